Context: an optimization exercise on an open-source flow, tuned for small area. The choices shown serve that exercise and are no tape-out recipe. RTL that was checked went through simulation tests only; none was proved equivalent to the original. The runs stand in the order in which they began. Some may have run side by side, so a run need not build on the results above it, and the first need not be the original design. Not every run is shown, and edits may drop behaviour that the tests do not exercise. Function not checked in run 2: the RTL went through the layout flow alone. No activity file was given, so power comes from the tool's default toggle rates.

[flow/run.sh]
#!/bin/bash
# synth_recipe.tcl (not shown) runs the flow's synth.tcl, then flattens the netlist and writes it again
# the make line also repeats each setting of config.mk as NAME=value (left out here)
make -C /OpenROAD-flow-scripts/flow DESIGN_CONFIG=/design/flow/config.mk WORK_HOME=/design/flow/orfs CLKGATE_MAP_FILE= SYNTH_SCRIPT=/design/flow/synth_recipe.tcl finish
[flow/config.mk]
export PLATFORM = sky130hd
export DESIGN_NAME = elevator_top
export DESIGN_NICKNAME = elevator_top
export VERILOG_FILES = /design/flow/design.v
export SDC_FILE = /design/flow/constraint.sdc
export NUM_CORES = 4
export LEC_CHECK = 0
export CAP_MARGIN = 20
export CORE_MARGIN = 2
export CORE_UTILIZATION = 30
export PLACE_DENSITY = 0.5
export SLEW_MARGIN = 20
[flow/constraint.sdc]
create_clock -name core_clock -period 5.0 [get_ports {clk}]
set_input_delay 1.0000 -clock core_clock [delete_from_list [all_inputs] [get_ports {clk}]]
set_output_delay 1.0000 -clock core_clock [all_outputs]
set_load 0.01 [all_outputs]
[flow/design.v]
module lights
(
input [2:0] floornum,
input [1:0] state,
output reg [6:0] floorseg,
output reg [6:0] stateseg
);
always @(floornum)begin
   case(floornum)
	3'b000: floorseg<=7'b0000001; 
	3'b001: floorseg<=7'b1001111; 
	3'b010: floorseg<=7'b0010010; 
	3'b011: floorseg<=7'b0000110; 
	3'b100: floorseg<=7'b1001100; 
	3'b101: floorseg<=7'b0100100; 
	3'b110: floorseg<=7'b0100000; 
	3'b111: floorseg<=7'b0001111; 
	default:floorseg<=7'b1111111; 
   endcase 
end
always @(state)begin
   case(state)
	2'b01: stateseg<=7'b1000001; 
	2'b10: stateseg<=7'b1000010; 
	default:stateseg<=7'b1111111; 
   endcase 
end
endmodule 
module elevatorController
(
input clk, reset, Dsensor, Emergency,  
Dopen, Dclose,  
F1, F2, F3, F4, 
F1up, F2down, F2up, 
F3down, F3up, F4down, 
output [1:0] state, 
output reg [2:0] floor 
);
reg[1:0] elevatorstate; 
reg doorstate; 
reg[3:0] count; 
reg[1:0] nextstate; 
reg[1:0] nextfloor; 
parameter CT = 4'b0101; 
parameter OPEN = 1'b1, CLOSED = 1'b0;  
parameter IDLE = 2'b00, UP = 2'b01, DOWN = 2'b10;
always @(posedge clk)begin
   if (reset == 1) begin  
	elevatorstate <= IDLE;
	doorstate <= CLOSED;
	count <= 0;
	nextstate <= IDLE;
	nextfloor <= 0;
	floor <= 0;
   end
   else begin 
 case(floor)
   0:  
     if(Emergency == 1)begin 
	doorstate <= OPEN; 
	nextstate <= 0;
	count <= 0;
	nextfloor <= 0;
	elevatorstate <= IDLE; 
     end
     else begin
	if(elevatorstate == IDLE && nextstate == IDLE)begin 
	   if(doorstate == CLOSED)begin  
		if(F1up == 1)begin  
	  	   doorstate <= OPEN;  
	  	   nextstate <= UP; 
		   count <= 0;  
		   nextfloor <= 0; 
	  	end
	  	else if(F2up == 1)begin
		   nextstate <= UP;
		   count <= 0;
		   nextfloor <= 1;  
		   floor <= 1;
		   elevatorstate <= UP;
	  	end
		else if(F2down == 1)begin
		   nextstate <= DOWN; 
		   count <= 0;
		   nextfloor <= 1;
		   floor <= 1;
		   elevatorstate <= UP;
		end
	  	else begin
		   if (F3up == 1)begin
		       nextstate <= UP;
		       count <= 0;
		       nextfloor <= 2;
		       floor <= 1;
		       elevatorstate <= UP;
		   end
		   else if (F3down == 1)begin
		       nextstate <= DOWN;
		       count <= 0;
		       nextfloor <= 2;
		       floor <= 1;
		       elevatorstate <= UP;
		   end
		   else if (F4down == 1)begin
		       nextstate <= DOWN;
		       count <= 0;
		       nextfloor <= 3;
		       floor <= 1;
		       elevatorstate <= UP;
		   end
		   else begin 
		       if (Dopen == 1) begin  
		           doorstate <= OPEN; 
		           count <= 0;
		       end
		       else if (F1 == 1) begin 
		           doorstate <= OPEN; 
		           count <= 0;
		       end
		       else begin
		           if (F2 == 1) begin 
			       nextstate <= IDLE; 
			       count <= 0;
			       nextfloor <= 1; 
			       floor <= 1;
			       elevatorstate <= UP;
			   end
		           else if (F3 == 1) begin
			       nextstate <= IDLE;
			       count <= 0;
			       nextfloor <= 2;
			       floor <= 1;
			       elevatorstate <= UP;
			   end
		           else if (F4 == 1) begin
			       nextstate <= IDLE;
			       count <= 0;
			       nextfloor <= 3;
			       floor <= 1;
			       elevatorstate <= UP;
			   end
			   else begin
			       doorstate <= CLOSED;
			       nextstate <= IDLE;
			       nextfloor <= floor;
			   end
		       end
		  end
	        end
	   end
	   else begin  
		if(count >= CT)begin
		   if(Dsensor == 1)begin 
		      doorstate <= OPEN; 
		   end
		   else begin
		      doorstate <= CLOSED; 
	 	   end
		end 
		else begin
		    if(Dclose == 1 && count >=3) 
		       count <= 5;
		    else
		       count <= count + 1; 
		end
	   end
	end
	else if (elevatorstate == IDLE && nextstate != IDLE)begin  
	   if(doorstate == OPEN)begin  
		if(count >= CT)begin 
		   if(Dsensor == 1)
		      doorstate <= OPEN; 
		   else
		      doorstate <= CLOSED; 
		end
		else
		    if(Dclose == 1 && count >=3) 
		       count <= 5;
		    else
		       count <= count + 1;
	   end
	   else begin
		if(F1 == 1)begin
		   doorstate <= OPEN;
		   count <= 2;
		end
		else if(Dopen == 1)begin
		   doorstate <= OPEN;
		   count <= 2;
		end
		else if(F1up == 1) begin
		   doorstate <= OPEN;
		   count <= 2;
		end
		else if(F2 == 1)begin
		   nextfloor <= 1;
		   floor <= 1;
		   elevatorstate <= UP;
		end
		else if(F3 == 1)begin
		   nextfloor <= 2;
		   floor <= 1;
		   elevatorstate <= UP;
		end
		else if(F4 == 1)begin
		   nextfloor <= 3;
		   floor <= 1;
		   elevatorstate <= UP;
		end
		else 
		   nextstate <= 0;
	   end
	end
	else begin 
	   if(elevatorstate == DOWN)begin
	   	nextfloor <= 0;
		elevatorstate <= IDLE;
		nextstate <= IDLE;
		count <= 0;
		doorstate <= OPEN;
	   end
	end
     end
    1: 
     if(Emergency == 1)begin
	if(elevatorstate == 1) 
	   floor <= 2; 
	else 
	   floor <= 0; 
     end
     else begin
	if(elevatorstate == UP)begin 
	   if(nextfloor == 1)begin 
	      if(F3 == 1 || F4 == 1)begin
		 nextstate <= UP; 
		 floor <= 2; 
	      end
	      else if(F3up == 1 || F4down == 1)begin
		 nextstate <= UP;
		 floor <= 2;
	      end
	      else if (F3down == 1)begin
		 nextstate <= UP;
		 floor <= 2;
	      end
	      else if (F2up == 1)begin
	         nextstate <= IDLE;
		 floor <= 2;
	      end
	      else if (F2down == 1) begin
		 nextstate <= IDLE;
		 floor <= 2;
	      end
	      else if (F1up || F1 == 1)begin
		 nextstate <= DOWN;
		 floor <= 2;
	      end
	      else begin
		 nextstate <= IDLE;
		 floor <= 2;
	      end
	   end
	   else if(nextfloor == 2 || nextfloor == 3)begin
	      if(F2 == 1 || F2up == 1)begin
		 nextfloor <= 1;
		 nextstate <= UP;
		 floor <= 2;
	      end
	      else
		 floor <= 2;
		 nextstate <= UP;
	   end
	   else
		 floor <= 2;
	end
	else begin 
	      nextstate <= UP; 
	      floor <= 0; 
	end
     end
    2:  
     if(Emergency == 1)begin
	doorstate <= OPEN; 
	nextstate <= 0;
	count <= 0;
	nextfloor <= 1;
	elevatorstate <= IDLE; 
     end
     else begin
	if(elevatorstate == IDLE && nextstate == IDLE)begin 
	   if(doorstate == CLOSED)begin  
		if(F2up == 1)begin  
	  	   doorstate <= OPEN;  
	  	   nextstate <= UP; 
		   count <= 0;  
		   nextfloor <= 1; 
	  	end
	  	else if(F2down == 1)begin
		   doorstate <= OPEN;
		   nextstate <= DOWN;
		   count <= 0;
		   nextfloor <= 1;
	  	end
		else if(F3up == 1)begin
		   nextstate <= UP; 
		   count <= 0;
		   nextfloor <= 2;
		   floor <= 3;
		   elevatorstate <= UP;
		end
	  	else begin
		   if (F3down == 1)begin
		       nextstate <= DOWN;
		       count <= 0;
		       nextfloor <= 2;
		       floor <= 3;
		       elevatorstate <= UP;
		   end
		   else if (F1up == 1)begin
		       nextstate <= UP;
		       count <= 0;
		       nextfloor <= 0;
		       floor <= 1;
		       elevatorstate <= DOWN;
		   end
		   else if (F4down == 1)begin
		       nextstate <= DOWN;
		       count <= 0;
		       nextfloor <= 3;
		       floor <= 3;
		       elevatorstate <= UP;
		   end
		   else begin 
		       if (Dopen == 1) begin 
		           doorstate <= OPEN;
		           count <= 0;
		       end
		       else if (F2 == 1) begin  
		           doorstate <= OPEN; 
		           count <= 0;
		       end
		       else begin
		           if (F3 == 1) begin  
			       nextstate <= UP; 
			       count <= 0;
			       nextfloor <= 2; 
			       floor <= 3;
			       elevatorstate <= UP;
			   end
		           else if (F1 == 1) begin
			       nextstate <= DOWN;
			       count <= 0;
			       nextfloor <= 0; 
			       floor <= 1;
			       elevatorstate <= DOWN;
			   end
		           else if (F4 == 1) begin
			       nextstate <= UP;
			       count <= 0;
			       nextfloor <= 3; 
			       floor <= 3;
			       elevatorstate <= UP;
			   end
			   else begin
			       doorstate <= CLOSED;
			       nextstate <= IDLE;
			       nextfloor <= floor;
			   end
		       end
		   end
	        end
	   end
	   else begin  
		if(count >= CT)begin
		   if(Dsensor == 1)begin 
		      doorstate <= OPEN; 
		   end
		   else begin
		      doorstate <= CLOSED; 
	 	   end
		end 
		else begin
		    if(Dclose == 1 && count >=3) 
		       count <= 5;
		    else
		       count <= count + 1; 
		end
	   end
	end
	else if (elevatorstate == IDLE && nextstate != IDLE)begin  
	   if(doorstate == OPEN)begin  
		if(count >= CT)begin 
		   if(Dsensor == 1)
		      doorstate <= OPEN; 
		   else
		      doorstate <= CLOSED; 
		end
		else
		    if(Dclose == 1 && count >=3) 
		       count <= 5;
		    else
		       count <= count + 1; 
	   end
	   else begin
		if(nextstate == UP)begin 
		   if(F2 == 1 || Dopen == 1)begin
		      doorstate <= OPEN;
		      count <= 2;
		   end
		   else if(F2up == 1)begin
		      doorstate <= OPEN;
		      count <= 2;	
		   end
		   else if(F3 == 1)begin
		      nextfloor <= 2;
		      floor <= 3;
		      elevatorstate <= UP;
		   end
		   else if(F4 == 1)begin
		      nextfloor <= 3;
		      floor <= 3;
		      elevatorstate <= UP;
		   end
		   else begin
		      nextstate <= IDLE;
		   end
		end
		else begin
		   if(F2 == 1 || Dopen == 1)begin
		      doorstate <= OPEN;
		      count <= 2;
		   end
		   else if(F2down == 1)begin
		      doorstate <= OPEN;
		      count <= 2;	
		   end
		   else if(F1 == 1)begin
		      nextfloor <= 0;
		      floor <= 1;
		      elevatorstate <= DOWN;
		   end
		   else begin
		      nextstate <= IDLE;
		   end
		end
	   end
	end
	else begin 
	   if(elevatorstate == UP)begin 
	      if(doorstate == CLOSED)begin 
		 if(nextfloor == 1)begin
		    doorstate <= OPEN;
		    count <= 0;
		 end
		 else if(nextfloor == 2 || nextfloor == 3) 
		    floor <= 3;
		 else
		    floor <= 1;
	      end
	      else begin 
		 if(count >= CT)begin 
		    if(Dsensor == 1)
		       doorstate <= OPEN; 
		    else begin
		       if(nextstate == UP)begin
			  if(F2 == 1 || F2up == 1)begin
			     floor <= 2;
			     doorstate <= OPEN;
			     count <= 3;
			  end
			  else begin
			     floor <= 3;
			     elevatorstate <= UP;
		     	     doorstate <= CLOSED; 
			     if(F3 == 1 || F3up == 1)
				nextfloor <= 2;
			     else
				nextfloor <= 3;
			  end
		       end
		       else if(nextstate == DOWN)begin
			  if(F2 == 1 || F2down == 1)begin
			     floor <= 2;
			     doorstate <= OPEN;
			     count <= 3;
			  end
			  else begin
			     floor <= 1;
			     elevatorstate <= DOWN;
			     doorstate <= CLOSED;
			     nextfloor <= 0;
			  end
		       end
		       else begin
			  elevatorstate <= IDLE;
			  doorstate <= CLOSED;
		       end
		    end
		 end
		 else
		    if(Dclose == 1 && count >=3) 
		       count <= 5;
		    else
		       count <= count + 1; 
	      end
	   end
	   else begin 
	      if(doorstate == CLOSED)begin 
		 if(nextfloor == 1)begin
		    doorstate <= OPEN;
		    count <= 0;
		 end
		 else if(nextfloor == 0) 
		    floor <= 1; 
		 else
		    floor <= 3; 
	      end
	      else begin 
		 if(count >= CT)begin 
		    if(Dsensor == 1)
		       doorstate <= OPEN; 
		    else begin
		       if(nextstate == DOWN)begin
			  if(F2 == 1 || F2down == 1)begin
			     floor <= 2;
			     doorstate <= OPEN;
			     count <= 3;
			  end
			  else begin
			     floor <= 1;
			     elevatorstate <= DOWN;
		     	     doorstate <= CLOSED; 
			     nextfloor <= 0;
			  end
		       end
		       else if(nextstate == UP)begin
			  if(F2 == 1 || F2up == 1)begin
			     floor <= 2;
			     doorstate <= OPEN;
			     count <= 3;
			  end
			  else begin
			     floor <= 3;
			     elevatorstate <= UP;
			     doorstate <= CLOSED;
			     nextfloor <= 2;
			  end
		       end
		       else begin
			  elevatorstate <= IDLE;
			  doorstate <= CLOSED;
		       end
		    end
		 end
		 else
		    if(Dclose == 1 && count >=3) 
		       count <= 5;
		    else
		       count <= count + 1; 
	      end
	   end
	end
     end
    3:  
     if(Emergency == 1)begin
	if(elevatorstate == 1) 
	   floor <= 4; 
	else 
	   floor <= 2; 
     end
     else begin
	if(elevatorstate == UP)begin 
	   if(nextfloor == 2)begin 
	      if(F4 == 1)begin 
		 nextstate <= UP; 
		 floor <= 4; 
	      end
	      else if(F4down == 1)begin 
		 nextstate <= UP; 
		 floor <= 4;
	      end
	      else if (F3up == 1)begin
		 nextstate <= IDLE;
		 floor <= 4;
	      end
	      else if (F3down == 1 || F3 == 1)begin
	         nextstate <= IDLE;
		 floor <= 4;
	      end
	      else if (F2up == 1 || F2down == 1 || F2 == 1) begin
		 nextstate <= DOWN;
		 floor <= 4;
	      end
	      else if (F1up || F1 == 1)begin
		 nextstate <= DOWN;
		 floor <= 4;
	      end
	      else begin
		 nextstate <= IDLE;
		 floor <= 4;
	      end
	   end
	   else if(nextfloor == 3)begin
	      if(F3 == 1 || F3up == 1)begin
		 nextfloor <= 2;
		 nextstate <= UP;
		 floor <= 4;
	      end
	      else
		 floor <= 4;
		 nextstate <= UP;
	   end
	   else
		 floor <= 4;
	end
	else begin 
	   if(nextfloor == 1)begin 
	      if(F1 == 1||F1up == 1)begin
		 nextstate <= DOWN; 
		 floor <= 2; 
	      end
	      else if(F2 == 1 || F2down == 1 || F2up == 1)begin
		 nextstate <= IDLE;
		 floor <= 2;
	      end
	      else if (F3up == 1 || F3 == 1 || F3down == 1)begin
		 nextstate <= UP;
		 floor <= 2;
	      end
	      else if (F4down == 1|| F4 == 1)begin
	         nextstate <= UP;
		 floor <= 2;
	      end
	      else begin
		 nextstate <= IDLE;
		 floor <= 2;
	      end
	   end
	   else if(nextfloor == 0)begin
	      if(F2 == 1 || F2up == 1)begin
		 nextfloor <= 1;
		 nextstate <= DOWN;
		 floor <= 2;
	      end
	      else
		 floor <= 2;
		 nextstate <= DOWN;
	   end
	   else 
		 floor <= 2;
	end
     end
    4:
     if(Emergency == 1)begin
	doorstate <= OPEN; 
	nextstate <= 0;
	count <= 0;
	nextfloor <= 0;
	elevatorstate <= IDLE; 
     end
     else begin
	if(elevatorstate == IDLE && nextstate == IDLE)begin 
	   if(doorstate == CLOSED)begin  
		if(F3down == 1)begin  
	  	   doorstate <= OPEN;  
	  	   nextstate <= DOWN; 
		   count <= 0;  
		   nextfloor <= 2; 
	  	end
	  	else if(F3up == 1)begin
		   doorstate <= OPEN;
		   nextstate <= UP;
		   count <= 0;
		   nextfloor <= 2;
	  	end
		else if(F2down == 1)begin
		   nextstate <= DOWN; 
		   count <= 0;
		   nextfloor <= 1;
		   floor <= 3;
		   elevatorstate <= DOWN;
		end
	  	else begin
		   if (F2up == 1)begin
		       nextstate <= UP;
		       count <= 0;
		       nextfloor <= 1;
		       floor <= 3;
		       elevatorstate <= DOWN;
		   end
		   else if (F4down == 1)begin
		       nextstate <= DOWN;
		       count <= 0;
		       nextfloor <= 3;
		       floor <= 5;
		       elevatorstate <= UP;
		   end
		   else if (F1up == 1)begin
		       nextstate <= UP;
		       count <= 0;
		       nextfloor <= 0;
		       floor <= 3;
		       elevatorstate <= DOWN;
		   end
		   else begin 
		       if (Dopen == 1) begin 
		           doorstate <= OPEN;
		           count <= 0;
		       end
		       else if (F3 == 1) begin  
		           doorstate <= OPEN; 
		           count <= 0;
		       end
		       else begin
		           if (F2 == 1) begin  
			       nextstate <= DOWN; 
			       count <= 0;
			       nextfloor <= 1; 
			       floor <= 3;
			       elevatorstate <= DOWN;
			   end
		           else if (F4 == 1) begin
			       nextstate <= UP;
			       count <= 0;
			       nextfloor <= 3; 
			       floor <= 5;
			       elevatorstate <= UP;
			   end
		           else if (F1 == 1) begin
			       nextstate <= DOWN;
			       count <= 0;
			       nextfloor <= 0; 
			       floor <= 3;
			       elevatorstate <= DOWN;
			   end
			   else begin
			       doorstate <= CLOSED;
			       nextstate <= IDLE;
			       nextfloor <= floor;
			   end
		       end
		   end
	        end
	   end
	   else begin  
		if(count >= CT)begin
		   if(Dsensor == 1)begin 
		      doorstate <= OPEN; 
		   end
		   else begin
		      doorstate <= CLOSED; 
	 	   end
		end 
		else begin
		    if(Dclose == 1 && count >=3) 
		       count <= 5;
		    else
		       count <= count + 1; 
		end
	   end
	end
	else if (elevatorstate == IDLE && nextstate != IDLE)begin  
	   if(doorstate == OPEN)begin  
		if(count >= CT)begin 
		   if(Dsensor == 1)
		      doorstate <= OPEN; 
		   else
		      doorstate <= CLOSED; 
		end
		else
		    if(Dclose == 1 && count >=3) 
		       count <= 5;
		    else
		       count <= count + 1; 
	   end
	   else begin
		if(nextstate == DOWN)begin 
		   if(F3 == 1 || Dopen == 1)begin
		      doorstate <= OPEN;
		      count <= 2;
		   end
		   else if(F3down == 1)begin
		      doorstate <= OPEN;
		      count <= 2;	
		   end
		   else if(F2 == 1)begin
		      nextfloor <= 1;
		      floor <= 3;
		      elevatorstate <= DOWN;
		   end
		   else if(F1 == 1)begin
		      nextfloor <= 0;
		      floor <= 3;
		      elevatorstate <= DOWN;
		   end
		   else begin
		      nextstate <= IDLE;
		   end
		end
		else begin
		   if(F3 == 1 || Dopen == 1)begin
		      doorstate <= OPEN;
		      count <= 2;
		   end
		   else if(F3up == 1)begin
		      doorstate <= OPEN;
		      count <= 2;	
		   end
		   else if(F4 == 1)begin
		      nextfloor <= 3;
		      floor <= 5;
		      elevatorstate <= UP;
		   end
		   else begin
		      nextstate <= IDLE;
		   end
		end
	   end
	end
	else begin 
	   if(elevatorstate == UP)begin 
	      if(doorstate == CLOSED)begin 
		 if(nextfloor == 2)begin
		    doorstate <= OPEN;
		    count <= 0;
		 end
		 else if(nextfloor == 3) 
		    floor <= 5;
		 else
		    floor <= 3;
	      end
	      else begin 
		 if(count >= CT)begin 
		    if(Dsensor == 1)
		       doorstate <= OPEN; 
		    else begin
		       if(nextstate == UP)begin
			  if(F3 == 1 || F3up == 1)begin
			     floor <= 4;
			     doorstate <= OPEN;
			     count <= 3;
			  end
			  else begin
			     floor <= 5;
			     elevatorstate <= UP;
		     	     doorstate <= CLOSED; 
			     nextfloor <= 3;
			  end
		       end
		       else if(nextstate == DOWN)begin
			  if(F3 == 1 || F3down == 1)begin
			     floor <= 4;
			     doorstate <= OPEN;
			     count <= 3;
			  end
			  else begin
			     floor <= 3;
			     elevatorstate <= DOWN;
			     doorstate <= CLOSED;
			     if(F2 == 1 || F2down == 1)
				nextfloor <= 1;
			     else
				nextfloor <= 0;
			  end
		       end
		       else begin
			  elevatorstate <= IDLE;
			  doorstate <= CLOSED;
		       end
		    end
		 end
		 else
		    if(Dclose == 1 && count >=3) 
		       count <= 5;
		    else
		       count <= count + 1; 
	      end
	   end
	   else begin 
	      if(doorstate == CLOSED)begin 
		 if(nextfloor == 2)begin
		    doorstate <= OPEN;
		    count <= 0;
		 end
		 else if(nextfloor == 0 || nextfloor == 1) 
		    floor <= 3; 
		 else
		    floor <= 5; 
	      end
	      else begin 
		 if(count >= CT)begin 
		    if(Dsensor == 1)
		       doorstate <= OPEN; 
		    else begin
		       if(nextstate == DOWN)begin
			  if(F3 == 1 || F3down == 1)begin
			     floor <= 4;
			     doorstate <= OPEN;
			     count <= 3;
			  end
			  else begin
			     floor <= 3;
			     elevatorstate <= DOWN;
		     	     doorstate <= CLOSED; 
			     if(F2 == 1 || F2down == 1)
				nextfloor <= 1;
			     else
				nextfloor <= 0;
			  end
		       end
		       else if(nextstate == UP)begin
			  floor <= 5;
			  elevatorstate <= UP;
			  doorstate <= CLOSED;
			  nextfloor <= 3;
		       end
		       else begin
			  elevatorstate <= IDLE;
			  doorstate <= CLOSED;
		       end
		    end
		 end
		 else
		    if(Dclose == 1 && count >=3) 
		       count <= 5;
		    else
		       count <= count + 1; 
	      end
	   end
	end
     end
    5: 
     if(Emergency == 1)begin
	if(elevatorstate == 1) 
	   floor <= 6; 
	else 
	   floor <= 4; 
     end
     else begin
	if(elevatorstate == DOWN)begin 
	   if(nextfloor == 2)begin 
	      if(F1 == 1 || F2 == 1)begin
		 nextstate <= DOWN; 
		 floor <= 4; 
	      end
	      else if(F1up == 1 || F2down == 1)begin
		 nextstate <= DOWN;
		 floor <= 4;
	      end
	      else if (F2up == 1)begin
		 nextstate <= DOWN;
		 floor <= 4;
	      end
	      else if (F3down == 1)begin
	         nextstate <= IDLE;
		 floor <= 4;
	      end
	      else if (F3up == 1 || F3 == 1) begin
		 nextstate <= IDLE;
		 floor <= 4;
	      end
	      else if (F4down || F4 == 1)begin
		 nextstate <= UP;
		 floor <= 4;
	      end
	      else begin
		 nextstate <= IDLE;
		 floor <= 4;
	      end
	   end
	   else if(nextfloor == 0 || nextfloor == 1)begin
	      if(F3 == 1 || F3down == 1)begin
		 nextfloor <= 2;
		 nextstate <= DOWN;
		 floor <= 4;
	      end
	      else
		 floor <= 4;
		 nextstate <= DOWN;
	   end
	   else
		 floor <= 4;
	end
	else begin 
	      nextstate <= DOWN; 
	      floor <= 6; 
	end
     end
    6:
     if(Emergency == 1)begin
	doorstate <= OPEN; 
	nextstate <= 0;
	count <= 0;
	nextfloor <= 0;
	elevatorstate <= IDLE; 
     end
     else begin
	if(elevatorstate == IDLE && nextstate == IDLE)begin 
	   if(doorstate == CLOSED)begin  
		if(F4down == 1)begin  
	  	   doorstate <= OPEN;  
	  	   nextstate <= DOWN; 
		   count <= 0;  
		   nextfloor <= 3; 
	  	end
	  	else if(F3down == 1)begin
		   nextstate <= DOWN;
		   count <= 0;
		   nextfloor <= 2;  
		   floor <= 5;
		   elevatorstate <= DOWN;
	  	end
		else if(F3up == 1)begin
		   nextstate <= UP; 
		   count <= 0;
		   nextfloor <= 2;
		   floor <= 5;
		   elevatorstate <= DOWN;
		end
	  	else begin
		   if (F2down == 1)begin
		       nextstate <= DOWN;
		       count <= 0;
		       nextfloor <= 1;
		       floor <= 5;
		       elevatorstate <= DOWN;
		   end
		   else if (F2up == 1)begin
		       nextstate <= UP;
		       count <= 0;
		       nextfloor <= 1;
		       floor <= 5;
		       elevatorstate <= DOWN;
		   end
		   else if (F1up == 1)begin
		       nextstate <= UP;
		       count <= 0;
		       nextfloor <= 0;
		       floor <= 5;
		       elevatorstate <= DOWN;
		   end
		   else begin 
		       if (Dopen == 1) begin  
		           doorstate <= OPEN; 
		           count <= 0;
		       end
		       else if (F4 == 1) begin 
		           doorstate <= OPEN; 
		           count <= 0;
		       end
		       else begin
		           if (F3 == 1) begin 
			       nextstate <= IDLE; 
			       count <= 0;
			       nextfloor <= 2; 
			       floor <= 5;
			       elevatorstate <= DOWN;
			   end
		           else if (F2 == 1) begin
			       nextstate <= IDLE;
			       count <= 0;
			       nextfloor <= 1;
			       floor <= 5;
			       elevatorstate <= DOWN;
			   end
		           else if (F1 == 1) begin
			       nextstate <= IDLE;
			       count <= 0;
			       nextfloor <= 0;
			       floor <= 5;
			       elevatorstate <= DOWN;
			   end
			   else begin
			       doorstate <= CLOSED;
			       nextstate <= IDLE;
			       nextfloor <= floor;
			   end
		       end
		  end
	        end
	   end
	   else begin  
		if(count >= CT)begin
		   if(Dsensor == 1)begin 
		      doorstate <= OPEN; 
		   end
		   else begin
		      doorstate <= CLOSED; 
	 	   end
		end 
		else begin
		    if(Dclose == 1 && count >=3) 
		       count <= 5;
		    else
		       count <= count + 1; 
		end
	   end
	end
	else if (elevatorstate == IDLE && nextstate != IDLE)begin  
	   if(doorstate == OPEN)begin  
		if(count >= CT)begin 
		   if(Dsensor == 1)
		      doorstate <= OPEN; 
		   else
		      doorstate <= CLOSED; 
		end
		else
		    if(Dclose == 1 && count >=3) 
		       count <= 5;
		    else
		       count <= count + 1;
	   end
	   else begin
		if(F4 == 1)begin
		   doorstate <= OPEN;
		   count <= 2;
		end
		else if(Dopen == 1)begin
		   doorstate <= OPEN;
		   count <= 2; 
		end
		else if(F4down == 1) begin
		   doorstate <= OPEN;
		   count <= 2;
		end
		else if(F3 == 1)begin
		   nextfloor <= 2;
		   floor <= 5;
		   elevatorstate <= DOWN;
		end
		else if(F2 == 1)begin
		   nextfloor <= 1;
		   floor <= 5;
		   elevatorstate <= DOWN;
		end
		else if(F1 == 1)begin
		   nextfloor <= 0;
		   floor <= 5;
		   elevatorstate <= DOWN;
		end
		else 
		   nextstate <= 0; 
	   end
	end
	else begin 
	   if(elevatorstate == UP)begin
	   	nextfloor <= 3;
		elevatorstate <= IDLE;
		nextstate <= IDLE;
		count <= 0;
		doorstate <= OPEN;
	   end
	end
     end
	default 
	begin 
	floor <= 0;
	elevatorstate <= 0;
	doorstate <= 0;
	count <= 0;
	nextstate <= 0;
	nextfloor <= 0;
	end
 endcase 
 end
end
assign state = elevatorstate;
endmodule 
module elevator_top
(
input clk, reset, Dsensor, Emergency,
Dopen, Dclose,
F1, F2, F3, F4,
F1up, F2down, F2up,
F3down, F3up, F4down,
output reg [6:0] floordisp, 
output reg [6:0] statedisp, 
output emergencylight 
);
wire [2:0] tempfloor;
wire [1:0] tempstate;
reg [2:0] floor;
reg [2:0] heldfloor; 
reg [1:0] state;
wire [6:0] fseg, sseg; 
elevatorController eC1(
clk, reset, Dsensor, Emergency, Dopen, Dclose,
F1, F2, F3, F4, F1up, F2down, F2up, F3down, F3up, F4down,
tempstate, tempfloor);
always@(*)begin
   state <= tempstate;
   floordisp <= fseg;
   statedisp <= sseg;
end
always@(posedge clk)begin
   if(reset == 1)
      heldfloor <= 1;
   else
      heldfloor <= floor;
end
always@(*)begin
   if(tempfloor == 0)
      floor <= 1;
   else if(tempfloor == 2)
      floor <= 2;
   else if(tempfloor == 4)
      floor <= 3;
   else if(tempfloor == 6)
      floor <= 4;
   else
      floor <= heldfloor;
end
lights lut1(
floor, state,
fseg, sseg);
assign emergencylight = Emergency;
endmodule
==> flow_results.org, run 1 <==
** Clocking
- Once the clock tree was built, the setup fixing pass inserted 0 buffers.
- In this run the number of H-tree levels came out at 1.
- Number of hold buffers added after CTS :: 0
- At the later pin of the worst-skew pair, clock insertion delay measures around 0.26 ns.
- Gates resized during post-CTS repair numbered 0.
- The clock drives 17 sinks.
- No sink is reached through more buffers than the 2 on the longest clock path.
- Clock tree from TritonCTS :: done
- Clock-pin slew was measured on the worst setup and hold paths at 0.06 ns.
- The tree is rooted in a clkbuf_16.
- Clock tree synthesis inserted a total of 3 buffers.

** Timing
- For the finished layout, the period the worst path requires is approximately 3.9 ns.
- Final hold slack :: approximately 0.57 ns
- Summed over all failing endpoints, the final setup total negative slack is 0 ns.
- The number of pins with negative max-slew slack in the final report was 0.
- Slew of the pin with the lowest slew margin :: 1.08 ns
- In this run the tightest slew margin relative to its limit is between 20 and 30%.
- Setup violations remaining at the end of the flow were counted as 0.
- After layout, the worst path uses between 70% and 80% of the clock period.
- Setup repair after global routing left no endpoint under its margin.
- The final hold violation count is 0.
- Final worst clock skew :: about 0.002 ns
- Fmax :: roughly 250 MHz

** Worst setup path
- Data on the critical path is required at its endpoint by 5.17 ns.
- The endpoint identified for the worst register-to-register timing path is eC1.count[2].
- Cell chain of the critical path :: inv_1 -> ha_1 -> nand2_1 -> o21ai_0 -> o211ai_1 -> a21oi_1 -> a32o_1 -> a21oi_1 -> o31ai_1
- The worst register-to-register path has a depth of 9.
- In this run the register-to-register setup slack is ~1.1 ns.
- In this run the worst path has a maximum fanout of 27.
- The worst setup path is launched from a register.
- The worst setup path is captured at a register.
- In this design, the stage delay of the slowest critical-path cell is 0.93 ns.
- The worst register-to-register path begins at eC1.elevatorstate[1].
- Library cell appearing most often on the critical path :: a21oi_1
- Crit path DAT :: ~4 ns
- Among all stages on the critical path, the largest delay is contributed by ha_1.
- The setup path with the least slack is of type register to register.

** Synthesis
- Seq/Total Area, Yosys :: under 10%
- Average cell area after synthesis :: 6.38 um^2
- In this run the cell area of the synthesized design comes to between 4000 and 5000 um^2.
- Among all flip-flop cells after synthesis, the most frequent one is dfxtp_1.
- The largest total area in the synthesized netlist belongs to a21oi_1.
- Seq cells post-synth :: 17
- The number of nets in the synthesized netlist is 730.
- The top cell type by area accounts for ~8% of the synthesized area.
- a21oi_1 is the most common cell in the netlist.
- Top cells by count, synth :: a21oi_1, nor2_1, o21ai_0
- Ranking of synthesized cells by area :: a21oi_1, dfxtp_1, o21ai_0, nor2_1, ha_1
- Synthesis instantiated 80 different standard cells from the library.
- After synthesis, the share of flip-flops with an asynchronous set or reset is 0%.
- After technology mapping, the gate count stands at between 600 and 700.
- Number of flops mapped to enable cells by yosys :: 0
- The Yosys step of the flow raised 3 warnings.

** Routing
- Post-route DRC :: 0
- The final route contains between 6,000 and 7,000 vias.
- Number of optimization iterations in the first detailed-route pass :: 9
- After detailed routing, the average wire length per cell comes to between 20 and 30 um.
- In this run, the number of DRC markers left after iteration 0 of detailed routing was between 1,000 and 1,500.
- Total wire length :: between 20 and 25 mm
- In the routed layout, each cell is associated on average with a via count of approximately 7.0.
- In this run the remaining antenna-violating nets after routing total 0.

** Power and ir drop
- Maximum VDD drop :: 182 uV
- Power dissipated by switching net loads :: 1.25 mW
- Fraction of power spent switching nets :: between 60% and 70%
- The share of total power dissipated in the clock network is under 10%.
- Part of the total power dissipated in combinational logic :: a little under 80%
- The analysis attributes to cell leakage a power of roughly 1.6 nW.
- Overall power consumption after layout is estimated at around 2.1 mW.
- For this design the ratio of total power to cell area is approximately 420 nW/um^2.
- Flop pwr share :: around 13%
- Cell internal power was estimated by the tool at about 800 uW.

** Hold path
- The startpoint identified for the worst hold timing path is heldfloor[0].
- Worst Hold Class :: register to register
- Along the worst hold path, the cell count comes to 2.
- Hold Path End :: heldfloor[0]

** GRT
- The first global-routing pass estimated 33.9 mm of wire.
- Number of global-route vias before repair :: around 5,500
- Pin count of the biggest net entering global routing :: a little over 40
- Total routing resource utilization after global routing :: between 20% and 30%
- The number of antenna violations at the first check in global routing came to 0.
- Total congestion overflow :: 0

** Die
- Once the floorplan was initialized, standard cells occupied between 30 and 40% of the core.
- Row generation in the floorplan step produced 44 rows.
- Core region area :: ~14,000 um^2
- Overall die height :: approximately 130 um
- Ports :: 31
- From left edge to right edge, the die measures 126 um.
- Die outline area :: between 15,000 and 20,000 um^2

** Placement
- At the end of routability-driven placement, the weighted congestion stood at around 1.0.
- Count of buffers from port buffering :: 29
- Total half-perimeter wirelength after legalization and detailed placement :: around 16 mm

** Cells and area
- Layout cells sized above 1 :: between 7 and 8%
- Area added between synthesis and finish :: 9.68%
- The net count of the finished layout is a little over 700.
- Diode count :: 0
- Number of fillers in the final layout :: between 1,500 and 2,000

** Flow run
- Number of maximum-capacitance constraint violations :: 0

** Outcome
- Result of the run :: timing/DRC/antenna clean
per-stage QoR:
step	util, %	cell area (um^2)	instances	worst slack (ns)
2_1_floorplan	-	4450	697	1.45
3_3_place_gp	33.1	4800	856	1.01
3_5_place_dp	33.1	4800	856	1.02
4_1_cts	33.7	4880	860	1.27
5_1_grt	33.7	4880	860	0.939
6_report	33.7	4880	860	1.08
layer usage:
layer  wire length (um)  part of all wire (%)  vias up  global-route usage [%]
met5                  0                     0        -                    2.48
met4               1420                   6.3        0                    13.8
met3               2860                    13      111                    6.37
met2               9290                    41      555                    40.3
met1               9100                    40     2795                    36.8
li1                   -                     -     2601                       -
critical path: cells and delay by family (launching register included):
kind	cells	cell delay [ns]
and+or+nand+nor	1	0.46
DFF	1	0.40
AOI/OAI and AO/OA	6	1.79
buffers and inverters	1	0.25
adders and majority gates	1	0.93
how the worst max path moves through the flow:
stage,start,endpoint,slack (ns),depth (start not counted)
global route,eC1.elevatorstate[1],eC1.count[2],0.94,9
global placement,F2down,eC1.count[1],1.01,6
detailed placement,F2down,eC1.count[1],1.02,6
finish,eC1.elevatorstate[1],eC1.count[2],1.08,9
floorplan,eC1.floor[0],floordisp[3],1.45,8
CTS,F2down,eC1.count[1],1.27,6
state kept, by name (all words and copies together), names as in the netlist:
register	flops
eC1.nextstate	2
eC1.floor	3
eC1.count	4
eC1.nextfloor	2
eC1.elevatorstate	2
heldfloor	3
eC1.doorstate	1
layout by cell type, fill, tap and decap left out, types with 7 or more instances in the layout:
cell type         n
nor2_1           65
clkdlybuf4s50_1  29
o311ai_0          8
inv_1            24
nand2b_1         11
dfxtp_1          17
a31oi_1          21
a21oi_1          71
a22oi_1           8
mux2i_1          11
o31ai_1          14
o21ai_0          59
nand3_1          20
nand2_1          47
ha_1             17
a211oi_1         13
o22ai_1           9
buf_4            28
nand4_1          10
o211ai_1         18
nor3_1           22
or3_1             7
nor2b_1          13
final cells by class:
type                            count  area [um^2]  share of cell area, %
Multi-Input combinational cell    571         3620                   74.3
Timing Repair Buffer               57          500                   10.3
Sequential cell                    17          340                   6.98
Tap cell                          184          230                   4.72
Inverter                           27          101                   2.08
Clock buffer                        3         75.1                   1.54
Clock inverter                      1         5.00                  0.103
logic make-up after synthesis:
group / count (synthesis) / synth area share (%)
AND/OR/NAND/NOR: 247 / 29.6
XOR/XNOR: 2 / 0.394
adder cells (fa/ha/maj): 17 / 4.78
buffers and inverters: 109 / 10.8
flip-flops: 17 / 7.66
multiplexers: 12 / 2.73
AO/OA/AOI/OAI: 292 / 44.0
other: 1 / 0.0844
power groups by stage:
stage	combinational [mW]	clock [mW]	sequential, mW
after global placement	1.55	0	0.255
final	1.61	0.179	0.258
after floorplan	1.06	0	0.192
after detailed placement	1.53	0	0.255
after CTS	1.54	0.179	0.252
after global routing	1.68	0.185	0.265
==> run 2, diff against run 1 <==
==> flow/design.v (replaced) <==
module lights
(
input [1:0] floornum,    
input [1:0] state,
output reg [6:0] floorseg,
output reg [6:0] stateseg
);
always @(*) begin
   case(floornum)
	2'd0: floorseg = 7'b1001111; 
	2'd1: floorseg = 7'b0010010; 
	2'd2: floorseg = 7'b0000110; 
	default: floorseg = 7'b1001100; 
   endcase
end
always @(*) begin
   case(state)
	2'b01: stateseg = 7'b1000001; 
	2'b10: stateseg = 7'b1000010; 
	default: stateseg = 7'b1111111;
   endcase
end
endmodule
module elevatorController
(
input clk, reset, Dsensor, Emergency,
Dopen, Dclose,
F1, F2, F3, F4,
F1up, F2down, F2up,
F3down, F3up, F4down,
output [1:0] state,
output reg [2:0] floor
);
parameter IDLE = 2'b00, UP = 2'b01, DOWN = 2'b10;
reg [1:0] es;      
reg door;          
reg [2:0] count;   
reg [1:0] ns;      
reg [1:0] nf;      
wire [1:0] k = floor[2:1];
wire done = count[2] & count[0];    
reg [2:0] next_count;
always @(*) begin
  case (count)
  3'd0: next_count = 3'd1;
  3'd1: next_count = 3'd2;
  3'd2: next_count = 3'd3;
  3'd3: next_count = Dclose ? 3'd5 : 3'd4;
  default: next_count = 3'd5;
  endcase
end
always @(posedge clk) begin
  if (reset) begin
    es <= IDLE; door <= 0; count <= 0; ns <= IDLE; nf <= 0; floor <= 0;
  end else if (floor[0]) begin
    if (Emergency) begin
      case ({k, es[0]})
      3'b000: floor <= 3'd0;
      3'b001: floor <= 3'd2;
      3'b010: floor <= 3'd2;
      3'b011: floor <= 3'd4;
      3'b100: floor <= 3'd4;
      default: floor <= 3'd6;
      endcase
    end else begin
      case (k)
      2'd0: if (es[0]) begin
              floor <= 3'd2;
              if (nf == 2'd1) begin
                if (F3 | F4 | F3up | F4down | F3down) ns <= UP;
                else if (F2up | F2down) ns <= IDLE;
                else if (F1up | F1) ns <= DOWN;
                else ns <= IDLE;
              end else if (nf[1]) begin
                ns <= UP;
                if (F2 | F2up) nf <= 2'd1;
              end
            end else begin
              ns <= UP; floor <= 3'd0;
            end
      2'd1: if (es[0]) begin
              floor <= 3'd4;
              if (nf == 2'd2) begin
                if (F4 | F4down) ns <= UP;
                else if (F3up | F3down | F3) ns <= IDLE;
                else if (F2up | F2down | F2 | F1up | F1) ns <= DOWN;
                else ns <= IDLE;
              end else if (nf == 2'd3) begin
                ns <= UP;
                if (F3 | F3up) nf <= 2'd2;
              end
            end else begin
              floor <= 3'd2;
              if (nf == 2'd1) begin
                if (F1 | F1up) ns <= DOWN;
                else if (F2 | F2down | F2up) ns <= IDLE;
                else if (F3up | F3 | F3down | F4down | F4) ns <= UP;
                else ns <= IDLE;
              end else if (nf == 2'd0) begin
                ns <= DOWN;
                if (F2 | F2up) nf <= 2'd1;
              end
            end
      default: if (es[1]) begin
              floor <= 3'd4;
              if (nf == 2'd2) begin
                if (F1 | F2 | F1up | F2down | F2up) ns <= DOWN;
                else if (F3down | F3up | F3) ns <= IDLE;
                else if (F4down | F4) ns <= UP;
                else ns <= IDLE;
              end else if (~nf[1]) begin
                ns <= DOWN;
                if (F3 | F3down) nf <= 2'd2;
              end
            end else begin
              ns <= DOWN; floor <= 3'd6;
            end
      endcase
    end
  end else if (Emergency) begin
    door <= 1; ns <= IDLE; count <= 0; es <= IDLE;
  end else if (es == IDLE) begin
    if (door) begin
      if (done) door <= Dsensor;
      else count <= next_count;
    end else if (ns == IDLE) begin
      count <= 0;
      case (k)
      2'd0:
        if (F1up) begin door <= 1; ns <= UP; end
        else if (F2up)   begin ns <= UP;   nf <= 2'd1; floor <= 3'd1; es <= UP; end
        else if (F2down) begin ns <= DOWN; nf <= 2'd1; floor <= 3'd1; es <= UP; end
        else if (F3up)   begin ns <= UP;   nf <= 2'd2; floor <= 3'd1; es <= UP; end
        else if (F3down) begin ns <= DOWN; nf <= 2'd2; floor <= 3'd1; es <= UP; end
        else if (F4down) begin ns <= DOWN; nf <= 2'd3; floor <= 3'd1; es <= UP; end
        else if (Dopen | F1) door <= 1;
        else if (F2) begin nf <= 2'd1; floor <= 3'd1; es <= UP; end
        else if (F3) begin nf <= 2'd2; floor <= 3'd1; es <= UP; end
        else if (F4) begin nf <= 2'd3; floor <= 3'd1; es <= UP; end
      2'd1:
        if (F2up) begin door <= 1; ns <= UP; end
        else if (F2down) begin door <= 1; ns <= DOWN; end
        else if (F3up)   begin ns <= UP;   nf <= 2'd2; floor <= 3'd3; es <= UP; end
        else if (F3down) begin ns <= DOWN; nf <= 2'd2; floor <= 3'd3; es <= UP; end
        else if (F1up)   begin ns <= UP;   nf <= 2'd0; floor <= 3'd1; es <= DOWN; end
        else if (F4down) begin ns <= DOWN; nf <= 2'd3; floor <= 3'd3; es <= UP; end
        else if (Dopen | F2) door <= 1;
        else if (F3) begin ns <= UP;   nf <= 2'd2; floor <= 3'd3; es <= UP; end
        else if (F1) begin ns <= DOWN; nf <= 2'd0; floor <= 3'd1; es <= DOWN; end
        else if (F4) begin ns <= UP;   nf <= 2'd3; floor <= 3'd3; es <= UP; end
      2'd2:
        if (F3down) begin door <= 1; ns <= DOWN; end
        else if (F3up) begin door <= 1; ns <= UP; end
        else if (F2down) begin ns <= DOWN; nf <= 2'd1; floor <= 3'd3; es <= DOWN; end
        else if (F2up)   begin ns <= UP;   nf <= 2'd1; floor <= 3'd3; es <= DOWN; end
        else if (F4down) begin ns <= DOWN; nf <= 2'd3; floor <= 3'd5; es <= UP; end
        else if (F1up)   begin ns <= UP;   nf <= 2'd0; floor <= 3'd3; es <= DOWN; end
        else if (Dopen | F3) door <= 1;
        else if (F2) begin ns <= DOWN; nf <= 2'd1; floor <= 3'd3; es <= DOWN; end
        else if (F4) begin ns <= UP;   nf <= 2'd3; floor <= 3'd5; es <= UP; end
        else if (F1) begin ns <= DOWN; nf <= 2'd0; floor <= 3'd3; es <= DOWN; end
      2'd3:
        if (F4down) begin door <= 1; ns <= DOWN; end
        else if (F3down) begin ns <= DOWN; nf <= 2'd2; floor <= 3'd5; es <= DOWN; end
        else if (F3up)   begin ns <= UP;   nf <= 2'd2; floor <= 3'd5; es <= DOWN; end
        else if (F2down) begin ns <= DOWN; nf <= 2'd1; floor <= 3'd5; es <= DOWN; end
        else if (F2up)   begin ns <= UP;   nf <= 2'd1; floor <= 3'd5; es <= DOWN; end
        else if (F1up)   begin ns <= UP;   nf <= 2'd0; floor <= 3'd5; es <= DOWN; end
        else if (Dopen | F4) door <= 1;
        else if (F3) begin nf <= 2'd2; floor <= 3'd5; es <= DOWN; end
        else if (F2) begin nf <= 2'd1; floor <= 3'd5; es <= DOWN; end
        else if (F1) begin nf <= 2'd0; floor <= 3'd5; es <= DOWN; end
      endcase
    end else begin
      count <= 3'd2;
      case (k)
      2'd0:
        if (F1 | Dopen | F1up) door <= 1;
        else if (F2) begin nf <= 2'd1; floor <= 3'd1; es <= UP; end
        else if (F3) begin nf <= 2'd2; floor <= 3'd1; es <= UP; end
        else if (F4) begin nf <= 2'd3; floor <= 3'd1; es <= UP; end
        else ns <= IDLE;
      2'd1:
        if (ns[0]) begin
          if (F2 | Dopen | F2up) door <= 1;
          else if (F3) begin nf <= 2'd2; floor <= 3'd3; es <= UP; end
          else if (F4) begin nf <= 2'd3; floor <= 3'd3; es <= UP; end
          else ns <= IDLE;
        end else begin
          if (F2 | Dopen | F2down) door <= 1;
          else if (F1) begin nf <= 2'd0; floor <= 3'd1; es <= DOWN; end
          else ns <= IDLE;
        end
      2'd2:
        if (ns[1]) begin
          if (F3 | Dopen | F3down) door <= 1;
          else if (F2) begin nf <= 2'd1; floor <= 3'd3; es <= DOWN; end
          else if (F1) begin nf <= 2'd0; floor <= 3'd3; es <= DOWN; end
          else ns <= IDLE;
        end else begin
          if (F3 | Dopen | F3up) door <= 1;
          else if (F4) begin nf <= 2'd3; floor <= 3'd5; es <= UP; end
          else ns <= IDLE;
        end
      2'd3:
        if (F4 | Dopen | F4down) door <= 1;
        else if (F3) begin nf <= 2'd2; floor <= 3'd5; es <= DOWN; end
        else if (F2) begin nf <= 2'd1; floor <= 3'd5; es <= DOWN; end
        else if (F1) begin nf <= 2'd0; floor <= 3'd5; es <= DOWN; end
        else ns <= IDLE;
      endcase
    end
  end else if (k == 2'd0 || k == 2'd3) begin
    es <= IDLE; ns <= IDLE; count <= 0; door <= 1;
  end else if (~door) begin
    if (k[0] ? (nf == 2'd1) : (nf == 2'd2)) begin door <= 1; count <= 0; end
    else if (k[0]) floor <= nf[1] ? 3'd3 : 3'd1;
    else floor <= nf[1] ? 3'd5 : 3'd3;
  end else if (~done) begin
    count <= next_count;
  end else if (~Dsensor) begin
    if (k == 2'd1) begin
      if (ns == UP) begin
        if (F2 | F2up) count <= 3'd3;
        else begin floor <= 3'd3; es <= UP; door <= 0; nf <= (es[0] & ~(F3 | F3up)) ? 2'd3 : 2'd2; end
      end else if (ns == DOWN) begin
        if (F2 | F2down) count <= 3'd3;
        else begin floor <= 3'd1; es <= DOWN; door <= 0; nf <= 2'd0; end
      end else begin
        es <= IDLE; door <= 0;
      end
    end else begin
      if (ns == UP) begin
        if (es[0] & (F3 | F3up)) count <= 3'd3;
        else begin floor <= 3'd5; es <= UP; door <= 0; nf <= 2'd3; end
      end else if (ns == DOWN) begin
        if (F3 | F3down) count <= 3'd3;
        else begin floor <= 3'd3; es <= DOWN; door <= 0; nf <= (F2 | F2down) ? 2'd1 : 2'd0; end
      end else begin
        es <= IDLE; door <= 0;
      end
    end
  end
end
assign state = es;
endmodule
module elevator_top
(
input clk, reset, Dsensor, Emergency,
Dopen, Dclose,
F1, F2, F3, F4,
F1up, F2down, F2up,
F3down, F3up, F4down,
output [6:0] floordisp,
output [6:0] statedisp,
output emergencylight
);
wire [2:0] floor;
wire [1:0] state;
elevatorController eC1(
clk, reset, Dsensor, Emergency, Dopen, Dclose,
F1, F2, F3, F4, F1up, F2down, F2up, F3down, F3up, F4down,
state, floor);
reg [1:0] shown;
always @(*) begin
  case ({floor, state[1]})
  4'b0000, 4'b0001, 4'b0010: shown = 2'd0;
  4'b0011, 4'b0100, 4'b0101, 4'b0110: shown = 2'd1;
  4'b0111, 4'b1000, 4'b1001, 4'b1010: shown = 2'd2;
  default: shown = 2'd3;
  endcase
end
lights lut1(shown, state, floordisp, statedisp);
assign emergencylight = Emergency;
endmodule
==> flow/flow/run.sh (new file) <==
#!/bin/bash
bash standard.sh > standard.log 2>&1
==> flow/standard.sh (new file) <==
#!/bin/bash
# synth_recipe.tcl (not shown) runs the flow's synth.tcl, then flattens the netlist and writes it again
# the make line also repeats each setting of config.mk as NAME=value (left out here)
make -C /OpenROAD-flow-scripts/flow DESIGN_CONFIG=/design/flow/config.mk WORK_HOME=/design/flow/orfs CLKGATE_MAP_FILE= SYNTH_SCRIPT=/design/flow/synth_recipe.tcl "${@:-finish}"
removed: flow/run.sh
==> flow_results.org, run 2 <==
** GRT
- Number of global-route vias before repair :: 4,635 (-16%)
- Number of antenna violations at the first check in global routing :: 0 (unchanged)
- Total congestion overflow :: 0 (unchanged)
- The maximum number of pins on one net before global-route repair was 25 (-39%).
- The first-pass GRT wire length was 27.9 mm (-18%).
- The global-route usage over all layers was 27.5% (+0.27 points).

** Timing
- The slew at the pin closest to its max-slew limit came to 0.841 ns (-0.241 ns).
- The period utilization came to 80.5% (+2.1 points).
- The post-route minimum period came to 4.03 ns (+0.103 ns).
- Fmax :: 248 MHz (-2.6%)
- Final worst clock skew :: 0.000917 ns (-0.00108 ns)
- The sum of negative setup slack is 0 ns (unchanged).
- Slew HR :: 43.8% (+16 points)
- Setup repair after global routing left no endpoint under its margin.
- The number of pins with negative max-slew slack in the final report is 0 (unchanged).
- Final hold slack :: 0.563 ns (-0.00329 ns)
- The final hold violation count was 0 (unchanged).
- Final setup violation count :: 0 (unchanged)

** Placement
- Total half-perimeter wirelength after legalization and detailed placement :: 13.0 mm (-19%)
- Routability-driven placement congestion ratio :: 1.08 (+4.3%)
- Area after DPL :: 3970 um^2 (-17%)
- The count of port buffers added during placement was 28 (-3.4%).

** Synthesis
- Main combinational cell family by area after synthesis :: compound AO/OA/AOI/OAI gates
- The fraction of synthesized cell area in xor and xnor cells is 0.243% (-0.15 points).
- Average cell area after synthesis :: 6.31 um^2 (-1.1%)
- Proportion of synthesized area in mux cells :: 1.95% (-0.78 points)
- The number of flops mapped to enable cells by yosys was 0 (unchanged).
- The number of nets produced by synthesis was 605 (-17%).
- The synthesis warning total was 3 (unchanged).
- The area share of and/or/nand/nor cells after synthesis is 31.2% (+1.7 points).
- After synthesis, the cell types taking the most area are dfxtp_1, o21ai_0, nor2_1, a21oi_1, ha_1.
- Most repeated cell in the gate-level netlist after synthesis :: nor2_1
- Async SR Flop Fraction :: 0% (unchanged)
- Top cells by count, synth :: nor2_1, o21ai_0, a21oi_1
- The adder and majority cell fraction of the synthesized area came to 6.25% (+1.5 points).
- Cell type contributing the most total cell area after synthesis :: dfxtp_1
- Seq/Total Area, Yosys :: 7.23% (-0.43 points)
- The total standard cell area after synthesis came to 3600 um^2 (-19%).
- The number of distinct library cells after synthesis is 74 (-7.5%).
- Cell count after synthesis :: 571 (-18%)
- Seq cells post-synth :: 13 (-4)
- Most used flip-flop cell after synthesis :: dfxtp_1
- The top-area cell type share of the netlist area is 7.23% (-0.77 points).
- Compound-Gate Fraction of Synth Area :: 42.6% (-1.3 points)

** Die
- Overall die height :: 114 um (-9.7%)
- Horizontal die dimension :: 114 um (-9.7%)
- The starting density of the core is 30.4% (-0.34 points).
- The die footprint is 12,900 um^2 (-18%).
- The number of standard-cell rows in the floorplan is 40 (-9.1%).
- The I/O pin total came to 31 (unchanged).
- The core footprint is 11,900 um^2 (-18%).

** Worst setup path
- Largest delay share family, worst path :: simple AND/OR/NAND/NOR gates
- Type of origin of the critical path :: input port
- Among all stages on the critical path, the largest delay is contributed by clkdlybuf4s50_1.
- The critical path in this run is classified as input port to register.
- The count of buffer and inverter cells on the critical path came to 1 (unchanged).
- Worst EP required :: 5.11 ns (-0.06 ns)
- The top fanout value on the critical path is 20 (-26%).
- The largest incremental delay on the critical path is 0.84 ns (-0.09 ns).
- Library cell appearing most often on the critical path :: o22ai_1
- The worst setup path is captured at a register.
- The critical path data arrival time was 4.14 ns (+0.05 ns).
- Traced cell by cell, the critical path runs through clkdlybuf4s50_1 -> nor2_1 -> o22ai_1 -> a22oi_1 -> a21oi_1 -> nor3_1 -> mux2i_1 -> o22ai_1.

** Cells and area
- The final standard cell utilization of the core came to 34.1% (+0.46 points).
- The share of final-layout standard cells stronger than drive strength 1 is 6.70% (-0.99 points).
- Diode count :: 0 (unchanged)
- Leading cell type in the layout, fill and taps excluded :: nor2_1
- Area of all placed cells without fillers :: 4050 um^2 (-17%)
- Leaving out fill and tap cells, the most frequent cells in the layout are nor2_1, o21ai_0, a21oi_1.
- Registers with the highest flip-flop counts :: eC1.count x3, eC1.floor x3
- Area added between synthesis and finish :: 12.4%
- Number of fillers in the final layout :: 1,301 (-18%)
- The final-stage net count came to 602 (-15%).

** Clocking
- TritonCTS built the clock tree.
- Post-CTS Setup Inserts :: 0 (unchanged)
- Resized Gates After CTS :: 0 (unchanged)
- The clock latency on the worst-skew pair was 0.25 ns (about the same).
- Clock Root Buffer :: clkbuf_16
- The TritonCTS sink count was 13 (-4).
- Number of hold buffers added after CTS :: 0 (unchanged)
- Longest Clk Path Bufs :: 2 (unchanged)
- The clock-pin slew on the worst setup and hold paths came to 0.05 ns (about the same).
- Level count of the clock H-tree :: 1 (unchanged)
- The number of CTS-inserted buffers came to 3 (unchanged).

** Power and ir drop
- The leakage power is 1.35 nW (-18%).
- The power consumption is 1.63 mW (-20%).
- The peak ir drop on the vdd network came to 220 uV (+21%).
- The power per cell area came to 404 nW/um^2 (-4.0%).

** Outcome
- Result of the run :: timing/DRC/antenna clean

** Routing
- The post-detailed-routing wire length was 18.2 mm (-20%).
- DR vias/cell :: 7.06 (+0.12%)
- Via count of the routed design :: 5,039 (-17%)
- Post-route DRC :: 0 (unchanged)
- The number of nets still failing antenna checks after routing is 0 (unchanged).
- The number of DRC markers after the initial detailed-route iteration is 823 (-31%).
- Post-DR wirelength/cell :: 25.5 um (-3.3%)
- Number of optimization iterations in the first detailed-route pass :: 10 (+1)

** Flow run
- Number of maximum-capacitance constraint violations :: 0 (unchanged)

** Hold path
- Worst Hold Class :: register to register
==> run 2: cell types whose count changed after synthesis, moves of 6 or more <==
cell	change
nand3_1	-10
buf_2	-8
clkbuf_1	-9
o31ai_1	-8
o21ai_0	-11
o211ai_1	-7
a31oi_1	-6
nand2_1	-9
a21oi_1	-26
==> run 2: kinds of logic after synthesis <==
kind of cell / after synthesis
AOI/OAI and AO/OA: 223
xor gates and xnor gates: 1
adders and majority gates: 18
buffers and inverters: 88
DFF: 13
muxes: 7
other: 2
and+or+nand+nor: 219
==> run 2: power breakdown <==
group / total, mW / switching [mW] / leakage (nW) / internal (mW)
clock: 0.160 / 0.0520 / 0.0382 / 0.108
combinational: 1.29 / 0.834 / 1.21 / 0.456
sequential: 0.183 / 0.0551 / 0.106 / 0.128
==> run 2: metrics by stage <==
stage | worst slack [ns] | std cells
6_report | 0.973 | 714
2_1_floorplan | 2.06 | 571
3_5_place_dp | 0.885 | 710
3_3_place_gp | 0.858 | 710
4_1_cts | 1.15 | 714
5_1_grt | 0.763 | 714
==> run 2: layout make-up <==
| type | count | area [um^2] | area share [%] |
|---|---|---|---|
| well taps | 147 | 184 | 4.54 |
| clock buffers | 4 | 78.8 | 1.95 |
| flip-flops and latches | 13 | 260 | 6.43 |
| multi-input cells | 470 | 2970 | 73.4 |
| repair buffers | 49 | 438 | 10.8 |
| inverters | 31 | 116 | 2.87 |
==> run 2: routing by layer <==
metal | wire length [um] | GRT usage, % | vias to the layer above
li1 | - | - | 2158
met1 | 6830 | 36.1 | 2312
met2 | 7660 | 42.8 | 456
met3 | 2570 | 7.23 | 113
met4 | 1150 | 11.5 | 0
met5 | 0 | 0 | -
==> run 2: final timing paths <==
check / from / endpoint / slack, ns / cells past startpoint
setup / recovery: F2 / eC1.floor[1] / 0.97 / 8
hold / removal: eC1.count[1] / eC1.count[1] / 0.56 / 2
setup reg to reg: eC1.floor[2] / eC1.floor[1] / 1.45 / 9
hold reg to reg: eC1.count[1] / eC1.count[1] / 0.56 / 2
==> run 2: worst min-delay path, delay by kind of cell (launching register included) <==
family           cells  cell delay [ns]
AND/OR/NAND/NOR      1             0.05
flip-flops           1             0.34
multiplexers         1             0.13
==> run 3, diff against run 2 <==
==> flow/design.v (replaced) <==
module lights
(
input [1:0] floornum,    
input [1:0] state,
output reg [6:0] floorseg,
output reg [6:0] stateseg
);
always @(*) begin
   case(floornum)
	2'd0: floorseg = 7'b1001111; 
	2'd1: floorseg = 7'b0010010; 
	2'd2: floorseg = 7'b0000110; 
	default: floorseg = 7'b1001100; 
   endcase
end
always @(*) begin
   case(state)
	2'b01: stateseg = 7'b1000001; 
	2'b10: stateseg = 7'b1000010; 
	default: stateseg = 7'b1111111;
   endcase
end
endmodule
module elevatorController
(
input clk, reset, Dsensor, Emergency,
Dopen, Dclose,
F1, F2, F3, F4,
F1up, F2down, F2up,
F3down, F3up, F4down,
output [1:0] state,
output [1:0] dfloor
);
parameter IDLE = 2'b00, UP = 2'b01, DOWN = 2'b10;
parameter C0 = 3'b000, C2 = 3'b011, C3 = 3'b111;
reg [1:0] d;
reg odd;
reg [1:0] es;
reg door;
reg [2:0] c;
reg [1:0] ns;
reg [1:0] nf;
wire done = c[2] & ~c[1];                                    
wire [2:0] c_step = {c[1], c[0] & ~(Dclose & c[2]), ~c[2]};  
wire [3:0] Fin   = {F4, F3, F2, F1};
wire [3:0] Hup   = {1'b0, F3up, F2up, F1up};
wire [3:0] Hdown = {F4down, F3down, F2down, 1'b0};
always @(posedge clk) begin
  if (reset) begin
    d <= 0; odd <= 0; es <= IDLE; door <= 0; c <= C0; ns <= IDLE; nf <= 0;
  end else if (odd) begin
    odd <= 0;
    d <= es[0] ? d + 2'd1 : d - 2'd1;
    if (!Emergency) begin
      if (es[0]) begin
        case (d)
        2'd0:  
          if (nf == 2'd1) begin
            if (F3 | F4 | F3up | F4down | F3down) ns <= UP;
            else if (F2up | F2down) ns <= IDLE;
            else if (F1up | F1) ns <= DOWN;
            else ns <= IDLE;
          end else if (nf[1]) begin
            ns <= UP;
            if (F2 | F2up) nf <= 2'd1;
          end
        2'd1:  
          if (nf == 2'd2) begin
            if (F4 | F4down) ns <= UP;
            else if (F3up | F3down | F3) ns <= IDLE;
            else if (F2up | F2down | F2 | F1up | F1) ns <= DOWN;
            else ns <= IDLE;
          end else if (nf == 2'd3) begin
            ns <= UP;
            if (F3 | F3up) nf <= 2'd2;
          end
        default: ;
        endcase
      end else begin
        case (d)
        2'd2:  
          if (nf == 2'd1) begin
            if (F1 | F1up) ns <= DOWN;
            else if (F2 | F2down | F2up) ns <= IDLE;
            else if (F3up | F3 | F3down | F4down | F4) ns <= UP;
            else ns <= IDLE;
          end else if (nf == 2'd0) begin
            ns <= DOWN;
            if (F2 | F2up) nf <= 2'd1;
          end
        2'd3:  
          if (nf == 2'd2) begin
            if (F1 | F2 | F1up | F2down | F2up) ns <= DOWN;
            else if (F3down | F3up | F3) ns <= IDLE;
            else if (F4down | F4) ns <= UP;
            else ns <= IDLE;
          end else if (~nf[1]) begin
            ns <= DOWN;
            if (F3 | F3down) nf <= 2'd2;
          end
        default: ;
        endcase
      end
    end
  end else if (Emergency) begin
    door <= 1; ns <= IDLE; c <= C0; es <= IDLE;
  end else if (es == IDLE) begin
    if (door) begin
      if (done) door <= Dsensor;
      else c <= c_step;
    end else if (ns == IDLE) begin
      c <= C0;
      case (d)
      2'd0:
        if (F1up) begin door <= 1; ns <= UP; end
        else if (F2up)   begin ns <= UP;   nf <= 2'd1; odd <= 1; es <= UP; end
        else if (F2down) begin ns <= DOWN; nf <= 2'd1; odd <= 1; es <= UP; end
        else if (F3up)   begin ns <= UP;   nf <= 2'd2; odd <= 1; es <= UP; end
        else if (F3down) begin ns <= DOWN; nf <= 2'd2; odd <= 1; es <= UP; end
        else if (F4down) begin ns <= DOWN; nf <= 2'd3; odd <= 1; es <= UP; end
        else if (Dopen | F1) door <= 1;
        else if (F2) begin nf <= 2'd1; odd <= 1; es <= UP; end
        else if (F3) begin nf <= 2'd2; odd <= 1; es <= UP; end
        else if (F4) begin nf <= 2'd3; odd <= 1; es <= UP; end
      2'd1:
        if (F2up) begin door <= 1; ns <= UP; end
        else if (F2down) begin door <= 1; ns <= DOWN; end
        else if (F3up)   begin ns <= UP;   nf <= 2'd2; odd <= 1; es <= UP; end
        else if (F3down) begin ns <= DOWN; nf <= 2'd2; odd <= 1; es <= UP; end
        else if (F1up)   begin ns <= UP;   nf <= 2'd0; odd <= 1; es <= DOWN; end
        else if (F4down) begin ns <= DOWN; nf <= 2'd3; odd <= 1; es <= UP; end
        else if (Dopen | F2) door <= 1;
        else if (F3) begin ns <= UP;   nf <= 2'd2; odd <= 1; es <= UP; end
        else if (F1) begin ns <= DOWN; nf <= 2'd0; odd <= 1; es <= DOWN; end
        else if (F4) begin ns <= UP;   nf <= 2'd3; odd <= 1; es <= UP; end
      2'd2:
        if (F3down) begin door <= 1; ns <= DOWN; end
        else if (F3up) begin door <= 1; ns <= UP; end
        else if (F2down) begin ns <= DOWN; nf <= 2'd1; odd <= 1; es <= DOWN; end
        else if (F2up)   begin ns <= UP;   nf <= 2'd1; odd <= 1; es <= DOWN; end
        else if (F4down) begin ns <= DOWN; nf <= 2'd3; odd <= 1; es <= UP; end
        else if (F1up)   begin ns <= UP;   nf <= 2'd0; odd <= 1; es <= DOWN; end
        else if (Dopen | F3) door <= 1;
        else if (F2) begin ns <= DOWN; nf <= 2'd1; odd <= 1; es <= DOWN; end
        else if (F4) begin ns <= UP;   nf <= 2'd3; odd <= 1; es <= UP; end
        else if (F1) begin ns <= DOWN; nf <= 2'd0; odd <= 1; es <= DOWN; end
      2'd3:
        if (F4down) begin door <= 1; ns <= DOWN; end
        else if (F3down) begin ns <= DOWN; nf <= 2'd2; odd <= 1; es <= DOWN; end
        else if (F3up)   begin ns <= UP;   nf <= 2'd2; odd <= 1; es <= DOWN; end
        else if (F2down) begin ns <= DOWN; nf <= 2'd1; odd <= 1; es <= DOWN; end
        else if (F2up)   begin ns <= UP;   nf <= 2'd1; odd <= 1; es <= DOWN; end
        else if (F1up)   begin ns <= UP;   nf <= 2'd0; odd <= 1; es <= DOWN; end
        else if (Dopen | F4) door <= 1;
        else if (F3) begin nf <= 2'd2; odd <= 1; es <= DOWN; end
        else if (F2) begin nf <= 2'd1; odd <= 1; es <= DOWN; end
        else if (F1) begin nf <= 2'd0; odd <= 1; es <= DOWN; end
      endcase
    end else begin
      c <= C2;
      case (d)
      2'd0:
        if (F1 | Dopen | F1up) door <= 1;
        else if (F2) begin nf <= 2'd1; odd <= 1; es <= UP; end
        else if (F3) begin nf <= 2'd2; odd <= 1; es <= UP; end
        else if (F4) begin nf <= 2'd3; odd <= 1; es <= UP; end
        else ns <= IDLE;
      2'd1:
        if (ns[0]) begin
          if (F2 | Dopen | F2up) door <= 1;
          else if (F3) begin nf <= 2'd2; odd <= 1; es <= UP; end
          else if (F4) begin nf <= 2'd3; odd <= 1; es <= UP; end
          else ns <= IDLE;
        end else begin
          if (F2 | Dopen | F2down) door <= 1;
          else if (F1) begin nf <= 2'd0; odd <= 1; es <= DOWN; end
          else ns <= IDLE;
        end
      2'd2:
        if (ns[1]) begin
          if (F3 | Dopen | F3down) door <= 1;
          else if (F2) begin nf <= 2'd1; odd <= 1; es <= DOWN; end
          else if (F1) begin nf <= 2'd0; odd <= 1; es <= DOWN; end
          else ns <= IDLE;
        end else begin
          if (F3 | Dopen | F3up) door <= 1;
          else if (F4) begin nf <= 2'd3; odd <= 1; es <= UP; end
          else ns <= IDLE;
        end
      2'd3:
        if (F4 | Dopen | F4down) door <= 1;
        else if (F3) begin nf <= 2'd2; odd <= 1; es <= DOWN; end
        else if (F2) begin nf <= 2'd1; odd <= 1; es <= DOWN; end
        else if (F1) begin nf <= 2'd0; odd <= 1; es <= DOWN; end
        else ns <= IDLE;
      endcase
    end
  end else if (d == 2'd0 || d == 2'd3) begin
    es <= IDLE; ns <= IDLE; c <= C0; door <= 1;
  end else if (~door) begin
    if (nf == d) begin door <= 1; c <= C0; end
    else odd <= 1;
  end else if (~done) begin
    c <= c_step;
  end else if (~Dsensor) begin
    if (d == 2'd1) begin
      if (ns == UP) begin
        if (F2 | F2up) c <= C3;
        else begin odd <= 1; es <= UP; door <= 0; nf <= (es[0] & ~(F3 | F3up)) ? 2'd3 : 2'd2; end
      end else if (ns == DOWN) begin
        if (F2 | F2down) c <= C3;
        else begin odd <= 1; es <= DOWN; door <= 0; nf <= 2'd0; end
      end else begin
        es <= IDLE; door <= 0;
      end
    end else begin
      if (ns == UP) begin
        if (es[0] & (F3 | F3up)) c <= C3;
        else begin odd <= 1; es <= UP; door <= 0; nf <= 2'd3; end
      end else if (ns == DOWN) begin
        if (F3 | F3down) c <= C3;
        else begin odd <= 1; es <= DOWN; door <= 0; nf <= (F2 | F2down) ? 2'd1 : 2'd0; end
      end else begin
        es <= IDLE; door <= 0;
      end
    end
  end
end
assign state = es;
assign dfloor = d;
endmodule
module elevator_top
(
input clk, reset, Dsensor, Emergency,
Dopen, Dclose,
F1, F2, F3, F4,
F1up, F2down, F2up,
F3down, F3up, F4down,
output [6:0] floordisp, 
output [6:0] statedisp, 
output emergencylight 
);
wire [1:0] dfloor;   
wire [1:0] state;
elevatorController eC1(
clk, reset, Dsensor, Emergency, Dopen, Dclose,
F1, F2, F3, F4, F1up, F2down, F2up, F3down, F3up, F4down,
state, dfloor);
lights lut1(dfloor, state, floordisp, statedisp);
assign emergencylight = Emergency;
endmodule
==> flow/flow/run.sh (replaced) <==
#!/bin/bash
# Layout flow: the standard synthesis, then the combinational logic between
# the standard synthesis's flip-flops is re-optimised for area with ABC
# (flip-flop instances, names and cell types are kept; four tries with
# different ABC seeds, the smallest is used), then the standard flow from
# floorplan to finish.
set -euo pipefail
RES=$PWD/orfs/results/$FLOW_PLATFORM/elevator_top/base
bash standard.sh $RES/1_2_yosys.v > standard_synth.log 2>&1
cp $RES/1_2_yosys.v $RES/1_2_yosys_std.v
LIB=$FLOW_HOME/platforms/$FLOW_PLATFORM/lib/sky130_fd_sc_hd__tt_025C_1v80.lib
for s in 1 2 3 4; do
  sed -e "s#@SEED@#$s#g" flow/area.abc > area_$s.abc
  sed -e "s#@LIB@#$LIB#g" -e "s#@IN@#$RES/1_2_yosys_std.v#g" -e "s#@OUT@#$PWD/resynth_$s.v#g" \
      -e "s#@ABC@#$PWD/area_$s.abc#g" -e "s#@STAT@#$PWD/resynth_$s.stat#g" flow/resynth.ys > resynth_$s.ys
  yosys -s resynth_$s.ys > resynth_$s.log 2>&1 &
done
wait
best=$(for s in 1 2 3 4; do echo "$(grep 'Chip area' resynth_$s.stat | awk '{print $NF}') $s"; done | sort -g | head -1 | awk '{print $2}')
echo "using resynth_$best" > resynth_choice.txt
cat resynth_*.stat | grep 'Chip area' >> resynth_choice.txt
cp resynth_$best.v $RES/1_2_yosys.v
bash standard.sh > standard_finish.log 2>&1
==> flow/flow/area.abc (new file) <==
strash
&get -n
&deepsyn -T 60 -S @SEED@
&put
dch -f
amap
topo
==> flow/flow/resynth.ys (new file) <==
# read the cells' functions, keep the flip-flops and tie cells as instances
read_liberty -ignore_miss_func @LIB@
read_verilog -defer @IN@
hierarchy -top elevator_top
blackbox sky130_fd_sc_hd__df* sky130_fd_sc_hd__conb_1
# hide the names of the combinational cells so that nets keep the netlist's names
rename -hide c:* t:sky130_fd_sc_hd__df* %d
flatten
opt -purge
abc -script @ABC@ -liberty @LIB@ -dont_use sky130_fd_sc_hd__probe_p_8 -dont_use sky130_fd_sc_hd__probec_p_8 -dont_use sky130_fd_sc_hd__lpflow_*
opt_clean -purge
hilomap -singleton -hicell sky130_fd_sc_hd__conb_1 HI -locell sky130_fd_sc_hd__conb_1 LO
insbuf -buf sky130_fd_sc_hd__buf_1 A X
splitnets
opt_clean -purge
select elevator_top
write_verilog -noattr -noexpr -nohex -nodec -selected @OUT@
select -clear
blackbox sky130_fd_sc_hd__*
tee -o @STAT@ stat -liberty @LIB@
==> flow_results.org, run 3 <==
** Die
- Ports :: 31 (unchanged)
- Initial Util :: 31.3% (+0.95 points)
- Die outline area :: 4740 um^2 (-63%)
- The core footprint is 4030 um^2 (-66%).
- The number of standard-cell rows in the floorplan was 23 (-43%).
- Horizontal die dimension :: 68.8 um (-39%)
- The die height was 68.8 um (-39%).

** Clocking
- Clock tree from TritonCTS :: done
- The clock latency on the worst-skew pair was 0.26 ns (about the same).
- The tree is rooted in a clkbuf_8.
- The maximum buffer depth of the clock tree came to 2 (unchanged).
- Number of hold buffers added after CTS :: 0 (unchanged)
- Sink count of the clock tree :: 13 (unchanged)
- The number of CTS-inserted buffers is 3 (unchanged).
- Post-CTS Setup Inserts :: 0 (unchanged)
- Clock-pin slew of the registers on the worst-case setup and hold paths :: 0.07 ns (+0.02 ns)
- Level count of the clock H-tree :: 1 (unchanged)
- The quantity of gates resized following cts is 0 (unchanged).

** Worst setup path
- The critical path data arrival time is 3.96 ns (-0.18 ns).
- The worst setup path is launched from an input port.
- The required time reported for the critical path endpoint was 5.14 ns (+0.03 ns).
- STA classifies the critical path endpoint as a register.
- The critical path is of the input port to register type.
- The number of cells on the worst reg-to-reg path is 11 (+2).
- Worst Path Max Fanout :: 5 (-75%)

** Cells and area
- From synthesis to final layout, the design area changed by 28.8%.
- The share of final-layout standard cells stronger than drive strength 1 came to 1.72% (-5.0 points).
- Leading cell type in the layout, fill and taps excluded :: nor2_1
- Number of flip-flops under the largest register name :: 3
- Leaving out fill and tap cells, the most frequent cells in the layout are nor2_1, clkinv_1, clkdlybuf4s50_1.
- Diode count :: 0 (unchanged)
- Top reg by flops :: eC1.c
- Final layout net count :: 250 (-58%)

** Routing
- Number of optimization iterations in the first detailed-route pass :: 4 (-6)
- The number of DRC markers after the initial detailed-route iteration is 227 (-72%).
- DR vias/cell :: 5.72 (-19%)
- The post-detailed-routing wire length came to 4.72 mm (-74%).
- Via count of the routed design :: 1,619 (-68%)
- Routed Antenna Nets :: 0 (unchanged)
- The routed length per placed instance is 16.7 um (-35%).
- Post-route DRC :: 0 (unchanged)

** Synthesis
- The mean post-synth cell area came to 6.06 um^2 (-3.9%).
- The total standard cell area after synthesis came to 1260 um^2 (-65%).
- Count of synthesis-stage warnings from yosys :: 2 (-1)
- Cell count after synthesis :: 208 (-64%)
- The number of nets produced by synthesis came to 224 (-63%).

** GRT
- Total congestion overflow :: 0 (unchanged)
- The number of antenna violations at the first check in global routing was 0 (unchanged).
- Total routing resource utilization after global routing :: 21.5% (-6.0 points)
- The first-pass GRT wire length was 7.53 mm (-73%).
- The via count of the first global-routing pass was 1,529 (-67%).
- The maximum number of pins on one net before global-route repair was 13 (-48%).

** Hold path
- Worst Hold Class :: register to register
- Worst hold path stage count :: 2 (unchanged)

** Timing
- The period utilization came to 76.3% (-4.2 points).
- Aggregate negative setup slack :: 0 ns (unchanged)
- The largest clock skew in the final design was 0.00998 ns (+0.00906 ns).
- Hold Fails Final Rpt :: 0 (unchanged)
- Pins Over Slew Limit :: 0 (unchanged)
- The final number of setup-violating endpoints came to 0 (unchanged).
- The tightest slew margin relative to the limit was 54.0% (+10 points).
- The post-route minimum period was 3.82 ns (-0.211 ns).
- The slew at the pin closest to its max-slew limit is 0.672 ns (-0.169 ns).
- Setup repair after global routing left no endpoint under its margin.
- Fmax :: 262 MHz (+5.5%)

** Power and ir drop
- The power per cell area came to 557 nW/um^2 (+38%).
- The leakage power was 0.544 nW (-60%).
- The power consumption was 904 uW (-45%).
- Maximum VDD drop :: 233 uV (+6.0%)

** Placement
- Routability-driven placement congestion ratio :: 0.966 (-10%)
- The count of port buffers added during placement is 28 (unchanged).
- Total half-perimeter wirelength after legalization and detailed placement :: 3.69 mm (-72%)

** Flow run
- The count of max-cap constraint violations came to 0 (unchanged).

** Outcome
- Result of the run :: timing/DRC/antenna clean
run 3: area by class of cell:
| cell class | instances | area (um^2) |
|---|---|---|
| Timing Repair Buffer | 28 | 280 |
| Sequential cell | 13 | 260 |
| Fill cell | 439 | 2400 |
| Multi-Input combinational cell | 152 | 840 |
| Clock inverter | 1 | 5.00 |
| Inverter | 36 | 135 |
| Clock buffer | 3 | 41.3 |
| Tap cell | 50 | 62.6 |
run 3: report_power, final:
group	internal (mW)	leakage (nW)	switching [mW]	total (mW)
registers	0.140	0.106	0.0619	0.202
logic	0.238	0.412	0.361	0.598
clock network	0.0553	0.0255	0.0481	0.103
run 3: layer usage:
layer | share of wire [%] | track usage, % | wire (um) | up-vias
met3 | 7.2 | 2.44 | 341 | 13
met4 | 2.5 | 7.35 | 120 | 0
met5 | 0 | 0 | 0 | -
met2 | 45 | 36.2 | 2150 | 78
met1 | 45 | 28.4 | 2110 | 742
li1 | - | - | - | 786
run 3: worst paths after layout:
check                              start   endpoint  slack (ns)
worst max-delay path                F3up  eC1.nf[0]        1.18
worst min-delay path            eC1.c[0]   eC1.c[0]        0.48
worst max register to register  eC1.d[1]  eC1.nf[0]        1.55
worst min register to register  eC1.c[0]   eC1.c[0]        0.48
run 3: stage by stage:
step           hold WS (ns)  instance area (um^2)  setup WS (ns)  std cells  utilization, %
2_1_floorplan         0.434                  1260           1.94        208               -
3_3_place_gp          0.465                  1580          0.947        279            39.2
3_5_place_dp          0.463                  1580          0.974        279            39.2
4_1_cts               0.477                  1620           1.24        283            40.3
5_1_grt               0.501                  1620          0.919        283            40.3
6_report              0.475                  1620           1.18        283            40.3
run 3: worst max-delay path: stages:
cell and delay [ns]:
clkdlybuf4s50_1 0.51, a221o_1 0.42, nor2_1 0.14, o21ai_0 0.12
nor2_1 0.12, nor4_1 0.06, o21bai_1 0.19, o21a_1 0.15
nor2_1 0.11, a31oi_1 0.07, nor3_1 0.43, nor2_1 0.16
a21oi_1 0.19, nand2_1 0.07, o221a_1 0.20
==> run 4, diff against run 3 <==
--- a/flow/flow/run.sh
+++ b/flow/flow/run.sh
@@ -20,4 +20,4 @@
 echo "using resynth_$best" > resynth_choice.txt
 cat resynth_*.stat | grep 'Chip area' >> resynth_choice.txt
 cp resynth_$best.v $RES/1_2_yosys.v
-bash standard.sh > standard_finish.log 2>&1
+bash standard.sh BUFFER_PORTS_ARGS="-buffer_cell sky130_fd_sc_hd__buf_1" finish > standard_finish.log 2>&1
--- a/flow/config.mk
+++ b/flow/config.mk
@@ -8,5 +8,8 @@
 export CAP_MARGIN = 20
 export CORE_MARGIN = 2
 export CORE_UTILIZATION = 30
+export CTS_BUF_LIST = sky130_fd_sc_hd__clkbuf_4
+export CTS_CLUSTER_DIAMETER = 100
+export CTS_CLUSTER_SIZE = 30
 export PLACE_DENSITY = 0.5
 export SLEW_MARGIN = 20
==> flow_results.org, run 4 <==
** Routing
- Number of DRC violations after detailed-routing iteration 0 :: 193 (-15%)
- Post-DR wirelength/cell :: 16.8 um (+0.81%)
- Number of optimization iterations in the first detailed-route pass :: 4 (unchanged)
- Detailed route wirelength on metal2 :: 2.15 mm (+0.28%)
- The number of nets still failing antenna checks after routing was 0 (unchanged).
- The via-per-instance ratio was 5.98 (+4.6%).
- Via count of the routed design :: 1,753 (+8.3%)
- The residual DRC count was 0 (unchanged).
- The detailed-routed wire length on met3 is 521 um (+53%).
- The highest layer touched by signal routing is met4.
- The post-detailed-routing wire length is 4.92 mm (+4.4%).
- Wl on met1 :: 2.13 mm (+1.2%)

** Worst setup path
- Number of buffers and inverters on the critical path :: 2 (+1)
- Type of origin of the critical path :: register
- Crit path DAT :: 3.71 ns (-0.25 ns)
- Worst Path Max Fanout :: 10 (+5)
- Crit. End Element :: register
- Type of the setup path with the least slack :: register to register
- Slowest cell on the critical path :: dfxtp_1
- In this design, the critical path's most frequently occurring cell is nor2_1.
- Largest delay share family, worst path :: compound AO/OA/AOI/OAI gates
- Worst EP required :: 5.14 ns (about the same)
- Cell chain of the critical path :: clkinv_1 -> nor2_1 -> clkinv_1 -> nor3_1 -> nor2_1 -> o21ai_0 -> nor2_1 -> a31o_1 -> o21a_1 -> nor2_1 -> o21ai_0 -> o41ai_1 -> a21boi_0 -> o311a_1 -> nor3_1
- Maximum single-stage delay on the critical path :: 0.56 ns (+0.05 ns)

** Power and ir drop
- LEAKAGE :: 0.449 nW (-17%)
- The part of the power in registers was 23.4% (+1.0 points).
- Maximum VDD drop :: 238 uV (+2.2%)
- Clock network power share :: 9.4% (-2.0 points)
- The cell-internal power came to 344 uW (-21%).
- Fraction of power spent switching nets :: 55.6% (+3.6 points)
- Power density normalized to cell area :: 517 nW/um^2 (-7.1%)
- The logic gate share of total power came to 67.2% (+1.0 points).
- Power dissipated by switching net loads :: 431 uW (-8.4%)

** Cells and area
- The share of final-layout standard cells stronger than drive strength 1 was 2.88% (+1.2 points).
- The flip-flop count of the largest register, all copies and words added was 3 (unchanged).
- Area of all placed cells without fillers :: 1500 um^2 (-7.8%)
- Relative to the synthesized area, the layout overhead comes to 14.9%.
- The top cell types in the final layout, fill and taps aside, are nor2_1, clkinv_1, buf_1.
- The final-stage net count is 260 (+4.0%).
- Counting flops per register, the top entry is eC1.c.
- Leading cell type in the layout, fill and taps excluded :: nor2_1
- The antenna diode count is 0 (unchanged).

** Timing
- Hold Fails Final Rpt :: 0 (unchanged)
- Slew of the pin with the lowest slew margin :: 0.584 ns (-0.0884 ns)
- The sum of negative setup slack was 0 ns (unchanged).
- Setup repair after global routing left no endpoint under its margin.
- Pins Over Slew Limit :: 0 (unchanged)
- Fmax :: 280 MHz (+6.9%)
- Post-route minimum period :: 3.57 ns (-0.246 ns)
- Final worst clock skew :: 0.00164 ns (-0.00834 ns)
- Slew HR :: 61.1% (+7.0 points)
- Final worst path period share :: 71.4% (-4.9 points)
- Final setup violation count :: 0 (unchanged)

** GRT
- The via count of the first global-routing pass is 1,670 (+9.2%).
- The maximum number of pins on one net before global-route repair is 12 (-1).
- The number of antenna violations at the first check in global routing is 0 (unchanged).
- Total congestion overflow :: 0 (unchanged)
- Total routing resource utilization after global routing :: 20.1% (-1.4 points)
- The first-pass GRT wire length is 8.02 mm (+6.6%).

** Synthesis
- Cell count after synthesis :: 215 (+3.4%)
- The number of nets produced by synthesis came to 231 (+3.1%).
- The mean post-synth cell area is 6.06 um^2 (about the same).
- Post-Synthesis Cell Area :: 1300 um^2 (+3.4%)
- Count of synthesis-stage warnings from yosys :: 2 (unchanged)

** Clocking
- CTS Buf Count :: 3 (unchanged)
- Longest Clk Path Bufs :: 2 (unchanged)
- CTS placed an instance of clkbuf_4 at the clock tree root.
- Resized Gates After CTS :: 0 (unchanged)
- The post-CTS setup buffer count is 0 (unchanged).
- Sink count of the clock tree :: 13 (unchanged)
- Clock tree from TritonCTS :: done
- The clock latency on the worst-skew pair was 0.28 ns (+0.02 ns).
- The clock-pin slew on the worst setup and hold paths is 0.08 ns (about the same).
- Level count of the clock H-tree :: 1 (unchanged)
- The post-cts hold buffer count came to 0 (unchanged).

** Placement
- The count of port buffers added during placement came to 28 (unchanged).
- Routability-driven placement congestion ratio :: 0.966 (about the same)
- Area after DPL :: 1470 um^2 (-7.0%)
- Total half-perimeter wirelength after legalization and detailed placement :: 3.87 mm (+4.9%)

** Die
- The die footprint came to 4890 um^2 (+3.2%).
- The core footprint is 4090 um^2 (+1.4%).
- Horizontal die dimension :: 69.9 um (+1.6%)
- Initial Util :: 31.9% (+0.60 points)
- The I/O pin total is 31 (unchanged).
- The die height came to 69.9 um (+1.6%).
- Rows :: 23 (unchanged)

** Flow run
- Number of maximum-capacitance constraint violations :: 0 (unchanged)

** Hold path
- The min-delay analysis places its worst path in the category register to register.

** Outcome
- The run finished with no timing, DRC or antenna violations.
## run 4: cell types whose count changed in the layout (fill, tap and decap cells not counted), sizes merged, moves of 6 or more
cell / before / now
a21oi: 12 / 20
clkdlybuf4s50: 28 / 0
clkinv: 37 / 31
nand2: 17 / 11
buf: 0 / 31
nor3: 4 / 15
## run 4: path summary, 6_finish.rpt
check,slack (ns),cells after the start,startpoint,to
hold / removal,0.47,2,eC1.c[0],eC1.c[0]
setup reg to reg,1.43,15,eC1.d[0],eC1.nf[0]
setup / recovery,1.43,15,eC1.d[0],eC1.nf[0]
hold reg to reg,0.47,2,eC1.c[0],eC1.c[0]
## run 4: metal layers
metal / global-route usage, % / vias up
li1: - / 845
met3: 3.61 / 10
met1: 26.6 / 782
met5: 0 / -
met4: 9.83 / 0
met2: 31.3 / 116
## run 4: worst reg2reg max path: stages, from the launching register on
cell      delay (ns)
dfxtp_1         0.56
clkinv_1        0.39
nor2_1          0.38
clkinv_1        0.15
nor3_1          0.22
nor2_1          0.10
o21ai_0         0.18
nor2_1          0.08
a31o_1          0.21
o21a_1          0.10
nor2_1          0.10
o21ai_0         0.21
o41ai_1         0.18
a21boi_0        0.32
o311a_1         0.21
nor3_1          0.05
## run 4: per-stage QoR
step                      std cells  power [mW]  hold slack (ns)  utilization, %  setup WS, ns
final                           293       0.775            0.472            36.7          1.43
after global routing            293       0.854            0.514            36.7          1.14
after CTS                       293       0.771            0.485            36.7          1.54
after detailed placement        289       0.694            0.467            35.9          1.28
after global placement          289       0.707            0.460            35.9          1.31
after floorplan                 215       0.546            0.434               -          1.97
## run 4: area by class of cell
| type | instances | area (um^2) |
|---|---|---|
| Fill cell | 478 | 2590 |
| Multi-Input combinational cell | 164 | 901 |
| Sequential cell | 13 | 260 |
| Timing Repair Buffer | 31 | 128 |
| Inverter | 31 | 116 |
| Tap cell | 50 | 62.6 |
| Clock buffer | 4 | 30.0 |
## run 4: power by group through the flow
stage	sequential, mW	combinational [mW]	clock, mW
after global placement	0.185	0.522	0
after detailed placement	0.182	0.512	0
after CTS	0.180	0.515	0.0766
final	0.182	0.520	0.0727
after global routing	0.185	0.587	0.0813
after floorplan	0.166	0.380	0
==> run 5, diff against run 4 <==
--- a/flow/design.v
+++ b/flow/design.v
@@ -47,7 +47,7 @@
 wire [3:0] Hdown = {F4down, F3down, F2down, 1'b0};
 always @(posedge clk) begin
   if (reset) begin
-    d <= 0; odd <= 0; es <= IDLE; door <= 0; c <= C0; ns <= IDLE; nf <= 0;
+    d <= 0; odd <= 0; es <= IDLE; door <= 0; ns <= IDLE;
   end else if (odd) begin
     odd <= 0;
     d <= es[0] ? d + 2'd1 : d - 2'd1;
==> flow/flow/run.sh (replaced) <==
#!/bin/bash
# Layout flow: the standard synthesis, then the combinational logic between
# the standard synthesis's flip-flops is re-optimised for area with ABC
# (flip-flop instances, names and cell types are kept; eight tries with
# different ABC seeds, the smallest is used), then the standard flow from
# floorplan to finish.
set -euo pipefail
RES=$PWD/orfs/results/$FLOW_PLATFORM/elevator_top/base
bash standard.sh $RES/1_2_yosys.v > standard_synth.log 2>&1
cp $RES/1_2_yosys.v $RES/1_2_yosys_std.v
LIB=$FLOW_HOME/platforms/$FLOW_PLATFORM/lib/sky130_fd_sc_hd__tt_025C_1v80.lib
for s in 1 2 3 4 5 6 7 8; do
  sed -e "s#@SEED@#$s#g" flow/area.abc > area_$s.abc
  sed -e "s#@LIB@#$LIB#g" -e "s#@IN@#$RES/1_2_yosys_std.v#g" -e "s#@OUT@#$PWD/resynth_$s.v#g" \
      -e "s#@ABC@#$PWD/area_$s.abc#g" -e "s#@STAT@#$PWD/resynth_$s.stat#g" flow/resynth.ys > resynth_$s.ys
done
for s in 1 2 3 4 5 6 7 8; do
  yosys -s resynth_$s.ys > resynth_$s.log 2>&1 &
  if [ $s = 4 ]; then wait; fi
done
wait
best=$(for s in 1 2 3 4 5 6 7 8; do echo "$(grep 'Chip area' resynth_$s.stat | awk '{print $NF}') $s"; done | sort -g | head -1 | awk '{print $2}')
echo "using resynth_$best" > resynth_choice.txt
cat resynth_*.stat | grep 'Chip area' >> resynth_choice.txt
cp resynth_$best.v $RES/1_2_yosys.v
# ports are buffered with the smallest buffer
bash standard.sh BUFFER_PORTS_ARGS="-buffer_cell sky130_fd_sc_hd__buf_1" finish > standard_finish.log 2>&1
==> flow_results.org, run 5 <==
** Outcome
- Result of the run :: did not finish
- Stage where the flow stopped :: 1_synth
- The first error in the log reads "[ERROR ORD-2013] instance _415__reg LEF master $_DFF_P_ not found".

** Synthesis
- The synthesis warning total is 2 (unchanged).
==> run 6, diff against run 5 <==
==> flow/design.v (replaced) <==
module lights
(
input [1:0] floornum,    
input [1:0] state,
output reg [6:0] floorseg,
output reg [6:0] stateseg
);
always @(*) begin
   case(floornum)
	2'd0: floorseg = 7'b1001111; 
	2'd1: floorseg = 7'b0010010; 
	2'd2: floorseg = 7'b0000110; 
	default: floorseg = 7'b1001100; 
   endcase
end
always @(*) begin
   case(state)
	2'b01: stateseg = 7'b1000001; 
	2'b10: stateseg = 7'b1000010; 
	default: stateseg = 7'b1111111;
   endcase
end
endmodule
module elevatorController
(
input clk, reset, Dsensor, Emergency,
Dopen, Dclose,
F1, F2, F3, F4,
F1up, F2down, F2up,
F3down, F3up, F4down,
output [1:0] state,
output [1:0] dfloor
);
parameter IDLE = 2'b00, UP = 2'b01, DOWN = 2'b10;
parameter C0 = 3'b000, C2 = 3'b011, C3 = 3'b111;
reg [1:0] d;
reg odd;
reg [1:0] es;
reg door;
reg [2:0] c;
reg [1:0] ns;
reg [1:0] nf;
wire done = c[2] & ~c[1];                                    
wire [2:0] c_step = {c[1], c[0] & ~(Dclose & c[2]), ~c[2]};  
wire [3:0] Fin   = {F4, F3, F2, F1};
wire [3:0] Hup   = {1'b0, F3up, F2up, F1up};
wire [3:0] Hdown = {F4down, F3down, F2down, 1'b0};
wire [3:0] hall = Hup | Hdown;
wire anyhall = |hall;
wire [3:0] above = 4'b1110 << d;
wire [3:0] below = (4'b0001 << d) - 4'd1;
wire [3:0] beyond = (ns == IDLE) ? 4'b1111 : (ns[0] ? above : below);
wire [3:0] R = ((ns == IDLE) & anyhall) ? hall : (Fin & beyond);
wire found = |R;
reg [1:0] j;
always @(*) begin
  case (d)
  2'd0: j = R[0] ? 2'd0 : R[1] ? 2'd1 : R[2] ? 2'd2 : 2'd3;
  2'd1: j = R[1] ? 2'd1 : R[2] ? 2'd2 : R[0] ? 2'd0 : 2'd3;
  2'd2: j = R[2] ? 2'd2 : R[1] ? 2'd1 : R[3] ? 2'd3 : 2'd0;
  default: j = R[3] ? 2'd3 : R[2] ? 2'd2 : R[1] ? 2'd1 : 2'd0;
  endcase
end
wire jup = j > d;
wire jdir_up = d[1] ? ~Hdown[j] : Hup[j];
wire [1:0] jdir = jdir_up ? UP : DOWN;
wire [3:0] Hns = ns[0] ? Hup : Hdown;
wire [1:0] n = ns[0] ? d + 2'd1 : d - 2'd1;
wire stay = (Fin[d] | Hns[d]) & ~(d[1] & ns[0] & ~es[0]);
always @(posedge clk) begin
  if (reset) begin
    d <= 0; odd <= 0; es <= IDLE; door <= 0; c <= C0; ns <= IDLE; nf <= 0;
  end else if (odd) begin
    odd <= 0;
    d <= es[0] ? d + 2'd1 : d - 2'd1;
    if (!Emergency) begin
      if (es[0]) begin
        case (d)
        2'd0:  
          if (nf == 2'd1) begin
            if (F3 | F4 | F3up | F4down | F3down) ns <= UP;
            else if (F2up | F2down) ns <= IDLE;
            else if (F1up | F1) ns <= DOWN;
            else ns <= IDLE;
          end else if (nf[1]) begin
            ns <= UP;
            if (F2 | F2up) nf <= 2'd1;
          end
        2'd1:  
          if (nf == 2'd2) begin
            if (F4 | F4down) ns <= UP;
            else if (F3up | F3down | F3) ns <= IDLE;
            else if (F2up | F2down | F2 | F1up | F1) ns <= DOWN;
            else ns <= IDLE;
          end else if (nf == 2'd3) begin
            ns <= UP;
            if (F3 | F3up) nf <= 2'd2;
          end
        default: ;
        endcase
      end else begin
        case (d)
        2'd2:  
          if (nf == 2'd1) begin
            if (F1 | F1up) ns <= DOWN;
            else if (F2 | F2down | F2up) ns <= IDLE;
            else if (F3up | F3 | F3down | F4down | F4) ns <= UP;
            else ns <= IDLE;
          end else if (nf == 2'd0) begin
            ns <= DOWN;
            if (F2 | F2up) nf <= 2'd1;
          end
        2'd3:  
          if (nf == 2'd2) begin
            if (F1 | F2 | F1up | F2down | F2up) ns <= DOWN;
            else if (F3down | F3up | F3) ns <= IDLE;
            else if (F4down | F4) ns <= UP;
            else ns <= IDLE;
          end else if (~nf[1]) begin
            ns <= DOWN;
            if (F3 | F3down) nf <= 2'd2;
          end
        default: ;
        endcase
      end
    end
  end else if (Emergency) begin
    door <= 1; ns <= IDLE; c <= C0; es <= IDLE;
  end else if (es == IDLE) begin
    if (door) begin
      if (done) door <= Dsensor;
      else c <= c_step;
    end else if (ns == IDLE) begin
      c <= C0;
      if (anyhall & (j == d)) begin door <= 1; ns <= jdir; end
      else if (anyhall) begin odd <= 1; es <= jup ? UP : DOWN; ns <= jdir; nf <= j; end
      else if (Dopen | Fin[d]) door <= 1;
      else if (found) begin
        odd <= 1; es <= jup ? UP : DOWN; nf <= j;
        ns <= (d == 2'd1 || d == 2'd2) ? (jup ? UP : DOWN) : IDLE;
      end
    end else begin
      c <= C2;
      if (Dopen | Fin[d] | (ns[0] ? Hup[d] : Hdown[d])) door <= 1;
      else if (found) begin odd <= 1; es <= ns; nf <= j; end
      else ns <= IDLE;
    end
  end else if (d == 2'd0 || d == 2'd3) begin
    es <= IDLE; ns <= IDLE; c <= C0; door <= 1;
  end else if (~door) begin
    if (nf == d) begin door <= 1; c <= C0; end
    else odd <= 1;
  end else if (~done) begin
    c <= c_step;
  end else if (~Dsensor) begin
    if (ns == IDLE) begin
      es <= IDLE; door <= 0;
    end else if (stay) begin
      c <= C3;
    end else begin
      odd <= 1; es <= ns; door <= 0;
      nf <= (Fin[n] | Hns[n] | (d == 2'd1 & ~es[0])) ? n : {2{ns[0]}};
    end
  end
end
assign state = es;
assign dfloor = d;
endmodule
module elevator_top
(
input clk, reset, Dsensor, Emergency,
Dopen, Dclose,
F1, F2, F3, F4,
F1up, F2down, F2up,
F3down, F3up, F4down,
output [6:0] floordisp, 
output [6:0] statedisp, 
output emergencylight 
);
wire [1:0] dfloor;   
wire [1:0] state;
elevatorController eC1(
clk, reset, Dsensor, Emergency, Dopen, Dclose,
F1, F2, F3, F4, F1up, F2down, F2up, F3down, F3up, F4down,
state, dfloor);
lights lut1(dfloor, state, floordisp, statedisp);
assign emergencylight = Emergency;
endmodule
--- a/flow/flow/resynth.ys
+++ b/flow/flow/resynth.ys
@@ -2,7 +2,7 @@
 read_liberty -ignore_miss_func @LIB@
 read_verilog -defer @IN@
 hierarchy -top elevator_top
-blackbox sky130_fd_sc_hd__df* sky130_fd_sc_hd__conb_1
+blackbox sky130_fd_sc_hd__df* sky130_fd_sc_hd__edf* sky130_fd_sc_hd__sdf* sky130_fd_sc_hd__sedf* sky130_fd_sc_hd__dl* sky130_fd_sc_hd__conb_1
 # hide the names of the combinational cells so that nets keep the netlist's names
 rename -hide c:* t:sky130_fd_sc_hd__df* %d
 flatten
==> flow_results.org, run 6 <==
** Die
- The floorplan step defined a core boundary enclosing 3720 um^2.
- For this configuration, the core starts out at a cell density of 31.6%.
- 31 I/O pins were placed.
- Measured along the y axis, the die boundary spans around 67 um.
- Die outline area :: roughly 4400 um^2
- Rows :: 22
- Horizontal die dimension :: 66.6 um

** Power and ir drop
- Power dissipated by switching net loads :: between 400 and 500 uW
- Fraction of power spent switching nets :: 53.5%
- LEAKAGE :: between 0.4 and 0.5 nW
- Part of the total power dissipated in combinational logic :: between 60 and 70%
- Power density normalized to cell area :: between 500 and 600 nW/um^2
- The design draws 765 uW.
- Clock network power share :: 9.1%
- IR analysis of the VDD net gives a maximum drop of 226 uV.
- Flop pwr share :: a little over a quarter
- Internal :: 356 uW

** Worst setup path
- R2R setup slack :: around 1.5 ns
- The critical path is of the input port to register type.
- Worst Path Max Fanout :: 4
- In this run the critical register-to-register path is launched from eC1.d[0].
- Crit. End Element :: register
- Crit path DAT :: 4.09 ns
- Type of origin of the critical path :: input port
- Worst EP required :: 5.23 ns
- Path depth of the worst reg2reg path :: 14
- Worst reg2reg endpoint :: eC1.nf[0]

** GRT
- The number of antenna violations at the first check in global routing is 0.
- The via count of the first global-routing pass is around 1,400.
- Global-route wire length before repair :: roughly 6.2 mm
- Pin count of the biggest net entering global routing :: 13
- For this run, the total global-route usage over all layers was measured as ~18%.
- After global routing the overflow that remains totals 0.

** Synthesis
- Each instance of the synthesized netlist takes up on average slightly above 6 um^2.
- Cell count after synthesis :: 189
- The synthesized netlist occupies a cell area of ~1200 um^2.
- Post-synth net total :: 205
- Count of synthesis-stage warnings from yosys :: 2 (unchanged)

** Timing
- The final hold violation count was 0.
- The worst path uses slightly below 80% of the clock period.
- Aggregate negative setup slack :: 0 ns
- The number of pins with negative max-slew slack in the final report was 0.
- Final hold analysis gives a worst-case slack of approximately 0.49 ns.
- Headroom to the max-slew limit came out at 65.9%.
- Setup violations remaining at the end of the flow were counted as 0.
- Fmax :: around 260 MHz
- Between clock sinks in the finished design, the worst skew comes to around 0.0051 ns.
- Slew of the pin with the lowest slew margin :: 0.506 ns
- Setup repair after global routing left no endpoint under its margin.
- The routed design could run at a clock period as short as 3.86 ns.

** Routing
- Number of optimization iterations in the first detailed-route pass :: 4
- Total wire length :: around 3.7 mm
- Post-route DRC :: 0
- DR vias/cell :: between 5 and 6
- The detail route stage leaves a number of antenna-violating nets equal to 0.
- Dividing the detail-routed wire length by the instance count gives about 14 um.
- The detailed router placed approximately 1,500 vias in this run.
- Number of DRC violations after detailed-routing iteration 0 :: roughly 150

** Cells and area
- Of the cells placed in the final design, the portion with a size suffix greater than 1 is 1.87%.
- Final layout net count :: ~230
- The register with the most flip-flops in the layout has 3 of them.
- Diode count :: 0
- Ranked by flip-flop count, first place goes to eC1.c.
- Area added between synthesis and finish :: 14.4%
- The library cells used most frequently in the layout, excluding fill and tap cells, are nor2_1, buf_1, clkinv_1.
- Layout Cells excl Fill :: 262
- Cells fill between 30% and 40% of the core in the end.
- The library cell used most frequently in the layout, excluding fill and tap cells, is nor2_1.

** Flow run
- Number of maximum-capacitance constraint violations :: 0

** Placement
- Routability-driven placement congestion ratio :: around 0.9
- Summed over all nets, the half-perimeter wirelength after detailed placement is roughly 3 mm.
- Count of buffers from port buffering :: 28
- After detailed placement, the design holds a cell count of 258.

** Clocking
- Counting along the longest clock path gives a buffer depth of 2.
- Resized Gates After CTS :: 0
- Clock Root Buffer :: clkbuf_4
- Sink count of the clock tree :: 13
- Clock tree synthesis inserted a total of 3 buffers.
- Clock-pin slew of the registers on the worst-case setup and hold paths :: approximately 0.080 ns
- TritonCTS built the clock tree.
- In this run the number of H-tree levels came out at 1.
- Insertion delay of the later-clocked pin in the worst-skew pair :: around 0.28 ns
- Post-CTS Setup Inserts :: 0
- Number of hold buffers added after CTS :: 0

** Hold path
- The min-delay analysis places its worst path in the category register to register.
- Worst hold path stage count :: 1
- Hold Path End :: eC1.c[0]
- Worst min-delay path startpoint :: eC1.c[0]

** Outcome
- The run finished with no timing, DRC or antenna violations.
==> run 6: critical path, stage by stage <==
cell      delay (ns)
buf_1           0.10
or2_0           0.29
nor4_1          0.36
clkinv_1        0.14
nor2_1          0.19
nand2_1         0.08
nand2_1         0.08
o21a_1          0.14
a21oi_1         0.09
o21ai_0         0.12
nor2_1          0.11
nor2_1          0.09
a21oi_1         0.09
a211o_1         0.26
o21ai_0         0.33
o31ai_1         0.17
a31o_1          0.21
o21ai_0         0.07
o311a_1         0.17
==> run 6: area by class of cell <==
class	count	area [um^2]
Clock buffer	4	30.0
Multi-Input combinational cell	150	817
Tap cell	48	60.1
Inverter	19	71.3
Sequential cell	13	260
Timing Repair Buffer	28	105
Fill cell	428	2370
==> run 6: worst max-delay path by stage <==
stage	start	to	slack (ns)	depth (start not counted)
2_1_floorplan	F2up	eC1.ns[0]	1.41	15
3_3_place_gp	F2up	eC1.ns[1]	0.86	15
4_1_cts	F2up	eC1.nf[0]	1.21	19
6_report	F2up	eC1.nf[0]	1.14	19
5_1_grt	F2up	eC1.ns[0]	0.82	16
3_5_place_dp	F2up	eC1.ns[0]	0.94	16
==> run 6: per-layer routing <==
layer	GRT usage [%]	wire, um	up-vias
li1	-	-	732
met1	24.9	1740	669
met2	29.4	1700	56
met3	4.22	265	2
met4	3.06	14	0
met5	0	0	-
==> run 6: metrics by stage <==
stage,worst slack [ns],cell area (um^2)
after detailed placement,0.940,1310
after CTS,1.21,1340
after global routing,0.818,1340
after global placement,0.861,1310
final,1.14,1340
after floorplan,1.41,1170
==> run 6: power groups by stage <==
stage	clock [mW]	combinational [mW]	sequential, mW
2_1_floorplan	0	0.374	0.183
6_report	0.0696	0.490	0.205
4_1_cts	0.0738	0.486	0.203
5_1_grt	0.0768	0.553	0.213
3_5_place_dp	0	0.482	0.205
3_3_place_gp	0	0.498	0.211
==> run 7, diff against run 6 <==
--- a/flow/design.v
+++ b/flow/design.v
@@ -32,11 +32,11 @@
 output [1:0] dfloor
 );
 parameter IDLE = 2'b00, UP = 2'b01, DOWN = 2'b10;
-parameter C0 = 3'b000, C2 = 3'b011, C3 = 3'b111;
+parameter C0 = 3'b000, C2 = 3'b011, C3 = 3'b111, CL = 3'b010;
 reg [1:0] d;
 reg odd;
 reg [1:0] es;
-reg door;
+wire door = ~(~c[2] & c[1] & ~c[0]);    
 reg [2:0] c;
 reg [1:0] ns;
 reg [1:0] nf;
@@ -69,7 +69,7 @@
 wire stay = (Fin[d] | Hns[d]) & ~(d[1] & ns[0] & ~es[0]);
 always @(posedge clk) begin
   if (reset) begin
-    d <= 0; odd <= 0; es <= IDLE; door <= 0; c <= C0; ns <= IDLE; nf <= 0;
+    d <= 0; odd <= 0; es <= IDLE; c <= CL; ns <= IDLE; nf <= 0;
   end else if (odd) begin
     odd <= 0;
     d <= es[0] ? d + 2'd1 : d - 2'd1;
@@ -125,40 +125,38 @@
       end
     end
   end else if (Emergency) begin
-    door <= 1; ns <= IDLE; c <= C0; es <= IDLE;
+    ns <= IDLE; c <= C0; es <= IDLE;
   end else if (es == IDLE) begin
     if (door) begin
-      if (done) door <= Dsensor;
+      if (done) begin if (~Dsensor) c <= CL; end
       else c <= c_step;
     end else if (ns == IDLE) begin
-      c <= C0;
-      if (anyhall & (j == d)) begin door <= 1; ns <= jdir; end
+      if (anyhall & (j == d)) begin c <= C0; ns <= jdir; end
       else if (anyhall) begin odd <= 1; es <= jup ? UP : DOWN; ns <= jdir; nf <= j; end
-      else if (Dopen | Fin[d]) door <= 1;
+      else if (Dopen | Fin[d]) c <= C0;
       else if (found) begin
         odd <= 1; es <= jup ? UP : DOWN; nf <= j;
         ns <= (d == 2'd1 || d == 2'd2) ? (jup ? UP : DOWN) : IDLE;
       end
     end else begin
-      c <= C2;
-      if (Dopen | Fin[d] | (ns[0] ? Hup[d] : Hdown[d])) door <= 1;
+      if (Dopen | Fin[d] | (ns[0] ? Hup[d] : Hdown[d])) c <= C2;
       else if (found) begin odd <= 1; es <= ns; nf <= j; end
       else ns <= IDLE;
     end
   end else if (d == 2'd0 || d == 2'd3) begin
-    es <= IDLE; ns <= IDLE; c <= C0; door <= 1;
+    es <= IDLE; ns <= IDLE; c <= C0;
   end else if (~door) begin
-    if (nf == d) begin door <= 1; c <= C0; end
+    if (nf == d) c <= C0;
     else odd <= 1;
   end else if (~done) begin
     c <= c_step;
   end else if (~Dsensor) begin
     if (ns == IDLE) begin
-      es <= IDLE; door <= 0;
+      es <= IDLE; c <= CL;
     end else if (stay) begin
       c <= C3;
     end else begin
-      odd <= 1; es <= ns; door <= 0;
+      odd <= 1; es <= ns; c <= CL;
       nf <= (Fin[n] | Hns[n] | (d == 2'd1 & ~es[0])) ? n : {2{ns[0]}};
     end
   end
--- a/flow/flow/run.sh
+++ b/flow/flow/run.sh
@@ -15,13 +15,23 @@
       -e "s#@ABC@#$PWD/area_$s.abc#g" -e "s#@STAT@#$PWD/resynth_$s.stat#g" flow/resynth.ys > resynth_$s.ys
 done
 for s in 1 2 3 4 5 6 7 8; do
-  yosys -s resynth_$s.ys > resynth_$s.log 2>&1 &
+  (yosys -s resynth_$s.ys > resynth_$s.log 2>&1 || true) &
   if [ $s = 4 ]; then wait; fi
 done
 wait
-best=$(for s in 1 2 3 4 5 6 7 8; do echo "$(grep 'Chip area' resynth_$s.stat | awk '{print $NF}') $s"; done | sort -g | head -1 | awk '{print $2}')
-echo "using resynth_$best" > resynth_choice.txt
-cat resynth_*.stat | grep 'Chip area' >> resynth_choice.txt
+# candidates: finished tries whose netlist holds only library cells
+best=$(for s in 1 2 3 4 5 6 7 8; do
+  a=$(grep -s 'Chip area' resynth_$s.stat | awk '{print $NF}')
+  if [ -n "$a" ] && [ -s resynth_$s.v ] && ! grep -qE '^\s*\\\$' resynth_$s.v; then echo "$a $s"; fi
+done | sort -g | head -1 | awk '{print $2}')
+if [ -z "$best" ]; then
+  echo "no usable resynthesis, keeping the standard netlist" > resynth_choice.txt
+  cp $RES/1_2_yosys_std.v resynth_std.v
+  best=std
+else
+  echo "using resynth_$best" > resynth_choice.txt
+fi
+cat resynth_*.stat | grep 'Chip area' >> resynth_choice.txt || true
 cp resynth_$best.v $RES/1_2_yosys.v
 # ports are buffered with the smallest buffer
 bash standard.sh BUFFER_PORTS_ARGS="-buffer_cell sky130_fd_sc_hd__buf_1" finish > standard_finish.log 2>&1
==> flow_results.org, run 7 <==
** Timing
- Final worst clock skew :: 0.00110 ns (-0.00396 ns)
- Slew of the pin with the lowest slew margin :: 0.599 ns (+0.0931 ns)
- Final worst path period share :: 80.2% (+2.9 points)
- Setup repair after global routing left no endpoint under its margin.
- The tightest slew margin relative to the limit was 59.1% (-6.9 points).
- The post-route minimum period came to 4.01 ns (+0.147 ns).
- The final number of setup-violating endpoints came to 0 (unchanged).
- Aggregate negative setup slack :: 0 ns (unchanged)
- The number of pins with negative max-slew slack in the final report was 0 (unchanged).
- Hold Fails Final Rpt :: 0 (unchanged)
- The highest achievable clock rate is 249 MHz (-3.7%).

** Die
- Initial Util :: 31.2% (-0.42 points)
- Ports :: 31 (unchanged)
- The die footprint came to 4290 um^2 (-3.3%).
- The number of standard-cell rows in the floorplan came to 22 (unchanged).
- Core region area :: 3630 um^2 (-2.2%)
- The die extent in x was 65.5 um (-1.7%).
- The die height was 65.5 um (-1.7%).

** Clocking
- Post-CTS Setup Inserts :: 0 (unchanged)
- CTS Buf Count :: 3 (unchanged)
- The maximum buffer depth of the clock tree is 2 (unchanged).
- Sink count of the clock tree :: 12 (-1)
- The post-cts hold buffer count was 0 (unchanged).
- Insertion delay of the later-clocked pin in the worst-skew pair :: 0.27 ns (about the same)
- The count of H-tree levels built during CTS was 1 (unchanged).
- Clock tree synthesis selected as its root buffer the cell clkbuf_4.
- TritonCTS built the clock tree.
- Resized Gates After CTS :: 0 (unchanged)
- Clock-pin slew of the registers on the worst-case setup and hold paths :: 0.07 ns (about the same)

** Power and ir drop
- The power consumption is 648 uW (-15%).
- The peak ir drop on the vdd network is 166 uV (-26%).
- The leakage power is 0.408 nW (-2.9%).
- Power density normalized to cell area :: 494 nW/um^2 (-13%)

** Worst setup path
- Type of the setup path with the least slack :: register to register
- Worst EP required :: 5.16 ns (-0.07 ns)
- The top fanout value on the critical path came to 8 (+4).
- The worst setup path is captured at a register.
- Crit path DAT :: 4.17 ns (+0.08 ns)
- The worst setup path is launched from a register.

** Synthesis
- The gate count of the mapped netlist came to 187 (-1.1%).
- Post-synth net total :: 203 (-0.98%)
- Count of synthesis-stage warnings from yosys :: 2 (unchanged)
- Average cell area after synthesis :: 6.06 um^2 (-2.5%)
- The total standard cell area after synthesis was 1130 um^2 (-3.5%).

** Cells and area
- Final layout net count :: 231 (unchanged)
- The filler-free cell count of the finished design is 261 (-0.38%).
- The flip-flop count of the largest register, all copies and words added is 3 (unchanged).
- The filler cell count was 439 (+2.6%).
- Area added between synthesis and finish :: 15.6%
- Leading cell type in the layout, fill and taps excluded :: nor2_1
- Layout cells sized above 1 :: 2.35% (+0.48 points)
- The register with the most flip-flops in the final layout is eC1.c.
- Leading cell types in the layout, fill and taps excluded :: nor2_1, clkinv_1, buf_1
- Diode count :: 0 (unchanged)

** Routing
- The routed via count is 1,445 (-0.96%).
- The residual DRC count was 0 (unchanged).
- The number of DRC markers after the initial detailed-route iteration came to 111 (-24%).
- The via-per-instance ratio came to 5.54 (-0.58%).
- The number of nets still failing antenna checks after routing is 0 (unchanged).
- Number of optimization iterations in the first detailed-route pass :: 4 (unchanged)
- Total wire length :: 3.68 mm (-1.2%)
- The routed length per placed instance is 14.1 um (-0.83%).

** Outcome
- The run finished with no timing, DRC or antenna violations.

** Placement
- The number of instances in the placed design came to 258 (unchanged).
- The total half-perimeter wirelength after legalization and detailed placement came to 3.03 mm (+0.61%).
- Routability-driven placement congestion ratio :: 0.905 (+3.1%)
- The count of port buffers added during placement was 28 (unchanged).

** GRT
- Total routing resource utilization after global routing :: 17.7% (-0.46 points)
- Met1 Use GR :: 23.4% (-1.5 points)
- Number of antenna violations at the first check in global routing :: 0 (unchanged)
- Pin count of the biggest net entering global routing :: 16 (+3)
- GR met3 Demand/Resource :: 3.42% (-0.80 points)
- The global routing usage on met2 is 30.1% (+0.73 points).
- The first-pass GRT wire length is 5.93 mm (-4.4%).
- The via count of the first global-routing pass came to 1,287 (-5.7%).
- Total congestion overflow :: 0 (unchanged)
- met2 is the most crowded layer.

** Hold path
- Worst Hold Class :: register to register

** Flow run
- The count of max-cap constraint violations is 0 (unchanged).
## run 7: final timing paths
path | from | endpoint | slack (ns) | cells after the start
hold / removal | eC1.es[1] | eC1.es[1] | 0.50 | 2
hold reg to reg | eC1.es[1] | eC1.es[1] | 0.50 | 2
setup reg to reg | eC1.d[0] | eC1.nf[1] | 0.99 | 17
setup / recovery | eC1.d[0] | eC1.nf[1] | 0.99 | 17
## run 7: layout make-up
type / instances / area, um^2 / share of cell area (%)
flip-flops and latches: 12 / 240 / 18.3
well taps: 48 / 60.1 / 4.58
clock buffers: 3 / 22.5 / 1.72
multi-input cells: 139 / 758 / 57.9
repair buffers: 30 / 120 / 9.17
inverters: 29 / 109 / 8.31
## run 7: layer usage
layer / part of all wire (%) / routed length [um] / vias to the layer above
li1: - / - / 725
met1: 45 / 1650 / 655
met2: 47 / 1740 / 59
met3: 7.0 / 257 / 6
met4: 0.98 / 36 / 0
met5: 0 / 0 / -
## run 7: report_power, final
group,internal (mW),switching (mW)
clock,0.0279,0.0320
combinational,0.146,0.279
sequential,0.123,0.0396
total,0.297,0.350
## run 7: worst max-delay path: stages, from the launching register on
cell and delay [ns]:
dfxtp_1 0.51, clkinv_1 0.30, nor2_1 0.34, clkinv_1 0.19, nor3_1 0.15, a2111oi_0 0.09, o21ai_0 0.14, a21oi_1 0.11
or3_1 0.40, a2111oi_0 0.56, and2_0 0.23, a21oi_1 0.06, o21ai_0 0.26, clkinv_1 0.13, nor2b_1 0.17, nor2_1 0.05
a31oi_1 0.14, nor2_1 0.06
## run 7: per-stage QoR
step | area (um^2) | setup slack, ns | utilization (%) | hold WS (ns)
final | 1310 | 0.991 | 36.1 | 0.495
after global routing | 1310 | 0.540 | 36.1 | 0.531
after CTS | 1310 | 0.995 | 36.1 | 0.500
after detailed placement | 1290 | 0.854 | 35.4 | 0.489
after global placement | 1290 | 0.769 | 35.4 | 0.491
after floorplan | 1130 | 1.48 | - | 0.462
==> run 8, diff against run 7 <==
--- a/flow/flow/run.sh
+++ b/flow/flow/run.sh
@@ -1,7 +1,7 @@
 #!/bin/bash
 # Layout flow: the standard synthesis, then the combinational logic between
 # the standard synthesis's flip-flops is re-optimised for area with ABC
-# (flip-flop instances, names and cell types are kept; eight tries with
+# (flip-flop instances, names and cell types are kept; sixteen tries with
 # different ABC seeds, the smallest is used), then the standard flow from
 # floorplan to finish.
 set -euo pipefail
@@ -9,18 +9,18 @@
 bash standard.sh $RES/1_2_yosys.v > standard_synth.log 2>&1
 cp $RES/1_2_yosys.v $RES/1_2_yosys_std.v
 LIB=$FLOW_HOME/platforms/$FLOW_PLATFORM/lib/sky130_fd_sc_hd__tt_025C_1v80.lib
-for s in 1 2 3 4 5 6 7 8; do
+for s in $(seq 1 16); do
   sed -e "s#@SEED@#$s#g" flow/area.abc > area_$s.abc
   sed -e "s#@LIB@#$LIB#g" -e "s#@IN@#$RES/1_2_yosys_std.v#g" -e "s#@OUT@#$PWD/resynth_$s.v#g" \
       -e "s#@ABC@#$PWD/area_$s.abc#g" -e "s#@STAT@#$PWD/resynth_$s.stat#g" flow/resynth.ys > resynth_$s.ys
 done
-for s in 1 2 3 4 5 6 7 8; do
+for s in $(seq 1 16); do
   (yosys -s resynth_$s.ys > resynth_$s.log 2>&1 || true) &
-  if [ $s = 4 ]; then wait; fi
+  if [ $s = 8 ]; then wait; fi
 done
 wait
 # candidates: finished tries whose netlist holds only library cells
-best=$(for s in 1 2 3 4 5 6 7 8; do
+best=$(for s in $(seq 1 16); do
   a=$(grep -s 'Chip area' resynth_$s.stat | awk '{print $NF}')
   if [ -n "$a" ] && [ -s resynth_$s.v ] && ! grep -qE '^\s*\\\$' resynth_$s.v; then echo "$a $s"; fi
 done | sort -g | head -1 | awk '{print $2}')
==> flow/flow/area.abc (replaced) <==
strash
&get -n
&deepsyn -T 90 -S @SEED@
&put
dch -f
amap
topo
==> flow_results.org, run 8 <==
** Clocking
- The quantity of gates resized following cts is 0 (unchanged).
- Clock-pin slew of the registers on the worst-case setup and hold paths :: 0.08 ns (about the same)
- Level count of the clock H-tree :: 1 (unchanged)
- The TritonCTS sink count came to 12 (unchanged).
- TritonCTS built the clock tree.
- Post-CTS Setup Inserts :: 0 (unchanged)
- The post-cts hold buffer count was 0 (unchanged).
- The number of CTS-inserted buffers came to 3 (unchanged).
- Clock Root Buffer :: clkbuf_4
- Longest Clk Path Bufs :: 2 (unchanged)
- Insertion delay of the later-clocked pin in the worst-skew pair :: 0.27 ns (about the same)

** Timing
- The slew at the pin closest to its max-slew limit came to 0.625 ns (+0.0267 ns).
- The sum of negative setup slack is 0 ns (unchanged).
- The final hold violation count was 0 (unchanged).
- Pins Over Slew Limit :: 0 (unchanged)
- Slew HR :: 57.2% (-1.8 points)
- Setup repair after global routing left no endpoint under its margin.
- Fmax :: 268 MHz (+7.5%)
- Final hold slack :: 0.482 ns (-0.0131 ns)
- The largest clock skew in the final design came to 0.00350 ns (+0.00240 ns).
- The post-route minimum period was 3.73 ns (-0.279 ns).
- The final number of setup-violating endpoints is 0 (unchanged).
- Final worst path period share :: 74.6% (-5.6 points)

** Routing
- Number of DRC violations after detailed-routing iteration 0 :: 133 (+20%)
- Number of optimization iterations in the first detailed-route pass :: 4 (unchanged)
- DR vias/cell :: 5.52 (-0.34%)
- Via count of the routed design :: 1,429 (-1.1%)
- The post-detailed-routing wire length was 3.82 mm (+3.9%).
- Routed Antenna Nets :: 0 (unchanged)
- The routed length per placed instance is 14.7 um (+4.7%).
- The residual DRC count was 0 (unchanged).

** Power and ir drop
- Total chip power :: 703 uW (+8.5%)
- The peak ir drop on the vdd network was 191 uV (+15%).
- Power density normalized to cell area :: 543 nW/um^2 (+9.9%)
- LEAKAGE :: 0.404 nW (-0.90%)

** Cells and area
- Final layout net count :: 229 (-0.87%)
- Leading cell types in the layout, fill and taps excluded :: nor2_1, buf_1, clkinv_1
- The library cell used most frequently in the layout, excluding fill and tap cells, is nor2_1.
- The flip-flop count of the largest register, all copies and words added came to 3 (unchanged).
- Layout cells sized above 1 :: 1.90% (-0.45 points)
- Area of all placed cells without fillers :: 1290 um^2 (-1.2%)
- From synthesis to final layout, the design area changed by 15.0%.
- eC1.c holds more flip-flops than any other register.
- Core Util, Final :: 35.6% (-0.45 points)
- Diode count :: 0 (unchanged)
- The filler cell count was 443 (+0.91%).

** Hold path
- Worst Hold Class :: register to register
- The cell depth of the worst hold path came to 2 (unchanged).

** GRT
- Total routing resource utilization after global routing :: 19.6% (+1.9 points)
- The number of antenna violations at the first check in global routing was 0 (unchanged).
- The first-pass GRT wire length is 6.51 mm (+9.9%).
- Pin count of the biggest net entering global routing :: 14 (-2)
- Total congestion overflow :: 0 (unchanged)
- Number of global-route vias before repair :: 1,410 (+9.6%)

** Die
- The die height was 65.2 um (-0.37%).
- Rows :: 22 (unchanged)
- Core region area :: 3630 um^2 (unchanged)
- Die outline area :: 4250 um^2 (-0.73%)
- The die extent in x is 65.2 um (-0.37%).
- Ports :: 31 (unchanged)
- Initial Util :: 31.0% (-0.24 points)

** Placement
- Count of buffers from port buffering :: 28 (unchanged)
- The routability congestion estimate was 0.965 (+6.6%).
- The cell area after placement came to 1270 um^2 (-1.3%).
- Total half-perimeter wirelength after legalization and detailed placement :: 3.09 mm (+2.0%)

** Synthesis
- The synthesis warning total came to 2 (unchanged).
- The gate count of the mapped netlist came to 186 (-0.53%).
- Average cell area after synthesis :: 6.05 um^2 (-0.24%)
- Post-Synthesis Cell Area :: 1120 um^2 (-0.77%)
- Post-synth net total :: 202 (-0.49%)

** Worst setup path
- Crit. End Element :: register
- Type of origin of the critical path :: input port
- The required time reported for the critical path endpoint came to 5.19 ns (+0.03 ns).
- Path depth of the worst reg2reg path :: 11 (-6)
- Crit path DAT :: 3.92 ns (-0.25 ns)
- The critical path is of the input port to register type.
- Library cell appearing most often on the critical path :: nor2_1
- On the critical path, the stage with the largest delay is an instance of nor3_1.
- Cell chain of the critical path :: buf_1 -> nor2_1 -> nand2_1 -> nor3_1 -> nor2_1 -> clkinv_1 -> o311ai_0 -> o22ai_1 -> nor2_1 -> nand2_1 -> o21ai_0 -> nor2_1 -> clkinv_1 -> o21bai_1 -> nor2_1 -> a221oi_1 -> clkinv_1 -> o221ai_1
- Maximum single-stage delay on the critical path :: 0.38 ns (-0.18 ns)
- The top fanout value on the critical path is 4 (-4).

** Outcome
- Result of the run :: timing/DRC/antenna clean

** Flow run
- The count of max-cap constraint violations came to 0 (unchanged).
-- run 8: critical path, delay by kind of cell --
family,cells,cell delay [ns]
AND/OR/NAND/NOR,8,1.29
AO/OA/AOI/OAI,6,1.21
buffers and inverters,4,0.43
-- run 8: worst paths after layout --
path                            slack (ns)  startpoint        end
worst max register to register        1.85    eC1.d[0]  eC1.nf[1]
worst min-delay path                  0.48    eC1.c[0]   eC1.c[0]
worst min register to register        0.48    eC1.c[0]   eC1.c[0]
worst max-delay path                  1.27      F2down  eC1.ns[0]
-- run 8: final cells by class --
cell class	instances	area, um^2	share of cell area [%]
Multi-Input combinational cell	141	761	58.8
Inverter	26	97.6	7.54
Timing Repair Buffer	29	113	8.70
Tap cell	48	60.1	4.64
Clock buffer	3	22.5	1.74
Sequential cell	12	240	18.6
-- run 8: stage by stage --
| stage | std cells | worst slack [ns] |
|---|---|---|
| after floorplan | 186 | 1.74 |
| after global placement | 256 | 0.962 |
| after detailed placement | 256 | 1.04 |
| after CTS | 259 | 1.32 |
| after global routing | 259 | 0.964 |
| final | 259 | 1.27 |
-- run 8: metal layers --
metal  track usage [%]  share of wire [%]
met1              26.6                 48
met2              30.7                 43
met3              4.11                7.7
met4              7.03                1.4
met5                 0                  0
-- run 8: power breakdown --
group / leakage, nW / internal [mW] / switching, mW
Combinational: 0.293 / 0.158 / 0.310
Clock: 0.0138 / 0.0279 / 0.0318
Sequential: 0.0979 / 0.124 / 0.0508
==> run 9, diff against run 8 <==
==> flow/flow/run.sh (replaced) <==
#!/bin/bash
# Layout flow: the standard synthesis, then the combinational logic between
# the standard synthesis's flip-flops is re-optimised for area with ABC
# (flip-flop instances, names and cell types are kept; eight tries with
# different ABC seeds, the smallest is used), then the standard flow from
# floorplan to finish.
set -euo pipefail
RES=$PWD/orfs/results/$FLOW_PLATFORM/elevator_top/base
bash standard.sh $RES/1_2_yosys.v > standard_synth.log 2>&1
cp $RES/1_2_yosys.v $RES/1_2_yosys_std.v
LIB=$FLOW_HOME/platforms/$FLOW_PLATFORM/lib/sky130_fd_sc_hd__tt_025C_1v80.lib
for s in 1 2 3 4 5 6 7 8; do
  sed -e "s#@SEED@#$s#g" flow/area.abc > area_$s.abc
  sed -e "s#@LIB@#$LIB#g" -e "s#@IN@#$RES/1_2_yosys_std.v#g" -e "s#@OUT@#$PWD/resynth_$s.v#g" \
      -e "s#@ABC@#$PWD/area_$s.abc#g" -e "s#@STAT@#$PWD/resynth_$s.stat#g" flow/resynth.ys > resynth_$s.ys
done
for s in 1 2 3 4 5 6 7 8; do
  (yosys -s resynth_$s.ys > resynth_$s.log 2>&1 || true) &
  if [ $s = 4 ]; then wait; fi
done
wait
# candidates: finished tries whose netlist holds only library cells
best=$(for s in 1 2 3 4 5 6 7 8; do
  a=$(grep -s 'Chip area' resynth_$s.stat | awk '{print $NF}')
  if [ -n "$a" ] && [ -s resynth_$s.v ] && ! grep -qE '^\s*\\\$' resynth_$s.v; then echo "$a $s"; fi
done | sort -g | head -1 | awk '{print $2}')
if [ -z "$best" ]; then
  echo "no usable resynthesis, keeping the standard netlist" > resynth_choice.txt
  cp $RES/1_2_yosys_std.v resynth_std.v
  best=std
else
  echo "using resynth_$best" > resynth_choice.txt
fi
cat resynth_*.stat | grep 'Chip area' >> resynth_choice.txt || true
cp resynth_$best.v $RES/1_2_yosys.v
# ports are buffered with the smallest buffer
bash standard.sh BUFFER_PORTS_ARGS="-buffer_cell sky130_fd_sc_hd__buf_1" CTS_ARGS="-sink_clustering_enable -sink_clustering_size 30 -sink_clustering_max_diameter 100 -buf_list sky130_fd_sc_hd__clkbuf_4 -root_buf sky130_fd_sc_hd__clkbuf_4 -dont_use_dummy_load -repair_clock_nets" finish > standard_finish.log 2>&1
==> flow/flow/area.abc (replaced) <==
strash
&get -n
&deepsyn -T 60 -S @SEED@
&put
dch -f
amap
topo
==> flow_results.org, run 9 <==
** GRT
- The via count of the first global-routing pass was 1,287 (-8.7%).
- The maximum number of pins on one net before global-route repair came to 16 (+2).
- The number of antenna violations at the first check in global routing was 0 (unchanged).
- Global-route wire length before repair :: 5.93 mm (-9.0%)
- The final global-route overflow total was 0 (unchanged).
- The global-route usage over all layers was 17.7% (-1.9 points).

** Clocking
- Clock tree from TritonCTS :: done
- The TritonCTS sink count came to 12 (unchanged).
- The post-cts hold buffer count came to 0 (unchanged).
- Resized Gates After CTS :: 0 (unchanged)
- Level count of the clock H-tree :: 1 (unchanged)
- Clock tree synthesis selected as its root buffer the cell clkbuf_4.
- The clock latency on the worst-skew pair came to 0.27 ns (about the same).
- CTS Buf Count :: 3 (unchanged)
- Post-CTS Setup Inserts :: 0 (unchanged)
- Clock-pin slew of the registers on the worst-case setup and hold paths :: 0.07 ns (about the same)
- The maximum buffer depth of the clock tree is 2 (unchanged).

** Outcome
- Result of the run :: timing/DRC/antenna clean

** Die
- The die footprint is 4290 um^2 (+0.74%).
- The number of standard-cell rows in the floorplan was 22 (unchanged).
- The die height is 65.5 um (+0.37%).
- The starting density of the core came to 31.2% (+0.24 points).
- Horizontal die dimension :: 65.5 um (+0.37%)
- Ports :: 31 (unchanged)
- Core region area :: 3630 um^2 (unchanged)

** Synthesis
- Cell count after synthesis :: 187 (+0.54%)
- The number of nets produced by synthesis came to 203 (+0.50%).
- The total standard cell area after synthesis was 1130 um^2 (+0.78%).
- Count of synthesis-stage warnings from yosys :: 2 (unchanged)
- The mean post-synth cell area is 6.06 um^2 (+0.24%).

** Worst setup path
- R2R setup slack :: 0.99 ns (-0.86 ns)
- Type of the setup path with the least slack :: register to register
- The signal on the critical path passes through clkinv_1 -> nor2_1 -> clkinv_1 -> nor3_1 -> a2111oi_0 -> o21ai_0 -> a21oi_1 -> or3_1 -> a2111oi_0 -> and2_0 -> a21oi_1 -> o21ai_0 -> clkinv_1 -> nor2b_1 -> nor2_1 -> a31oi_1 -> nor2_1.
- The slowest stage of the critical path belongs to the cell a2111oi_0.
- Type of origin of the critical path :: register
- The critical path data arrival time came to 4.17 ns (+0.25 ns).
- Crit. End Element :: register
- The required time reported for the critical path endpoint came to 5.16 ns (-0.03 ns).
- Worst Path Max Fanout :: 8 (+4)
- Maximum single-stage delay on the critical path :: 0.56 ns (+0.18 ns)
- In this run the critical register-to-register path is captured at eC1.nf[1].
- Reg2Reg Launch Point :: eC1.d[0]
- Path depth of the worst reg2reg path :: 17 (+6)

** Hold path
- For hold timing, the worst endpoint is eC1.es[1].
- In this run the most critical hold path is launched from eC1.es[1].
- Worst hold path stage count :: 2 (unchanged)
- Worst Hold Class :: register to register

** Routing
- The via-per-instance ratio came to 5.54 (+0.34%).
- Via count of the routed design :: 1,445 (+1.1%)
- Post-DR wirelength/cell :: 14.1 um (-4.5%)
- Routed Antenna Nets :: 0 (unchanged)
- The post-detailed-routing wire length is 3.68 mm (-3.8%).
- The number of DRC markers after the initial detailed-route iteration came to 111 (-17%).
- Post-route DRC :: 0 (unchanged)
- Number of optimization iterations in the first detailed-route pass :: 4 (unchanged)

** Cells and area
- The antenna diode count came to 0 (unchanged).
- Area added between synthesis and finish :: 15.6%
- The library cells used most frequently in the layout, excluding fill and tap cells, are nor2_1, clkinv_1, buf_1.
- Top reg by flops :: eC1.c
- Layout cells sized above 1 :: 2.35% (+0.45 points)
- The final-stage net count was 231 (+0.87%).
- Number of fillers in the final layout :: 439 (-0.90%)
- Leading cell type in the layout, fill and taps excluded :: nor2_1
- The sequential standard cell area was 240 um^2 (unchanged).
- Area occupied by multi-input gates :: 758 um^2 (-0.33%)
- The flip-flop count of the largest register, all copies and words added is 3 (unchanged).

** Timing
- The sum of negative setup slack came to 0 ns (unchanged).
- Setup repair after global routing left no endpoint under its margin.
- The tightest slew margin relative to the limit came to 59.1% (+1.8 points).
- Final worst clock skew :: 0.00110 ns (-0.00240 ns)
- The number of pins with negative max-slew slack in the final report came to 0 (unchanged).
- Final worst path period share :: 80.2% (+5.6 points)
- Hold Fails Final Rpt :: 0 (unchanged)
- The post-route minimum period was 4.01 ns (+0.279 ns).
- Final setup violation count :: 0 (unchanged)
- Fmax :: 249 MHz (-7.0%)
- The slew at the pin closest to its max-slew limit was 0.599 ns (-0.0267 ns).

** Power and ir drop
- Part of the total power dissipated in combinational logic :: 65.6% (-1.0 points)
- Power density normalized to cell area :: 494 nW/um^2 (-9.0%)
- Flop pwr share :: 25.2% (+0.3 points)
- The peak ir drop on the vdd network is 166 uV (-13%).
- The power consumption is 648 uW (-7.9%).
- The switching power is 350 uW (-11%).
- LEAKAGE :: 0.408 nW (+0.90%)
- The switching share of total power came to 54.1% (-1.7 points).
- The cell-internal power was 297 uW (-4.2%).
- Clock network power share :: 9.2% (+0.7 points)

** Placement
- The count of port buffers added during placement is 28 (unchanged).
- The routability congestion estimate was 0.905 (-6.2%).
- Total half-perimeter wirelength after legalization and detailed placement :: 3.03 mm (-2.0%)

** Flow run
- The count of max-cap constraint violations came to 0 (unchanged).
run 9: power groups by stage:
stage                     clock network (mW)  logic [mW]  registers (mW)
after floorplan                            0       0.311           0.156
after global placement                     0       0.430           0.167
after detailed placement                   0       0.419           0.165
after CTS                             0.0622       0.421           0.162
after global routing                  0.0670       0.479           0.168
final                                 0.0599       0.425           0.163
run 9: area by class of cell:
cell class              count  share of cell area [%]
multi-input cells         139                    57.9
flip-flops and latches     12                    18.3
repair buffers             30                    9.17
inverters                  29                    8.31
well taps                  48                    4.58
clock buffers               3                    1.72
run 9: per-stage QoR:
stage / setup WS (ns) / cells / hold slack (ns) / area (um^2) / util (%)
after floorplan: 1.48 / 187 / 0.462 / 1130 / -
after global placement: 0.769 / 258 / 0.491 / 1290 / 35.4
after detailed placement: 0.854 / 258 / 0.489 / 1290 / 35.4
after CTS: 0.995 / 261 / 0.500 / 1310 / 36.1
after global routing: 0.540 / 261 / 0.531 / 1310 / 36.1
final: 0.991 / 261 / 0.495 / 1310 / 36.1
run 9: worst max-delay path by stage:
stage | startpoint | slack, ns | end
3_3_place_gp | F1up | 0.77 | eC1.nf[1]
6_report | eC1.d[0] | 0.99 | eC1.nf[1]
5_1_grt | eC1.d[0] | 0.54 | eC1.nf[1]
4_1_cts | eC1.d[0] | 0.99 | eC1.nf[1]
3_5_place_dp | F1 | 0.85 | eC1.nf[1]
2_1_floorplan | F1 | 1.48 | eC1.nf[1]
run 9: per-layer routing:
metal / wire length, um / global-route usage (%) / part of all wire, % / vias up
met3: 257 / 3.42 / 7.0 / 6
met4: 36 / 3.39 / 0.98 / 0
met1: 1650 / 23.4 / 45 / 655
met5: 0 / 0 / 0 / -
li1: - / - / - / 725
met2: 1740 / 30.1 / 47 / 59
run 9: worst max-delay path, delay by kind of cell, from the launching register on:
kind            cells  cell delay (ns)
simple gates        7             1.40
compound gates      7             1.36
buf+inv             3             0.62
flops               1             0.51
==> run 10, diff against run 9 <==
--- a/flow/flow/run.sh
+++ b/flow/flow/run.sh
@@ -34,4 +34,4 @@
 cat resynth_*.stat | grep 'Chip area' >> resynth_choice.txt || true
 cp resynth_$best.v $RES/1_2_yosys.v
 # ports are buffered with the smallest buffer
-bash standard.sh BUFFER_PORTS_ARGS="-buffer_cell sky130_fd_sc_hd__buf_1" CTS_ARGS="-sink_clustering_enable -sink_clustering_size 30 -sink_clustering_max_diameter 100 -buf_list sky130_fd_sc_hd__clkbuf_4 -root_buf sky130_fd_sc_hd__clkbuf_4 -dont_use_dummy_load -repair_clock_nets" finish > standard_finish.log 2>&1
+bash standard.sh BUFFER_PORTS_ARGS="-buffer_cell sky130_fd_sc_hd__buf_1" CTS_ARGS="-buf_list sky130_fd_sc_hd__clkbuf_4 -root_buf sky130_fd_sc_hd__clkbuf_4 -repair_clock_nets" finish > standard_finish.log 2>&1
==> flow_results.org, run 10 <==
** Outcome
- The run finished with no timing, DRC or antenna violations.

** Routing
- Post-DR wirelength/cell :: 14.1 um (unchanged)
- The routed via count was 1,445 (unchanged).
- Number of optimization iterations in the first detailed-route pass :: 4 (unchanged)
- The number of DRC markers after the initial detailed-route iteration came to 111 (unchanged).
- Total wire length :: 3.68 mm (unchanged)
- Routed Antenna Nets :: 0 (unchanged)
- The via-per-instance ratio was 5.54 (unchanged).
- Post-route DRC :: 0 (unchanged)

** Clocking
- Number of hold buffers added after CTS :: 0 (unchanged)
- The TritonCTS sink count was 12 (unchanged).
- The clock-pin slew on the worst setup and hold paths is 0.07 ns (about the same).
- Clock Root Buffer :: clkbuf_4
- The clock latency on the worst-skew pair came to 0.27 ns (about the same).
- The maximum buffer depth of the clock tree was 2 (unchanged).
- CTS Buf Count :: 3 (unchanged)
- Clock tree from TritonCTS :: done
- Level count of the clock H-tree :: 1 (unchanged)
- Resized Gates After CTS :: 0 (unchanged)
- The post-CTS setup buffer count was 0 (unchanged).

** Timing
- Final hold slack :: 0.495 ns (unchanged)
- Fmax :: 249 MHz (unchanged)
- The number of pins with negative max-slew slack in the final report is 0 (unchanged).
- Final setup violation count :: 0 (unchanged)
- Hold Fails Final Rpt :: 0 (unchanged)
- Final worst path period share :: 80.2% (unchanged)
- The slew at the pin closest to its max-slew limit came to 0.599 ns (unchanged).
- The tightest slew margin relative to the limit was 59.1% (unchanged).
- Post-route minimum period :: 4.01 ns (unchanged)
- Setup repair after global routing left no endpoint under its margin.
- Final Worst Setup Slack :: 0.991 ns (unchanged)
- The sum of negative setup slack came to 0 ns (unchanged).
- Final worst clock skew :: 0.00110 ns (unchanged)

** Worst setup path
- The count of buffer and inverter cells on the critical path is 3 (unchanged).
- The startpoint identified for the worst register-to-register timing path is eC1.d[0].
- Worst reg2reg endpoint :: eC1.nf[1]
- The top fanout value on the critical path is 8 (unchanged).
- Critical path endpoint :: eC1.nf[1]
- Worst EP required :: 5.16 ns (about the same)
- Maximum single-stage delay on the critical path :: 0.56 ns (about the same)
- The worst setup path is captured at a register.
- Number of cells on the critical path :: 17 (unchanged)
- R2R setup slack :: 0.99 ns (about the same)
- Cell chain of the critical path :: clkinv_1 -> nor2_1 -> clkinv_1 -> nor3_1 -> a2111oi_0 -> o21ai_0 -> a21oi_1 -> or3_1 -> a2111oi_0 -> and2_0 -> a21oi_1 -> o21ai_0 -> clkinv_1 -> nor2b_1 -> nor2_1 -> a31oi_1 -> nor2_1
- The critical path data arrival time is 4.17 ns (about the same).
- The most critical setup path has its startpoint at eC1.d[0].
- Type of origin of the critical path :: register
- The largest individual stage delay along the critical path comes from the cell a2111oi_0.
- Type of the setup path with the least slack :: register to register
- Path depth of the worst reg2reg path :: 17 (unchanged)
- Largest delay share family, worst path :: simple AND/OR/NAND/NOR gates

** Power and ir drop
- Power density normalized to cell area :: 494 nW/um^2 (unchanged)
- Maximum VDD drop :: 166 uV (unchanged)
- LEAKAGE :: 0.408 nW (unchanged)

** Die
- Die outline area :: 4290 um^2 (unchanged)
- The number of standard-cell rows in the floorplan came to 22 (unchanged).
- Ports :: 31 (unchanged)
- Overall die height :: 65.5 um (unchanged)
- The die extent in x was 65.5 um (unchanged).
- The core footprint came to 3630 um^2 (unchanged).
- The starting density of the core is 31.2% (unchanged).

** GRT
- Number of antenna violations at the first check in global routing :: 0 (unchanged)
- Most Crowded Layer GR :: met2
- Total routing resource utilization after global routing :: 17.7% (unchanged)
- Pin count of the biggest net entering global routing :: 16 (unchanged)
- The via count of the first global-routing pass was 1,287 (unchanged).
- The final global-route overflow total is 0 (unchanged).
- The global routing usage on met2 was 30.1% (unchanged).
- The first-pass GRT wire length was 5.93 mm (unchanged).
- GR met3 Demand/Resource :: 3.42% (unchanged)
- The global-route met1 utilization is 23.4% (unchanged).

** Synthesis
- The gate count of the mapped netlist was 187 (unchanged).
- The mean post-synth cell area was 6.06 um^2 (unchanged).
- The number of nets produced by synthesis came to 203 (unchanged).
- Post-Synthesis Cell Area :: 1130 um^2 (unchanged)
- The synthesis warning total was 2 (unchanged).

** Cells and area
- Core Util, Final :: 36.1% (unchanged)
- Top reg by flops :: eC1.c
- The share of final-layout standard cells stronger than drive strength 1 is 2.35% (unchanged).
- The antenna diode count is 0 (unchanged).
- Number of fillers in the final layout :: 439 (unchanged)
- The sequential standard cell area is 240 um^2 (unchanged).
- Layout Cells excl Fill :: 261 (unchanged)
- The area occupied by multi-input gates was 758 um^2 (unchanged).
- Leading cell type in the layout, fill and taps excluded :: nor2_1
- Leading cell types in the layout, fill and taps excluded :: nor2_1, clkinv_1, buf_1
- Area added between synthesis and finish :: 15.6% (unchanged)
- The flip-flop count of the largest register, all copies and words added is 3 (unchanged).
- The final-stage net count came to 231 (unchanged).

** Hold path
- The tightest min-delay check is of the register to register type.

** Placement
- Count of buffers from port buffering :: 28 (unchanged)
- The number of instances in the placed design was 258 (unchanged).
- Routability-driven placement congestion ratio :: 0.905 (unchanged)
- Post-Place Worst Slack :: 0.854 ns (unchanged)
- Total half-perimeter wirelength after legalization and detailed placement :: 3.03 mm (unchanged)

** Flow run
- Number of maximum-capacitance constraint violations :: 0 (unchanged)
[run 10: cell counts in the layout (fill, tap and decap cells not counted)]
No cell type changed its count.
[run 10: power breakdown]
part,internal (mW),switching [mW],total (mW)
sequential,0.123,0.0396,0.163
combinational,0.146,0.279,0.425
clock,0.0279,0.0320,0.0599
[run 10: final cells by class]
class,count,share of cell area (%)
multi-input combinational,139,57.9
sequential,12,18.3
timing repair buffer,30,9.17
inverter,29,8.31
tap,48,4.58
clock buffer,3,1.72
[run 10: worst min-delay path by stage]
stage | start | endpoint | slack [ns] | depth (start not counted)
CTS | eC1.es[1] | eC1.es[1] | 0.50 | 2
floorplan | eC1.es[1] | eC1.es[1] | 0.46 | 2
finish | eC1.es[1] | eC1.es[1] | 0.50 | 2
global placement | eC1.es[1] | eC1.es[1] | 0.49 | 2
detailed placement | eC1.es[1] | eC1.es[1] | 0.49 | 2
global route | eC1.es[1] | eC1.es[1] | 0.53 | 2
[run 10: metal layers]
metal | share of wire, % | routed length, um | vias up
li1 | - | - | 725
met5 | 0 | 0 | -
met2 | 47 | 1740 | 59
met1 | 45 | 1650 | 655
met3 | 7.0 | 257 | 6
met4 | 0.98 | 36 | 0
[run 10: through the flow]
stage	total power [mW]	instance area [um^2]
final	0.648	1310
after global routing	0.714	1310
after CTS	0.646	1310
after detailed placement	0.583	1290
after global placement	0.598	1290
after floorplan	0.468	1130
[run 10: tightest hold or removal path, delay by kind of cell (launching register included)]
family / cells / cell delay [ns]
AO/OA/AOI/OAI: 1 / 0.07
buffers and inverters: 1 / 0.06
flip-flops: 1 / 0.33
==> run 11, diff against run 10 <==
--- a/flow/flow/run.sh
+++ b/flow/flow/run.sh
@@ -34,4 +34,4 @@
 cat resynth_*.stat | grep 'Chip area' >> resynth_choice.txt || true
 cp resynth_$best.v $RES/1_2_yosys.v
 # ports are buffered with the smallest buffer
-bash standard.sh BUFFER_PORTS_ARGS="-buffer_cell sky130_fd_sc_hd__buf_1" CTS_ARGS="-buf_list sky130_fd_sc_hd__clkbuf_4 -root_buf sky130_fd_sc_hd__clkbuf_4 -repair_clock_nets" finish > standard_finish.log 2>&1
+bash standard.sh BUFFER_PORTS_ARGS="-buffer_cell sky130_fd_sc_hd__buf_1" CTS_ARGS="-sink_clustering_enable -sink_clustering_size 50 -sink_clustering_max_diameter 500 -sink_clustering_levels 1 -buf_list sky130_fd_sc_hd__clkbuf_4 -root_buf sky130_fd_sc_hd__clkbuf_4 -repair_clock_nets" finish > standard_finish.log 2>&1
==> flow_results.org, run 11 <==
** Cells and area
- The antenna diode count came to 0 (unchanged).
- Number of flip-flops under the largest register name :: 3 (unchanged)
- The final-stage net count was 231 (unchanged).
- Layout cells sized above 1 :: 2.35% (unchanged)
- The relative area change from synthesis to final layout came to 15.6% (unchanged).
- The filler-free cell count of the finished design came to 261 (unchanged).
- The final instance area came to 1310 um^2 (unchanged).
- Leading cell type in the layout, fill and taps excluded :: nor2_1
- Top reg by flops :: eC1.c
- Leaving out fill and tap cells, the most frequent cells in the layout are nor2_1, clkinv_1, buf_1.

** GRT
- Global-route wire length before repair :: 5.93 mm (unchanged)
- The global-route usage over all layers was 17.7% (unchanged).
- Number of antenna violations at the first check in global routing :: 0 (unchanged)
- Number of global-route vias before repair :: 1,287 (unchanged)
- The final global-route overflow total is 0 (unchanged).
- The maximum number of pins on one net before global-route repair came to 16 (unchanged).

** Worst setup path
- STA classifies the critical path startpoint as a register.
- Number of buffers and inverters on the critical path :: 3 (unchanged)
- The worst setup path is of the register to register kind.
- The largest individual stage delay along the critical path comes from the cell a2111oi_0.
- The critical path data arrival time came to 4.17 ns (about the same).
- The largest incremental delay on the critical path came to 0.56 ns (about the same).
- Crit. End Element :: register
- Worst EP required :: 5.16 ns (about the same)
- Cell chain of the critical path :: clkinv_1 -> nor2_1 -> clkinv_1 -> nor3_1 -> a2111oi_0 -> o21ai_0 -> a21oi_1 -> or3_1 -> a2111oi_0 -> and2_0 -> a21oi_1 -> o21ai_0 -> clkinv_1 -> nor2b_1 -> nor2_1 -> a31oi_1 -> nor2_1
- Largest delay share family, worst path :: simple AND/OR/NAND/NOR gates
- The top fanout value on the critical path is 8 (unchanged).

** Routing
- DR vias/cell :: 5.54 (unchanged)
- Post-route DRC :: 0 (unchanged)
- The total iterations of the first detailed-routing run is 4 (unchanged).
- The number of DRC markers after the initial detailed-route iteration came to 111 (unchanged).
- The post-detailed-routing wire length came to 3.68 mm (unchanged).
- Post-DR wirelength/cell :: 14.1 um (unchanged)
- The number of nets still failing antenna checks after routing was 0 (unchanged).
- The routed via count came to 1,445 (unchanged).

** Flow run
- The count of max-cap constraint violations came to 0 (unchanged).

** Power and ir drop
- The peak ir drop on the vdd network came to 166 uV (unchanged).
- Power density normalized to cell area :: 494 nW/um^2 (unchanged)
- LEAKAGE :: 0.408 nW (unchanged)

** Clocking
- CTS placed an instance of clkbuf_4 at the clock tree root.
- The post-cts hold buffer count is 0 (unchanged).
- The clock latency on the worst-skew pair was 0.27 ns (about the same).
- The clock-pin slew on the worst setup and hold paths is 0.07 ns (about the same).
- TritonCTS built the clock tree.
- Sink count of the clock tree :: 12 (unchanged)
- CTS Buf Count :: 3 (unchanged)
- Level count of the clock H-tree :: 1 (unchanged)
- Post-CTS Setup Inserts :: 0 (unchanged)
- Resized Gates After CTS :: 0 (unchanged)
- Longest Clk Path Bufs :: 2 (unchanged)

** Die
- The I/O pin total came to 31 (unchanged).
- Overall die height :: 65.5 um (unchanged)
- Die outline area :: 4290 um^2 (unchanged)
- The die extent in x was 65.5 um (unchanged).
- Rows :: 22 (unchanged)
- Core region area :: 3630 um^2 (unchanged)
- Initial Util :: 31.2% (unchanged)

** Timing
- Setup repair after global routing missed its margin :: no
- Pins Over Slew Limit :: 0 (unchanged)
- Post-route minimum period :: 4.01 ns (unchanged)
- The period utilization is 80.2% (unchanged).
- The post-route worst hold slack was 0.495 ns (unchanged).
- The final hold violation count came to 0 (unchanged).
- Final worst clock skew :: 0.00110 ns (unchanged)
- The sum of negative setup slack was 0 ns (unchanged).
- Slew of the pin with the lowest slew margin :: 0.599 ns (unchanged)
- Fmax :: 249 MHz (unchanged)
- Final setup violation count :: 0 (unchanged)
- The slack of the critical path was 0.991 ns (unchanged).
- The tightest slew margin relative to the limit is 59.1% (unchanged).

** Placement
- The routability congestion estimate came to 0.905 (unchanged).
- The count of port buffers added during placement is 28 (unchanged).
- Area after DPL :: 1290 um^2 (unchanged)
- Placed cell count :: 258 (unchanged)
- The worst setup slack before clock tree synthesis is 0.854 ns (unchanged).
- The total half-perimeter wirelength after legalization and detailed placement came to 3.03 mm (unchanged).

** Synthesis
- The total standard cell area after synthesis came to 1130 um^2 (unchanged).
- Post-synth net total :: 203 (unchanged)
- Cell count after synthesis :: 187 (unchanged)
- Average cell area after synthesis :: 6.06 um^2 (unchanged)
- Count of synthesis-stage warnings from yosys :: 2 (unchanged)

** Outcome
- Result of the run :: timing/DRC/antenna clean

** Hold path
- The path class of the tightest hold or removal check is register to register.
## run 11: power breakdown
part           total, mW  internal (mW)  switching [mW]
clock network     0.0599         0.0279          0.0320
logic              0.425          0.146           0.279
registers          0.163          0.123          0.0396
## run 11: final timing paths
path,startpoint,endpoint,slack [ns],depth (start not counted)
worst max-delay path,eC1.d[0],eC1.nf[1],0.99,17
worst min-delay path,eC1.es[1],eC1.es[1],0.50,2
worst max register to register,eC1.d[0],eC1.nf[1],0.99,17
worst min register to register,eC1.es[1],eC1.es[1],0.50,2
## run 11: per-stage QoR
step	total power, mW	utilization [%]
floorplan	0.468	-
global placement	0.598	35.4
detailed placement	0.583	35.4
CTS	0.646	36.1
global route	0.714	36.1
finish	0.648	36.1
## run 11: per-layer routing
| metal | up-vias | part of all wire, % | wire length (um) | GRT usage, % |
|---|---|---|---|---|
| met4 | 0 | 0.98 | 36 | 3.39 |
| met1 | 655 | 45 | 1650 | 23.4 |
| met2 | 59 | 47 | 1740 | 30.1 |
| li1 | 725 | - | - | - |
| met3 | 6 | 7.0 | 257 | 3.42 |
| met5 | - | 0 | 0 | 0 |
## run 11: final cells by class
type                       count  area [um^2]
clock buffer                   3         22.5
fill                         439         2320
inverter                      29          109
multi-input combinational    139          758
sequential                    12          240
tap                           48         60.1
timing repair buffer          30          120
## run 11: tightest hold or removal path, cell delays in order (launching register included)
cell	delay [ns]
dfxtp_1	0.33
clkinv_1	0.06
o22ai_1	0.07
==> run 12, diff against run 11 <==
==> flow/flow/run.sh (replaced) <==
#!/bin/bash
# Layout flow: the standard synthesis, then the combinational logic between
# the standard synthesis's flip-flops is re-optimised for area with ABC
# (flip-flop instances, names and cell types are kept; sixteen tries with
# different ABC seeds, the smallest is used), then the standard flow from
# floorplan to finish.
set -euo pipefail
RES=$PWD/orfs/results/$FLOW_PLATFORM/elevator_top/base
bash standard.sh $RES/1_2_yosys.v > standard_synth.log 2>&1
cp $RES/1_2_yosys.v $RES/1_2_yosys_std.v
LIB=$FLOW_HOME/platforms/$FLOW_PLATFORM/lib/sky130_fd_sc_hd__tt_025C_1v80.lib
for s in $(seq 1 16); do
  sed -e "s#@SEED@#$s#g" flow/area.abc > area_$s.abc
  sed -e "s#@LIB@#$LIB#g" -e "s#@IN@#$RES/1_2_yosys_std.v#g" -e "s#@OUT@#$PWD/resynth_$s.v#g" \
      -e "s#@ABC@#$PWD/area_$s.abc#g" -e "s#@STAT@#$PWD/resynth_$s.stat#g" flow/resynth.ys > resynth_$s.ys
done
for s in $(seq 1 16); do
  (yosys -s resynth_$s.ys > resynth_$s.log 2>&1 || true) &
  if [ $s = 8 ]; then wait; fi
done
wait
# candidates: finished tries whose netlist holds only library cells
best=$(for s in $(seq 1 16); do
  a=$(grep -s 'Chip area' resynth_$s.stat | awk '{print $NF}')
  if [ -n "$a" ] && [ -s resynth_$s.v ] && ! grep -qE '^\s*\\\$' resynth_$s.v; then echo "$a $s"; fi
done | sort -g | head -1 | awk '{print $2}')
if [ -z "$best" ]; then
  echo "no usable resynthesis, keeping the standard netlist" > resynth_choice.txt
  cp $RES/1_2_yosys_std.v resynth_std.v
  best=std
else
  echo "using resynth_$best" > resynth_choice.txt
fi
cat resynth_*.stat | grep 'Chip area' >> resynth_choice.txt || true
cp resynth_$best.v $RES/1_2_yosys.v
# ports are buffered with the smallest buffer
bash standard.sh BUFFER_PORTS_ARGS="-buffer_cell sky130_fd_sc_hd__buf_1" finish > standard_finish.log 2>&1
==> flow/flow/area.abc (replaced) <==
strash
&get -n
&deepsyn -T 240 -S @SEED@
&put
dch -f
amap
topo
==> flow_results.org, run 12 <==
** Worst setup path
- Startpoint of the most critical setup path :: F2down
- The worst register-to-register path begins at eC1.d[1].
- The setup slack on the worst flop-to-flop path was 1.77 ns (+0.78 ns).
- The required time reported for the critical path endpoint was 5.21 ns (+0.05 ns).
- The number of cells on the worst reg-to-reg path came to 14 (-3).
- Worst reg2reg endpoint :: eC1.nf[1]
- The critical path data arrival time is 4.23 ns (+0.06 ns).
- STA classifies the critical path endpoint as a register.
- Type of origin of the critical path :: input port
- The worst setup path is of the input port to register kind.
- Worst Path Max Fanout :: 5 (-3)

** Cells and area
- The share of final-layout standard cells stronger than drive strength 1 is 1.43% (-0.92 points).
- Leaving out fill and tap cells, the most frequent cells in the layout are nor2_1, buf_1, clkinv_1.
- The area growth from synthesis to layout is 15.0%.
- Top reg by flops :: eC1.c
- The antenna diode count came to 0 (unchanged).
- The final-stage net count was 227 (-1.7%).
- The library cell used most frequently in the layout, excluding fill and tap cells, is nor2_1.
- Number of flip-flops under the largest register name :: 3 (unchanged)

** Power and ir drop
- The power consumption is 737 uW (+14%).
- Clock network power share :: 8.9% (-0.3 points)
- The power per cell area is 581 nW/um^2 (+18%).
- The cell-internal power was 321 uW (+7.9%).
- Flop pwr share :: 25.8% (+0.6 points)
- Part of the total power dissipated in combinational logic :: 65.4% (-0.2 points)
- LEAKAGE :: 0.389 nW (-4.6%)
- Power dissipated by switching net loads :: 416 uW (+19%)
- Maximum VDD drop :: 164 uV (-1.4%)
- Fraction of power spent switching nets :: 56.5% (+2.4 points)

** Timing
- Final worst path period share :: 80.5% (+0.32 points)
- Final worst clock skew :: 0.00232 ns (+0.00122 ns)
- The post-route minimum period was 4.02 ns (+0.0159 ns).
- Final setup violation count :: 0 (unchanged)
- Slew of the pin with the lowest slew margin :: 0.665 ns (+0.0660 ns)
- Hold Fails Final Rpt :: 0 (unchanged)
- Pins Over Slew Limit :: 0 (unchanged)
- Setup repair after global routing left no endpoint under its margin.
- Slew HR :: 55.5% (-3.5 points)
- Fmax :: 248 MHz (-0.39%)
- The sum of negative setup slack is 0 ns (unchanged).

** Die
- The die height is 64.7 um (-1.3%).
- The core footprint is 3610 um^2 (-0.76%).
- The starting density of the core is 30.6% (-0.59 points).
- The I/O pin total is 31 (unchanged).
- Die outline area :: 4180 um^2 (-2.5%)
- The die extent in x is 64.7 um (-1.3%).
- The number of standard-cell rows in the floorplan is 22 (unchanged).

** Clocking
- Clock Root Buffer :: clkbuf_4
- Clock-pin slew of the registers on the worst-case setup and hold paths :: 0.08 ns (about the same)
- The post-cts hold buffer count is 0 (unchanged).
- The maximum buffer depth of the clock tree is 2 (unchanged).
- The count of H-tree levels built during CTS was 1 (unchanged).
- TritonCTS built the clock tree.
- The clock latency on the worst-skew pair came to 0.28 ns (about the same).
- Sink count of the clock tree :: 12 (unchanged)
- Resized Gates After CTS :: 0 (unchanged)
- The post-CTS setup buffer count was 0 (unchanged).
- CTS Buf Count :: 3 (unchanged)

** GRT
- The final global-route overflow total was 0 (unchanged).
- Total routing resource utilization after global routing :: 17.6% (-0.15 points)
- The number of antenna violations at the first check in global routing was 0 (unchanged).
- Number of global-route vias before repair :: 1,270 (-1.3%)
- Pin count of the biggest net entering global routing :: 20 (+4)
- The first-pass GRT wire length is 5.82 mm (-1.8%).

** Hold path
- Worst hold path stage count :: 2 (unchanged)
- Worst Hold Class :: register to register
- The path with the worst hold slack has its endpoint at eC1.c[0].
- Worst min-delay path startpoint :: eC1.c[0]

** Flow run
- The count of max-cap constraint violations is 0 (unchanged).

** Routing
- DR vias/cell :: 5.43 (-1.9%)
- Highest routed metal layer :: met4
- Detailed route wirelength on metal2 :: 1.49 mm (-14%)
- The number of DRC markers after the initial detailed-route iteration came to 106 (-4.5%).
- The detailed-routed wire length on met3 is 252 um (-1.9%).
- Routed Antenna Nets :: 0 (unchanged)
- Wl on met1 :: 1.63 mm (-1.2%)
- The post-detailed-routing wire length is 3.49 mm (-5.1%).
- Post-route DRC :: 0 (unchanged)
- Number of optimization iterations in the first detailed-route pass :: 4 (unchanged)
- The routed length per placed instance came to 13.5 um (-4.0%).
- Via count of the routed design :: 1,401 (-3.0%)

** Placement
- The routability congestion estimate was 0.919 (+1.5%).
- The count of port buffers added during placement was 28 (unchanged).
- The total half-perimeter wirelength after legalization and detailed placement is 2.78 mm (-8.2%).

** Synthesis
- The synthesis warning total was 2 (unchanged).
- The mean post-synth cell area came to 5.97 um^2 (-1.6%).
- The number of nets produced by synthesis is 201 (-0.99%).
- Post-Synthesis Cell Area :: 1100 um^2 (-2.6%)
- The gate count of the mapped netlist is 185 (-1.1%).

** Outcome
- The run finished with no timing, DRC or antenna violations.
==> run 12: worst max-delay path by stage <==
stage,end,slack [ns],cells after the start
after CTS,eC1.ns[0],1.05,18
after global routing,eC1.ns[0],0.49,18
after floorplan,eC1.ns[0],1.48,17
after global placement,eC1.ns[0],0.96,18
final,eC1.ns[0],0.98,18
after detailed placement,eC1.ns[0],0.76,18
==> run 12: final cells by class <==
class,count,area (um^2)
clock buffers,3,22.5
clock inverters,1,3.75
fillers,400,2340
inverters,22,82.6
multi-input cells,144,754
flip-flops and latches,12,240
well taps,48,60.1
repair buffers,28,105
==> run 12: per-stage QoR <==
step | setup WS (ns) | std cells | utilization (%) | cell area, um^2 | hold WS, ns
floorplan | 1.48 | 185 | - | 1100 | 0.448
global placement | 0.965 | 254 | 34.5 | 1240 | 0.470
detailed placement | 0.760 | 254 | 34.5 | 1240 | 0.468
CTS | 1.05 | 258 | 35.2 | 1270 | 0.482
global route | 0.494 | 258 | 35.2 | 1270 | 0.524
finish | 0.976 | 258 | 35.2 | 1270 | 0.488
==> run 12: routing by layer <==
| layer | GRT usage (%) | up-vias |
|---|---|---|
| met5 | 0 | - |
| met4 | 9.31 | 0 |
| met3 | 3.13 | 10 |
| met2 | 27.1 | 63 |
| met1 | 23.3 | 625 |
| li1 | - | 703 |
==> run 12: power groups by stage <==
stage               Sequential (mW)  Combinational [mW]  Clock, mW
finish                        0.190               0.482     0.0653
global route                  0.196               0.547     0.0678
CTS                           0.189               0.472     0.0645
detailed placement            0.191               0.470          0
global placement              0.194               0.478          0
floorplan                     0.171               0.367          0
==> run 12: critical path, cell delays in order <==
cell and delay, ns:
buf_1 0.13, nor2_1 0.20, nand2_1 0.08, nor3_1 0.48, clkinv_1 0.14, o21ai_0 0.22
o21ai_0 0.15, o22ai_1 0.31, a21oi_1 0.13, nor2_1 0.18, a21oi_1 0.05, o21ai_0 0.13
clkinv_1 0.15, o21bai_1 0.20, nor2_1 0.05, a221oi_1 0.34, clkinv_1 0.12, o221ai_1 0.17
==> run 13, diff against run 12 <==
--- a/flow/flow/run.sh
+++ b/flow/flow/run.sh
@@ -1,7 +1,7 @@
 #!/bin/bash
 # Layout flow: the standard synthesis, then the combinational logic between
 # the standard synthesis's flip-flops is re-optimised for area with ABC
-# (flip-flop instances, names and cell types are kept; sixteen tries with
+# (flip-flop instances, names and cell types are kept; thirty-two tries with
 # different ABC seeds, the smallest is used), then the standard flow from
 # floorplan to finish.
 set -euo pipefail
@@ -9,18 +9,18 @@
 bash standard.sh $RES/1_2_yosys.v > standard_synth.log 2>&1
 cp $RES/1_2_yosys.v $RES/1_2_yosys_std.v
 LIB=$FLOW_HOME/platforms/$FLOW_PLATFORM/lib/sky130_fd_sc_hd__tt_025C_1v80.lib
-for s in $(seq 1 16); do
+for s in $(seq 1 32); do
   sed -e "s#@SEED@#$s#g" flow/area.abc > area_$s.abc
   sed -e "s#@LIB@#$LIB#g" -e "s#@IN@#$RES/1_2_yosys_std.v#g" -e "s#@OUT@#$PWD/resynth_$s.v#g" \
       -e "s#@ABC@#$PWD/area_$s.abc#g" -e "s#@STAT@#$PWD/resynth_$s.stat#g" flow/resynth.ys > resynth_$s.ys
 done
-for s in $(seq 1 16); do
+for s in $(seq 1 32); do
   (yosys -s resynth_$s.ys > resynth_$s.log 2>&1 || true) &
-  if [ $s = 8 ]; then wait; fi
+  if [ $((s % 8)) = 0 ]; then wait; fi
 done
 wait
 # candidates: finished tries whose netlist holds only library cells
-best=$(for s in $(seq 1 16); do
+best=$(for s in $(seq 1 32); do
   a=$(grep -s 'Chip area' resynth_$s.stat | awk '{print $NF}')
   if [ -n "$a" ] && [ -s resynth_$s.v ] && ! grep -qE '^\s*\\\$' resynth_$s.v; then echo "$a $s"; fi
 done | sort -g | head -1 | awk '{print $2}')
==> flow_results.org, run 13 <==
** Outcome
- The flow ran to the end and the layout has no timing, DRC or antenna violations.

** GRT
- Total congestion overflow :: 0 (unchanged)
- Pin count of the biggest net entering global routing :: 20 (unchanged)
- The number of antenna violations at the first check in global routing came to 0 (unchanged).
- The via count of the first global-routing pass came to 1,270 (unchanged).
- Global-route wire length before repair :: 5.82 mm (unchanged)
- The global-route usage over all layers was 17.6% (unchanged).

** Die
- The starting density of the core came to 30.6% (unchanged).
- Core region area :: 3610 um^2 (unchanged)
- The die footprint came to 4180 um^2 (unchanged).
- Rows :: 22 (unchanged)
- The I/O pin total was 31 (unchanged).
- The die height came to 64.7 um (unchanged).
- The die extent in x is 64.7 um (unchanged).

** Routing
- The via-per-instance ratio was 5.43 (unchanged).
- Post-DR wirelength/cell :: 13.5 um (unchanged)
- Number of optimization iterations in the first detailed-route pass :: 4 (unchanged)
- The number of DRC markers after the initial detailed-route iteration is 106 (unchanged).
- Via count of the routed design :: 1,401 (unchanged)
- The post-detailed-routing wire length came to 3.49 mm (unchanged).
- Post-route DRC :: 0 (unchanged)
- Routed Antenna Nets :: 0 (unchanged)

** Worst setup path
- Slowest cell on the critical path :: nor3_1
- Type of origin of the critical path :: input port
- Worst reg2reg endpoint :: eC1.nf[1]
- R2R setup slack :: 1.77 ns (about the same)
- The top fanout value on the critical path was 5 (unchanged).
- Crit path DAT :: 4.23 ns (about the same)
- Worst EP required :: 5.21 ns (about the same)
- In this run the critical register-to-register path is launched from eC1.d[1].
- Type of the setup path with the least slack :: input port to register
- The largest incremental delay on the critical path is 0.48 ns (about the same).
- Cell chain of the critical path :: buf_1 -> nor2_1 -> nand2_1 -> nor3_1 -> clkinv_1 -> o21ai_0 -> o21ai_0 -> o22ai_1 -> a21oi_1 -> nor2_1 -> a21oi_1 -> o21ai_0 -> clkinv_1 -> o21bai_1 -> nor2_1 -> a221oi_1 -> clkinv_1 -> o221ai_1
- The worst setup path is captured at a register.
- The number of cells on the worst reg-to-reg path is 14 (unchanged).

** Clocking
- Longest Clk Path Bufs :: 2 (unchanged)
- Resized Gates After CTS :: 0 (unchanged)
- Clock Root Buffer :: clkbuf_4
- Sink count of the clock tree :: 12 (unchanged)
- Insertion delay of the later-clocked pin in the worst-skew pair :: 0.28 ns (about the same)
- TritonCTS built the clock tree.
- Clock-pin slew of the registers on the worst-case setup and hold paths :: 0.08 ns (about the same)
- The post-cts hold buffer count was 0 (unchanged).
- CTS Buf Count :: 3 (unchanged)
- Level count of the clock H-tree :: 1 (unchanged)
- Post-CTS Setup Inserts :: 0 (unchanged)

** Hold path
- The worst hold path belongs to the class register to register.
- The path with the worst hold slack has its endpoint at eC1.c[0].
- Worst min-delay path startpoint :: eC1.c[0]
- The cell depth of the worst hold path was 2 (unchanged).

** Synthesis
- Count of synthesis-stage warnings from yosys :: 2 (unchanged)
- The number of nets produced by synthesis came to 201 (unchanged).
- The total standard cell area after synthesis was 1100 um^2 (unchanged).
- The mean post-synth cell area was 5.97 um^2 (unchanged).
- The gate count of the mapped netlist came to 185 (unchanged).

** Cells and area
- In the layout the commonest cells are nor2_1, buf_1, clkinv_1.
- Diode count :: 0 (unchanged)
- The final-stage net count is 227 (unchanged).
- The flip-flop count of the largest register, all copies and words added was 3 (unchanged).
- Layout cells sized above 1 :: 1.43% (unchanged)
- Core Util, Final :: 35.2% (unchanged)
- Top reg by flops :: eC1.c
- Number of fillers in the final layout :: 400 (unchanged)
- Area of all placed cells without fillers :: 1270 um^2 (unchanged)
- Leading cell type in the layout, fill and taps excluded :: nor2_1
- The relative area change from synthesis to final layout was 15.0% (unchanged).

** Timing
- Aggregate negative setup slack :: 0 ns (unchanged)
- The largest clock skew in the final design was 0.00232 ns (unchanged).
- The post-route minimum period is 4.02 ns (unchanged).
- Pins Over Slew Limit :: 0 (unchanged)
- The highest achievable clock rate was 248 MHz (unchanged).
- The tightest slew margin relative to the limit came to 55.5% (unchanged).
- The period utilization was 80.5% (unchanged).
- Slew of the pin with the lowest slew margin :: 0.665 ns (unchanged)
- Final setup violation count :: 0 (unchanged)
- Hold Fails Final Rpt :: 0 (unchanged)
- Setup repair after global routing missed its margin :: no

** Power and ir drop
- The power per cell area is 581 nW/um^2 (unchanged).
- LEAKAGE :: 0.389 nW (unchanged)
- The peak ir drop on the vdd network came to 164 uV (unchanged).

** Placement
- Total half-perimeter wirelength after legalization and detailed placement :: 2.78 mm (unchanged)
- Count of buffers from port buffering :: 28 (unchanged)
- The routability congestion estimate came to 0.919 (unchanged).
- Area after DPL :: 1240 um^2 (unchanged)

** Flow run
- The count of max-cap constraint violations was 0 (unchanged).
## run 13: worst max path at each step
stage | from | end
5_1_grt | F2down | eC1.ns[0]
6_report | F2down | eC1.ns[0]
3_5_place_dp | F2down | eC1.ns[0]
3_3_place_gp | F2down | eC1.ns[0]
4_1_cts | F2down | eC1.ns[0]
2_1_floorplan | F2up | eC1.ns[0]
## run 13: where the power goes
group | leakage, nW | switching (mW) | internal, mW
sequential | 0.0979 | 0.0634 | 0.127
clock | 0.0154 | 0.0363 | 0.0290
combinational | 0.276 | 0.317 | 0.165
total | 0.389 | 0.416 | 0.321
## run 13: metal layers
| metal | up-vias | GRT usage [%] | part of all wire (%) |
|---|---|---|---|
| li1 | 703 | - | - |
| met1 | 625 | 23.3 | 47 |
| met2 | 63 | 27.1 | 43 |
| met3 | 10 | 3.13 | 7.2 |
| met4 | 0 | 9.31 | 3.4 |
| met5 | - | 0 | 0 |
## run 13: area by class of cell
type                    instances  area, um^2  share of cell area, %
well taps                      48        60.1                   4.73
repair buffers                 28         105                   8.28
inverters                      22        82.6                   6.51
clock inverters                 1        3.75                  0.296
multi-input cells             144         754                   59.5
flip-flops and latches         12         240                   18.9
clock buffers                   3        22.5                   1.78
## run 13: worst max-delay path, delay by kind of cell
kind / cells / cell delay, ns
simple gates: 5 / 0.99
buf+inv: 4 / 0.54
compound gates: 9 / 1.70
## run 13: stage by stage
step	power (mW)	cells	worst slack (ns)	hold slack [ns]
after floorplan	0.538	185	1.48	0.448
after global placement	0.672	254	0.965	0.470
after detailed placement	0.661	254	0.760	0.468
after CTS	0.725	258	1.05	0.482
after global routing	0.811	258	0.494	0.524
final	0.737	258	0.976	0.488
==> run 14, diff against run 13 <==
==> flow/run.sh (new file) <==
#!/bin/bash
# synth_recipe.tcl (not shown) runs the flow's synth.tcl, then flattens the netlist and writes it again
# the make line also repeats each setting of config.mk as NAME=value (left out here)
make -C /OpenROAD-flow-scripts/flow DESIGN_CONFIG=/design/flow/config.mk WORK_HOME=/design/flow/orfs CLKGATE_MAP_FILE= SYNTH_SCRIPT=/design/flow/synth_recipe.tcl finish
--- a/flow/config.mk
+++ b/flow/config.mk
@@ -8,8 +8,5 @@
 export CAP_MARGIN = 20
 export CORE_MARGIN = 2
 export CORE_UTILIZATION = 30
-export CTS_BUF_LIST = sky130_fd_sc_hd__clkbuf_4
-export CTS_CLUSTER_DIAMETER = 100
-export CTS_CLUSTER_SIZE = 30
 export PLACE_DENSITY = 0.5
 export SLEW_MARGIN = 20
removed: flow/flow/run.sh
removed: flow/flow/area.abc
removed: flow/flow/resynth.ys
removed: flow/standard.sh
==> flow_results.org, run 14 <==
** Outcome
- The run finished with no timing, DRC or antenna violations.

** Routing
- Number of optimization iterations in the first detailed-route pass :: 6 (+2)
- The routed via count was 2,567 (+83%).
- Post-route DRC :: 0 (unchanged)
- Total wire length :: 7.86 mm (+130%)
- Routed Antenna Nets :: 0 (unchanged)
- The routed length per placed instance was 18.0 um (+33%).
- The via-per-instance ratio was 5.87 (+8.2%).
- Number of DRC violations after detailed-routing iteration 0 :: 386 (+260%)

** Worst setup path
- The worst setup path is launched from an input port.
- Among all stages on the critical path, the largest delay is contributed by clkdlybuf4s50_1.
- Largest delay share family, worst path :: compound AO/OA/AOI/OAI gates
- The instance count on the critical path was 15 (-3).
- Type of the setup path with the least slack :: input port to register
- The top fanout value on the critical path came to 9 (+4).
- Crit. End Element :: register
- Maximum single-stage delay on the critical path :: 0.58 ns (+0.10 ns)
- The required time reported for the critical path endpoint was 5.14 ns (-0.07 ns).
- The count of buffer and inverter cells on the critical path is 2 (-2).
- The cell that appears most often on the critical path is a21oi_1.
- The critical path goes through clkdlybuf4s50_1 -> nor4_4 -> a21oi_1 -> o22a_1 -> a311oi_1 -> a211o_1 -> inv_1 -> ha_1 -> nand2_1 -> a211oi_1 -> nor2_1 -> a32oi_1 -> a21oi_1 -> or3_1 -> o41ai_1.
- Crit path DAT :: 4.71 ns (+0.48 ns)
- The number of cells on the worst reg-to-reg path is 18 (+4).

** Cells and area
- Diode count :: 0 (unchanged)
- The library cell used most frequently in the layout, excluding fill and tap cells, is nor2_1.
- Final layout net count :: 367 (+62%)
- The share of final-layout standard cells stronger than drive strength 1 was 11.5% (+10 points).
- Counting flops per register, the top entry is eC1.c.
- Core Util, Final :: 36.3% (+1.1 points)
- The flip-flop count of the largest register, all copies and words added was 3 (unchanged).
- In the layout the commonest cells are nor2_1, clkdlybuf4s50_1, a21oi_1.
- Area added between synthesis and finish :: 16.8%

** Synthesis
- Post-synth net total :: 351 (+75%)
- The gate count of the mapped netlist is 323 (+75%).
- Post-Synthesis Cell Area :: 2270 um^2 (+110%)
- Count of synthesis-stage warnings from yosys :: 2 (unchanged)
- The synthesized design contains 0 enable-type register cells.
- Of all cell types, the one taking the most synthesized area is dfxtp_1.
- Average cell area after synthesis :: 7.02 um^2 (+18%)
- In the post-synthesis netlist, the biggest area contributors are dfxtp_1, ha_1, a21oi_1, nor2_1, inv_1.
- Distinct cell type count after synthesis :: between 70 and 80
- After synthesis, flip-flops and latches occupy between 10% and 20% of the total area.
- After synthesis, the share of flip-flops with an asynchronous set or reset is 0%.
- The most used flip-flop cell after synthesis is dfxtp_1.
- Portion of synthesized cell area occupied by the leading cell type :: a little over a tenth
- Top cells by count, synth :: nor2_1, a21oi_1, inv_1
- Seq cells post-synth :: 12
- Most repeated cell in the gate-level netlist after synthesis :: nor2_1

** Clocking
- The number of CTS-inserted buffers came to 3 (unchanged).
- Clock tree from TritonCTS :: done
- Number of hold buffers added after CTS :: 0 (unchanged)
- Level count of the clock H-tree :: 1 (unchanged)
- Clock tree synthesis selected as its root buffer the cell clkbuf_8.
- Clock-pin slew of the registers on the worst-case setup and hold paths :: 0.05 ns (-0.03 ns)
- The TritonCTS sink count is 12 (unchanged).
- Longest Clk Path Bufs :: 2 (unchanged)
- Post-CTS Setup Inserts :: 0 (unchanged)
- Insertion delay of the later-clocked pin in the worst-skew pair :: 0.24 ns (-0.04 ns)
- The quantity of gates resized following cts is 0 (unchanged).

** Timing
- Hold Fails Final Rpt :: 0 (unchanged)
- Setup repair after global routing left no endpoint under its margin.
- The period utilization came to 91.4% (+11 points).
- The tightest slew margin relative to the limit came to 50.3% (-5.3 points).
- The number of pins with negative max-slew slack in the final report came to 0 (unchanged).
- Final Worst Setup Slack :: 0.431 ns (-0.545 ns)
- Final worst clock skew :: 0.00157 ns (-0.000752 ns)
- Post-route minimum period :: 4.57 ns (+0.545 ns)
- Final setup violation count :: 0 (unchanged)
- Fmax :: 219 MHz (-12%)
- Slew of the pin with the lowest slew margin :: 0.745 ns (+0.0803 ns)
- Aggregate negative setup slack :: 0 ns (unchanged)

** Hold path
- The cell depth of the worst hold path was 2 (unchanged).
- In this run the worst hold path is classified as register to register.

** GRT
- Total routing resource utilization after global routing :: 18.4% (+0.88 points)
- Pin count of the biggest net entering global routing :: 21 (+5.0%)
- The first-pass GRT wire length came to 12.6 mm (+120%).
- Total congestion overflow :: 0 (unchanged)
- The number of antenna violations at the first check in global routing was 0 (unchanged).
- The via count of the first global-routing pass came to 2,333 (+84%).

** Placement
- The total half-perimeter wirelength after legalization and detailed placement is 5.92 mm (+110%).
- Post-Place Worst Slack :: 0.304 ns (-0.456 ns)
- Routability-driven placement congestion ratio :: 0.918 (about the same)
- The count of port buffers added during placement was 28 (unchanged).

** Power and ir drop
- The power per cell area was 607 nW/um^2 (+4.4%).
- The leakage power was 0.954 nW (+150%).
- Total chip power :: 1.61 mW (+120%)
- The peak ir drop on the vdd network was 161 uV (-1.9%).

** Die
- The I/O pin total is 31 (unchanged).
- The starting density of the core is 31.1% (+0.49 points).
- The die extent in x was 90.9 um (+41%).
- Rows :: 31 (+41%)
- Overall die height :: 90.9 um (+41%)
- The core footprint is 7290 um^2 (+100%).
- Die outline area :: 8270 um^2 (+98%)

** Flow run
- Number of maximum-capacitance constraint violations :: 0 (unchanged)
## run 14: cell families (layout without fill, tap and decap cells)
family	Yosys count	after routing	synth area share, %
flops	12	12	10.6
mux	8	8	4.80
compound gates	111	111	35.9
buf+inv	52	67	11.0
other cells	2	2	0.331
fa+ha+maj	12	12	6.62
simple gates	121	121	28.8
xor+xnor	5	5	1.93
## run 14: routing by layer
metal / wire length [um] / GRT usage, % / share of wire (%)
met1: 3630 / 26.5 / 46
met2: 3480 / 27.9 / 44
met3: 636 / 4.32 / 8.1
met4: 115 / 3.91 / 1.5
met5: 0 / 0 / 0
## run 14: worst paths after layout
path	startpoint	end	slack, ns
worst min register to register	eC1.c[0]	eC1.c[0]	0.50
worst max register to register	eC1.d[0]	eC1.es[1]	0.82
worst max-delay path	F3down	eC1.es[1]	0.43
worst min-delay path	eC1.c[0]	eC1.c[0]	0.50
## run 14: where the power goes
part / internal (mW) / switching, mW
registers: 0.127 / 0.0701
logic: 0.539 / 0.765
clock network: 0.0696 / 0.0364
total: 0.735 / 0.872
## run 14: tightest hold or removal path, cell delays in order (launching register included)
cell,delay (ns)
dfxtp_1,0.33
nand2b_1,0.07
a21oi_1,0.05
## run 14: through the flow
stage / hold WS (ns) / instance area, um^2 / std cells
after floorplan: 0.472 / 2270 / 323
after global placement: 0.516 / 2590 / 433
after detailed placement: 0.500 / 2590 / 433
after CTS: 0.507 / 2650 / 437
after global routing: 0.519 / 2650 / 437
final: 0.504 / 2650 / 437
## run 14: area by class of cell
type	instances	area, um^2
fill	804	4640
multi-input combinational	259	1780
timing repair buffer	39	363
sequential	12	240
tap	99	124
inverter	24	90.1
clock buffer	4	55.1

[static timing again, ports no longer ideal]
The results above use ideal ports. As a check the final layouts listed here were re-extracted and re-timed, cells and wires unchanged.
Step 1: set_driving_cell puts a clkbuf_16 on clk and a buf_2 on each other input, an assumption about the parent block.
Step 2 times the ports against the registers' clock, not the clock port: input delays grow and output delays shrink by t, the midpoint of the rising clock arrivals with the driver on.
Three values: ideal, step 1, step 2; two values: the first two.
run	t, ns	slack for setup (ns)	worst setup path at the end
run 1	0.303	1.076 / 1.076 / 0.943	input to register
run 2	0.280	0.973 / 0.976 / 0.697	input to register
run 3	0.276	1.184 / 1.178 / 0.902	input to register
run 4	0.297	1.430 / 1.430 / 1.193	input to register
run 6	0.295	1.138 / 1.142 / 0.846	input to register
run 7	0.291	0.991 / 0.991 / 0.857	input to register
run 8	0.290	1.270 / 1.264 / 0.974	input to register
run 9	0.291	0.991 / 0.991 / 0.857	input to register
run 10	0.291	0.991 / 0.991 / 0.857	input to register
run 11	0.291	0.991 / 0.991 / 0.857	input to register
run 12	0.302	0.976 / 0.979 / 0.677	input to register
run 13	0.302	0.976 / 0.979 / 0.677	input to register
run 14	0.264	0.431 / 0.434 / 0.170	input to register
After both steps setup and hold are still met in every run listed.
